What follows belongs to an exercise in optimizing a design on an open flow for small area, a short achievable clock period and few clock cycles; a production flow would make more cautious choices.
At most, simulation tests tie the RTL to the original design; equivalence was not proved.
Runs are listed by start time; runs that overlapped did not see each other's results, and the first one shown may already differ from the original design.
Not every run is shown, and edits may drop behaviour that the tests do not exercise.
No functional check of the RTL was part of runs 2 to 6, 19 and 23.
Power is estimated from default activity; no workload was simulated.

$ cat flow/run.sh
#!/bin/bash
# synth_recipe.tcl (not shown) runs the flow's synth.tcl, then flattens the netlist and writes it again
# the make line also repeats each setting of config.mk as NAME=value (left out here)
make -C /OpenROAD-flow-scripts/flow DESIGN_CONFIG=/design/flow/config.mk WORK_HOME=/design/flow/orfs CLKGATE_MAP_FILE= SYNTH_SCRIPT=/design/flow/synth_recipe.tcl finish
$ cat flow/config.mk
export PLATFORM = sky130hd
export DESIGN_NAME = Top_002
export DESIGN_NICKNAME = Top_002
export VERILOG_FILES = /design/flow/design.v
export SDC_FILE = /design/flow/constraint.sdc
export NUM_CORES = 4
export LEC_CHECK = 0
export CAP_MARGIN = 20
export CORE_MARGIN = 2
export CORE_UTILIZATION = 40
export SLEW_MARGIN = 20
export SYNTH_MEMORY_MAX_BITS = 8192
$ cat flow/constraint.sdc
create_clock -name core_clock -period 31.0 [get_ports {CLK}]
set_input_delay 6.2000 -clock core_clock [delete_from_list [all_inputs] [get_ports {CLK}]]
set_output_delay 6.2000 -clock core_clock [all_outputs]
set_load 0.01 [all_outputs]
$ cat flow/design.v
`timescale 1ns / 1ps
module Contorl_Memory_002(a,spo);
	input [7:0] a;
	output reg [31:0] spo;
	always@(*)
		begin
		case(a)
			8'h00: spo = 32'h00000010;
			8'h01: spo = 32'h00000010;
			8'h02: spo = 32'h00000010;
			8'h03: spo = 32'h00000008;
			8'h04: spo = 32'h00100000;
			8'h10: spo = 32'h00004100;
			8'h11: spo = 32'h00000010;
			8'h12: spo = 32'h00000020;
			8'h13: spo = 32'h000700C0;
			8'h14: spo = 32'h00000200;
			8'h15: spo = 32'h00200002;
			8'h20: spo = 32'h00004100;
			8'h21: spo = 32'h00000800;
			8'h22: spo = 32'h00001000;
			8'h23: spo = 32'h00200802;
			8'h30: spo = 32'h00004100;
			8'h31: spo = 32'h00000010;
			8'h32: spo = 32'h00000020;
			8'h33: spo = 32'h000000C0;
			8'h34: spo = 32'h00000200;
			8'h35: spo = 32'h00200002;
			8'h40: spo = 32'h00004100;
			8'h41: spo = 32'h00000010;
			8'h42: spo = 32'h00000020;
			8'h43: spo = 32'h000100C0;
			8'h44: spo = 32'h00000200;
			8'h45: spo = 32'h00200002;
			8'h50: spo = 32'h00208000;
			8'h60: spo = 32'h00004100;
			8'h61: spo = 32'h00000010;
			8'h62: spo = 32'h00000020;
			8'h63: spo = 32'h000400C0;
			8'h64: spo = 32'h00000200;
			8'h65: spo = 32'h00200002;
			8'h70: spo = 32'h00004100;
			8'h71: spo = 32'h00000010;
			8'h72: spo = 32'h00000020;
			8'h73: spo = 32'h000500C0;
			8'h74: spo = 32'h00000200;
			8'h75: spo = 32'h00200002;
			8'h80: spo = 32'h00004100;
			8'h81: spo = 32'h00000010;
			8'h82: spo = 32'h00000020;
			8'h83: spo = 32'h000600C0;
			8'h84: spo = 32'h00000200;
			8'h85: spo = 32'h00200002;
			8'h90: spo = 32'h00004100;
			8'h91: spo = 32'h00000010;
			8'h92: spo = 32'h00000020;
			8'h93: spo = 32'h000900C0;
			8'h94: spo = 32'h00000200;
			8'h95: spo = 32'h00200002;
			8'hA0: spo = 32'h00004100;
			8'hA1: spo = 32'h00000010;
			8'hA2: spo = 32'h00000020;
			8'hA3: spo = 32'h000800C0;
			8'hA4: spo = 32'h00000200;
			8'hA5: spo = 32'h00200002;
			8'hB0: spo = 32'h00004100;
			8'hB1: spo = 32'h00000010;
			8'hB2: spo = 32'h00000020;
			8'hB3: spo = 32'h000200C0;
			8'hB4: spo = 32'h00000200;
			8'hB5: spo = 32'h00200002;
			8'hC0: spo = 32'h00004100;
			8'hC1: spo = 32'h00000010;
			8'hC2: spo = 32'h00000020;
			8'hC3: spo = 32'h000300C0;
			8'hC4: spo = 32'h00000200;
			8'hC5: spo = 32'h00200002;
			8'hF0: spo = 32'h00004000;
			8'hF1: spo = 32'h00200002;
			8'hF2: spo = 32'h00000004;
			8'hF3: spo = 32'h00200002;
			default: spo = 32'h00000000;
		endcase
	end
endmodule
`timescale 1ns / 1ps
module CU_001(CLK,IR,CAR,CBR,ROM,zflag,RST);
	input CLK,zflag,RST;
	input [7:0] IR;
	input [31:0] ROM;
	output reg [7:0] CAR;
	output reg [31:0] CBR;   
	parameter	STORE	= 8'b0000_0001,
				LOAD  	= 8'b0000_0010,
				ADD		= 8'b0000_0011,		
				SUB		= 8'b0000_0100,
				JMPGEZ	= 8'b0000_0101,
				JMP		= 8'b0000_0110,
				HALT	   = 8'b0000_0111,
				MPY		= 8'b0000_1000,
				DIV		= 8'b0000_1001,		
				AND		= 8'b0000_1010,		 
				OR		   = 8'b0000_1011,		 
				NOT		= 8'b0000_1100,		 
				SHR		= 8'b0000_1101,		 
				SHL		= 8'b0000_1110,		 
				INC		= 8'b0000_1111,		 
				DEC		= 8'b0001_0000;
	always@(posedge CLK or posedge RST)
		begin
		if(RST)
			begin
			CAR <= 8'h00;
			CBR <= 32'h0000_0010;
		end
		else
			begin
			CBR <= ROM;					
			case(ROM[22:20])
				3'b010: CAR <= 0;
				3'b100: CAR <= 8'h50;
				3'b001:begin
						 	case(IR)
								STORE:   CAR <= 8'h20;
								LOAD:	 	CAR <= 8'h10;	
								ADD:		CAR <= 8'h30;	
								SUB:		CAR <= 8'h40;
								AND:	 	CAR <= 8'h60;	
								OR: 	 	CAR <= 8'h70;	
								NOT:	 	CAR <= 8'h80;	
								SHR:	 	CAR <= 8'h90;	
								SHL:	 	CAR <= 8'hA0;	
								MPY:	 	CAR <= 8'hB0;	
								DIV:	 	CAR <= 8'hC0;						
								HALT: 	CAR <= 8'h50;
								JMP:		CAR <= 8'hF2;
								JMPGEZ:	if(!zflag)
												CAR <= 8'hF2;
											else
												CAR <= 8'hF0;
								default:	CAR <= 8'h00;
							endcase						
					end				
				3'b000: CAR <= CAR+1;				
				default:;			
			endcase
		end
	end
endmodule
`timescale 1ns / 1ps
module Contorl_Uint_003(CLK,zflag,IR,CBR,RST);
	input CLK,zflag,RST;
	input [7:0]IR;
	output [31:0]CBR;
	wire [7:0]CAR;
	wire [31:0]ROM;
	wire [31:0]CBR_CBR;
	CU_001 cu(.CLK(CLK),
				 .IR(IR),
				 .CAR(CAR),
				 .CBR(CBR_CBR),
				 .ROM(ROM),
				 .zflag(zflag),
				 .RST(RST));
	Contorl_Memory_002 cm_1(.a(CAR),
									.spo(ROM));
	assign CBR = CBR_CBR;
endmodule
`timescale 1ns / 1ps
module ALU_001(ACC_IN,BR_IN,ALU_OUT,CON,CLK,zflag,RST);
	input CLK,RST;
	input signed[15:0] BR_IN,ACC_IN;
	input [31:0] CON;
	output reg zflag;
	output reg [15:0] ALU_OUT;
	reg [15:0] res;
	always@(posedge CLK or posedge RST)
		begin
		if(RST)
			begin
			ALU_OUT <= 0;
			zflag <= 0;
		end
		else
			begin
			if(CON[6]&&CON[7])
				begin
				res = ALU_OUT;
				case(CON[19:16])
					4'b0000:	res = ACC_IN + BR_IN;
					4'b0001:	res = ACC_IN - BR_IN;
					4'b0010:	res = ACC_IN * BR_IN;
					4'b0011:	if(BR_IN == 0) res = 16'hFFFF; else res = ACC_IN / BR_IN;
					4'b0100:	res = ACC_IN & BR_IN;
					4'b0101:	res = ACC_IN | BR_IN;
					4'b0110:	res = ~BR_IN ;
					4'b0111:	res = BR_IN;
					4'b1000:	res = ACC_IN << 1;
					4'b1001:	res = ACC_IN >> 1;
					default:;
				endcase
				ALU_OUT <= res;
				if(res==0)
					zflag <= 1;
				else
					zflag <= 0;
			end
			else;
		end		
	end
endmodule
`timescale 1ns / 1ps
module ACC_001(CON,CLK,ALU_IN,ACC_OUT,RST);
	input CLK,RST;
	input[15:0] ALU_IN;
	input[31:0] CON;
	output reg[15:0] ACC_OUT;
	always@(posedge CLK or posedge RST)
		begin
		if(RST)
			begin
			ACC_OUT <= 0;
		end
		else
			begin
			if(CON[9])
				ACC_OUT <= ALU_IN;
			else;
		end
	end
endmodule
`timescale 1ns / 1ps
module BR_001(CON,CLK,MBR_IN,BR_OUT,RST);
	input CLK,RST;
	input[15:0] MBR_IN;
	input[31:0] CON;
	output reg[15:0] BR_OUT;
	always@(posedge CLK or posedge RST)
	begin
		if(RST)
			begin
			BR_OUT <= 0;
		end
		else
			begin
			if(CON[5])
				BR_OUT<=MBR_IN;
			else;
		end		
	end
endmodule
`timescale 1ns / 1ps
module IR_001(CLK,CON,MBR_IN,IR_OUT,RST);
	input CLK,RST;
	input[15:0] MBR_IN;
	input[31:0] CON;
	output reg [7:0] IR_OUT;
	always@(posedge CLK or posedge RST)
		begin
		if(RST)
			begin
			IR_OUT <= 0;
		end
		else
			begin
			if(CON[3])
			IR_OUT <= MBR_IN[15:8];
			else;
		end
	end
endmodule
`timescale 1ns / 1ps
module MAR_001(CON,CLK,MBR_IN,MAR_OUT,PC_IN,RST);
	input CLK,RST;
	input [7:0] PC_IN;
	input [15:0] MBR_IN;
	input [31:0] CON;
	output reg [7:0] MAR_OUT;
	always@(posedge CLK or posedge RST)
		begin
		if(RST)
			begin
			MAR_OUT <= 0;
		end
		else
			begin
			if(CON[8])
				MAR_OUT <= MBR_IN[7:0];
			else;
			if(CON[1])
				MAR_OUT <= PC_IN;
			else;
		end
	end
endmodule
`timescale 1ns / 1ps
module MBR_001(CON,CLK,RAM_IN,MBR_OUT,ACC_IN,R_W,RST);
	input CLK,RST;
	input [15:0] RAM_IN,ACC_IN;
	input [31:0] CON;
	output reg[15:0] MBR_OUT;
	output reg R_W;
	always@(posedge CLK or posedge RST)
		begin
		if(RST)
			begin
			R_W <= 0;
			MBR_OUT <= 0;
		end
		else
			begin
			if(CON[4])
				begin
				MBR_OUT <= RAM_IN;
				R_W <= 0;
			end
			else;
			if(CON[11])
				begin
				MBR_OUT <= ACC_IN;
				R_W <= 0;
			end
			else;
			if(CON[12])
				begin
				R_W <= 1;
			end
			else;					
		end
	end
endmodule
`timescale 1ns / 1ps
module PC_001(CLK,MBR_IN,PC_OUT,CON,RST);
	input CLK,RST;
	input[15:0] MBR_IN;
	input[31:0] CON;
	output reg [7:0] PC_OUT;
	always@(posedge CLK or posedge RST)
		begin
		if(RST)
			begin
			PC_OUT <= 0;
		end
		else
			begin
			if(CON[14])
				PC_OUT <= PC_OUT + 1;
			else;
			if(CON[2])
				PC_OUT <= MBR_IN[7:0];
			else;
		end
	end
endmodule
`timescale 1ns / 1ps
module Top_002(CLK,RST,MEM_ADDR,MEM_RDATA,MEM_WDATA,MEM_WE,HALTED);
	input CLK,RST;
	input [15:0]MEM_RDATA;
	output [7:0]MEM_ADDR;
	output [15:0]MEM_WDATA;
	output MEM_WE;
	output reg HALTED;
	wire [15:0]MBR_OUT,RAM_DATA,ACC_OUT,ALU_OUT,BR_OUT;
	wire R_W,flag;
	wire [31:0]CON;
	wire [7:0]MAR_OUT,PC_OUT,IR_OUT,IR_CU;
	assign RAM_DATA = MEM_RDATA;
	assign MEM_ADDR = MAR_OUT;
	assign MEM_WDATA = MBR_OUT;
	assign MEM_WE = R_W;
	always@ (posedge CLK or posedge RST)
		begin
		if(RST)
			HALTED <= 0;
		else if(CON[15])
			HALTED <= 1;
	end
	assign IR_CU = CON[3] ? MBR_OUT[15:8] : IR_OUT;
	MBR_001 mbr(.CON(CON),
					.CLK(CLK),
					.RAM_IN(RAM_DATA),
					.MBR_OUT(MBR_OUT),
					.ACC_IN(ACC_OUT),
					.R_W(R_W),
					.RST(RST));
	MAR_001 mar(.CON(CON),
					.CLK(CLK),
					.MBR_IN(MBR_OUT),
					.MAR_OUT(MAR_OUT),
					.PC_IN(PC_OUT),
					.RST(RST));
	PC_001 pc(.CLK(CLK),
				 .MBR_IN(MBR_OUT),
				 .PC_OUT(PC_OUT),
				 .CON(CON),
				 .RST(RST));
	ACC_001 acc(.CON(CON),
					.CLK(CLK),
					.ALU_IN(ALU_OUT),
					.ACC_OUT(ACC_OUT),
					.RST(RST));
	ALU_001 alu(.ACC_IN(ACC_OUT),
					.BR_IN(BR_OUT),
					.ALU_OUT(ALU_OUT),
					.CON(CON),
					.CLK(CLK),
					.zflag(flag),
					.RST(RST));
	IR_001 ir(.CLK(CLK),
				 .CON(CON),
				 .MBR_IN(MBR_OUT),
				 .IR_OUT(IR_OUT),
				 .RST(RST));
	BR_001 br(.CON(CON),
				 .CLK(CLK),
				 .MBR_IN(MBR_OUT),
				 .BR_OUT(BR_OUT),
				 .RST(RST));
	Contorl_Uint_003 contorl_unit(.CLK(CLK),
											.zflag(flag),
											.IR(IR_CU),
											.CBR(CON),
											.RST(RST));
endmodule
==> results of run 1 <==
## worst max-delay path, delay by kind of cell, from the launching register on
family                     cells  cell delay (ns)
AOI/OAI and AO/OA             59            11.08
xor gates and xnor gates       1             0.08
adders and majority gates     17             4.74
buffers and inverters         10             1.55
DFF                            1             0.39
muxes                          6             2.06
and+or+nand+nor               44             9.79
## cell usage in the layout, fill, tap and decap left out, types with 14 or more instances in the layout
cell | netlist | routed
nand2_1 | 256 | 252
ha_1 | 227 | 216
nor2_1 | 199 | 197
inv_1 | 180 | 178
buf_4 | 0 | 151
a21oi_1 | 150 | 134
o21ai_0 | 145 | 128
dfrtp_1 | 114 | 114
xnor2_1 | 99 | 98
fa_1 | 80 | 80
mux2_2 | 73 | 73
nor3_1 | 71 | 71
and2_1 | 71 | 66
xor2_1 | 62 | 61
mux2i_1 | 55 | 53
o21a_1 | 51 | 51
clkdlybuf4s50_1 | 0 | 43
nand3_1 | 44 | 42
a21o_1 | 33 | 33
or3_1 | 32 | 31
nand2b_1 | 28 | 28
a211oi_1 | 33 | 24
nor2b_1 | 25 | 24
o31ai_1 | 28 | 22
a31oi_1 | 25 | 22
o211ai_1 | 19 | 19
nand4_1 | 19 | 19
clkbuf_16 | 0 | 17
a21oi_2 | 0 | 15
or2_2 | 14 | 14
## metal layers
| metal | GRT usage [%] | routed length [µm] | vias to the layer above |
|---|---|---|---|
| met3 | 4.62 | 5620 | 173 |
| met1 | 36.0 | 29700 | 9345 |
| met4 | 10.7 | 2830 | 0 |
| met2 | 41.7 | 30200 | 852 |
| met5 | 0 | 0 | - |
| li1 | - | - | 8981 |
## state kept, by name, summed over array words and instances (netlist names)
signal / flops
alu.zflag: 1
alu.ALU_OUT: 16
mar.MAR_OUT: 8
HALTED: 1
contorl_unit.cu.CAR: 8
mbr.MBR_OUT: 16
mbr.R_W: 1
br.BR_OUT: 16
ir.IR_OUT: 8
pc.PC_OUT: 8
contorl_unit.cu.CBR: 16
acc.ACC_OUT: 16
## cell type report
cell class                 count  area share, %
clock buffer                  17           1.88
clock inverter                15          0.863
inverter                     183           3.07
multi-input combinational   2049           70.9
sequential                   115           12.7
tap                          615           3.40
timing repair buffer         199           7.13
## cells by family (layout without fill, tap and decap cells)
logic type | after synthesis | count (layout) | synth area share (%)
xor gates and xnor gates | 162 | 162 | 7.32
and+or+nand+nor | 828 | 828 | 20.5
DFF | 115 | 115 | 14.8
AOI/OAI and AO/OA | 624 | 624 | 21.2
adders and majority gates | 307 | 307 | 22.8
buffers and inverters | 323 | 414 | 6.34
muxes | 128 | 128 | 7.05
## timing repair
| action | in CTS | in global routing |
|---|---|---|
| pin swaps | 0 | 33 |
| resized for setup | 28 | 120 |
| endpoints found under the hold margin | 0 | 0 |
| hold buffers | 0 | 0 |
| gates cloned | 0 | 1 |
| setup endpoints to repair | 16 | 17 |
| setup buffers | 0 | 37 |
## through the flow
| stage | setup WS, ns | hold WS, ns | utilization [%] |
|---|---|---|---|
| 3_5_place_dp | -1.23 | 0.424 | 43.9 |
| 5_1_grt | -0.290 | 0.459 | 47.2 |
| 2_1_floorplan | 0.117 | 0.404 | - |
| 6_report | 1.20 | 0.435 | 47.2 |
| 3_3_place_gp | -0.674 | 0.422 | 43.9 |
| 4_1_cts | 0.0259 | 0.441 | 45.5 |
## path summary, 6_finish.rpt
path                                                   start                         end  slack (ns)  depth (start not counted)
max                               acc.ACC_OUT[1]$_DFFE_PP0P_       alu.zflag$_DFFE_PP0P_        1.20                        137
min                        contorl_unit.cu.CBR[12]$_DFF_PP0_         mbr.R_W$_DFFE_PP0P_        0.44                          1
max reg2reg                       acc.ACC_OUT[1]$_DFFE_PP0P_       alu.zflag$_DFFE_PP0P_        1.20                        137
min reg2reg                contorl_unit.cu.CBR[12]$_DFF_PP0_         mbr.R_W$_DFFE_PP0P_        0.44                          1
max in group asynchronous                                RST  alu.ALU_OUT[0]$_DFFE_PP0P_       23.73                          3
min in group asynchronous                                RST  mar.MAR_OUT[1]$_DFFE_PP0P_        6.16                          2
==> notes.md, run 1 <==
- Relative slew slack: 18.3%
- Count leader, synth: nand2_1
- Final Instance Area: ~23,000 µm²
- Initial DRC Count: 1,606
- Async SR Flop Fraction: 100%
- Final wirelength: 68,300 µm
- Status: no timing/DRC/antenna violations
- Routed len/inst: around 21 µm
- Register area: roughly 2900 µm²
- Fmax: between 0.03 and 0.04 GHz
- First-pass GRT wire length: ~100,000 µm
- Share of cells above drive strength 1: 15.8%
- Post-synthesis sequential area ratio: between 10 and 15%
- CORE AREA: 47,900 µm²
- Post-synth EDFFs: 0
- Die Ht: between 200 and 250 µm
- Tmin final: 29.80 ns
- Fin. max-slew vios: 0
- Via/cell ratio: 6.06
- Placed cell count: between 3,000 and 4,000
- Clk_skew: 0.0145 ns
- Startpoint Class: register
- # fillers: 4,588
- CTS H-tree depth: 4
- Yosys top cell area share: 14.6%
- Ports: 44
- Data arrival, critical path: roughly 30 ns
- CTS Sinks: roughly 120
- Site Rows: 80
- Syn avg cell area: 7.83 µm²
- Tcrit/Tclk final: a little over nine tenths
- Syn-to-layout area delta: 16.2%
- Synth top cells by count: nand2_1 (256), ha_1 (227), nor2_1 (199)
- Nets: 2,890
- HP Class: reg -> reg
- Fin cells: ~3,200
- Full die area: 50,500 µm²
- IO Port Bufs: 43
- N_diodes: 0
- Drc violations: 0
- Worst Setup Path Type: reg -> reg
- Max cap viols: 0
- Synth unique cells: 87
- Via count: 19,351
- Post-synth top flop: dfrtp_1
- DP Area: ~21,000 µm²
- Post-route ant nets: 0
- Largest area contributor in the netlist: dfrtp_1
- Final hold viol count: 0
- Setup TNS: 0 ns
- Global-route usage over all layers: between 20% and 30%
- Post-DP HPWL: 49,800 µm
- Initial DRT Pass Iterations: 8
- Global route total overflow: 0
- Die W: around 220 µm
- Antenna violations before repair: 0
- Worst-Margin Slew: about 1.2 ns
- GP Congestion: approximately 0.94
- Starting Density: 40.6%
- Clock transition at path regs: 0.06 ns
- Post-synth net total: around 2,800
- Synth warnings: 10
- CTS tree: yes
- Area occupied by multi-input gates: 16,000 µm²
- Skew-Pair Late Insertion Delay: roughly 0.43 ns
- Flops & latches, synth: between 100 and 150
- Top post-synthesis cells by area: dfrtp_1 (15%), ha_1 (15%), fa_1 (8.2%), nand2_1 (4.9%), xnor2_1 (4.5%)
- Gate Count Post-Synth: ~2,500
- Crit path max-delay cell type: or4b_2
- CP endpoint kind: register
- Largest net degree at the start of global routing: 80
- Cts bufs inserted: 17
- Most common cell on crit path: ha_1
- Synth Cell Area: 19,500 µm²
- Finish-stage setup viols: 0
- Delay of the slowest cell on the worst path: 0.60 ns
- Worst Path Required: 31.33 ns
- Clock tree buffer depth: 2
- CP Max Fanout: 10
- Root Buffer: clkbuf_16
- Vias in the first global route: around 18,000
Testbench counts, summed over its fixed seeds: cycles 1,151,094.
Power of run 1 is not shown: default switching activity piles up to over one toggle a cycle in this logic, so the estimate is an artifact.
==> run 2, diff against run 1 <==
==> flow/design.v (replaced) <==
`timescale 1ns / 1ps
module Top_002(CLK,RST,MEM_ADDR,MEM_RDATA,MEM_WDATA,MEM_WE,HALTED);
	input CLK,RST;
	input [15:0]MEM_RDATA;
	output [7:0]MEM_ADDR;
	output [15:0]MEM_WDATA;
	output MEM_WE;
	output reg HALTED;
	parameter K = 4;                
	localparam NI = 16 / K;         
	reg [7:0]  PC;
	reg [15:0] ACC, BR, R;
	reg        Z;
	reg [3:0]  op;                  
	reg        pv;                  
	reg        isF, isO, isS, isI;
	reg        WE;
	reg [3:0]  cnt;
	reg        negq;                
	assign MEM_ADDR  = isF ? PC : BR[7:0];
	assign MEM_WDATA = ACC;
	assign MEM_WE    = WE;
	wire [15:0] neg = -ACC;
	reg [15:0] alu;
	always @(*) begin
		case (op)
			4'h2:    alu = BR;
			4'h3:    alu = ACC + BR;
			4'h4:    alu = ACC - BR;
			4'h8:    alu = R;
			4'h9:    alu = (negq && BR != 16'h0) ? neg : ACC;
			4'hA:    alu = ACC & BR;
			4'hB:    alu = ACC | BR;
			4'hC:    alu = ~BR;
			4'hD:    alu = {1'b0, ACC[15:1]};
			4'hE:    alu = {ACC[14:0], 1'b0};
			default: alu = ACC;
		endcase
	end
	wire zn = pv ? (alu == 16'h0) : Z;
	wire        isdiv = op[0];
	wire        inv   = isdiv & ~BR[15];
	wire [15:0] Y     = BR ^ {16{inv}};
	reg  [15:0] rs, qs, X;
	reg  [16:0] S;
	reg         c;
	integer j;
	always @(*) begin
		rs = R; qs = ACC;
		for (j = 0; j < K; j = j + 1) begin
			X = {rs[14:0], isdiv & qs[15]};
			S = {1'b0, X} + {1'b0, Y} + {16'h0, inv};
			c = isdiv ? S[16] : qs[15];
			rs = c ? S[15:0] : X;
			qs = {qs[14:0], S[16]};
		end
	end
	wire [3:0] d = MEM_RDATA[11:8];
	wire [7:0] pc1 = PC + 8'd1;
	always @(posedge CLK or posedge RST) begin
		if (RST) begin
			PC <= 8'h0; ACC <= 16'h0; Z <= 1'b0; pv <= 1'b0;
			isF <= 1'b1; isO <= 1'b0; isS <= 1'b0; isI <= 1'b0;
			WE <= 1'b0; HALTED <= 1'b0;
		end else begin
			if (isF) begin
				if (pv) begin
					ACC <= alu;
					Z <= zn;
				end
				pv <= 1'b0;
				case (d)
					4'h1: begin isF <= 1'b0; isS <= 1'b1; WE <= 1'b1; PC <= pc1; end
					4'h5: PC <= zn ? pc1 : MEM_RDATA[7:0];
					4'h6: PC <= MEM_RDATA[7:0];
					4'h7: begin isF <= 1'b0; HALTED <= 1'b1; end
					4'hD, 4'hE: begin pv <= 1'b1; PC <= pc1; end
					default: begin isF <= 1'b0; isO <= 1'b1; PC <= pc1; end
				endcase
			end
			if (isO) begin
				isO <= 1'b0;
				if (op == 4'h8 || op == 4'h9) begin
					isI <= 1'b1;
					if (op[0] && ACC[15]) ACC <= neg;
				end else begin
					isF <= 1'b1;
					pv <= 1'b1;
				end
			end
			if (isS) begin
				isS <= 1'b0; WE <= 1'b0; isF <= 1'b1;
			end
			if (isI) begin
				ACC <= qs;
				if (cnt == NI - 1) begin
					isI <= 1'b0; isF <= 1'b1; pv <= 1'b1;
				end
			end
		end
	end
	always @(posedge CLK) begin
		if (isF) op <= d;
		if (isF | isO) BR <= MEM_RDATA;
		if (isO) begin
			R <= 16'h0;
			cnt <= 4'h0;
			negq <= ACC[15] ^ MEM_RDATA[15];
		end
		if (isI) begin
			R <= rs;
			cnt <= cnt + 4'h1;
		end
	end
endmodule
==> run 2 against run 1 <==
Effect of this change:
- still clean
- synthesized cell count decreased by 46%
- die area down 46%
- count of clock-buffer cells in the layout down 7
- area after synthesis shrank 46%
- cell count down 48%
- sequential share of layout area rose by 5.2 points
- maximum frequency rose by 120%
- via count decreased by 45%
- register-to-register slack improved by 16 ns
- clock skew decreased by 0.0016 ns
- critical endpoint is now R[11]$_SDFFCE_PN0P_
- highest routed layer unchanged
==> notes.md, run 2 <==
- CP Max Fanout: 66 (was 10)
- Tcrit/Tclk final: 43.6% (was 96.1%)
- Flops & latches, synth: 73 (was 115)
- Vias in the first global route: 9,889 (was 18,444)
- Data arrival, critical path: 13.72 ns (was 30.13 ns)
- Crit path max-delay cell type: a2111oi_0 (was or4b_2)
- Share of cells above drive strength 1: 7.20% (was 15.8%)
- Startpoint Class: register (unchanged)
- Most common cell after layout, fill and taps aside: nand2_1 (unchanged)
- HP Class: reg -> reg (unchanged)
- Tmin final: 13.51 ns (was 29.80 ns)
- Grt peak-use layer: met2 (unchanged)
- Antenna violations before repair: 0 (unchanged)
- R2R Path Start: op[0]$_DFFE_PP_ (was acc.ACC_OUT[1]$_DFFE_PP0P_)
- Most frequent cells in the layout: nand2_1 (122), nor2_1 (113), a21oi_1 (97), o21ai_0 (91), ha_1 (81) (was nand2_1 (252), ha_1 (216), nor2_1 (197), inv_1 (178), buf_4 (151))
- CTS tree: yes (unchanged)
- Die W: 166 µm (was 225 µm)
- Final hold viol count: 0 (unchanged)
- Post-route ant nets: 0 (unchanged)
- Syn-to-layout area delta: 8.62% (was 16.2%)
- Status: no timing/DRC/antenna violations (unchanged)
- Skew-Pair Late Insertion Delay: 0.35 ns (was 0.43 ns)
- Setup TNS: 0 ns (unchanged)
- Post-synth EDFFs: 41 (was 0)
- Via count: 10,714 (was 19,351)
- Worst Setup Path Type: reg -> reg (unchanged)
- CTS Sinks: 73 (was 115)
- Root Buffer: clkbuf_16 (unchanged)
- GP Congestion: 0.948 (was 0.939)
- Yosys top cell area share: 11.8% (was 14.6%)
- Full die area: 27,400 µm² (was 50,500 µm²)
- Final wirelength: 38,400 µm (was 68,300 µm)
- Routed len/inst: 23.0 µm (was 21.4 µm)
- Site Rows: 59 (was 80)
- Largest net degree at the start of global routing: 67 (was 80)
- R2r setup slk: 17.49 ns (was 1.20 ns)
- Global-route usage over all layers: 28.0% (was 26.5%)
- Clk_skew: 0.0130 ns (was 0.0145 ns)
- Fmax: 0.0740 GHz (was 0.0336 GHz)
- Syn avg cell area: 7.81 µm² (was 7.83 µm²)
- Top post-synthesis cells by area: edfxtp_1 (12%), ha_1 (9.7%), dfrtp_1 (7.4%), xnor2_1 (6.0%), a21oi_1 (4.7%) (was dfrtp_1 (15%), ha_1 (15%), fa_1 (8.2%), nand2_1 (4.9%), xnor2_1 (4.5%))
- Largest area contributor in the netlist: edfxtp_1 (was dfrtp_1)
- # fillers: 2,638 (was 4,588)
- Worst r2r dst: R[11]$_SDFFCE_PN0P_ (was alu.zflag$_DFFE_PP0P_)
- Starting Density: 40.4% (was 40.6%)
- Post-synth net total: 1,440 (was 2,812)
- Via/cell ratio: 6.42 (was 6.06)
- Clock transition at path regs: 0.07 ns (was 0.06 ns)
- Routing usage on met1: 39.2% (was 36.0%)
- GRT met3 Usage: 5.62% (was 4.62%)
- Async SR Flop Fraction: 43.8% (was 100%)
- Count leader, synth: nand2_1 (unchanged)
- Drc violations: 0 (unchanged)
- Clock tree buffer depth: 2 (unchanged)
- Gate Count Post-Synth: 1,336 (was 2,487)
- Biggest regs: ACC (16), BR (16), R (16)
- Cts bufs inserted: 9 (was 17)
- Post-synth top flop: edfxtp_1 (was dfrtp_1)
- Synth top cells by count: nand2_1 (122), nor2_1 (113), a21oi_1 (97) (was nand2_1 (256), ha_1 (227), nor2_1 (199))
- CP endpoint kind: register (unchanged)
- Worst-Margin Slew: 1.00 ns (was 1.22 ns)
- Post-DP HPWL: 28,600 µm (was 49,800 µm)
- Synth warnings: 1 (was 10)
- Finish-stage setup viols: 0 (unchanged)
- N_diodes: 0 (unchanged)
- Post-CTS setup buffers: 0 (unchanged)
- IO Port Bufs: 43 (unchanged)
- Post-synthesis sequential area ratio: 19.5% (was 14.8%)
- Ports: 44 (unchanged)
- Met2 Usage GRT: 41.9% (was 41.7%)
- Initial DRC Count: 1,237 (was 1,606)
- CORE AREA: 25,800 µm² (was 47,900 µm²)
- Most common cell on crit path: a21o_1 (was ha_1)
- Worst Path Required: 31.21 ns (was 31.33 ns)
- Top Family by Delay on Critical Path: compound AO/OA/AOI/OAI gates (unchanged)
- Initial DRT Pass Iterations: 5 (was 8)
- Worst Hold Path Cells: 1 (unchanged)
- Hold endpoint: isS$_DFF_PP0_ (was mbr.R_W$_DFFE_PP0P_)
- Delay of the slowest cell on the worst path: 0.82 ns (was 0.60 ns)
- RSZ-0062 raised after global routing: false
- Post_cts resized: 0 (was 28)
- Die Ht: 166 µm (was 225 µm)
- Nets: 1,433 (was 2,890)
- Synth Cell Area: 10,400 µm² (was 19,500 µm²)
- Hold_sp: isS$_DFF_PP0_ (was contorl_unit.cu.CBR[12]$_DFF_PP0_)
- Synth unique cells: 95 (was 87)
- CTS H-tree depth: 3 (was 4)
- Reg2reg path depth: 43 (was 137)
- Max cap viols: 0 (unchanged)
- WP buf/inv: 1 (was 10)
- Global route total overflow: 0 (unchanged)
- First-pass GRT wire length: 58,300 µm (was 105,000 µm)
- Relative slew slack: 31.6% (was 18.3%)
- Post-CTS Hold Buffers: 0 (unchanged)
- Fin. max-slew vios: 0 (unchanged)
run 2: cell types whose count changed in the layout (fill, tap and decap cells not counted), moves of 44 or more:
cell	previous run	this run
inv_1	178	37
ha_1	216	81
buf_4	151	18
nand2_1	252	122
nor2_1	197	113
dfrtp_1	114	31
fa_1	80	5
and2_1	66	15
mux2_2	73	28
nor3_1	71	27
run 2: worst max-delay path by stage:
stage	slack [ns]	end	cells after the start	start
6_report	17.49	R[11]$_SDFFCE_PN0P_	43	op[0]$_DFFE_PP_
5_1_grt	16.61	R[10]$_SDFFCE_PN0P_	43	op[0]$_DFFE_PP_
4_1_cts	17.79	R[11]$_SDFFCE_PN0P_	43	op[0]$_DFFE_PP_
3_5_place_dp	17.82	R[11]$_SDFFCE_PN0P_	43	op[0]$_DFFE_PP_
3_3_place_gp	18.04	R[10]$_SDFFCE_PN0P_	43	op[0]$_DFFE_PP_
2_1_floorplan	18.72	R[10]$_SDFFCE_PN0P_	52	op[0]$_DFFE_PP_
run 2: area by class of cell:
| class | count | area [µm²] | share of cell area (%) |
|---|---|---|---|
| well taps | 335 | 419 | 3.70 |
| clock buffers | 10 | 229 | 2.02 |
| clock inverters | 6 | 43.8 | 0.386 |
| multi-input cells | 1144 | 7900 | 69.7 |
| flip-flops and latches | 73 | 2030 | 17.9 |
| inverters | 40 | 150 | 1.32 |
| repair buffers | 61 | 566 | 4.99 |
run 2: cell families after synthesis:
| family | synth area share, % |
|---|---|
| AND/OR/NAND/NOR | 23.7 |
| XOR/XNOR | 8.39 |
| buffers and inverters | 4.87 |
| AO/OA/AOI/OAI | 28.6 |
| multiplexers | 4.33 |
| flip-flops | 19.5 |
| adder cells (fa/ha/maj) | 10.7 |
run 2: metal layers:
metal  share of wire (%)  routed length, µm
met5                   0                  0
met1                  44              17000
met2                  43              16400
met3                 8.9               3420
met4                 4.1               1570
run 2: metrics by stage:
stage | setup WS [ns] | util, % | cell area (µm²) | cells | hold slack, ns
floorplan | 18.72 | - | 10400 | 1336 | 0.446
global placement | 18.04 | 42.8 | 11100 | 1653 | 0.468
detailed placement | 17.82 | 42.8 | 11100 | 1653 | 0.476
CTS | 17.79 | 43.9 | 11300 | 1669 | 0.486
global route | 16.61 | 43.9 | 11300 | 1669 | 0.495
finish | 17.49 | 43.9 | 11300 | 1669 | 0.482
Power of run 2 is left out for the same reason.
==> run 3, diff against run 2 <==
==> flow/design.v (replaced) <==
`timescale 1ns / 1ps
module Top_002(CLK,RST,MEM_ADDR,MEM_RDATA,MEM_WDATA,MEM_WE,HALTED);
	input CLK,RST;
	input [15:0]MEM_RDATA;
	output [7:0]MEM_ADDR;
	output [15:0]MEM_WDATA;
	output MEM_WE;
	output reg HALTED;
	reg [7:0]  PC;
	reg [15:0] ACC, BR, R;
	reg        Z;
	reg [3:0]  op;                  
	reg        pv;                  
	reg        isF, isO, isI;
	reg        WE;
	reg [3:0]  cnt;
	reg        negq;                
	assign MEM_ADDR  = isF ? PC : BR[7:0];
	assign MEM_WDATA = ACC;
	assign MEM_WE    = WE;
	wire o_ld  = (op == 4'h2);
	wire o_add = (op == 4'h3);
	wire o_sub = (op == 4'h4);
	wire o_mpy = (op == 4'h8);
	wire o_div = (op == 4'h9);
	wire o_and = (op == 4'hA);
	wire o_or  = (op == 4'hB);
	wire o_not = (op == 4'hC);
	wire o_shr = (op == 4'hD);
	wire o_shl = (op == 4'hE);
	wire isdiv  = op[0];
	wire dinv   = isdiv & ~BR[15];
	wire do_neg = ~isI & o_div & (isO ? ACC[15] : negq);
	wire selA   = ~isI & (o_add | o_sub | o_and | o_or | o_shl | (o_div & ~do_neg) | (isO & o_mpy));
	wire selR   = ~isI & ~isO & o_mpy;
	wire selBB  = isI | o_ld | o_add | o_sub | o_and | o_or | o_not;
	wire selBA  = ~isI & (o_shl | do_neg);
	wire inv    = isI ? dinv : (o_sub | o_not | do_neg);
	wire cin    = isI ? dinv : (o_sub | do_neg);
	wire [15:0] X = (ACC & {16{selA}}) | (R & {16{selR}}) |
	                ({R[14:0], isdiv & ACC[15]} & {16{isI}});
	wire [15:0] Y = ((BR & {16{selBB}}) | (ACC & {16{selBA}})) ^ {16{inv}};
	wire [15:0] p = X ^ Y;
	wire [15:0] g = X & Y;
	wire [16:0] sum = {1'b0, X} + {1'b0, Y} + {16'h0, cin};
	wire        cout = sum[16];
	wire div0 = o_div & (BR == 16'h0);
	wire [15:0] res = o_and ? g :
	                  o_or  ? (g | p) :
	                  o_shr ? {1'b0, ACC[15:1]} :
	                  (sum[15:0] | {16{div0 & ~isO}});
	wire zn = pv ? (res == 16'h0) : Z;
	wire takes = isdiv ? cout : ACC[15];    
	wire sml = (res[15:4] == 12'h0);
	reg [15:0] nacc;
	reg [3:0]  ncnt;
	always @(*) begin
		nacc = res; ncnt = 4'd0;
		if (sml) begin
			if (res[3])      begin nacc = {res[3:0], 12'h0}; ncnt = 4'd12; end
			else if (res[2]) begin nacc = {res[2:0], 13'h0}; ncnt = 4'd13; end
			else if (res[1]) begin nacc = {res[1:0], 14'h0}; ncnt = 4'd14; end
			else             begin nacc = {res[0], 15'h0};   ncnt = 4'd15; end
		end
	end
	wire zro = sml & (res[3:0] == 4'h0);
	wire [3:0] d = MEM_RDATA[11:8];
	wire [7:0] pc1 = PC + 8'd1;
	always @(posedge CLK or posedge RST) begin
		if (RST) begin
			PC <= 8'h0; ACC <= 16'h0; Z <= 1'b0; pv <= 1'b0;
			isF <= 1'b1; isO <= 1'b0; isI <= 1'b0;
			WE <= 1'b0; HALTED <= 1'b0;
		end else begin
			if (isF) begin
				if (pv) begin
					ACC <= res;
					Z <= zn;
				end
				pv <= 1'b0;
				case (d)
					4'h1: begin isF <= 1'b0; WE <= 1'b1; PC <= pc1; end
					4'h5: PC <= zn ? pc1 : MEM_RDATA[7:0];
					4'h6: PC <= MEM_RDATA[7:0];
					4'h7: begin isF <= 1'b0; HALTED <= 1'b1; end
					4'hD, 4'hE: begin pv <= 1'b1; PC <= pc1; end
					default: begin isF <= 1'b0; isO <= 1'b1; PC <= pc1; end
				endcase
			end
			if (isO) begin
				isO <= 1'b0;
				if ((o_mpy | o_div) & ~zro) begin
					isI <= 1'b1;
				end else begin
					isF <= 1'b1;
					pv <= 1'b1;
				end
				if (o_mpy | o_div)
					ACC <= nacc;
			end
			if (WE) begin
				WE <= 1'b0; isF <= 1'b1;
			end
			if (isI) begin
				ACC <= {ACC[14:0], cout};
				if (cnt == 4'd15) begin
					isI <= 1'b0; isF <= 1'b1; pv <= 1'b1;
				end
			end
		end
	end
	always @(posedge CLK) begin
		if (isF) op <= d;
		if (isF | isO) BR <= MEM_RDATA;
		if (isO) begin
			R <= 16'h0;
			cnt <= ncnt;
			negq <= ACC[15] ^ MEM_RDATA[15];
		end
		if (isI) begin
			R <= takes ? sum[15:0] : X;
			cnt <= cnt + 4'd1;
		end
	end
endmodule
==> run 3 against run 2 <==
Effect of this change:
- utilization up 2.3 points
- global-route usage fell by 3.7 points
- critical path type is now reg -> out
- count of clock-buffer cells in the layout is 1 higher
- sequential share of layout area increased by 9.8 points
- critical endpoint is now MEM_ADDR[2]
- highest routed layer unchanged
- synthesized cell count fell by 44%
- maximum frequency increased by 63%
==> notes.md, run 3 <==
- Post-DP HPWL: 13,900 µm (was 28,600 µm)
- Setup TNS: 0 ns (unchanged)
- Starting Density: 40.6% (was 40.4%)
- CTS Sinks: 72 (was 73)
- Fin cells: 988 (was 1,669)
- Final core utilization: 46.2% (was 43.9%)
- Ports: 44 (unchanged)
- Cts bufs inserted: 9 (unchanged)
- Tmin final: 8.28 ns (was 13.51 ns)
- HP Class: reg -> reg (unchanged)
- Final wirelength: 20,000 µm (was 38,400 µm)
- Global-route usage over all layers: 24.3% (was 28.0%)
- Placed cell count: 972 (was 1,653)
- Vias in the first global route: 5,606 (was 9,889)
- R2R Path Start: op[0]$_DFFE_PP_ (unchanged)
- Die Ht: 130 µm (was 166 µm)
- Post-Synth Simple-Gate Area: 18.9% (was 23.7%)
- Routed len/inst: 20.3 µm (was 23.0 µm)
- Hold_sp: HALTED$_DFFE_PP0P_ (was isS$_DFF_PP0_)
- Full die area: 17,000 µm² (was 27,400 µm²)
- CTS tree: yes (unchanged)
- Most common cell after layout, fill and taps aside: nand2_1 (unchanged)
- Yosys top cell area share: 19.3% (was 11.8%)
- Post-CTS Hold Buffers: 0 (unchanged)
- Worst-Margin Slew: 1.03 ns (was 1.00 ns)
- Async SR Flop Fraction: 43.1% (was 43.8%)
- Post-synth top flop: edfxtp_1 (unchanged)
- CP Max Fanout: 22 (was 66)
- Synth warnings: 1 (unchanged)
- CP endpoint kind: output pin (was register)
- Finish-stage setup viols: 0 (unchanged)
- Tcrit/Tclk final: 26.7% (was 43.6%)
- Post-synth EDFFs: 41 (unchanged)
- Largest net degree at the start of global routing: 65 (was 67)
- N_diodes: 0 (unchanged)
- Data arrival, critical path: 2.08 ns (was 13.72 ns)
- Top post-synthesis cells by area: edfxtp_1 (19%), dfrtp_1 (12%), ha_1 (6.7%), nand2_1 (4.5%), nor2_1 (3.7%) (was edfxtp_1 (12%), ha_1 (9.7%), dfrtp_1 (7.4%), xnor2_1 (6.0%), a21oi_1 (4.7%))
- Post-synth net total: 807 (was 1,440)
- Post-Synth XOR/XNOR Area: 4.26% (was 8.39%)
- Synth Cell Area: 6380 µm² (was 10,400 µm²)
- Post-CTS setup buffers: 0 (unchanged)
- Via count: 5,941 (was 10,714)
- Site Rows: 46 (was 59)
- Nets: 821 (was 1,433)
- Initial DRT Pass Iterations: 6 (was 5)
- Max cap viols: 0 (unchanged)
- Antenna violations before repair: 0 (unchanged)
- Via/cell ratio: 6.01 (was 6.42)
- Die W: 130 µm (was 166 µm)
- Compound-cell area share of the yosys netlist: 28.3% (was 28.6%)
- Largest family of logic cells by synthesized area: compound AO/OA/AOI/OAI gates (unchanged)
- Syn-to-layout area delta: 13.8% (was 8.62%)
- Flops & latches, synth: 72 (was 73)
- Clk_skew: 0.0106 ns (was 0.0130 ns)
- Adder-cell share of the synthesized area: 7.30% (was 10.7%)
- Share of cells above drive strength 1: 8.42% (was 7.20%)
- Startpoint Class: register (unchanged)
- Post-route ant nets: 0 (unchanged)
- GP Congestion: 0.919 (was 0.948)
- Most frequent cells in the layout: nand2_1 (77), nor2_1 (63), inv_1 (54), a21oi_1 (46), clkdlybuf4s50_1 (43) (was nand2_1 (122), nor2_1 (113), a21oi_1 (97), o21ai_0 (91), ha_1 (81))
- Worst Path Required: 24.80 ns (was 31.21 ns)
- Worst Setup Path Type: reg -> out (was reg -> reg)
- CORE AREA: 15,700 µm² (was 25,800 µm²)
- RSZ-0062 raised after global routing: false (unchanged)
- Synth top cells by count: nand2_1 (77), nor2_1 (63), inv_1 (54) (was nand2_1 (122), nor2_1 (113), a21oi_1 (97))
- Post_cts resized: 0 (unchanged)
- Final hold viol count: 0 (unchanged)
- Clock tree buffer depth: 2 (unchanged)
- IO Port Bufs: 43 (unchanged)
- Status: no timing/DRC/antenna violations (unchanged)
- Critical Path Source: isF$_DFF_PP1_ (was op[0]$_DFFE_PP_)
- # fillers: 1,540 (was 2,638)
- Drc violations: 0 (unchanged)
- Clock transition at path regs: 0.06 ns (was 0.07 ns)
- Syn avg cell area: 8.47 µm² (was 7.81 µm²)
- Post-synthesis sequential area ratio: 31.5% (was 19.5%)
- Skew-Pair Late Insertion Delay: 0.35 ns (about the same)
- Largest area contributor in the netlist: edfxtp_1 (unchanged)
- Biggest regs: ACC (16), BR (16), R (16) (unchanged)
- Post-synthesis mux area share: 3.26% (was 4.33%)
- Hold Slack: 0.477 ns (was 0.482 ns)
- Count leader, synth: nand2_1 (unchanged)
- Global route total overflow: 0 (unchanged)
- Initial DRC Count: 578 (was 1,237)
- Relative slew slack: 30.7% (was 31.6%)
- Gate Count Post-Synth: 753 (was 1,336)
- Root Buffer: clkbuf_16 (unchanged)
- CTS H-tree depth: 3 (unchanged)
- Fin. max-slew vios: 0 (unchanged)
- Fmax: 0.121 GHz (was 0.0740 GHz)
- First-pass GRT wire length: 31,400 µm (was 58,300 µm)
- Synth unique cells: 83 (was 95)
## run 3: kinds of logic (layout without fill, tap and decap cells)
kind of cell,count (synthesis),count (layout)
multiplexers,19,19
XOR/XNOR,31,31
flip-flops,72,72
buffers and inverters,104,123
adder cells (fa/ha/maj),36,36
AND/OR/NAND/NOR,241,241
AO/OA/AOI/OAI,250,250
## run 3: worst paths after layout
| path | to | slack [ns] | depth (start not counted) |
|---|---|---|---|
| min reg2reg | HALTED$_DFFE_PP0P_ | 0.48 | 1 |
| min in group asynchronous | ACC[9]$_DFF_PP0_ | 6.27 | 3 |
| max | MEM_ADDR[2] | 22.72 | 2 |
| min | HALTED$_DFFE_PP0P_ | 0.48 | 1 |
| max in group asynchronous | isI$_DFF_PP0_ | 24.36 | 3 |
| max reg2reg | PC[0]$_DFFE_PP0P_ | 25.01 | 21 |
## run 3: worst max-delay path: stages (launching register included)
cell             delay [ns]
dfstp_2                0.83
mux2_2                 0.41
clkdlybuf4s50_1        0.48
## run 3: cell type report
cell class              count  area (µm²)  share of cell area (%)
clock buffers              11         243                    3.34
clock inverters             5        56.3                   0.776
inverters                  54         203                    2.79
multi-input cells         577        3970                    54.7
flip-flops and latches     72        2010                    27.7
well taps                 216         270                    3.72
repair buffers             53         505                    6.97
## run 3: stage by stage
stage / instance area (µm²) / setup slack, ns
floorplan: 6380 / 23.27
global placement: 6950 / 22.58
detailed placement: 6950 / 22.47
CTS: 7250 / 22.71
global route: 7260 / 22.64
finish: 7260 / 22.72
## run 3: per-layer routing
layer | GRT usage [%] | vias to the layer above | routed length [µm]
met5 | 0 | - | 0
met4 | 9.30 | 0 | 577
met3 | 2.71 | 43 | 1050
met2 | 40.3 | 210 | 9400
met1 | 32.6 | 2885 | 8990
li1 | - | 2803 | -
Power of run 3 is not shown: the default activity estimate is doubtful for this run.
==> run 4, diff against run 3 <==
--- a/flow/design.v
+++ b/flow/design.v
@@ -7,5 +7,5 @@
 	output MEM_WE;
 	output reg HALTED;
-	reg [7:0]  PC;
+	reg [7:0]  PC, MAR;
 	reg [15:0] ACC, BR, R;
 	reg        Z;
@@ -16,5 +16,5 @@
 	reg [3:0]  cnt;
 	reg        negq;                
-	assign MEM_ADDR  = isF ? PC : BR[7:0];
+	assign MEM_ADDR  = MAR;
 	assign MEM_WDATA = ACC;
 	assign MEM_WE    = WE;
@@ -66,8 +66,12 @@
 	wire zro = sml & (res[3:0] == 4'h0);
 	wire [3:0] d = MEM_RDATA[11:8];
+	wire [7:0] a = MEM_RDATA[7:0];
 	wire [7:0] pc1 = PC + 8'd1;
+	wire jump = ~d[3] & d[2] & ((d[1] & ~d[0]) | (~d[1] & d[0] & ~zn));
+	wire opnd = (d == 4'h1) | (d == 4'h2) | (d == 4'h3) | (d == 4'h4) |
+	            (d[3] & ~(d[2] & (d[1] | d[0])));
 	always @(posedge CLK or posedge RST) begin
 		if (RST) begin
-			PC <= 8'h0; ACC <= 16'h0; Z <= 1'b0; pv <= 1'b0;
+			PC <= 8'h0; MAR <= 8'h0; ACC <= 16'h0; Z <= 1'b0; pv <= 1'b0;
 			isF <= 1'b1; isO <= 1'b0; isI <= 1'b0;
 			WE <= 1'b0; HALTED <= 1'b0;
@@ -79,13 +83,15 @@
 				end
 				pv <= 1'b0;
+				PC <= jump ? a : pc1;
+				MAR <= (jump | opnd) ? a : pc1;
 				case (d)
-					4'h1: begin isF <= 1'b0; WE <= 1'b1; PC <= pc1; end
-					4'h5: PC <= zn ? pc1 : MEM_RDATA[7:0];
-					4'h6: PC <= MEM_RDATA[7:0];
+					4'h1: begin isF <= 1'b0; WE <= 1'b1; end
+					4'h5, 4'h6: ;
 					4'h7: begin isF <= 1'b0; HALTED <= 1'b1; end
-					4'hD, 4'hE: begin pv <= 1'b1; PC <= pc1; end
-					default: begin isF <= 1'b0; isO <= 1'b1; PC <= pc1; end
+					4'hD, 4'hE: pv <= 1'b1;
+					default: begin isF <= 1'b0; isO <= 1'b1; end
 				endcase
-			end
+			end else
+				MAR <= PC;
 			if (isO) begin
 				isO <= 1'b0;
@@ -112,5 +118,5 @@
 	always @(posedge CLK) begin
 		if (isF) op <= d;
-		if (isF | isO) BR <= MEM_RDATA;
+		if (isO) BR <= MEM_RDATA;
 		if (isO) begin
 			R <= 16'h0;
==> run 4 against run 3 <==
Effect of this change:
- first-iteration DRC count rose by 20%
- maximum frequency down 1.6%
- utilization is 0.61 points higher
- worst hold slack improved by 0.0058 ns
- count of clock-buffer cells in the layout fell by 2
==> notes.md, run 4 <==
- Post-CTS Hold Buffers: 0 (unchanged)
- Tcrit/Tclk final: 27.1% (was 26.7%)
- Global route total overflow: 0 (unchanged)
- Clock transition at path regs: 0.06 ns (about the same)
- Flops & latches, synth: 80 (was 72)
- Post_cts resized: 0 (unchanged)
- Starting Density: 41.0% (was 40.6%)
- CTS tree: yes (unchanged)
- Met2 Usage GRT: 38.7% (was 40.3%)
- Worst r2r dst: ACC[2]$_DFF_PP0_ (was PC[0]$_DFFE_PP0P_)
- Worst Path Required: 31.25 ns (was 24.80 ns)
- Clk_skew: 0.00882 ns (was 0.0106 ns)
- Global-route usage over all layers: 23.9% (was 24.3%)
- R2R Path Start: isI$_DFF_PP0_ (was op[0]$_DFFE_PP_)
- Reg2reg path depth: 17 (was 21)
- IO Port Bufs: 43 (unchanged)
- R2r setup slk: 24.45 ns (was 25.01 ns)
- Fmax: 0.119 GHz (was 0.121 GHz)
- Via/cell ratio: 6.35 (was 6.01)
- Async SR Flop Fraction: 48.8% (was 43.1%)
- Syn-to-layout area delta: 14.2% (was 13.8%)
- Worst-Margin Slew: 0.991 ns (was 1.03 ns)
- Final wirelength: 19,200 µm (was 20,000 µm)
- Skew-Pair Late Insertion Delay: 0.35 ns (about the same)
- CTS Sinks: 80 (was 72)
- Share of cells above drive strength 1: 6.91% (was 8.42%)
- Clock tree buffer depth: 2 (unchanged)
- Die Ht: 129 µm (was 130 µm)
- Antenna violations before repair: 0 (unchanged)
- Syn avg cell area: 8.75 µm² (was 8.47 µm²)
- CTS H-tree depth: 3 (unchanged)
- Post-synth top flop: edfxtp_1 (unchanged)
- Count leader, synth: nand2_1 (unchanged)
- Routed len/inst: 20.8 µm (was 20.3 µm)
- Most common cell after layout, fill and taps aside: nand2_1 (unchanged)
- Yosys top cell area share: 19.8% (was 19.3%)
- Tmin final: 8.41 ns (was 8.28 ns)
- Initial DRC Count: 694 (was 578)
- Synth top cells by count: nand2_1 (66), nor2_1 (58), inv_1 (47) (was nand2_1 (77), nor2_1 (63), inv_1 (54))
- Synth Cell Area: 6230 µm² (was 6380 µm²)
- CORE AREA: 15,200 µm² (was 15,700 µm²)
- First-pass GRT wire length: 31,000 µm (was 31,400 µm)
- Post-route ant nets: 0 (unchanged)
- Relative slew slack: 33.5% (was 30.7%)
- Grt peak-use layer: met2 (unchanged)
- Routing usage on met1: 31.8% (was 32.6%)
- Drc violations: 0 (unchanged)
- Largest area contributor in the netlist: edfxtp_1 (unchanged)
- Full die area: 16,600 µm² (was 17,000 µm²)
- Die W: 129 µm (was 130 µm)
- Setup ws final: 22.59 ns (was 22.72 ns)
- Fin. max-slew vios: 0 (unchanged)
- Status: no timing/DRC/antenna violations (unchanged)
- N_diodes: 0 (unchanged)
- Site Rows: 45 (was 46)
- Vias in the first global route: 5,806 (was 5,606)
- Most frequent cells in the layout: nand2_1 (66), nor2_1 (58), inv_1 (46), clkdlybuf4s50_1 (43), edfxtp_1 (41) (was nand2_1 (77), nor2_1 (63), inv_1 (54), a21oi_1 (46), clkdlybuf4s50_1 (43))
- Hold_sp: HALTED$_DFFE_PP0P_ (unchanged)
- Initial DRT Pass Iterations: 8 (was 6)
- Nets: 787 (was 821)
- CP endpoint kind: register (was output pin)
- Final hold viol count: 0 (unchanged)
- Cts bufs inserted: 9 (unchanged)
- Worst Hold Path Cells: 1 (unchanged)
- Root Buffer: clkbuf_16 (unchanged)
- Synth unique cells: 72 (was 83)
- CP Max Fanout: 23 (was 22)
- Worst Setup Path Type: in -> reg (was reg -> out)
- Startpoint Class: primary input (was register)
- Post-synth net total: 766 (was 807)
- Ports: 44 (unchanged)
- Finish-stage setup viols: 0 (unchanged)
- Gate Count Post-Synth: 712 (was 753)
- Via count: 5,879 (was 5,941)
- Post-synthesis sequential area ratio: 35.5% (was 31.5%)
- Top post-synthesis cells by area: edfxtp_1 (20%), dfrtp_1 (15%), ha_1 (6.8%), nand2_1 (4.0%), nor2_1 (3.5%) (was edfxtp_1 (19%), dfrtp_1 (12%), ha_1 (6.7%), nand2_1 (4.5%), nor2_1 (3.7%))
- Post-DP HPWL: 13,200 µm (was 13,900 µm)
- Setup TNS: 0 ns (unchanged)
- Max cap viols: 0 (unchanged)
- HP Class: reg -> reg (unchanged)
- GRT met3 Usage: 4.70% (was 2.71%)
- Data arrival, critical path: 8.67 ns (was 2.08 ns)
- Synth warnings: 1 (unchanged)
- Largest net degree at the start of global routing: 56 (was 65)
- GP Congestion: 0.899 (was 0.919)
- RSZ-0062 raised after global routing: false (unchanged)
- Post-synth EDFFs: 41 (unchanged)
- Biggest regs: ACC (16), BR (16), R (16) (unchanged)
- Post-CTS setup buffers: 0 (unchanged)
- Hold endpoint: HALTED$_DFFE_PP0P_ (unchanged)
- Place WS: 22.26 ns (was 22.47 ns)
[run 4: cell count changes after synthesis, moves of 11 or more]
cell,before,now
o22ai_1,5,16
xnor2_1,24,7
xor2_1,7,24
o211ai_1,10,28
a22o_1,19,2
nand2_1,77,66
a222oi_1,0,15
[run 4: cells by family after synthesis]
| kind of cell | after synthesis | share of synthesized area, % |
|---|---|---|
| multiplexers | 19 | 3.15 |
| flip-flops | 80 | 35.5 |
| buffers and inverters | 95 | 5.97 |
| adder cells (fa/ha/maj) | 36 | 7.47 |
| AO/OA/AOI/OAI | 226 | 25.8 |
| AND/OR/NAND/NOR | 225 | 17.8 |
| XOR/XNOR | 31 | 4.36 |
[run 4: metrics by stage]
stage | hold WS [ns] | std cells | utilization (%) | instance area [µm²]
finish | 0.482 | 926 | 46.8 | 7110
global route | 0.506 | 926 | 46.8 | 7110
CTS | 0.485 | 926 | 46.8 | 7110
detailed placement | 0.466 | 910 | 44.8 | 6810
global placement | 0.457 | 910 | 44.8 | 6810
floorplan | 0.435 | 712 | - | 6230
[run 4: worst max-delay path by stage]
stage / cells after the start / slack (ns) / end / startpoint
finish: 9 / 22.59 / MAR[2]$_DFF_PP0_ / MEM_RDATA[9]
global route: 9 / 22.35 / MAR[2]$_DFF_PP0_ / MEM_RDATA[8]
CTS: 9 / 22.65 / MAR[2]$_DFF_PP0_ / MEM_RDATA[9]
detailed placement: 9 / 22.26 / MAR[2]$_DFF_PP0_ / MEM_RDATA[9]
global placement: 9 / 22.41 / MAR[2]$_DFF_PP0_ / MEM_RDATA[9]
floorplan: 7 / 23.22 / MAR[3]$_DFF_PP0_ / MEM_RDATA[9]
[run 4: cell type report]
class,instances,area [µm²]
clock inverters,7,80.1
well taps,188,235
fillers,1498,8090
repair buffers,55,520
clock buffers,9,225
multi-input cells,537,3660
flip-flops and latches,80,2210
inverters,50,188
[run 4: critical path, stage by stage]
cell and delay (ns):
clkdlybuf4s50_1 0.61, nand2b_1 0.17, o21ai_0 0.11, nand2_1 0.57, inv_1 0.20, nor4_1 0.26
a21oi_1 0.09, and3_1 0.20, o311ai_2 0.24
[run 4: routing by layer]
metal | up-vias | wire length [µm] | part of all wire (%)
met5 | - | 0 | 0
met4 | 0 | 515 | 2.7
met3 | 44 | 1500 | 7.8
met2 | 269 | 9010 | 47
met1 | 2847 | 8210 | 43
li1 | 2719 | - | -
Power of run 4 is not shown: the default activity estimate is doubtful for this run.
==> run 5, diff against run 4 <==
--- a/flow/design.v
+++ b/flow/design.v
@@ -29,13 +29,15 @@
 	wire o_shr = (op == 4'hD);
 	wire o_shl = (op == 4'hE);
+	wire md     = o_mpy | o_div;
 	wire isdiv  = op[0];
-	wire dinv   = isdiv & ~BR[15];
-	wire do_neg = ~isI & o_div & (isO ? ACC[15] : negq);
-	wire selA   = ~isI & (o_add | o_sub | o_and | o_or | o_shl | (o_div & ~do_neg) | (isO & o_mpy));
+	wire minv   = isdiv ? ~BR[15] : negq;      
+	wire do_neg = ~isI & (isO ? (md & ACC[15]) : (o_div & negq));
+	wire selA   = ~isI & (o_add | o_sub | o_and | o_or | o_shl |
+	                      (isO & md & ~ACC[15]) | (~isO & o_div & ~negq));
 	wire selR   = ~isI & ~isO & o_mpy;
 	wire selBB  = isI | o_ld | o_add | o_sub | o_and | o_or | o_not;
 	wire selBA  = ~isI & (o_shl | do_neg);
-	wire inv    = isI ? dinv : (o_sub | o_not | do_neg);
-	wire cin    = isI ? dinv : (o_sub | do_neg);
+	wire inv    = isI ? minv : (o_sub | o_not | do_neg);
+	wire cin    = isI ? minv : (o_sub | do_neg);
 	wire [15:0] X = (ACC & {16{selA}}) | (R & {16{selR}}) |
 	                ({R[14:0], isdiv & ACC[15]} & {16{isI}});
@@ -45,24 +47,24 @@
 	wire [16:0] sum = {1'b0, X} + {1'b0, Y} + {16'h0, cin};
 	wire        cout = sum[16];
-	wire div0 = o_div & (BR == 16'h0);
-	wire [15:0] res = o_and ? g :
-	                  o_or  ? (g | p) :
-	                  o_shr ? {1'b0, ACC[15:1]} :
-	                  (sum[15:0] | {16{div0 & ~isO}});
+	wire bz   = (BR == 16'h0);
+	wire div0 = o_div & bz;
+	wire m_sum = ~(o_and | o_or | o_shr);
+	wire [15:0] res = (g & {16{o_and}}) | ((g | p) & {16{o_or}}) |
+	                  ({1'b0, ACC[15:1]} & {16{o_shr}}) |
+	                  (sum[15:0] & {16{m_sum}}) | {16{div0 & ~isO}};
 	wire zn = pv ? (res == 16'h0) : Z;
 	wire takes = isdiv ? cout : ACC[15];    
-	wire sml = (res[15:4] == 12'h0);
-	reg [15:0] nacc;
-	reg [3:0]  ncnt;
+	wire sml  = (res[15:4] == 12'h0);
+	wire zro  = sml & (res[3:0] == 4'h0);
+	wire nrm  = isO & sml;
+	reg [3:0] top;
+	reg [3:0] ncnt;
 	always @(*) begin
-		nacc = res; ncnt = 4'd0;
-		if (sml) begin
-			if (res[3])      begin nacc = {res[3:0], 12'h0}; ncnt = 4'd12; end
-			else if (res[2]) begin nacc = {res[2:0], 13'h0}; ncnt = 4'd13; end
-			else if (res[1]) begin nacc = {res[1:0], 14'h0}; ncnt = 4'd14; end
-			else             begin nacc = {res[0], 15'h0};   ncnt = 4'd15; end
-		end
+		if (res[3])      begin top = res[3:0];         ncnt = 4'd12; end
+		else if (res[2]) begin top = {res[2:0], 1'b0}; ncnt = 4'd13; end
+		else if (res[1]) begin top = {res[1:0], 2'b0}; ncnt = 4'd14; end
+		else             begin top = {res[0], 3'b0};   ncnt = 4'd15; end
 	end
-	wire zro = sml & (res[3:0] == 4'h0);
+	wire [15:0] nacc = {nrm ? top : res[15:12], res[11:0] & {12{~nrm}}};
 	wire [3:0] d = MEM_RDATA[11:8];
 	wire [7:0] a = MEM_RDATA[7:0];
@@ -79,5 +81,5 @@
 			if (isF) begin
 				if (pv) begin
-					ACC <= res;
+					ACC <= nacc;
 					Z <= zn;
 				end
@@ -96,5 +98,5 @@
 			if (isO) begin
 				isO <= 1'b0;
-				if ((o_mpy | o_div) & ~zro) begin
+				if (md & ~zro) begin
 					isI <= 1'b1;
 				end else begin
@@ -102,5 +104,5 @@
 					pv <= 1'b1;
 				end
-				if (o_mpy | o_div)
+				if (md)
 					ACC <= nacc;
 			end
@@ -110,5 +112,5 @@
 			if (isI) begin
 				ACC <= {ACC[14:0], cout};
-				if (cnt == 4'd15) begin
+				if (cnt == 4'd15 || bz) begin
 					isI <= 1'b0; isF <= 1'b1; pv <= 1'b1;
 				end
@@ -119,12 +121,8 @@
 		if (isF) op <= d;
 		if (isO) BR <= MEM_RDATA;
+		R <= {16{isI}} & (takes ? sum[15:0] : X);
+		cnt <= isO ? (sml ? ncnt : 4'd0) : cnt + 4'd1;
 		if (isO) begin
-			R <= 16'h0;
-			cnt <= ncnt;
-			negq <= ACC[15] ^ MEM_RDATA[15];
-		end
-		if (isI) begin
-			R <= takes ? sum[15:0] : X;
-			cnt <= cnt + 4'd1;
+			negq <= ACC[15] ^ (op[0] & MEM_RDATA[15]);
 		end
 	end
==> run 5 against run 4 <==
Effect of this change:
- global-route usage grew 1.1 points
- first-iteration DRC count is 21% lower
- register-to-register slack better by 0.27 ns
- wire length grew 3.6%
==> notes.md, run 5 <==
- Clock tree buffer depth: 2 (unchanged)
- Drc violations: 0 (unchanged)
- Worst Path Required: 31.26 ns (was 31.25 ns)
- N_diodes: 0 (unchanged)
- Post-route ant nets: 0 (unchanged)
- Final wirelength: 19,900 µm (was 19,200 µm)
- Power per cell area: 95.0 nW/µm²
- R2r setup slk: 24.72 ns (was 24.45 ns)
- Startpoint Class: primary input (unchanged)
- Worst Setup Path Type: in -> reg (unchanged)
- Starting Density: 40.4% (was 41.0%)
- Skew-Pair Late Insertion Delay: 0.36 ns (was 0.35 ns)
- Top post-synthesis cells by area: dfrtp_1 (16%), edfxtp_1 (10%), ha_1 (7.0%), dfxtp_1 (6.6%), nand2_1 (3.6%) (was edfxtp_1 (20%), dfrtp_1 (15%), ha_1 (6.8%), nand2_1 (4.0%), nor2_1 (3.5%))
- Clock transition at path regs: 0.06 ns (about the same)
- Fmax: 0.121 GHz (was 0.119 GHz)
- Post-synth net total: 740 (was 766)
- Die W: 127 µm (was 129 µm)
- Hold Slack: 0.467 ns (was 0.482 ns)
- Clk_skew: 0.0142 ns (was 0.00882 ns)
- Global-route usage over all layers: 25.0% (was 23.9%)
- R2R Path Start: op[3]$_DFFE_PP_ (was isI$_DFF_PP0_)
- Routed len/inst: 22.0 µm (was 20.8 µm)
- Syn avg cell area: 8.85 µm² (was 8.75 µm²)
- Relative slew slack: 27.0% (was 33.5%)
- CTS Sinks: 80 (unchanged)
- CORE AREA: 15,000 µm² (was 15,200 µm²)
- Gate Count Post-Synth: 686 (was 712)
- RSZ-0062 raised after global routing: false (unchanged)
- Hold_sp: HALTED$_DFFE_PP0P_ (unchanged)
- Vias in the first global route: 5,637 (was 5,806)
- CTS H-tree depth: 3 (unchanged)
- Worst-Margin Slew: 1.09 ns (was 0.991 ns)
- Ports: 44 (unchanged)
- Post-synth EDFFs: 21 (was 41)
- Largest area contributor in the netlist: dfrtp_1 (was edfxtp_1)
- Most common cell after layout, fill and taps aside: nand2_1 (unchanged)
- Via count: 5,781 (was 5,879)
- Final hold viol count: 0 (unchanged)
- First-pass GRT wire length: 31,200 µm (was 31,000 µm)
- Synth unique cells: 94 (was 72)
- Root Buffer: clkbuf_16 (unchanged)
- VDD IR max: 0.0311 mV
- Area occupied by multi-input gates: 3680 µm² (was 3660 µm²)
- Max cap viols: 0 (unchanged)
- Via/cell ratio: 6.38 (was 6.35)
- Fin. max-slew vios: 0 (unchanged)
- Count leader, synth: nand2_1 (unchanged)
- Reg2reg path depth: 20 (was 17)
- Tcrit/Tclk final: 26.7% (was 27.1%)
- HP Class: reg -> reg (unchanged)
- Most frequent cells in the layout: nand2_1 (58), nor2_1 (53), inv_1 (50), clkdlybuf4s50_1 (43), dfrtp_1 (38) (was nand2_1 (66), nor2_1 (58), inv_1 (46), clkdlybuf4s50_1 (43), edfxtp_1 (41))
- Global route total overflow: 0 (unchanged)
- Synth warnings: 1 (unchanged)
- Static leakage: 0.00279 µW
- CP Max Fanout: 9 (was 23)
- Worst Hold Path Cells: 1 (unchanged)
- Initial DRT Pass Iterations: 6 (was 8)
- Status: no timing/DRC/antenna violations (unchanged)
- Yosys top cell area share: 15.7% (was 19.8%)
- CP endpoint kind: register (unchanged)
- Final core utilization: 46.4% (was 46.8%)
- Register area: 2010 µm² (was 2210 µm²)
- Synth top cells by count: nand2_1 (58), nor2_1 (53), inv_1 (51) (was nand2_1 (66), nor2_1 (58), inv_1 (47))
- Nets: 767 (was 787)
- Full die area: 16,200 µm² (was 16,600 µm²)
- Post-DP HPWL: 14,200 µm (was 13,200 µm)
- Biggest regs: ACC (16), BR (16), R (16) (unchanged)
- Design Power: roughly 660 µW
- Finish-stage setup viols: 0 (unchanged)
- Initial DRC Count: 550 (was 694)
- Flops & latches, synth: 80 (unchanged)
- Placed cell count: 890 (was 910)
- # fillers: 1,455 (was 1,498)
- Largest net degree at the start of global routing: 55 (was 56)
- GP Congestion: 0.933 (was 0.899)
- CTS tree: yes (unchanged)
- Post_cts resized: 0 (unchanged)
- Setup TNS: 0 ns (unchanged)
- IO Port Bufs: 43 (unchanged)
- Site Rows: 45 (unchanged)
- Worst r2r dst: ACC[12]$_DFF_PP0_ (was ACC[2]$_DFF_PP0_)
- Post-CTS Hold Buffers: 0 (unchanged)
- Post-synth top flop: dfrtp_1 (was edfxtp_1)
- Syn-to-layout area delta: 14.9% (was 14.2%)
- Synth Cell Area: 6070 µm² (was 6230 µm²)
- Post-CTS setup buffers: 0 (unchanged)
- Tmin final: 8.29 ns (was 8.41 ns)
- Critical Path Source: MEM_RDATA[11] (was MEM_RDATA[9])
- Data arrival, critical path: 8.55 ns (was 8.67 ns)
- Die Ht: 127 µm (was 129 µm)
- Antenna violations before repair: 0 (unchanged)
- Fin cells: 906 (was 926)
- Async SR Flop Fraction: 48.8% (unchanged)
- Cts bufs inserted: 9 (unchanged)
- Hold endpoint: HALTED$_DFFE_PP0P_ (unchanged)
- Share of cells above drive strength 1: 10.2% (was 6.91%)
- Post-synthesis sequential area ratio: 33.1% (was 35.5%)
run 5: routing by layer:
metal  wire length (µm)  track usage (%)
met3               1330             3.77
met1               8550             33.2
met5                  0                0
met4                632             12.7
met2               9430             39.7
run 5: metrics by stage:
stage | area (µm²) | worst slack, ns
finish | 6970 | 22.71
global route | 6970 | 22.58
CTS | 6970 | 22.76
detailed placement | 6650 | 22.40
global placement | 6650 | 22.43
floorplan | 6070 | 23.32
run 5: cell type report:
class | count | share of cell area, %
timing repair buffer | 56 | 7.57
inverter | 52 | 2.80
multi-input combinational | 514 | 52.8
clock buffer | 9 | 3.23
sequential | 80 | 28.8
tap | 188 | 3.37
clock inverter | 7 | 1.45
run 5: worst max-delay path: stages:
cell and delay (ns):
clkdlybuf4s50_1 0.55, or2_2 0.35, o32ai_1 0.40, inv_1 0.20
nor2_1 0.51, nor3_1 0.13, nor3_1 0.21
run 5: cell families (layout without fill, tap and decap cells):
| logic type | after synthesis | in the layout | synth area share [%] |
|---|---|---|---|
| AOI/OAI and AO/OA | 216 | 216 | 27.3 |
| xor gates and xnor gates | 32 | 32 | 4.62 |
| adders and majority gates | 36 | 36 | 7.67 |
| buffers and inverters | 92 | 124 | 6.74 |
| DFF | 80 | 80 | 33.1 |
| muxes | 12 | 12 | 2.08 |
| and+or+nand+nor | 218 | 218 | 18.6 |
run 5: worst max-delay path by stage:
stage | end | slack, ns | cells after the start
global route | MAR[1]$_DFF_PP0_ | 22.58 | 7
finish | MAR[1]$_DFF_PP0_ | 22.71 | 7
global placement | MAR[2]$_DFF_PP0_ | 22.43 | 7
floorplan | MAR[2]$_DFF_PP0_ | 23.32 | 7
CTS | MAR[1]$_DFF_PP0_ | 22.76 | 7
detailed placement | MAR[1]$_DFF_PP0_ | 22.40 | 7
run 5: power breakdown:
group,internal [µW],switching [µW]
registers,139,40.5
logic,151,211
clock network,71.3,48.9
==> run 6, diff against run 5 <==
--- a/flow/design.v
+++ b/flow/design.v
@@ -7,5 +7,5 @@
 	output MEM_WE;
 	output reg HALTED;
-	reg [7:0]  PC, MAR;
+	reg [7:0]  MAR;
 	reg [15:0] ACC, BR, R;
 	reg        Z;
@@ -69,56 +69,42 @@
 	wire [3:0] d = MEM_RDATA[11:8];
 	wire [7:0] a = MEM_RDATA[7:0];
-	wire [7:0] pc1 = PC + 8'd1;
-	wire jump = ~d[3] & d[2] & ((d[1] & ~d[0]) | (~d[1] & d[0] & ~zn));
-	wire opnd = (d == 4'h1) | (d == 4'h2) | (d == 4'h3) | (d == 4'h4) |
-	            (d[3] & ~(d[2] & (d[1] | d[0])));
+	wire [7:0] pc1 = MAR + 8'd1;
+	wire i_st  = ~d[3] & ~d[2] & ~d[1] & d[0];         
+	wire i_hlt = ~d[3] & d[2] & d[1] & d[0];           
+	wire i_shx = d[3] & d[2] & (d[1] | d[0]);          
+	wire i_opO = (~d[2] & ~i_st) | (d[2] & ~d[1] & ~d[0]);    
+	wire i_stF = d[2] & (d[1] ^ d[0]);                 
+	wire maj  = (d[3] & d[1]) | (d[3] & d[0]) | (d[1] & d[0]);
+	wire nad  = d[2] & (maj | (d[0] & zn));
+	wire last = (cnt == 4'd15) | bz;    
+	wire endO = isO & (~md | zro);      
 	always @(posedge CLK or posedge RST) begin
 		if (RST) begin
-			PC <= 8'h0; MAR <= 8'h0; ACC <= 16'h0; Z <= 1'b0; pv <= 1'b0;
+			MAR <= 8'h0; ACC <= 16'h0; Z <= 1'b0; pv <= 1'b0;
 			isF <= 1'b1; isO <= 1'b0; isI <= 1'b0;
 			WE <= 1'b0; HALTED <= 1'b0;
 		end else begin
-			if (isF) begin
-				if (pv) begin
-					ACC <= nacc;
-					Z <= zn;
-				end
-				pv <= 1'b0;
-				PC <= jump ? a : pc1;
-				MAR <= (jump | opnd) ? a : pc1;
-				case (d)
-					4'h1: begin isF <= 1'b0; WE <= 1'b1; end
-					4'h5, 4'h6: ;
-					4'h7: begin isF <= 1'b0; HALTED <= 1'b1; end
-					4'hD, 4'hE: pv <= 1'b1;
-					default: begin isF <= 1'b0; isO <= 1'b1; end
-				endcase
-			end else
-				MAR <= PC;
-			if (isO) begin
-				isO <= 1'b0;
-				if (md & ~zro) begin
-					isI <= 1'b1;
-				end else begin
-					isF <= 1'b1;
-					pv <= 1'b1;
-				end
-				if (md)
-					ACC <= nacc;
-			end
-			if (WE) begin
-				WE <= 1'b0; isF <= 1'b1;
-			end
-			if (isI) begin
+			isF <= (isF & i_stF) | endO | WE | (isI & last);
+			isO <= isF & i_opO;
+			isI <= (isO & md & ~zro) | (isI & ~last);
+			WE  <= isF & i_st;
+			pv  <= (isF & i_shx) | endO | (isI & last);
+			if (isF & i_hlt) HALTED <= 1'b1;
+			if (isF & ~nad)
+				MAR <= a;
+			else if (isF)
+				MAR <= pc1;
+			else if (~isI)
+				MAR <= BR[7:0];
+			if (isF & pv) Z <= zn;
+			if ((isF & pv) | (isO & md))
+				ACC <= nacc;
+			else if (isI)
 				ACC <= {ACC[14:0], cout};
-				if (cnt == 4'd15 || bz) begin
-					isI <= 1'b0; isF <= 1'b1; pv <= 1'b1;
-				end
-			end
 		end
 	end
 	always @(posedge CLK) begin
 		if (isF) op <= d;
-		if (isO) BR <= MEM_RDATA;
+		if (isF | isO) BR <= {MEM_RDATA[15:8], isF ? pc1 : MEM_RDATA[7:0]};
 		R <= {16{isI}} & (takes ? sum[15:0] : X);
 		cnt <= isO ? (sml ? ncnt : 4'd0) : cnt + 4'd1;
==> flow/flow/run.sh (new file) <==
#!/bin/bash
export SETUP_SLACK_MARGIN=${MARGIN:-24}
bash standard.sh > standard.log 2>&1
==> flow/standard.sh (new file) <==
#!/bin/bash
# synth_recipe.tcl (not shown) runs the flow's synth.tcl, then flattens the netlist and writes it again
# the make line also repeats each setting of config.mk as NAME=value (left out here)
make -C /OpenROAD-flow-scripts/flow DESIGN_CONFIG=/design/flow/config.mk WORK_HOME=/design/flow/orfs CLKGATE_MAP_FILE= SYNTH_SCRIPT=/design/flow/synth_recipe.tcl "${@:-finish}"
removed: flow/run.sh
==> run 6 against run 5 <==
Effect of this change:
- still clean
- global-route usage decreased by 0.19 points
- area after synthesis decreased by 4.1%
- wire length decreased by 3.9%
- critical path type is now reg -> out
- critical endpoint is now MEM_WDATA[13]
==> notes.md, run 6 <==
- Nets: 773 (was 767)
- Site Rows: 44 (was 45)
- # fillers: 1,326 (was 1,455)
- Synth unique cells: 74 (was 94)
- Skew-Pair Late Insertion Delay: 0.35 ns (was 0.36 ns)
- WP buf/inv: 1 (was 2)
- Post-synth EDFFs: 21 (unchanged)
- Initial DRT Pass Iterations: 8 (was 6)
- Register area: 1830 µm² (was 2010 µm²)
- Final wirelength: 19,200 µm (was 19,900 µm)
- Root Buffer: clkbuf_16 (unchanged)
- Via/cell ratio: 6.27 (was 6.38)
- Initial DRC Count: 833 (was 550)
- CTS Sinks: 72 (was 80)
- Post-DP HPWL: 12,400 µm (was 14,200 µm)
- Worst r2r dst: MAR[0]$_DFFE_PP0P_ (was ACC[12]$_DFF_PP0_)
- Most common cell after layout, fill and taps aside: nand2_1 (unchanged)
- Post-CTS Hold Buffers: 0 (unchanged)
- Startpoint Class: register (was primary input)
- VDD IR max: 0.0368 mV (was 0.0311 mV)
- Final hold viol count: 0 (unchanged)
- Reg2reg path depth: 16 (was 20)
- Largest net degree at the start of global routing: 64 (was 55)
- Crit path cell chain: buf_6 (was clkdlybuf4s50_1, or2_2, o32ai_1, inv_1, nor2_1, nor3_1, nor3_1)
- CTS H-tree depth: 3 (unchanged)
- CORE AREA: 14,400 µm² (was 15,000 µm²)
- Clock transition at path regs: 0.06 ns (about the same)
- Gate Count Post-Synth: 671 (was 686)
- Die Ht: 125 µm (was 127 µm)
- Cts bufs inserted: 9 (unchanged)
- N_diodes: 0 (unchanged)
- Status: no timing/DRC/antenna violations (unchanged)
- Clock tree buffer depth: 2 (unchanged)
- Design Power: 739 µW (was 662 µW)
- Syn-to-layout area delta: 21.1% (was 14.9%)
- First-pass GRT wire length: 30,600 µm (was 31,200 µm)
- Static leakage: 0.00306 µW (was 0.00279 µW)
- Async SR Flop Fraction: 43.1% (was 48.8%)
- Worst Path Required: 24.80 ns (was 31.26 ns)
- Max cap viols: 0 (unchanged)
- Crit path max-delay cell type: dfrtp_2 (was clkdlybuf4s50_1)
- Tmin final: 7.12 ns (was 8.29 ns)
- Setup TNS: 0 ns (unchanged)
- HP Class: reg -> reg (unchanged)
- Biggest regs: ACC (16), BR (16), R (16) (unchanged)
- Area occupied by multi-input gates: 3750 µm² (was 3680 µm²)
- Post-synth net total: 727 (was 740)
- Antenna violations before repair: 0 (unchanged)
- Post-synth top flop: dfrtp_1 (unchanged)
- Clk_skew: 0.00881 ns (was 0.0142 ns)
- CP endpoint kind: output pin (was register)
- Via count: 5,677 (was 5,781)
- Synth warnings: 1 (unchanged)
- Fmax: 0.140 GHz (was 0.121 GHz)
- Syn avg cell area: 8.67 µm² (was 8.85 µm²)
- Worst Setup EP: MEM_WDATA[13] (was MAR[1]$_DFF_PP0_)
- Worst Setup Path Type: reg -> out (was in -> reg)
- Drc violations: 0 (unchanged)
- GP Congestion: 0.927 (was 0.933)
- Fin cells: 906 (unchanged)
- Critical Path Source: ACC[13]$_DFFE_PP0P_ (was MEM_RDATA[11])
- Vias in the first global route: 5,598 (was 5,637)
- Yosys top cell area share: 12.9% (was 15.7%)
- Largest area contributor in the netlist: dfrtp_1 (unchanged)
- Global-route usage over all layers: 24.8% (was 25.0%)
- Starting Density: 40.5% (was 40.4%)
- Delay of the slowest cell on the worst path: 0.44 ns (was 0.55 ns)
- Post-route ant nets: 0 (unchanged)
- Relative slew slack: 34.9% (was 27.0%)
- IO Port Bufs: 43 (unchanged)
- R2R Path Start: op[3]$_DFFE_PP_ (unchanged)
- Count leader, synth: nand2_1 (unchanged)
- Levels on crit path: 1 (was 7)
- Tcrit/Tclk final: 23.0% (was 26.7%)
- Top Family by Delay on Critical Path: flip-flops (was simple AND/OR/NAND/NOR gates)
- Share of cells above drive strength 1: 19.3% (was 10.2%)
- R2r setup slk: 24.21 ns (was 24.72 ns)
- Full die area: 15,500 µm² (was 16,200 µm²)
- RSZ-0062 raised after global routing: true (was false)
- Fin. max-slew vios: 0 (unchanged)
- Placed cell count: 856 (was 890)
- Global route total overflow: 0 (unchanged)
- Finish-stage setup viols: 0 (unchanged)
- Routed len/inst: 21.1 µm (was 22.0 µm)
- Post-synthesis sequential area ratio: 31.1% (was 33.1%)
- Synth Cell Area: 5820 µm² (was 6070 µm²)
- Top post-synthesis cells by area: dfrtp_1 (13%), edfxtp_1 (11%), ha_1 (7.7%), dfxtp_1 (6.9%), xnor2_1 (3.8%) (was dfrtp_1 (16%), edfxtp_1 (10%), ha_1 (7.0%), dfxtp_1 (6.6%), nand2_1 (3.6%))
- Data arrival, critical path: 0.92 ns (was 8.55 ns)
- Synth top cells by count: nand2_1 (53), nor2_1 (48), inv_1 (46) (was nand2_1 (58), nor2_1 (53), inv_1 (51))
- Die W: 125 µm (was 127 µm)
- Power per cell area: 105 nW/µm² (was 95.0 nW/µm²)
- Ports: 44 (unchanged)
- Worst-Margin Slew: 0.971 ns (was 1.09 ns)
- CTS tree: yes (unchanged)
- Flops & latches, synth: 72 (was 80)
- Most frequent cells in the layout: nand2_1 (52), nor2_1 (47), inv_1 (46), buf_4 (41), ha_1 (35) (was nand2_1 (58), nor2_1 (53), inv_1 (50), clkdlybuf4s50_1 (43), dfrtp_1 (38))
- CP Max Fanout: 2 (was 9)
## run 6: cell types whose count changed in the layout (fill, tap and decap cells not counted), moves of 11 or more
cell and delta:
o221ai_1 -11, o211a_1 +11, buf_6 +20, dfrtp_1 -27, buf_4 +28, nor2b_1 +13, dfrtp_2 +19, clkdlybuf4s50_1 -30
## run 6: how the worst min path moves through the flow
stage / from / slack [ns] / cells after the start / to
2_1_floorplan: isO$_DFF_PP0_ / 0.45 / 0 / negq$_DFFE_PP_
6_report: cnt[0]$_DFF_P_ / 0.49 / 1 / cnt[0]$_DFF_P_
4_1_cts: HALTED$_DFFE_PP0P_ / 0.48 / 1 / HALTED$_DFFE_PP0P_
3_3_place_gp: HALTED$_DFFE_PP0P_ / 0.46 / 1 / HALTED$_DFFE_PP0P_
3_5_place_dp: HALTED$_DFFE_PP0P_ / 0.47 / 1 / HALTED$_DFFE_PP0P_
5_1_grt: cnt[0]$_DFF_P_ / 0.51 / 1 / cnt[0]$_DFF_P_
## run 6: logic make-up after synthesis
kind of cell             Yosys count  synth area share (%)
adder cells (fa/ha/maj)           38                  8.43
AND/OR/NAND/NOR                  201                  17.8
multiplexers                      20                  3.53
buffers and inverters             97                  6.51
AO/OA/AOI/OAI                    208                  27.4
flip-flops                        72                  31.1
XOR/XNOR                          35                  5.27
## run 6: layer usage
| metal | up-vias | global-route usage (%) | share of wire (%) |
|---|---|---|---|
| met3 | 45 | 3.95 | 7.4 |
| met5 | - | 0 | 0 |
| met2 | 291 | 40.0 | 47 |
| li1 | 2591 | - | - |
| met1 | 2750 | 32.4 | 42 |
| met4 | 0 | 12.0 | 3.5 |
## run 6: power breakdown
part           total (µW)  switching, µW  internal [µW]  leakage [µW]
Sequential            164           33.5            131      0.000712
Clock                 117           43.7           73.2      0.000157
Combinational         458            265            193       0.00219
## run 6: per-stage QoR
| stage | hold WS, ns | util (%) | setup WS, ns | cell area [µm²] |
|---|---|---|---|---|
| 6_report | 0.494 | 49.1 | 23.88 | 7050 |
| 5_1_grt | 0.507 | 49.1 | 23.88 | 7050 |
| 4_1_cts | 0.478 | 48.5 | 23.89 | 6960 |
| 3_5_place_dp | 0.466 | 44.3 | 23.07 | 6370 |
| 3_3_place_gp | 0.458 | 44.3 | 23.11 | 6370 |
| 2_1_floorplan | 0.449 | - | 23.81 | 5830 |
## run 6: layout make-up
cell class	instances	area share, %
clock buffers	12	3.50
clock inverters	4	1.10
inverters	46	2.45
multi-input cells	503	53.2
flip-flops and latches	72	26.0
well taps	184	3.27
repair buffers	85	10.5
## run 6: repair_timing
| item | in CTS | in global routing |
|---|---|---|
| setup buffers | 28 | 5 |
| cloned | 1 | 0 |
| gates resized for setup | 175 | 8 |
| setup endpoints to repair | 41 | 50 |
| pin swaps | 5 | 3 |
==> run 7, diff against run 6 <==
--- a/flow/design.v
+++ b/flow/design.v
@@ -33,24 +33,21 @@
 	wire minv   = isdiv ? ~BR[15] : negq;      
 	wire do_neg = ~isI & (isO ? (md & ACC[15]) : (o_div & negq));
-	wire selA   = ~isI & (o_add | o_sub | o_and | o_or | o_shl |
+	wire selA   = ~isI & (o_add | o_sub | o_shl |
 	                      (isO & md & ~ACC[15]) | (~isO & o_div & ~negq));
 	wire selR   = ~isI & ~isO & o_mpy;
-	wire selBB  = isI | o_ld | o_add | o_sub | o_and | o_or | o_not;
+	wire selBB  = isI | o_ld | o_add | o_sub | o_or | o_not;
 	wire selBA  = ~isI & (o_shl | do_neg);
 	wire inv    = isI ? minv : (o_sub | o_not | do_neg);
 	wire cin    = isI ? minv : (o_sub | do_neg);
-	wire [15:0] X = (ACC & {16{selA}}) | (R & {16{selR}}) |
-	                ({R[14:0], isdiv & ACC[15]} & {16{isI}});
+	wire [15:0] eA = {16{selA}} | (BR & {16{o_and}}) | (~BR & {16{o_or}});
+	wire [15:0] X = (ACC & eA) | (R & {16{selR}}) |
+	                ({R[14:0], isdiv & ACC[15]} & {16{isI}}) |
+	                ({1'b0, ACC[15:1]} & {16{o_shr}});
 	wire [15:0] Y = ((BR & {16{selBB}}) | (ACC & {16{selBA}})) ^ {16{inv}};
-	wire [15:0] p = X ^ Y;
-	wire [15:0] g = X & Y;
 	wire [16:0] sum = {1'b0, X} + {1'b0, Y} + {16'h0, cin};
 	wire        cout = sum[16];
 	wire bz   = (BR == 16'h0);
 	wire div0 = o_div & bz;
-	wire m_sum = ~(o_and | o_or | o_shr);
-	wire [15:0] res = (g & {16{o_and}}) | ((g | p) & {16{o_or}}) |
-	                  ({1'b0, ACC[15:1]} & {16{o_shr}}) |
-	                  (sum[15:0] & {16{m_sum}}) | {16{div0 & ~isO}};
+	wire [15:0] res = sum[15:0] | {16{div0 & ~isO}};
 	wire zn = pv ? (res == 16'h0) : Z;
 	wire takes = isdiv ? cout : ACC[15];    
==> flow/flow/run.sh (replaced) <==
#!/bin/bash
# Layout flow: the standard flow (standard.sh: ORFS synthesis to final
# layout, unchanged), run with
#  - a setup-slack margin, so that ORFS's repair_timing sizes the design for
#    a period shorter than the design's;
export SETUP_SLACK_MARGIN=${MARGIN:-24}
export BUFFER_PORTS_ARGS="-buffer_cell sky130_fd_sc_hd__buf_1"
bash standard.sh > standard.log 2>&1
--- a/flow/config.mk
+++ b/flow/config.mk
@@ -8,5 +8,6 @@
 export CAP_MARGIN = 20
 export CORE_MARGIN = 2
-export CORE_UTILIZATION = 40
+export CORE_UTILIZATION = 70
+export CTS_BUF_LIST = sky130_fd_sc_hd__clkbuf_4 sky130_fd_sc_hd__clkbuf_8
 export SLEW_MARGIN = 20
 export SYNTH_MEMORY_MAX_BITS = 8192
==> run 7 against run 6 <==
Effect of this change:
- clock skew grew 0.0055 ns
- via count grew 8.0%
- worst hold slack gained 0.016 ns
- flip-flop and latch count is the same
- area after synthesis shrank 6.6%
- maximum frequency shrank 1.6%
==> notes.md, run 7 <==
- Status: no timing/DRC/antenna violations (unchanged)
- Worst Path Required: 24.80 ns (about the same)
- IO Port Bufs: 43 (unchanged)
- Clock tree buffer depth: 2 (unchanged)
- Initial DRC Count: 1,168 (was 833)
- Full die area: 8490 µm² (was 15,500 µm²)
- WP buf/inv: 1 (unchanged)
- Site Rows: 32 (was 44)
- Biggest regs: ACC (16), BR (16), R (16) (unchanged)
- RSZ-0062 raised after global routing: true (unchanged)
- Die W: 92.1 µm (was 125 µm)
- Root Buffer: clkbuf_8 (was clkbuf_16)
- Largest area contributor in the netlist: dfrtp_1 (unchanged)
- Crit path cell chain: clkbuf_2 (was buf_6)
- Worst-Margin Slew: 1.08 ns (was 0.971 ns)
- Via count: 6,132 (was 5,677)
- CTS Sinks: 72 (unchanged)
- Worst Setup Path Type: reg -> out (unchanged)
- Final wirelength: 20,600 µm (was 19,200 µm)
- Final hold viol count: 0 (unchanged)
- Post-synthesis sequential area ratio: 33.2% (was 31.1%)
- CP endpoint kind: output pin (unchanged)
- Skew-Pair Late Insertion Delay: 0.38 ns (was 0.35 ns)
- Global route total overflow: 0 (unchanged)
- CP Max Fanout: 3 (was 2)
- CTS tree: yes (unchanged)
- Antenna violations before repair: 0 (unchanged)
- Flops & latches, synth: 72 (unchanged)
- Most common cell after layout, fill and taps aside: nand2_1 (unchanged)
- Clk_skew: 0.0143 ns (was 0.00881 ns)
- Synth top cells by count: nand2_1 (62), nor2_1 (42), a21oi_1 (35) (was nand2_1 (53), nor2_1 (48), inv_1 (46))
- Syn avg cell area: 8.71 µm² (was 8.67 µm²)
- N_diodes: 0 (unchanged)
- Count leader, synth: nand2_1 (unchanged)
- Tmin final: 7.24 ns (was 7.12 ns)
- HP Class: reg -> reg (unchanged)
- Post-CTS Hold Buffers: 0 (unchanged)
- Post-synth top flop: dfrtp_1 (unchanged)
- Max cap viols: 0 (unchanged)
- Setup TNS: 0 ns (unchanged)
- Data arrival, critical path: 1.04 ns (was 0.92 ns)
- Tcrit/Tclk final: 23.4% (was 23.0%)
- First-pass GRT wire length: 29,300 µm (was 30,600 µm)
- Clock transition at path regs: 0.10 ns (was 0.06 ns)
- Routed len/inst: 26.0 µm (was 21.1 µm)
- Nets: 726 (was 773)
- Post-route ant nets: 0 (unchanged)
- Fin. max-slew vios: 0 (unchanged)
- Via/cell ratio: 7.72 (was 6.27)
- Relative slew slack: 28.1% (was 34.9%)
- Vias in the first global route: 5,482 (was 5,598)
- Most frequent cells in the layout: nand2_1 (62), buf_4 (43), nor2_1 (42), o21ai_0 (31), a21oi_1 (30) (was nand2_1 (52), nor2_1 (47), inv_1 (46), buf_4 (41), ha_1 (35))
- CTS H-tree depth: 3 (unchanged)
- Synth warnings: 1 (unchanged)
- Post-synth net total: 663 (was 727)
- Synth unique cells: 72 (was 74)
- Startpoint Class: register (unchanged)
- Finish-stage setup viols: 0 (unchanged)
- Post-synth EDFFs: 21 (unchanged)
- Yosys top cell area share: 13.8% (was 12.9%)
- Initial DRT Pass Iterations: 9 (was 8)
- Top post-synthesis cells by area: dfrtp_1 (14%), edfxtp_1 (12%), dfxtp_1 (7.4%), ha_1 (4.4%), nand2_1 (4.3%) (was dfrtp_1 (13%), edfxtp_1 (11%), ha_1 (7.7%), dfxtp_1 (6.9%), xnor2_1 (3.8%))
- Synth Cell Area: 5440 µm² (was 5820 µm²)
- Ports: 44 (unchanged)
- Share of cells above drive strength 1: 24.4% (was 19.3%)
- Die Ht: 92.1 µm (was 125 µm)
- Largest net degree at the start of global routing: 54 (was 64)
- Global-route usage over all layers: 44.8% (was 24.8%)
- Post-DP HPWL: 11,200 µm (was 12,400 µm)
- Drc violations: 0 (unchanged)
- Fmax: 0.138 GHz (was 0.140 GHz)
- Gate Count Post-Synth: 624 (was 671)
- Top Family by Delay on Critical Path: flip-flops (unchanged)
- Delay of the slowest cell on the worst path: 0.47 ns (was 0.44 ns)
- Crit path max-delay cell type: dfrtp_1 (was dfrtp_2)
- Async SR Flop Fraction: 43.1% (unchanged)
- GP Congestion: 0.944 (was 0.927)
- Cts bufs inserted: 9 (unchanged)
- Starting Density: 71.5% (was 40.5%)
- CORE AREA: 7610 µm² (was 14,400 µm²)
- Syn-to-layout area delta: 20.7% (was 21.1%)
==> run 7: metrics by stage <==
| stage | cells | setup WS (ns) | area (µm²) | utilization, % | hold slack, ns |
|---|---|---|---|---|---|
| final | 794 | 23.76 | 6560 | 86.3 | 0.510 |
| after global routing | 794 | 23.80 | 6560 | 86.3 | 0.545 |
| after CTS | 784 | 23.87 | 6290 | 82.6 | 0.515 |
| after detailed placement | 738 | 22.90 | 5670 | 74.6 | 0.483 |
| after global placement | 738 | 23.02 | 5670 | 74.6 | 0.448 |
| after floorplan | 624 | 23.75 | 5480 | - | 0.441 |
==> run 7: final timing paths <==
check | start | end | depth (start not counted) | slack (ns)
max | MAR[7]$_DFFE_PP0P_ | MEM_ADDR[7] | 1 | 23.76
max reg2reg | isO$_DFF_PP0_ | MAR[2]$_DFFE_PP0P_ | 16 | 24.49
min | cnt[0]$_DFF_P_ | cnt[0]$_DFF_P_ | 1 | 0.51
min reg2reg | cnt[0]$_DFF_P_ | cnt[0]$_DFF_P_ | 1 | 0.51
min in group asynchronous | RST | MAR[0]$_DFFE_PP0P_ | 3 | 5.92
max in group asynchronous | RST | ACC[6]$_DFFE_PP0P_ | 3 | 24.68
==> run 7: kinds of logic (layout without fill, tap and decap cells) <==
logic type | after synthesis | in the layout | share of synthesized area (%)
xor gates and xnor gates | 47 | 47 | 7.57
AOI/OAI and AO/OA | 195 | 195 | 26.0
buffers and inverters | 57 | 124 | 4.23
muxes | 25 | 25 | 4.81
DFF | 72 | 72 | 33.2
and+or+nand+nor | 207 | 208 | 19.1
adders and majority gates | 21 | 21 | 5.11
==> run 7: final cells by class <==
type	instances	area (µm²)
timing repair buffer	91	708
sequential	72	1830
clock inverter	7	61.3
inverter	17	63.8
clock buffer	9	124
multi-input combinational	496	3650
tap	102	128
fill	382	1050
==> run 7: layer usage <==
metal  wire length [µm]  share of wire [%]  global-route usage, %
met4               1740                8.4                   20.9
met5                  0                  0                      0
met3               2610                 13                   10.6
met2               9240                 45                   73.1
met1               7050                 34                   56.3
==> run 7: repair_timing <==
item,in CTS,in global routing
pin swaps,9,6
gates cloned,2,0
setup endpoints to repair,34,34
buffers inserted,28,10
gates resized for setup,47,60
Testbench counts for the RTL of run 7, summed over its fixed seeds: cycles 251,751.
Power of run 7 is not shown: the default activity estimate is doubtful for this run.
==> run 8, diff against run 7 <==
--- a/flow/config.mk
+++ b/flow/config.mk
@@ -8,5 +8,5 @@
 export CAP_MARGIN = 20
 export CORE_MARGIN = 2
-export CORE_UTILIZATION = 70
+export CORE_UTILIZATION = 55
 export CTS_BUF_LIST = sky130_fd_sc_hd__clkbuf_4 sky130_fd_sc_hd__clkbuf_8
 export SLEW_MARGIN = 20
==> run 8 against run 7 <==
Effect of this change:
- final area is 3.2% lower
- synthesized cell count unchanged
- wire length is 19% lower
- clock skew barely moved
- utilization is 21 points lower
- still clean
- maximum frequency up 1.5%
- critical endpoint is now MEM_WDATA[15]
==> notes.md, run 8 <==
- Most frequent cells in the layout: nand2_1 (62), nor2_1 (42), buf_4 (40), a21oi_1 (35), o21ai_0 (31) (was nand2_1 (62), buf_4 (43), nor2_1 (42), o21ai_0 (31), a21oi_1 (30))
- Relative slew slack: 33.6% (was 28.1%)
- Crit path max-delay cell type: dfrtp_2 (was dfrtp_1)
- Register area: 1830 µm² (about the same)
- Flops & latches, synth: 72 (unchanged)
- Final core utilization: 65.6% (was 86.3%)
- CP endpoint kind: output pin (unchanged)
- Drc violations: 0 (unchanged)
- Delay of the slowest cell on the worst path: 0.45 ns (was 0.47 ns)
- Hold Slack: 0.480 ns (was 0.510 ns)
- Via/cell ratio: 6.51 (was 7.72)
- Biggest regs: ACC (16), BR (16), R (16) (unchanged)
- Post-synth EDFFs: 21 (unchanged)
- Post-synth top flop: dfrtp_1 (unchanged)
- Root Buffer: clkbuf_8 (unchanged)
- Ports: 44 (unchanged)
- Initial DRC Count: 477 (was 1,168)
- Area occupied by multi-input gates: 3500 µm² (was 3650 µm²)
- Yosys top cell area share: 13.8% (unchanged)
- Syn avg cell area: 8.71 µm² (unchanged)
- Most common cell after layout, fill and taps aside: nand2_1 (unchanged)
- N_diodes: 0 (unchanged)
- Final Instance Area: 6350 µm² (was 6560 µm²)
- Post-DP HPWL: 11,300 µm (was 11,200 µm)
- Crit path cell chain: buf_6 (was clkbuf_2)
- Site Rows: 36 (was 32)
- Global-route usage over all layers: 31.7% (was 44.8%)
- Antenna violations before repair: 0 (unchanged)
- Routed len/inst: 20.4 µm (was 26.0 µm)
- Initial DRT Pass Iterations: 5 (was 9)
- Max cap viols: 0 (unchanged)
- Final wirelength: 16,700 µm (was 20,600 µm)
- CTS Sinks: 72 (unchanged)
- Post-CTS Hold Buffers: 0 (unchanged)
- Hold_sp: cnt[0]$_DFF_P_ (unchanged)
- Count leader, synth: nand2_1 (unchanged)
- Post-synth net total: 663 (unchanged)
- Full die area: 10,700 µm² (was 8490 µm²)
- Fin. max-slew vios: 0 (unchanged)
- Share of cells above drive strength 1: 20.4% (was 24.4%)
- Starting Density: 56.1% (was 71.5%)
- Data arrival, critical path: 0.93 ns (was 1.04 ns)
- Startpoint Class: register (unchanged)
- Die Ht: 103 µm (was 92.1 µm)
- Top post-synthesis cells by area: dfrtp_1 (14%), edfxtp_1 (12%), dfxtp_1 (7.4%), ha_1 (4.4%), nand2_1 (4.3%) (unchanged)
- Top Family by Delay on Critical Path: flip-flops (unchanged)
- CORE AREA: 9680 µm² (was 7610 µm²)
- CTS H-tree depth: 3 (unchanged)
- Largest net degree at the start of global routing: 54 (unchanged)
- Worst-Margin Slew: 0.993 ns (was 1.08 ns)
- Global route total overflow: 0 (unchanged)
- Synth top cells by count: nand2_1 (62), nor2_1 (42), a21oi_1 (35) (unchanged)
- Skew-Pair Late Insertion Delay: 0.36 ns (was 0.38 ns)
- Fmax: 0.140 GHz (was 0.138 GHz)
- Vias in the first global route: 4,980 (was 5,482)
- Setup TNS: 0 ns (unchanged)
- Post-route ant nets: 0 (unchanged)
- Cts bufs inserted: 9 (unchanged)
- CP Max Fanout: 2 (was 3)
- Synth Cell Area: 5440 µm² (unchanged)
- Clock tree buffer depth: 2 (unchanged)
- Via count: 5,322 (was 6,132)
- Largest area contributor in the netlist: dfrtp_1 (unchanged)
- Clk_skew: 0.0143 ns (about the same)
- Gate Count Post-Synth: 624 (unchanged)
- R2R Path Start: op[0]$_DFFE_PP_ (was isO$_DFF_PP0_)
- # fillers: 798 (was 382)
- Critical Path Source: ACC[15]$_DFFE_PP0P_ (was MAR[7]$_DFFE_PP0P_)
- RSZ-0062 raised after global routing: true (unchanged)
- R2r setup slk: 25.01 ns (was 24.49 ns)
- WP buf/inv: 1 (unchanged)
- Worst Setup Path Type: reg -> out (unchanged)
- Finish-stage setup viols: 0 (unchanged)
- Nets: 719 (was 726)
- HP Class: reg -> reg (unchanged)
- Tmin final: 7.13 ns (was 7.24 ns)
- Synth unique cells: 72 (unchanged)
- CTS tree: yes (unchanged)
- GP Congestion: 0.900 (was 0.944)
- First-pass GRT wire length: 25,700 µm (was 29,300 µm)
- IO Port Bufs: 43 (unchanged)
- Synth warnings: 1 (unchanged)
- Syn-to-layout area delta: 16.8% (was 20.7%)
- Die W: 103 µm (was 92.1 µm)
- Async SR Flop Fraction: 43.1% (unchanged)
- DP Area: 5700 µm² (was 5670 µm²)
- Post-synthesis sequential area ratio: 33.2% (unchanged)
- Final hold viol count: 0 (unchanged)
- Tcrit/Tclk final: 23.0% (was 23.4%)
- Clock transition at path regs: 0.09 ns (was 0.10 ns)
- Worst Path Required: 24.80 ns (about the same)
- Status: no timing/DRC/antenna violations (unchanged)
[run 8: stage by stage]
step | instances | setup WS (ns)
after floorplan | 624 | 23.75
after global placement | 768 | 23.01
after global routing | 818 | 23.85
after CTS | 810 | 23.86
after detailed placement | 768 | 22.90
final | 818 | 23.87
[run 8: worst paths after layout]
kind                                        to  depth (start not counted)
hold / removal                  cnt[0]$_DFF_P_                          1
setup / recovery                 MEM_WDATA[15]                          1
hold reg to reg                 cnt[0]$_DFF_P_                          1
max in group asynchronous   MAR[0]$_DFFE_PP0P_                          3
setup reg to reg           ACC[12]$_DFFE_PP0P_                         16
min in group asynchronous   MAR[3]$_DFFE_PP0P_                          3
[run 8: repair_timing]
action | CTS | global route
endpoints found under the hold margin | 0 | 0
pin swaps | 4 | 7
setup buffers | 26 | 7
resized for setup | 33 | 44
cloned | 0 | 1
endpoints found under the setup margin | 34 | 34
[run 8: metal layers]
layer	wire length (µm)	GRT usage (%)	up-vias	share of wire, %
met5	0	0	-	0
met4	586	16.3	0	3.5
met3	1130	5.31	37	6.8
met2	7750	48.7	241	47
met1	7190	43.0	2554	43
li1	-	-	2490	-
[run 8: final cells by class]
type                    instances  area share [%]
clock buffers                   9            1.95
clock inverters                 7           0.965
flip-flops and latches         72            28.7
well taps                     133            2.62
inverters                      17            1.00
multi-input cells             496            55.1
repair buffers                 84            9.61
[run 8: cell families (layout without fill, tap and decap cells)]
| kind of cell | count (synthesis) | count (layout) | share of synthesized area [%] |
|---|---|---|---|
| buffers and inverters | 57 | 117 | 4.23 |
| AND/OR/NAND/NOR | 207 | 208 | 19.1 |
| flip-flops | 72 | 72 | 33.2 |
| adder cells (fa/ha/maj) | 21 | 21 | 5.11 |
| multiplexers | 25 | 25 | 4.81 |
| XOR/XNOR | 47 | 47 | 7.57 |
| AO/OA/AOI/OAI | 195 | 195 | 26.0 |
Power of run 8 is not shown: the default activity estimate is doubtful for this run.
==> run 9, diff against run 8 <==
--- a/flow/flow/run.sh
+++ b/flow/flow/run.sh
@@ -4,5 +4,5 @@
 #  - a setup-slack margin, so that ORFS's repair_timing sizes the design for
 #    a period shorter than the design's;
-export SETUP_SLACK_MARGIN=${MARGIN:-24}
+export SETUP_SLACK_MARGIN=${MARGIN:-23.3}
 export BUFFER_PORTS_ARGS="-buffer_cell sky130_fd_sc_hd__buf_1"
 bash standard.sh > standard.log 2>&1
--- a/flow/config.mk
+++ b/flow/config.mk
@@ -8,5 +8,5 @@
 export CAP_MARGIN = 20
 export CORE_MARGIN = 2
-export CORE_UTILIZATION = 55
+export CORE_UTILIZATION = 70
 export CTS_BUF_LIST = sky130_fd_sc_hd__clkbuf_4 sky130_fd_sc_hd__clkbuf_8
 export SLEW_MARGIN = 20
==> run 9 against run 8 <==
Effect of this change:
- wire length shrank 6.6%
- critical endpoint is now MAR[4]$_DFFE_PP0P_
- via count shrank 0.19%
- maximum frequency shrank 4.9%
- area after synthesis is the same
- clock skew shrank 0.0022 ns
- highest routed layer unchanged
- still clean
- synthesized cell count is the same
==> notes.md, run 9 <==
- Largest net degree at the start of global routing: 54 (unchanged)
- Global route total overflow: 0 (unchanged)
- Post-CTS Hold Buffers: 0 (unchanged)
- Nets: 684 (was 719)
- R2r setup slk: 24.89 ns (was 25.01 ns)
- Setup TNS: 0 ns (unchanged)
- Worst-Margin Slew: 1.07 ns (was 0.993 ns)
- First-pass GRT wire length: 25,200 µm (was 25,700 µm)
- Ports: 44 (unchanged)
- Die W: 92.1 µm (was 103 µm)
- Area occupied by multi-input gates: 3430 µm² (was 3500 µm²)
- Data arrival, critical path: 7.75 ns (was 0.93 ns)
- Final wirelength: 15,600 µm (was 16,700 µm)
- Most frequent cells in the layout: nand2_1 (62), buf_1 (43), nor2_1 (42), a21oi_1 (35), o21ai_0 (31) (was nand2_1 (62), nor2_1 (42), buf_4 (40), a21oi_1 (35), o21ai_0 (31))
- Clk_skew: 0.0120 ns (was 0.0143 ns)
- Worst r2r dst: MAR[5]$_DFFE_PP0P_ (was ACC[12]$_DFFE_PP0P_)
- Synth Cell Area: 5440 µm² (unchanged)
- Root Buffer: clkbuf_8 (unchanged)
- Post-route ant nets: 0 (unchanged)
- Count leader, synth: nand2_1 (unchanged)
- Most common cell after layout, fill and taps aside: nand2_1 (unchanged)
- Clock transition at path regs: 0.08 ns (was 0.09 ns)
- Worst Setup Path Type: in -> reg (was reg -> out)
- Full die area: 8490 µm² (was 10,700 µm²)
- N_diodes: 0 (unchanged)
- Worst Path Required: 31.25 ns (was 24.80 ns)
- CP endpoint kind: register (was output pin)
- Reg2reg path depth: 15 (was 16)
- Global-route usage over all layers: 37.7% (was 31.7%)
- Post-DP HPWL: 10,800 µm (was 11,300 µm)
- Startpoint Class: primary input (was register)
- Via/cell ratio: 7.06 (was 6.51)
- Yosys top cell area share: 13.8% (unchanged)
- Post-synth net total: 663 (unchanged)
- Syn-to-layout area delta: 7.92% (was 16.8%)
- R2R Path Start: isO$_DFF_PP0_ (was op[0]$_DFFE_PP_)
- Hold_sp: HALTED$_DFFE_PP0P_ (was cnt[0]$_DFF_P_)
- Post-synthesis sequential area ratio: 33.2% (unchanged)
- Clock tree buffer depth: 2 (unchanged)
- Tmin final: 7.50 ns (was 7.13 ns)
- Post-CTS setup buffers: 0 (was 26)
- Finish-stage setup viols: 0 (unchanged)
- Initial DRT Pass Iterations: 8 (was 5)
- Via count: 5,312 (was 5,322)
- CTS Sinks: 72 (unchanged)
- Status: no timing/DRC/antenna violations (unchanged)
- Flops & latches, synth: 72 (unchanged)
- Share of cells above drive strength 1: 8.46% (was 20.4%)
- Initial DRC Count: 582 (was 477)
- RSZ-0062 raised after global routing: false (was true)
- GP Congestion: 0.953 (was 0.900)
- HP Class: reg -> reg (unchanged)
- Drc violations: 0 (unchanged)
- Register area: 1810 µm² (was 1830 µm²)
- Fin. max-slew vios: 0 (unchanged)
- Post-synth EDFFs: 21 (unchanged)
- Fmax: 0.133 GHz (was 0.140 GHz)
- Syn avg cell area: 8.71 µm² (unchanged)
- # fillers: 566 (was 798)
- Skew-Pair Late Insertion Delay: 0.36 ns (about the same)
- CTS H-tree depth: 3 (unchanged)
- Gate Count Post-Synth: 624 (unchanged)
- CP Max Fanout: 9 (was 2)
- Biggest regs: ACC (16), BR (16), R (16) (unchanged)
- Vias in the first global route: 5,017 (was 4,980)
- Largest area contributor in the netlist: dfrtp_1 (unchanged)
- Post-synth top flop: dfrtp_1 (unchanged)
- Async SR Flop Fraction: 43.1% (unchanged)
- Final hold viol count: 0 (unchanged)
- Starting Density: 71.5% (was 56.1%)
- Routed len/inst: 20.7 µm (was 20.4 µm)
- Synth warnings: 1 (unchanged)
- CORE AREA: 7610 µm² (was 9680 µm²)
- Hold endpoint: HALTED$_DFFE_PP0P_ (was cnt[0]$_DFF_P_)
- Antenna violations before repair: 0 (unchanged)
- Worst Hold Path Cells: 1 (unchanged)
- Top post-synthesis cells by area: dfrtp_1 (14%), edfxtp_1 (12%), dfxtp_1 (7.4%), ha_1 (4.4%), nand2_1 (4.3%) (unchanged)
- Die Ht: 92.1 µm (was 103 µm)
- Relative slew slack: 28.6% (was 33.6%)
- CTS tree: yes (unchanged)
- Max cap viols: 0 (unchanged)
- IO Port Bufs: 43 (unchanged)
- Cts bufs inserted: 9 (unchanged)
- Synth unique cells: 72 (unchanged)
- Tcrit/Tclk final: 24.2% (was 23.0%)
- Synth top cells by count: nand2_1 (62), nor2_1 (42), a21oi_1 (35) (unchanged)
- Site Rows: 32 (was 36)
## run 9: through the flow
| step | instances | instance area (µm²) | worst slack [ns] | hold slack (ns) | util [%] |
|---|---|---|---|---|---|
| finish | 752 | 5870 | 23.50 | 0.481 | 77.1 |
| global route | 752 | 5870 | 23.31 | 0.500 | 77.1 |
| CTS | 752 | 5860 | 23.48 | 0.491 | 77.1 |
| detailed placement | 736 | 5630 | 22.82 | 0.472 | 74.1 |
| global placement | 736 | 5630 | 23.05 | 0.461 | 74.1 |
| floorplan | 624 | 5440 | 23.59 | 0.441 | - |
## run 9: timing repair
action                                 CTS  global route
gates resized for setup                  1             1
setup endpoints to repair                8             1
endpoints found under the hold margin    0             0
## run 9: cells by family after synthesis
logic type | synth area share [%]
AO/OA/AOI/OAI | 26.0
XOR/XNOR | 7.57
multiplexers | 4.81
flip-flops | 33.2
adder cells (fa/ha/maj) | 5.11
buffers and inverters | 4.23
AND/OR/NAND/NOR | 19.1
## run 9: how the worst max path moves through the flow
stage | startpoint | slack (ns) | to
2_1_floorplan | MEM_RDATA[8] | 23.59 | MAR[1]$_DFFE_PP0P_
6_report | MEM_RDATA[9] | 23.50 | MAR[4]$_DFFE_PP0P_
3_5_place_dp | MEM_RDATA[9] | 22.82 | MAR[5]$_DFFE_PP0P_
5_1_grt | MEM_RDATA[9] | 23.31 | MAR[5]$_DFFE_PP0P_
4_1_cts | MEM_RDATA[9] | 23.48 | MAR[5]$_DFFE_PP0P_
3_3_place_gp | MEM_RDATA[9] | 23.05 | MAR[0]$_DFFE_PP0P_
## run 9: layout make-up
type                            count  area share [%]
Inverter                           17            1.09
Tap cell                          102            2.17
Clock inverter                      7            1.75
Multi-Input combinational cell    495            58.4
Sequential cell                    72            30.8
Clock buffer                        9            2.11
Timing Repair Buffer               50            3.65
## run 9: worst max-delay path, stage by stage
cell and delay, ns:
buf_1 0.17, ha_1 0.25, nor3_1 0.70, a21oi_1 0.16, nor3_1 0.27
## run 9: layer usage
| metal | vias to the layer above | track usage [%] | routed length, µm | part of all wire [%] |
|---|---|---|---|---|
| li1 | 2419 | - | - | - |
| met1 | 2474 | 50.1 | 6050 | 39 |
| met2 | 356 | 60.4 | 7400 | 48 |
| met3 | 63 | 7.31 | 1560 | 10 |
| met4 | 0 | 15.9 | 554 | 3.6 |
| met5 | - | 0 | 0 | 0 |
Power of run 9 is not shown: the default activity estimate is doubtful for this run.
==> run 10, diff against run 9 <==
==> flow/run.sh (new file) <==
#!/bin/bash
# synth_recipe.tcl (not shown) runs the flow's synth.tcl, then flattens the netlist and writes it again
# the make line also repeats each setting of config.mk as NAME=value (left out here)
make -C /OpenROAD-flow-scripts/flow DESIGN_CONFIG=/design/flow/config.mk WORK_HOME=/design/flow/orfs CLKGATE_MAP_FILE= SYNTH_SCRIPT=/design/flow/synth_recipe.tcl finish
removed: flow/flow/run.sh
removed: flow/standard.sh
==> run 10 against run 9 <==
Effect of this change:
- still clean on timing, DRC and antenna
- setup slack worse by 0.44 ns
- clock skew up 0.0030 ns
- synthesized cell count stayed put
- worst hold slack worse by 0.0038 ns
- critical path type unchanged
- critical endpoint is now MAR[2]$_DFFE_PP0P_
- largest cell class unchanged
==> notes.md, run 10 <==
- Post-synthesis sequential area ratio: 33.2% (unchanged)
- Skew-Pair Late Insertion Delay: 0.35 ns (was 0.36 ns)
- Die Ht: 92.1 µm (unchanged)
- Hold endpoint: HALTED$_DFFE_PP0P_ (unchanged)
- Largest net degree at the start of global routing: 54 (unchanged)
- Starting Density: 71.5% (unchanged)
- Area occupied by multi-input gates: 3420 µm² (was 3430 µm²)
- Clk_skew: 0.0150 ns (was 0.0120 ns)
- Final wirelength: 15,900 µm (was 15,600 µm)
- Reg2reg path depth: 15 (unchanged)
- Clock tree buffer depth: 2 (unchanged)
- Cts bufs inserted: 9 (unchanged)
- Final hold viol count: 0 (unchanged)
- Routed len/inst: 21.2 µm (was 20.7 µm)
- Global-route usage over all layers: 38.1% (was 37.7%)
- Tcrit/Tclk final: 25.6% (was 24.2%)
- Setup TNS: 0 ns (unchanged)
- Post-synth EDFFs: 21 (unchanged)
- Initial DRT Pass Iterations: 6 (was 8)
- Worst-Margin Slew: 1.07 ns (about the same)
- First-pass GRT wire length: 25,500 µm (was 25,200 µm)
- Post-CTS setup buffers: 0 (unchanged)
- Nets: 685 (was 684)
- Gate Count Post-Synth: 624 (unchanged)
- N_diodes: 0 (unchanged)
- RSZ-0062 raised after global routing: false (unchanged)
- Largest area contributor in the netlist: dfrtp_1 (unchanged)
- Met1 WL: 6130 µm (was 6050 µm)
- Setup ws final: 23.06 ns (was 23.50 ns)
- Met3 wire length: 1520 µm (was 1560 µm)
- Startpoint Class: primary input (unchanged)
- Fin. max-slew vios: 0 (unchanged)
- Fmax: 0.126 GHz (was 0.133 GHz)
- Worst Path Required: 31.23 ns (was 31.25 ns)
- Post_cts resized: 0 (was 1)
- Metal2 WL: 7570 µm (was 7400 µm)
- Via count: 5,383 (was 5,312)
- CORE AREA: 7610 µm² (unchanged)
- Ports: 44 (unchanged)
- R2R Path Start: isO$_DFF_PP0_ (unchanged)
- Top post-synthesis cells by area: dfrtp_1 (14%), edfxtp_1 (12%), dfxtp_1 (7.4%), ha_1 (4.4%), nand2_1 (4.3%) (unchanged)
- Initial DRC Count: 587 (was 582)
- Synth unique cells: 72 (unchanged)
- Worst Hold Path Cells: 1 (unchanged)
- # fillers: 529 (was 566)
- Register area: 1810 µm² (unchanged)
- HP Class: reg -> reg (unchanged)
- Most common cell after layout, fill and taps aside: nand2_1 (unchanged)
- Highest routed layer: met4 (unchanged)
- Clock transition at path regs: 0.09 ns (was 0.08 ns)
- Place WS: 22.40 ns (was 22.82 ns)
- Finish-stage setup viols: 0 (unchanged)
- Post-DP HPWL: 11,100 µm (was 10,800 µm)
- Tmin final: 7.94 ns (was 7.50 ns)
- Syn avg cell area: 8.71 µm² (unchanged)
- CTS H-tree depth: 3 (unchanged)
- Hold_sp: HALTED$_DFFE_PP0P_ (unchanged)
- Biggest regs: ACC (16), BR (16), R (16) (unchanged)
- Async SR Flop Fraction: 43.1% (unchanged)
- R2r setup slk: 25.04 ns (was 24.89 ns)
- Global route total overflow: 0 (unchanged)
- Worst r2r dst: MAR[2]$_DFFE_PP0P_ (was MAR[5]$_DFFE_PP0P_)
- Flops & latches, synth: 72 (unchanged)
- Antenna violations before repair: 0 (unchanged)
- Most frequent cells in the layout: nand2_1 (62), clkdlybuf4s50_1 (43), nor2_1 (42), a21oi_1 (35), o21ai_0 (31) (was nand2_1 (62), buf_1 (43), nor2_1 (42), a21oi_1 (35), o21ai_0 (31))
- Synth top cells by count: nand2_1 (62), nor2_1 (42), a21oi_1 (35) (unchanged)
- Drc violations: 0 (unchanged)
- Syn-to-layout area delta: 12.4% (was 7.92%)
- Relative slew slack: 28.4% (was 28.6%)
- Yosys top cell area share: 13.8% (unchanged)
- Post-synth top flop: dfrtp_1 (unchanged)
- CTS tree: yes (unchanged)
- GP Congestion: 0.940 (was 0.953)
- Post-route ant nets: 0 (unchanged)
- Vias in the first global route: 5,226 (was 5,017)
- Die W: 92.1 µm (unchanged)
- Count leader, synth: nand2_1 (unchanged)
- Synth Cell Area: 5440 µm² (unchanged)
- Full die area: 8490 µm² (unchanged)
- Share of cells above drive strength 1: 8.45% (was 8.46%)
- Status: no timing/DRC/antenna violations (unchanged)
- Post-synth net total: 663 (unchanged)
- IO Port Bufs: 43 (unchanged)
- Max cap viols: 0 (unchanged)
- CP Max Fanout: 11 (was 9)
- Post-CTS Hold Buffers: 0 (unchanged)
- Synth warnings: 1 (unchanged)
- Root Buffer: clkbuf_8 (unchanged)
- Data arrival, critical path: 8.17 ns (was 7.75 ns)
- Worst Setup Path Type: in -> reg (unchanged)
- CTS Sinks: 72 (unchanged)
- CP endpoint kind: register (unchanged)
- Via/cell ratio: 7.15 (was 7.06)
- Site Rows: 32 (unchanged)
run 10: changes by cell type in the layout (fill, tap and decap cells not counted), sizes merged:
| cell | change |
|---|---|
| clkinv | +1 |
| bufinv | -1 |
| clkdlybuf4s50 | +43 |
| buf | -42 |
run 10: kinds of logic (layout without fill, tap and decap cells):
logic type	Yosys count	after routing	synth area share [%]
buffers and inverters	57	84	4.23
AO/OA/AOI/OAI	195	195	26.0
AND/OR/NAND/NOR	207	207	19.1
XOR/XNOR	47	47	7.57
multiplexers	25	25	4.81
flip-flops	72	72	33.2
adder cells (fa/ha/maj)	21	21	5.11
run 10: through the flow:
step	cell area (µm²)	hold WS, ns	utilization (%)	std cells
2_1_floorplan	5440	0.441	-	624
3_3_place_gp	5900	0.461	77.6	736
3_5_place_dp	5900	0.462	77.6	736
4_1_cts	6100	0.483	80.2	752
5_1_grt	6110	0.510	80.3	753
6_report	6110	0.477	80.3	753
run 10: metal layers:
layer	vias up	global-route usage, %
li1	2425	-
met1	2532	47.4
met2	356	63.2
met3	70	7.81
met4	0	18.9
met5	-	0
run 10: worst max-delay path by stage:
| stage | from | endpoint | slack [ns] | depth (start not counted) |
|---|---|---|---|---|
| floorplan | MEM_RDATA[8] | MAR[1]$_DFFE_PP0P_ | 23.59 | 8 |
| global placement | MEM_RDATA[9] | MAR[7]$_DFFE_PP0P_ | 22.64 | 7 |
| detailed placement | MEM_RDATA[9] | MAR[2]$_DFFE_PP0P_ | 22.40 | 7 |
| CTS | MEM_RDATA[9] | MAR[2]$_DFFE_PP0P_ | 22.76 | 7 |
| global route | MEM_RDATA[9] | MAR[2]$_DFFE_PP0P_ | 22.94 | 8 |
| finish | MEM_RDATA[9] | MAR[2]$_DFFE_PP0P_ | 23.06 | 8 |
run 10: worst max-delay path: stages:
cell,delay [ns]
clkdlybuf4s50_1,0.62
ha_1,0.25
a211oi_1,0.07
nor2b_1,0.37
buf_4,0.27
nand3_1,0.11
a21oi_1,0.20
nor3_1,0.08
run 10: final cells by class:
type	instances	area share, %
repair buffers	51	8.02
clock buffers	9	2.03
clock inverters	7	1.27
flip-flops and latches	72	29.6
inverters	17	1.04
multi-input cells	495	55.9
well taps	102	2.09
Power of run 10 is not shown: the default activity estimate is doubtful for this run.
==> run 11, diff against run 10 <==
==> flow/flow/run.sh (new file) <==
#!/bin/bash
# Layout flow: the standard flow (standard.sh: ORFS synthesis to final
# layout, unchanged), run with
#  - a setup-slack margin, so that ORFS's repair_timing sizes the design for
#    a period shorter than the design's;
export SETUP_SLACK_MARGIN=${MARGIN:-24}
export BUFFER_PORTS_ARGS="-buffer_cell sky130_fd_sc_hd__buf_1"
bash standard.sh > standard.log 2>&1
==> flow/standard.sh (new file) <==
#!/bin/bash
# synth_recipe.tcl (not shown) runs the flow's synth.tcl, then flattens the netlist and writes it again
# the make line also repeats each setting of config.mk as NAME=value (left out here)
make -C /OpenROAD-flow-scripts/flow DESIGN_CONFIG=/design/flow/config.mk WORK_HOME=/design/flow/orfs CLKGATE_MAP_FILE= SYNTH_SCRIPT=/design/flow/synth_recipe.tcl "${@:-finish}"
--- a/flow/config.mk
+++ b/flow/config.mk
@@ -8,5 +8,5 @@
 export CAP_MARGIN = 20
 export CORE_MARGIN = 2
-export CORE_UTILIZATION = 70
+export CORE_UTILIZATION = 48
 export CTS_BUF_LIST = sky130_fd_sc_hd__clkbuf_4 sky130_fd_sc_hd__clkbuf_8
 export SLEW_MARGIN = 20
removed: flow/run.sh
==> run 11 against run 10 <==
Effect of this change:
- count of clock-buffer cells in the layout is 4 higher
- register-to-register slack worse by 0.14 ns
- still clean
- clock skew is 0.0041 ns lower
- critical endpoint is now MEM_WDATA[15]
==> notes.md, run 11 <==
- Fin cells: 827 (was 753)
- Via/cell ratio: 6.46 (was 7.15)
- Worst Setup Path Type: reg -> out (was in -> reg)
- Post-synth top flop: dfrtp_1 (unchanged)
- Synth Cell Area: 5440 µm² (unchanged)
- # fillers: 972 (was 529)
- Hold Slack: 0.479 ns (was 0.477 ns)
- IO Port Bufs: 43 (unchanged)
- N_diodes: 0 (unchanged)
- Max cap viols: 0 (unchanged)
- Die W: 110 µm (was 92.1 µm)
- Synth top cells by count: nand2_1 (62), nor2_1 (42), a21oi_1 (35) (unchanged)
- Ports: 44 (unchanged)
- Setup ws final: 23.86 ns (was 23.06 ns)
- Async SR Flop Fraction: 43.1% (unchanged)
- Fin. max-slew vios: 0 (unchanged)
- Drc violations: 0 (unchanged)
- CORE AREA: 10,900 µm² (was 7610 µm²)
- First-pass GRT wire length: 27,300 µm (was 25,500 µm)
- VDD IR max: 0.0571 mV
- Syn avg cell area: 8.71 µm² (unchanged)
- Gate Count Post-Synth: 624 (unchanged)
- Routed len/inst: 21.0 µm (was 21.2 µm)
- Largest area contributor in the netlist: dfrtp_1 (unchanged)
- Worst Setup EP: MEM_WDATA[15] (was MAR[2]$_DFFE_PP0P_)
- Fmax: 0.140 GHz (was 0.126 GHz)
- Post-synthesis sequential area ratio: 33.2% (unchanged)
- Nets: 721 (was 685)
- Startpoint Class: register (was primary input)
- Global-route usage over all layers: 27.9% (was 38.1%)
- Site Rows: 38 (was 32)
- Full die area: 12,200 µm² (was 8490 µm²)
- Clk_skew: 0.0109 ns (was 0.0150 ns)
- Vias in the first global route: 5,054 (was 5,226)
- Antenna violations before repair: 0 (unchanged)
- Tcrit/Tclk final: 23.0% (was 25.6%)
- CP Max Fanout: 2 (was 11)
- Via count: 5,345 (was 5,383)
- Synth warnings: 1 (unchanged)
- Power per cell area: roughly 110 nW/µm²
- Yosys top cell area share: 13.8% (unchanged)
- Crit path cell chain: buf_6 (was clkdlybuf4s50_1, ha_1, a211oi_1, nor2b_1, buf_4, nand3_1, a21oi_1, nor3_1)
- Reg2reg path depth: 16 (was 15)
- Final Instance Area: 6470 µm² (was 6110 µm²)
- Post-route ant nets: 0 (unchanged)
- Post-synth net total: 663 (unchanged)
- Flops & latches, synth: 72 (unchanged)
- Data arrival, critical path: 0.94 ns (was 8.17 ns)
- Placed cell count: 775 (was 736)
- Die Ht: 110 µm (was 92.1 µm)
- WP buf/inv: 1 (was 2)
- Levels on crit path: 1 (was 8)
- Synth unique cells: 72 (unchanged)
- Initial DRT Pass Iterations: 6 (unchanged)
- Delay of the slowest cell on the worst path: 0.44 ns (was 0.62 ns)
- Top Family by Delay on Critical Path: flip-flops (was buffers and inverters)
- Root Buffer: clkbuf_8 (unchanged)
- CP endpoint kind: output pin (was register)
- Global route total overflow: 0 (unchanged)
- Clock tree buffer depth: 2 (unchanged)
- Crit path max-delay cell type: dfrtp_2 (was clkdlybuf4s50_1)
- Cts bufs inserted: 9 (unchanged)
- Final wirelength: 17,400 µm (was 15,900 µm)
- Clock transition at path regs: 0.09 ns (about the same)
- RSZ-0062 raised after global routing: true (was false)
- DP Area: 5710 µm² (was 5900 µm²)
- Count leader, synth: nand2_1 (unchanged)
- Tmin final: 7.14 ns (was 7.94 ns)
- HP Class: reg -> reg (unchanged)
- Worst-Margin Slew: 0.929 ns (was 1.07 ns)
- Initial DRC Count: 524 (was 587)
- Static leakage: 0.00262 µW
- Critical Path Source: ACC[15]$_DFFE_PP0P_ (was MEM_RDATA[9])
- Setup TNS: 0 ns (unchanged)
- Worst r2r dst: MAR[6]$_DFFE_PP0P_ (was MAR[2]$_DFFE_PP0P_)
- Top post-synthesis cells by area: dfrtp_1 (14%), edfxtp_1 (12%), dfxtp_1 (7.4%), ha_1 (4.4%), nand2_1 (4.3%) (unchanged)
- Syn-to-layout area delta: 19.0% (was 12.4%)
- CTS Sinks: 72 (unchanged)
- Most frequent cells in the layout: nand2_1 (62), nor2_1 (42), buf_4 (42), o21ai_0 (31), a21oi_1 (31) (was nand2_1 (62), clkdlybuf4s50_1 (43), nor2_1 (42), a21oi_1 (35), o21ai_0 (31))
- GP Congestion: 0.862 (was 0.940)
- Biggest regs: ACC (16), BR (16), R (16) (unchanged)
- Relative slew slack: 38.1% (was 28.4%)
- CTS tree: yes (unchanged)
- Most common cell after layout, fill and taps aside: nand2_1 (unchanged)
- Worst Path Required: 24.80 ns (was 31.23 ns)
- Status: no timing/DRC/antenna violations (unchanged)
- Post-DP HPWL: 11,300 µm (was 11,100 µm)
- R2R Path Start: isO$_DFF_PP0_ (unchanged)
- Finish-stage setup viols: 0 (unchanged)
- Largest net degree at the start of global routing: 54 (unchanged)
- R2r setup slk: 24.90 ns (was 25.04 ns)
- Post-synth EDFFs: 21 (unchanged)
- CTS H-tree depth: 3 (unchanged)
- Post-CTS Hold Buffers: 0 (unchanged)
- Share of cells above drive strength 1: 22.6% (was 8.45%)
- Skew-Pair Late Insertion Delay: 0.38 ns (was 0.35 ns)
- Starting Density: 49.7% (was 71.5%)
- Final hold viol count: 0 (unchanged)
- Place WS: 22.88 ns (was 22.40 ns)
-- run 11: cell types whose count changed in the layout (fill, tap and decap cells not counted), sizes merged --
| cell | delta |
|---|---|
| clkinv | -1 |
| inv | -2 |
| clkdlybuf4s50 | -43 |
| clkinvlp | -1 |
| clkbuf | +18 |
| buf | +65 |
-- run 11: area by class of cell --
cell class	count	area (µm²)	area share (%)
clock inverter	3	43.8	0.677
multi-input combinational	495	3570	55.2
clock buffer	13	154	2.38
tap	140	175	2.71
timing repair buffer	87	633	9.79
inverter	17	63.8	0.986
sequential	72	1830	28.3
-- run 11: kinds of logic after synthesis --
family / synth area share (%)
XOR/XNOR: 7.57
flip-flops: 33.2
multiplexers: 4.81
adder cells (fa/ha/maj): 5.11
AND/OR/NAND/NOR: 19.1
AO/OA/AOI/OAI: 26.0
buffers and inverters: 4.23
-- run 11: worst register-to-register path, cell delays in order, from the launching register on --
cell	delay, ns
dfrtp_1	0.78
nor2b_1	0.14
nand2_1	0.29
o221ai_1	0.16
nand2_1	0.47
o21ai_0	0.19
a221o_1	0.36
fa_1	0.46
fa_1	0.51
a21o_1	0.23
a221o_2	0.38
o211ai_1	0.27
a21oi_1	0.12
nor3_1	0.60
nand4_1	0.61
a21oi_2	0.37
nor3_2	0.06
-- run 11: routing by layer --
| metal | global-route usage [%] | vias up | part of all wire, % |
|---|---|---|---|
| met5 | 0 | - | 0 |
| met4 | 14.7 | 0 | 3.9 |
| met3 | 4.50 | 44 | 7.7 |
| met2 | 43.1 | 260 | 46 |
| met1 | 37.6 | 2552 | 42 |
| li1 | - | 2489 | - |
-- run 11: what timing repair did --
| action | 4_1_cts | 5_1_grt |
|---|---|---|
| resized for setup | 38 | 47 |
| gates cloned | 0 | 1 |
| setup endpoints to repair | 34 | 34 |
| buffers inserted | 26 | 9 |
| pin swaps | 6 | 6 |
-- run 11: stage by stage --
step | power, µW | utilization [%]
2_1_floorplan | 484 | -
3_3_place_gp | 593 | 52.2
3_5_place_dp | 596 | 52.2
4_1_cts | 711 | 56.9
5_1_grt | 792 | 59.2
6_report | 737 | 59.2
-- run 11: how the worst min path moves through the flow --
stage / startpoint / end / slack, ns / depth (start not counted)
final: HALTED$_DFFE_PP0P_ / HALTED$_DFFE_PP0P_ / 0.48 / 1
after global placement: HALTED$_DFFE_PP0P_ / HALTED$_DFFE_PP0P_ / 0.47 / 1
after CTS: HALTED$_DFFE_PP0P_ / HALTED$_DFFE_PP0P_ / 0.49 / 1
after floorplan: cnt[0]$_DFF_P_ / cnt[0]$_DFF_P_ / 0.44 / 1
after detailed placement: HALTED$_DFFE_PP0P_ / HALTED$_DFFE_PP0P_ / 0.47 / 1
after global routing: HALTED$_DFFE_PP0P_ / HALTED$_DFFE_PP0P_ / 0.52 / 1
-- run 11: power breakdown --
part / switching, µW / leakage (µW) / internal (µW)
clock network: 38.7 / 0.000105 / 40.9
registers: 30.3 / 0.000710 / 133
logic: 295 / 0.00180 / 200
total: 364 / 0.00262 / 373
==> run 12, diff against run 11 <==
--- a/flow/flow/run.sh
+++ b/flow/flow/run.sh
@@ -4,5 +4,5 @@
 #  - a setup-slack margin, so that ORFS's repair_timing sizes the design for
 #    a period shorter than the design's;
-export SETUP_SLACK_MARGIN=${MARGIN:-24}
+export SETUP_SLACK_MARGIN=${MARGIN:-23.6}
 export BUFFER_PORTS_ARGS="-buffer_cell sky130_fd_sc_hd__buf_1"
 bash standard.sh > standard.log 2>&1
--- a/flow/config.mk
+++ b/flow/config.mk
@@ -8,5 +8,5 @@
 export CAP_MARGIN = 20
 export CORE_MARGIN = 2
-export CORE_UTILIZATION = 48
+export CORE_UTILIZATION = 62
 export CTS_BUF_LIST = sky130_fd_sc_hd__clkbuf_4 sky130_fd_sc_hd__clkbuf_8
 export SLEW_MARGIN = 20
==> run 12 against run 11 <==
Effect of this change:
- still clean on timing, DRC and antenna
- via count down 1.3%
- flip-flop and latch count did not move
- wire length shrank 9.9%
- register-to-register slack improved by 0.11 ns
- count of clock-buffer cells in the layout down 4
- critical path type is now in -> reg
- critical endpoint is now MAR[4]$_DFFE_PP0P_
- largest cell class unchanged
==> notes.md, run 12 <==
- Status: no timing/DRC/antenna violations (unchanged)
- Post-DP HPWL: 10,800 µm (was 11,300 µm)
- Vias in the first global route: 5,131 (was 5,054)
- Largest area contributor in the netlist: dfrtp_1 (unchanged)
- Crit path max-delay cell type: ha_1 (was dfrtp_2)
- Via/cell ratio: 6.92 (was 6.46)
- # fillers: 717 (was 972)
- Site Rows: 34 (was 38)
- Crit path cell chain: buf_1, ha_1, a211oi_2, nor2b_4, buf_12, buf_4, o22ai_1, nor3_1 (was buf_6)
- Final hold viol count: 0 (unchanged)
- Die W: 97.7 µm (was 110 µm)
- Data arrival, critical path: 7.54 ns (was 0.94 ns)
- Async SR Flop Fraction: 43.1% (unchanged)
- Final Instance Area: 5950 µm² (was 6470 µm²)
- Nets: 688 (was 721)
- Ports: 44 (unchanged)
- Worst-Margin Slew: 0.906 ns (was 0.929 ns)
- Cts bufs inserted: 9 (unchanged)
- Clock tree buffer depth: 2 (unchanged)
- Tcrit/Tclk final: 23.5% (was 23.0%)
- Antenna violations before repair: 0 (unchanged)
- Die Ht: 97.7 µm (was 110 µm)
- Global-route usage over all layers: 33.0% (was 27.9%)
- Post-synthesis sequential area ratio: 33.2% (unchanged)
- Initial DRC Count: 506 (was 524)
- Routed len/inst: 20.5 µm (was 21.0 µm)
- Initial DRT Pass Iterations: 8 (was 6)
- Hold_sp: Z$_DFFE_PP0P_ (was HALTED$_DFFE_PP0P_)
- Root Buffer: clkbuf_8 (unchanged)
- Post-synth EDFFs: 21 (unchanged)
- Full die area: 9540 µm² (was 12,200 µm²)
- Yosys top cell area share: 13.8% (unchanged)
- Synth warnings: 1 (unchanged)
- Final wirelength: 15,600 µm (was 17,400 µm)
- DP Area: 5650 µm² (was 5710 µm²)
- CORE AREA: 8590 µm² (was 10,900 µm²)
- Relative slew slack: 39.4% (was 38.1%)
- Post-synth top flop: dfrtp_1 (unchanged)
- Register area: 1810 µm² (was 1830 µm²)
- IO Port Bufs: 43 (unchanged)
- Gate Count Post-Synth: 624 (unchanged)
- Tmin final: 7.29 ns (was 7.14 ns)
- Startpoint Class: primary input (was register)
- Starting Density: 63.3% (was 49.7%)
- N_diodes: 0 (unchanged)
- Most common cell after layout, fill and taps aside: nand2_1 (unchanged)
- CTS Sinks: 72 (unchanged)
- Flops & latches, synth: 72 (unchanged)
- Drc violations: 0 (unchanged)
- Critical Path Source: MEM_RDATA[9] (was ACC[15]$_DFFE_PP0P_)
- First-pass GRT wire length: 25,200 µm (was 27,300 µm)
- Clock transition at path regs: 0.08 ns (was 0.09 ns)
- Max cap viols: 0 (unchanged)
- Syn-to-layout area delta: 9.43% (was 19.0%)
- Share of cells above drive strength 1: 9.48% (was 22.6%)
- Syn avg cell area: 8.71 µm² (unchanged)
- GP Congestion: 0.943 (was 0.862)
- CTS tree: yes (unchanged)
- Synth top cells by count: nand2_1 (62), nor2_1 (42), a21oi_1 (35) (unchanged)
- CTS H-tree depth: 3 (unchanged)
- Finish-stage setup viols: 0 (unchanged)
- Synth Cell Area: 5440 µm² (unchanged)
- Area occupied by multi-input gates: 3440 µm² (was 3570 µm²)
- Most frequent cells in the layout: nand2_1 (62), buf_1 (43), nor2_1 (42), a21oi_1 (35), o21ai_0 (31) (was nand2_1 (62), nor2_1 (42), buf_4 (42), o21ai_0 (31), a21oi_1 (31))
- Largest net degree at the start of global routing: 54 (unchanged)
- Post-route ant nets: 0 (unchanged)
- Clk_skew: 0.0148 ns (was 0.0109 ns)
- Via count: 5,276 (was 5,345)
- Skew-Pair Late Insertion Delay: 0.36 ns (was 0.38 ns)
- Count leader, synth: nand2_1 (unchanged)
- Fmax: 0.137 GHz (was 0.140 GHz)
- Fin. max-slew vios: 0 (unchanged)
- Worst Path Required: 31.25 ns (was 24.80 ns)
- Post-synth net total: 663 (unchanged)
- RSZ-0062 raised after global routing: true (unchanged)
- Biggest regs: ACC (16), BR (16), R (16) (unchanged)
- CP endpoint kind: register (was output pin)
- Delay of the slowest cell on the worst path: 0.29 ns (was 0.44 ns)
- Top post-synthesis cells by area: dfrtp_1 (14%), edfxtp_1 (12%), dfxtp_1 (7.4%), ha_1 (4.4%), nand2_1 (4.3%) (unchanged)
- Synth unique cells: 72 (unchanged)
- Setup TNS: 0 ns (unchanged)
- R2R Path Start: isO$_DFF_PP0_ (unchanged)
- Worst Setup Path Type: in -> reg (was reg -> out)
- HP Class: reg -> reg (unchanged)
- CP Max Fanout: 14 (was 2)
- Global route total overflow: 0 (unchanged)
-- run 12: cell counts after synthesis --
Identical to the previous run, type by type.
-- run 12: cells by family after synthesis --
| group | share of synthesized area [%] |
|---|---|
| xor gates and xnor gates | 7.57 |
| AOI/OAI and AO/OA | 26.0 |
| DFF | 33.2 |
| adders and majority gates | 5.11 |
| and+or+nand+nor | 19.1 |
| buffers and inverters | 4.23 |
| muxes | 4.81 |
-- run 12: path summary, 6_finish.rpt --
kind	endpoint	slack (ns)	cells past startpoint
max in group asynchronous	isI$_DFF_PP0_	24.72	3
min in group asynchronous	MAR[1]$_DFFE_PP0P_	5.91	3
worst min register to register	Z$_DFFE_PP0P_	0.48	2
worst min-delay path	Z$_DFFE_PP0P_	0.48	2
worst max register to register	MAR[5]$_DFFE_PP0P_	25.01	16
worst max-delay path	MAR[4]$_DFFE_PP0P_	23.71	8
-- run 12: worst max-delay path: cells and delay by family --
kind                     cells  cell delay (ns)
AND/OR/NAND/NOR              2             0.14
AO/OA/AOI/OAI                2             0.44
buffers and inverters        3             0.47
adder cells (fa/ha/maj)      1             0.29
-- run 12: final cells by class --
| type | count | area share, % |
|---|---|---|
| flip-flops and latches | 72 | 30.4 |
| inverters | 17 | 1.07 |
| repair buffers | 54 | 4.31 |
| well taps | 108 | 2.27 |
| clock inverters | 7 | 2.00 |
| clock buffers | 9 | 2.08 |
| multi-input cells | 495 | 57.8 |
-- run 12: timing repair --
action / CTS / global route
endpoints found under the setup margin: 9 / 8
buffers inserted: 0 / 3
hold buffers: 0 / 0
gates cloned: 0 / 0
resized for setup: 3 / 3
pin swaps: 0 / 0
-- run 12: per-stage QoR --
| stage | utilization [%] | hold slack, ns | setup slack [ns] | std cells |
|---|---|---|---|---|
| floorplan | - | 0.441 | 23.62 | 624 |
| global placement | 65.7 | 0.463 | 23.01 | 743 |
| detailed placement | 65.7 | 0.468 | 22.82 | 743 |
| CTS | 68.7 | 0.485 | 23.66 | 759 |
| global route | 69.2 | 0.499 | 23.59 | 762 |
| finish | 69.2 | 0.482 | 23.71 | 762 |
-- run 12: metal layers --
metal	global-route usage [%]	share of wire (%)
met2	51.8	48
met5	0	0
met4	19.0	4.2
met3	6.55	7.8
met1	42.2	40
Power of run 12 is not shown: the default activity estimate is doubtful for this run.
==> run 13, diff against run 12 <==
--- a/flow/flow/run.sh
+++ b/flow/flow/run.sh
@@ -4,5 +4,8 @@
 #  - a setup-slack margin, so that ORFS's repair_timing sizes the design for
 #    a period shorter than the design's;
+#  - small port buffers (every port still gets its buffer); repair_timing
+#    upsizes the ones on critical paths;
 export SETUP_SLACK_MARGIN=${MARGIN:-23.6}
 export BUFFER_PORTS_ARGS="-buffer_cell sky130_fd_sc_hd__buf_1"
+export CTS_ARGS="-sink_clustering_enable -repair_clock_nets -dont_use_dummy_load -sink_clustering_size 30 -sink_clustering_max_diameter 60 -buf_list {sky130_fd_sc_hd__clkbuf_4 sky130_fd_sc_hd__clkbuf_8}"
 bash standard.sh > standard.log 2>&1
--- a/flow/config.mk
+++ b/flow/config.mk
@@ -8,6 +8,5 @@
 export CAP_MARGIN = 20
 export CORE_MARGIN = 2
-export CORE_UTILIZATION = 62
-export CTS_BUF_LIST = sky130_fd_sc_hd__clkbuf_4 sky130_fd_sc_hd__clkbuf_8
+export CORE_UTILIZATION = 68
 export SLEW_MARGIN = 20
 export SYNTH_MEMORY_MAX_BITS = 8192
==> run 13 against run 12 <==
Effect of this change:
- sequential share of layout area grew 0.73 points
- largest cell class unchanged
- critical path depth is the same
- maximum frequency shrank 1.0%
- wire length grew 0.61%
- die area shrank 8.5%
- synthesized cell count is the same
- still clean
- global-route usage grew 4.1 points
- non-clock buffer count shrank 2
- setup slack lost 0.076 ns
==> notes.md, run 13 <==
- Via count: 5,307 (was 5,276)
- Most frequent cells in the layout: nand2_1 (62), buf_1 (43), nor2_1 (42), a21oi_1 (35), o21ai_0 (31) (unchanged)
- Synth top cells by count: nand2_1 (62), nor2_1 (42), a21oi_1 (35) (unchanged)
- Gate Count Post-Synth: 624 (unchanged)
- CTS H-tree depth: 3 (unchanged)
- Flops & latches, synth: 72 (unchanged)
- Top post-synthesis cells by area: dfrtp_1 (14%), edfxtp_1 (12%), dfxtp_1 (7.4%), ha_1 (4.4%), nand2_1 (4.3%) (unchanged)
- Post-synthesis sequential area ratio: 33.2% (unchanged)
- Tmin final: 7.37 ns (was 7.29 ns)
- IO Port Bufs: 43 (unchanged)
- Largest area contributor in the netlist: dfrtp_1 (unchanged)
- Data arrival, critical path: 7.60 ns (was 7.54 ns)
- CORE AREA: 7730 µm² (was 8590 µm²)
- Worst Setup Path Type: in -> reg (unchanged)
- Post-synth EDFFs: 21 (unchanged)
- Post-synthesis mux area share: 4.81% (unchanged)
- Global route total overflow: 0 (unchanged)
- Top Family by Delay on Critical Path: buffers and inverters (unchanged)
- Yosys top cell area share: 13.8% (unchanged)
- Fin. max-slew vios: 0 (unchanged)
- Clk_skew: 0.0317 ns (was 0.0148 ns)
- Most common cell after layout, fill and taps aside: nand2_1 (unchanged)
- Largest family of logic cells by synthesized area: compound AO/OA/AOI/OAI gates (unchanged)
- WP buf/inv: 3 (unchanged)
- Largest net degree at the start of global routing: 54 (unchanged)
- Root Buffer: clkbuf_8 (unchanged)
- Final core utilization: 75.2% (was 69.2%)
- Global-route usage over all layers: 37.0% (was 33.0%)
- Delay of the slowest cell on the worst path: 0.32 ns (was 0.29 ns)
- Relative slew slack: 24.5% (was 39.4%)
- Synth warnings: 1 (unchanged)
- Syn avg cell area: 8.71 µm² (unchanged)
- Placed cell count: 736 (was 743)
- CTS Sinks: 72 (unchanged)
- R2r setup slk: 24.85 ns (was 25.01 ns)
- Biggest regs: ACC (16), BR (16), R (16) (unchanged)
- N_diodes: 0 (unchanged)
- Post-Synth Simple-Gate Area: 19.1% (unchanged)
- Full die area: 8730 µm² (was 9540 µm²)
- Synth Cell Area: 5440 µm² (unchanged)
- Compound-cell area share of the yosys netlist: 26.0% (unchanged)
- Via/cell ratio: 7.10 (was 6.92)
- Crit path max-delay cell type: a211oi_2 (was ha_1)
- R2R Path Start: isO$_DFF_PP0_ (unchanged)
- Synth unique cells: 72 (unchanged)
- Count leader, synth: nand2_1 (unchanged)
- Tcrit/Tclk final: 23.8% (was 23.5%)
- Die Ht: 93.4 µm (was 97.7 µm)
- Critical Path Source: MEM_RDATA[9] (unchanged)
- HP Class: reg -> reg (unchanged)
- Status: no timing/DRC/antenna violations (unchanged)
- Fin cells: 747 (was 762)
- Setup TNS: 0 ns (unchanged)
- Syn-to-layout area delta: 6.81% (was 9.43%)
- Post-synth top flop: dfrtp_1 (unchanged)
- Cts bufs inserted: 9 (unchanged)
- Initial DRT Pass Iterations: 6 (was 8)
- Worst Setup EP: MAR[2]$_DFFE_PP0P_ (was MAR[4]$_DFFE_PP0P_)
- Final wirelength: 15,700 µm (was 15,600 µm)
- Worst r2r dst: ACC[12]$_DFFE_PP0P_ (was MAR[5]$_DFFE_PP0P_)
- Final hold viol count: 0 (unchanged)
- Worst Path Required: 31.23 ns (was 31.25 ns)
- Async SR Flop Fraction: 43.1% (unchanged)
- Site Rows: 32 (was 34)
- Max cap viols: 0 (unchanged)
- Ports: 44 (unchanged)
- Post-DP HPWL: 11,000 µm (was 10,800 µm)
- Crit path cell chain: buf_1, ha_1, a211oi_2, nor2b_4, buf_12, buf_4, o22ai_1, nor3_1 (unchanged)
- Clock transition at path regs: 0.09 ns (was 0.08 ns)
- Nets: 686 (was 688)
- CP endpoint kind: register (unchanged)
- Die W: 93.4 µm (was 97.7 µm)
- Drc violations: 0 (unchanged)
- Post-Synth XOR/XNOR Area: 7.57% (unchanged)
- Finish-stage setup viols: 0 (unchanged)
- Routed len/inst: 21.1 µm (was 20.5 µm)
- Adder-cell share of the synthesized area: 5.11% (unchanged)
- Vias in the first global route: 5,155 (was 5,131)
- Reg2reg path depth: 16 (unchanged)
- Skew-Pair Late Insertion Delay: 0.36 ns (about the same)
- Share of cells above drive strength 1: 8.22% (was 9.48%)
- Clock tree buffer depth: 2 (unchanged)
- CP Max Fanout: 15 (was 14)
- Post-route ant nets: 0 (unchanged)
- Levels on crit path: 8 (unchanged)
- Antenna violations before repair: 0 (unchanged)
- RSZ-0062 raised after global routing: false (was true)
- Initial DRC Count: 679 (was 506)
- Hold Slack: 0.478 ns (was 0.482 ns)
- Post-synth net total: 663 (unchanged)
- Worst-Margin Slew: 1.13 ns (was 0.906 ns)
- GP Congestion: 0.950 (was 0.943)
- Fmax: 0.136 GHz (was 0.137 GHz)
- First-pass GRT wire length: 25,400 µm (was 25,200 µm)
- Starting Density: 70.4% (was 63.3%)
- Startpoint Class: primary input (unchanged)
- Post-CTS Hold Buffers: 0 (unchanged)
- CTS tree: yes (unchanged)
[run 13: cell counts after synthesis]
No cell type changed its count.
[run 13: how the worst min path moves through the flow]
stage	from	end	slack (ns)	depth (start not counted)
global route	HALTED$_DFFE_PP0P_	HALTED$_DFFE_PP0P_	0.51	1
floorplan	cnt[0]$_DFF_P_	cnt[0]$_DFF_P_	0.44	1
finish	HALTED$_DFFE_PP0P_	HALTED$_DFFE_PP0P_	0.48	1
CTS	HALTED$_DFFE_PP0P_	HALTED$_DFFE_PP0P_	0.48	1
detailed placement	HALTED$_DFFE_PP0P_	HALTED$_DFFE_PP0P_	0.46	1
global placement	HALTED$_DFFE_PP0P_	HALTED$_DFFE_PP0P_	0.45	1
[run 13: final cells by class]
| type | instances | area, µm² |
|---|---|---|
| tap | 102 | 128 |
| multi-input combinational | 495 | 3440 |
| fill | 597 | 1920 |
| clock buffer | 9 | 124 |
| sequential | 72 | 1810 |
| inverter | 17 | 63.8 |
| timing repair buffer | 52 | 241 |
[run 13: cells by family (layout without fill, tap and decap cells)]
group                    count (synthesis)  in the layout
AND/OR/NAND/NOR                        207            207
AO/OA/AOI/OAI                          195            195
flip-flops                              72             72
buffers and inverters                   57             78
XOR/XNOR                                47             47
multiplexers                            25             25
adder cells (fa/ha/maj)                 21             21
[run 13: routing by layer]
| layer | routed length [µm] | GRT usage (%) |
|---|---|---|
| met1 | 6210 | 47.3 |
| met2 | 7480 | 59.8 |
| met3 | 1460 | 8.14 |
| met4 | 600 | 17.3 |
| met5 | 0 | 0 |
[run 13: through the flow]
| stage | instance area (µm²) | setup WS (ns) |
|---|---|---|
| 2_1_floorplan | 5440 | 23.62 |
| 3_3_place_gp | 5630 | 23.01 |
| 3_5_place_dp | 5630 | 22.85 |
| 4_1_cts | 5770 | 23.66 |
| 5_1_grt | 5810 | 23.57 |
| 6_report | 5810 | 23.63 |
[run 13: what timing repair did]
item,4_1_cts,5_1_grt
gates resized for setup,3,2
setup buffers,0,2
pin swaps,0,0
setup endpoints to repair,8,8
hold endpoints to repair,0,0
Power of run 13 is not shown: the default activity estimate is doubtful for this run.
==> run 14, diff against run 13 <==
--- a/flow/config.mk
+++ b/flow/config.mk
@@ -8,5 +8,5 @@
 export CAP_MARGIN = 20
 export CORE_MARGIN = 2
-export CORE_UTILIZATION = 68
+export CORE_UTILIZATION = 62
 export SLEW_MARGIN = 20
 export SYNTH_MEMORY_MAX_BITS = 8192
==> run 14 against run 13 <==
Effect of this change:
- register-to-register slack better by 0.08 ns
- count of clock-buffer cells in the layout unchanged
- area after synthesis unchanged
- die area up 9.2%
- utilization down 7.3 points
- first-iteration DRC count down 35%
- synthesized cell count unchanged
- global-route usage down 4.3 points
- critical path type unchanged
- worst hold slack better by 0.0011 ns
- final area up 0.41%
- wire length down 0.80%
- flip-flop and latch count unchanged
==> notes.md, run 14 <==
- Status: no timing/DRC/antenna violations (unchanged)
- Worst r2r dst: MAR[5]$_DFFE_PP0P_ (was ACC[12]$_DFFE_PP0P_)
- Reg2reg path depth: 16 (unchanged)
- Syn-to-layout area delta: 7.25% (was 6.81%)
- Global-route usage over all layers: 32.8% (was 37.0%)
- Highest routed layer: met4 (unchanged)
- IO Port Bufs: 43 (unchanged)
- Global route total overflow: 0 (unchanged)
- Gate Count Post-Synth: 624 (unchanged)
- HP Class: reg -> reg (unchanged)
- Relative slew slack: 40.0% (was 24.5%)
- Post-synthesis mux area share: 4.81% (unchanged)
- CTS H-tree depth: 3 (unchanged)
- Post-CTS Hold Buffers: 0 (unchanged)
- Biggest regs: ACC (16), BR (16), R (16) (unchanged)
- Post-Synth XOR/XNOR Area: 7.57% (unchanged)
- Most frequent cells in the layout: nand2_1 (62), buf_1 (43), nor2_1 (42), a21oi_1 (35), o21ai_0 (31) (unchanged)
- Routed len/inst: 20.7 µm (was 21.1 µm)
- Worst Path Required: 31.26 ns (was 31.23 ns)
- Adder-cell share of the synthesized area: 5.11% (unchanged)
- Critical Path Source: MEM_RDATA[9] (unchanged)
- Cts bufs inserted: 9 (unchanged)
- Initial DRC Count: 444 (was 679)
- Starting Density: 63.3% (was 70.4%)
- R2R Path Start: isO$_DFF_PP0_ (unchanged)
- Post-Synth Simple-Gate Area: 19.1% (unchanged)
- Fin. max-slew vios: 0 (unchanged)
- Final wirelength: 15,600 µm (was 15,700 µm)
- Crit path cell chain: buf_1, ha_1, or3_4, o2111ai_1, nor3b_1 (was buf_1, ha_1, a211oi_2, nor2b_4, buf_12, buf_4, o22ai_1, nor3_1)
- Largest net degree at the start of global routing: 54 (unchanged)
- Tcrit/Tclk final: 23.5% (was 23.8%)
- Top post-synthesis cells by area: dfrtp_1 (14%), edfxtp_1 (12%), dfxtp_1 (7.4%), ha_1 (4.4%), nand2_1 (4.3%) (unchanged)
- Drc violations: 0 (unchanged)
- Met3 wire length: 1070 µm (was 1460 µm)
- Post-DP HPWL: 10,800 µm (was 11,000 µm)
- Worst-Margin Slew: 0.896 ns (was 1.13 ns)
- Initial DRT Pass Iterations: 6 (unchanged)
- Via count: 5,255 (was 5,307)
- Top Family by Delay on Critical Path: simple AND/OR/NAND/NOR gates (was buffers and inverters)
- CP endpoint kind: register (unchanged)
- Delay of the slowest cell on the worst path: 0.45 ns (was 0.32 ns)
- Via/cell ratio: 6.96 (was 7.10)
- Root Buffer: clkbuf_8 (unchanged)
- CTS tree: yes (unchanged)
- Yosys top cell area share: 13.8% (unchanged)
- Hold Slack: 0.480 ns (was 0.478 ns)
- Tmin final: 7.28 ns (was 7.37 ns)
- Worst Hold Path Cells: 2 (was 1)
- RSZ-0062 raised after global routing: true (was false)
- CORE AREA: 8590 µm² (was 7730 µm²)
- Skew-Pair Late Insertion Delay: 0.36 ns (about the same)
- CTS Sinks: 72 (unchanged)
- Clk_skew: 0.0196 ns (was 0.0317 ns)
- Post-synth net total: 663 (unchanged)
- Finish-stage setup viols: 0 (unchanged)
- GP Congestion: 0.943 (was 0.950)
- N_diodes: 0 (unchanged)
- Most common cell after layout, fill and taps aside: nand2_1 (unchanged)
- Worst Setup Path Type: in -> reg (unchanged)
- Compound-cell area share of the yosys netlist: 26.0% (unchanged)
- Largest family of logic cells by synthesized area: compound AO/OA/AOI/OAI gates (unchanged)
- Crit path max-delay cell type: or3_4 (was a211oi_2)
- CP Max Fanout: 9 (was 15)
- Vias in the first global route: 5,072 (was 5,155)
- Die W: 97.7 µm (was 93.4 µm)
- Post-route ant nets: 0 (unchanged)
- First-pass GRT wire length: 25,000 µm (was 25,400 µm)
- Ports: 44 (unchanged)
- Die Ht: 97.7 µm (was 93.4 µm)
- Setup TNS: 0 ns (unchanged)
- Async SR Flop Fraction: 43.1% (unchanged)
- Share of cells above drive strength 1: 8.66% (was 8.22%)
- Max cap viols: 0 (unchanged)
- Fmax: 0.137 GHz (was 0.136 GHz)
- Site Rows: 34 (was 32)
- Syn avg cell area: 8.71 µm² (unchanged)
- Largest area contributor in the netlist: dfrtp_1 (unchanged)
- Worst Setup EP: MAR[0]$_DFFE_PP0P_ (was MAR[2]$_DFFE_PP0P_)
- Levels on crit path: 5 (was 8)
- Synth warnings: 1 (unchanged)
- Nets: 688 (was 686)
- Met1 WL: 6470 µm (was 6210 µm)
- Full die area: 9540 µm² (was 8730 µm²)
- Final hold viol count: 0 (unchanged)
- Data arrival, critical path: 7.54 ns (was 7.60 ns)
- Count leader, synth: nand2_1 (unchanged)
- Startpoint Class: primary input (unchanged)
- R2r setup slk: 24.93 ns (was 24.85 ns)
- Synth Cell Area: 5440 µm² (unchanged)
- Synth unique cells: 72 (unchanged)
- Metal2 WL: 7430 µm (was 7480 µm)
- WP buf/inv: 1 (was 3)
- Synth top cells by count: nand2_1 (62), nor2_1 (42), a21oi_1 (35) (unchanged)
- Antenna violations before repair: 0 (unchanged)
- Flops & latches, synth: 72 (unchanged)
- Post-synth EDFFs: 21 (unchanged)
- Post-synthesis sequential area ratio: 33.2% (unchanged)
- Clock transition at path regs: 0.06 ns (was 0.09 ns)
- Post-synth top flop: dfrtp_1 (unchanged)
- Clock tree buffer depth: 2 (unchanged)
## run 14: cell count changes in the layout (fill, tap and decap cells not counted), sizes merged
cell  change
buf       +2
## run 14: final cells by class
type / count / area, µm²
inverters: 17 / 63.8
repair buffers: 54 / 256
well taps: 108 / 135
clock buffers: 9 / 124
multi-input cells: 495 / 3440
fillers: 732 / 2760
flip-flops and latches: 72 / 1810
## run 14: worst reg2reg max path: stages, from the launching register on
cell and delay, ns:
dfrtp_1 0.74, nor2b_1 0.13, nand2_1 0.27, o221ai_1 0.17
nand2_1 0.50, o21ai_0 0.18, a221o_1 0.36, fa_1 0.45
fa_1 0.51, a21o_1 0.24, a221o_2 0.39, o211ai_1 0.27
a21oi_1 0.10, nor3_1 0.72, nand4_1 0.54, a21oi_1 0.30
nor3_1 0.08
## run 14: metal layers
layer  vias to the layer above  global-route usage [%]
met4                         0                    18.1
met3                        59                    6.55
met5                         -                       0
li1                       2422                       -
met2                       245                    51.8
met1                      2529                    42.0
## run 14: metrics by stage
step | worst slack (ns) | utilization, % | instances | instance area (µm²)
4_1_cts | 23.63 | 67.3 | 752 | 5780
3_5_place_dp | 22.82 | 65.7 | 743 | 5650
6_report | 23.72 | 67.9 | 755 | 5830
3_3_place_gp | 23.01 | 65.7 | 743 | 5650
5_1_grt | 23.57 | 67.9 | 755 | 5830
2_1_floorplan | 23.62 | - | 624 | 5440
## run 14: how the worst min path moves through the flow
stage                             from                  to  slack, ns
CTS                      Z$_DFFE_PP0P_       Z$_DFFE_PP0P_       0.48
detailed placement       Z$_DFFE_PP0P_       Z$_DFFE_PP0P_       0.47
global route        HALTED$_DFFE_PP0P_  HALTED$_DFFE_PP0P_       0.50
global placement         Z$_DFFE_PP0P_       Z$_DFFE_PP0P_       0.46
finish                   Z$_DFFE_PP0P_       Z$_DFFE_PP0P_       0.48
floorplan               cnt[0]$_DFF_P_      cnt[0]$_DFF_P_       0.44
## run 14: cell families (layout without fill, tap and decap cells)
kind of cell    Yosys count  count (layout)
flops                    72              72
compound gates          195             195
buf+inv                  57              80
simple gates            207             207
fa+ha+maj                21              21
mux                      25              25
xor+xnor                 47              47
## run 14: repair_timing
| action | CTS | global route |
|---|---|---|
| gates resized for setup | 2 | 4 |
| endpoints found under the hold margin | 0 | 0 |
| buffers inserted | 0 | 3 |
| setup endpoints to repair | 8 | 9 |
| pin swaps | 0 | 0 |
Power of run 14 is not shown: the default activity estimate is doubtful for this run.
==> run 15, diff against run 14 <==
--- a/flow/flow/run.sh
+++ b/flow/flow/run.sh
@@ -8,4 +8,4 @@
 export SETUP_SLACK_MARGIN=${MARGIN:-23.6}
 export BUFFER_PORTS_ARGS="-buffer_cell sky130_fd_sc_hd__buf_1"
-export CTS_ARGS="-sink_clustering_enable -repair_clock_nets -dont_use_dummy_load -sink_clustering_size 30 -sink_clustering_max_diameter 60 -buf_list {sky130_fd_sc_hd__clkbuf_4 sky130_fd_sc_hd__clkbuf_8}"
+export CTS_ARGS="-sink_clustering_enable -repair_clock_nets -dont_use_dummy_load -sink_clustering_size 36 -sink_clustering_max_diameter 70 -buf_list {sky130_fd_sc_hd__clkbuf_8}"
 bash standard.sh > standard.log 2>&1
==> run 15 against run 14 <==
Effect of this change:
- clock skew did not move
- synthesized cell count did not move
- area after synthesis did not move
- cell count did not move
- largest cell class unchanged
==> notes.md, run 15 <==
- Status: no timing/DRC/antenna violations (unchanged)
- Startpoint Class: primary input (unchanged)
- Setup TNS: 0 ns (unchanged)
- Worst-Margin Slew: 0.896 ns (unchanged)
- IO Port Bufs: 43 (unchanged)
- Full die area: 9540 µm² (unchanged)
- Post-synth net total: 663 (unchanged)
- Most common cell after layout, fill and taps aside: nand2_1 (unchanged)
- # fillers: 732 (unchanged)
- Tmin final: 7.28 ns (unchanged)
- Crit path max-delay cell type: or3_4 (unchanged)
- Worst Path Required: 31.26 ns (about the same)
- Async SR Flop Fraction: 43.1% (unchanged)
- Starting Density: 63.3% (unchanged)
- Post-Synth Simple-Gate Area: 19.1% (unchanged)
- Crit path cell chain: buf_1, ha_1, or3_4, o2111ai_1, nor3b_1 (unchanged)
- CTS H-tree depth: 3 (unchanged)
- RSZ-0062 raised after global routing: true (unchanged)
- Syn avg cell area: 8.71 µm² (unchanged)
- Post-Synth XOR/XNOR Area: 7.57% (unchanged)
- Initial DRT Pass Iterations: 6 (unchanged)
- Ports: 44 (unchanged)
- Share of cells above drive strength 1: 8.66% (unchanged)
- Via count: 5,255 (unchanged)
- CP Max Fanout: 9 (unchanged)
- Post-synth top flop: dfrtp_1 (unchanged)
- Syn-to-layout area delta: 7.25% (unchanged)
- Final hold viol count: 0 (unchanged)
- Relative slew slack: 40.0% (unchanged)
- Tcrit/Tclk final: 23.5% (unchanged)
- Post-synthesis mux area share: 4.81% (unchanged)
- Antenna violations before repair: 0 (unchanged)
- Critical Path Source: MEM_RDATA[9] (unchanged)
- Synth warnings: 1 (unchanged)
- Hold_sp: Z$_DFFE_PP0P_ (unchanged)
- Post-synthesis sequential area ratio: 33.2% (unchanged)
- Root Buffer: clkbuf_8 (unchanged)
- Synth unique cells: 72 (unchanged)
- Die W: 97.7 µm (unchanged)
- Most frequent cells in the layout: nand2_1 (62), buf_1 (43), nor2_1 (42), a21oi_1 (35), o21ai_0 (31) (unchanged)
- Count leader, synth: nand2_1 (unchanged)
- Delay of the slowest cell on the worst path: 0.45 ns (about the same)
- Post-synth EDFFs: 21 (unchanged)
- Compound-cell area share of the yosys netlist: 26.0% (unchanged)
- Vias in the first global route: 5,072 (unchanged)
- Initial DRC Count: 444 (unchanged)
- Top Family by Delay on Critical Path: simple AND/OR/NAND/NOR gates (unchanged)
- WP buf/inv: 1 (unchanged)
- Nets: 688 (unchanged)
- Largest net degree at the start of global routing: 54 (unchanged)
- Synth top cells by count: nand2_1 (62), nor2_1 (42), a21oi_1 (35) (unchanged)
- CTS Sinks: 72 (unchanged)
- Register area: 1810 µm² (unchanged)
- Clk_skew: 0.0196 ns (unchanged)
- Largest family of logic cells by synthesized area: compound AO/OA/AOI/OAI gates (unchanged)
- Via/cell ratio: 6.96 (unchanged)
- Worst Setup Path Type: in -> reg (unchanged)
- Fin. max-slew vios: 0 (unchanged)
- GP Congestion: 0.943 (unchanged)
- Finish-stage setup viols: 0 (unchanged)
- Cts bufs inserted: 9 (unchanged)
- Data arrival, critical path: 7.54 ns (about the same)
- Largest area contributor in the netlist: dfrtp_1 (unchanged)
- Site Rows: 34 (unchanged)
- Adder-cell share of the synthesized area: 5.11% (unchanged)
- R2R Path Start: isO$_DFF_PP0_ (unchanged)
- HP Class: reg -> reg (unchanged)
- Biggest regs: ACC (16), BR (16), R (16) (unchanged)
- CP endpoint kind: register (unchanged)
- Post-CTS Hold Buffers: 0 (unchanged)
- Routed len/inst: 20.7 µm (unchanged)
- Clock tree buffer depth: 2 (unchanged)
- Skew-Pair Late Insertion Delay: 0.36 ns (about the same)
- Flops & latches, synth: 72 (unchanged)
- Max cap viols: 0 (unchanged)
- CORE AREA: 8590 µm² (unchanged)
- Yosys top cell area share: 13.8% (unchanged)
- Gate Count Post-Synth: 624 (unchanged)
- Global route total overflow: 0 (unchanged)
- CTS tree: yes (unchanged)
- Area occupied by multi-input gates: 3440 µm² (unchanged)
- Drc violations: 0 (unchanged)
- First-pass GRT wire length: 25,000 µm (unchanged)
- Final wirelength: 15,600 µm (unchanged)
- Post-DP HPWL: 10,800 µm (unchanged)
- Synth Cell Area: 5440 µm² (unchanged)
- N_diodes: 0 (unchanged)
- Top post-synthesis cells by area: dfrtp_1 (14%), edfxtp_1 (12%), dfxtp_1 (7.4%), ha_1 (4.4%), nand2_1 (4.3%) (unchanged)
- Fmax: 0.137 GHz (unchanged)
- Die Ht: 97.7 µm (unchanged)
- Clock transition at path regs: 0.06 ns (about the same)
- Global-route usage over all layers: 32.8% (unchanged)
- Post-route ant nets: 0 (unchanged)
## run 15: cell counts after synthesis
Identical to the previous run, type by type.
## run 15: routing by layer
layer / part of all wire [%] / up-vias / track usage (%)
met5: 0 / - / 0
met2: 48 / 245 / 51.8
li1: - / 2422 / -
met3: 6.8 / 59 / 6.55
met4: 4.1 / 0 / 18.1
met1: 41 / 2529 / 42.0
## run 15: kinds of logic (layout without fill, tap and decap cells)
logic type               count (synthesis)  after routing
flip-flops                              72             72
AO/OA/AOI/OAI                          195            195
adder cells (fa/ha/maj)                 21             21
multiplexers                            25             25
buffers and inverters                   57             80
XOR/XNOR                                47             47
AND/OR/NAND/NOR                        207            207
## run 15: area by class of cell
class,instances,share of cell area (%)
sequential,72,31.0
clock buffer,9,2.12
inverter,17,1.09
multi-input combinational,495,59.0
timing repair buffer,54,4.40
tap,108,2.32
## run 15: final timing paths
path	to	slack [ns]	cells after the start
hold reg to reg	Z$_DFFE_PP0P_	0.48	2
setup reg to reg	MAR[5]$_DFFE_PP0P_	24.93	16
setup / recovery	MAR[0]$_DFFE_PP0P_	23.72	5
hold / removal	Z$_DFFE_PP0P_	0.48	2
max in group asynchronous	isI$_DFF_PP0_	24.71	3
min in group asynchronous	MAR[1]$_DFFE_PP0P_	5.90	3
## run 15: per-stage QoR
step / utilization, % / cell area [µm²] / instances / hold slack, ns / setup slack [ns]
floorplan: - / 5440 / 624 / 0.441 / 23.62
detailed placement: 65.7 / 5650 / 743 / 0.468 / 22.82
global placement: 65.7 / 5650 / 743 / 0.463 / 23.01
CTS: 67.3 / 5780 / 752 / 0.482 / 23.63
global route: 67.9 / 5830 / 755 / 0.499 / 23.57
finish: 67.9 / 5830 / 755 / 0.480 / 23.72
## run 15: tightest hold or removal path: stages, from the launching register on
cell and delay (ns):
dfrtp_1 0.33, nand2_1 0.04, o21ai_0 0.07
## run 15: timing repair
action                     in CTS  in global routing
setup buffers                   0                  3
setup endpoints to repair       8                  9
gates resized for setup         2                  4
Power of run 15 is not shown: the default activity estimate is doubtful for this run.
==> run 16, diff against run 15 <==
--- a/flow/flow/run.sh
+++ b/flow/flow/run.sh
@@ -8,4 +8,4 @@
 export SETUP_SLACK_MARGIN=${MARGIN:-23.6}
 export BUFFER_PORTS_ARGS="-buffer_cell sky130_fd_sc_hd__buf_1"
-export CTS_ARGS="-sink_clustering_enable -repair_clock_nets -dont_use_dummy_load -sink_clustering_size 36 -sink_clustering_max_diameter 70 -buf_list {sky130_fd_sc_hd__clkbuf_8}"
+export CTS_ARGS="-sink_clustering_enable -repair_clock_nets -dont_use_dummy_load -sink_clustering_size 30 -sink_clustering_max_diameter 60 -buf_list {sky130_fd_sc_hd__clkbuf_4 sky130_fd_sc_hd__clkbuf_8}"
 bash standard.sh > standard.log 2>&1
--- a/flow/config.mk
+++ b/flow/config.mk
@@ -9,4 +9,5 @@
 export CORE_MARGIN = 2
 export CORE_UTILIZATION = 62
+export GPL_TIMING_DRIVEN = 1
 export SLEW_MARGIN = 20
 export SYNTH_MEMORY_MAX_BITS = 8192
==> run 16 against run 15 <==
Effect of this change:
- first-iteration DRC count did not move
- register-to-register slack barely moved
- non-clock buffer count did not move
- critical path type unchanged
- synthesized cell count did not move
- maximum frequency did not move
- die area did not move
- area after synthesis did not move
- final area did not move
- clock skew did not move
- critical endpoint unchanged
- cell count did not move
==> notes.md, run 16 <==
- Skew-Pair Late Insertion Delay: 0.36 ns (about the same)
- Count leader, synth: nand2_1 (unchanged)
- Fmax: 0.137 GHz (unchanged)
- IO Port Bufs: 43 (unchanged)
- Initial DRT Pass Iterations: 6 (unchanged)
- Global-route usage over all layers: 32.8% (unchanged)
- Final hold viol count: 0 (unchanged)
- CTS Sinks: 72 (unchanged)
- Die W: 97.7 µm (unchanged)
- CTS tree: yes (unchanged)
- Post-synth net total: 663 (unchanged)
- Post-synth EDFFs: 21 (unchanged)
- Clk_skew: 0.0196 ns (unchanged)
- Antenna violations before repair: 0 (unchanged)
- Starting Density: 63.3% (unchanged)
- Max cap viols: 0 (unchanged)
- Synth Cell Area: 5440 µm² (unchanged)
- Synth top cells by count: nand2_1 (62), nor2_1 (42), a21oi_1 (35) (unchanged)
- Flops & latches, synth: 72 (unchanged)
- Vias in the first global route: 5,072 (unchanged)
- CORE AREA: 8590 µm² (unchanged)
- Post-Synth XOR/XNOR Area: 7.57% (unchanged)
- Post-synthesis mux area share: 4.81% (unchanged)
- Drc violations: 0 (unchanged)
- Worst Setup Path Type: in -> reg (unchanged)
- Gate Count Post-Synth: 624 (unchanged)
- Syn-to-layout area delta: 7.25% (unchanged)
- Post-route ant nets: 0 (unchanged)
- Routed len/inst: 20.7 µm (unchanged)
- Startpoint Class: primary input (unchanged)
- CP endpoint kind: register (unchanged)
- Cts bufs inserted: 9 (unchanged)
- Delay of the slowest cell on the worst path: 0.45 ns (about the same)
- Crit path cell chain: buf_1, ha_1, or3_4, o2111ai_1, nor3b_1 (unchanged)
- Most common cell after layout, fill and taps aside: nand2_1 (unchanged)
- Post-CTS Hold Buffers: 0 (unchanged)
- Post-Synth Simple-Gate Area: 19.1% (unchanged)
- Crit path max-delay cell type: or3_4 (unchanged)
- Largest net degree at the start of global routing: 54 (unchanged)
- Ports: 44 (unchanged)
- Compound-cell area share of the yosys netlist: 26.0% (unchanged)
- HP Class: reg -> reg (unchanged)
- N_diodes: 0 (unchanged)
- First-pass GRT wire length: 25,000 µm (unchanged)
- Via/cell ratio: 6.96 (unchanged)
- # fillers: 732 (unchanged)
- Adder-cell share of the synthesized area: 5.11% (unchanged)
- Register area: 1810 µm² (unchanged)
- Area occupied by multi-input gates: 3440 µm² (unchanged)
- Data arrival, critical path: 7.54 ns (about the same)
- Largest area contributor in the netlist: dfrtp_1 (unchanged)
- Relative slew slack: 40.0% (unchanged)
- Yosys top cell area share: 13.8% (unchanged)
- Most frequent cells in the layout: nand2_1 (62), buf_1 (43), nor2_1 (42), a21oi_1 (35), o21ai_0 (31) (unchanged)
- Biggest regs: ACC (16), BR (16), R (16) (unchanged)
- Nets: 688 (unchanged)
- Die Ht: 97.7 µm (unchanged)
- Post-synthesis sequential area ratio: 33.2% (unchanged)
- Full die area: 9540 µm² (unchanged)
- CTS H-tree depth: 3 (unchanged)
- Initial DRC Count: 444 (unchanged)
- Clock tree buffer depth: 2 (unchanged)
- Tcrit/Tclk final: 23.5% (unchanged)
- Fin. max-slew vios: 0 (unchanged)
- Synth warnings: 1 (unchanged)
- Finish-stage setup viols: 0 (unchanged)
- Site Rows: 34 (unchanged)
- Post-DP HPWL: 10,800 µm (unchanged)
- Via count: 5,255 (unchanged)
- Clock transition at path regs: 0.06 ns (about the same)
- Largest family of logic cells by synthesized area: compound AO/OA/AOI/OAI gates (unchanged)
- Top post-synthesis cells by area: dfrtp_1 (14%), edfxtp_1 (12%), dfxtp_1 (7.4%), ha_1 (4.4%), nand2_1 (4.3%) (unchanged)
- CP Max Fanout: 9 (unchanged)
- Tmin final: 7.28 ns (unchanged)
- Final core utilization: 67.9% (unchanged)
- Status: no timing/DRC/antenna violations (unchanged)
- Syn avg cell area: 8.71 µm² (unchanged)
- Async SR Flop Fraction: 43.1% (unchanged)
- Share of cells above drive strength 1: 8.66% (unchanged)
- Global route total overflow: 0 (unchanged)
- Synth unique cells: 72 (unchanged)
- GP Congestion: 0.943 (unchanged)
- RSZ-0062 raised after global routing: true (unchanged)
- Final wirelength: 15,600 µm (unchanged)
- Post-synth top flop: dfrtp_1 (unchanged)
- Worst-Margin Slew: 0.896 ns (unchanged)
- Root Buffer: clkbuf_8 (unchanged)
- Worst Path Required: 31.26 ns (about the same)
- Setup TNS: 0 ns (unchanged)
-- run 16: final timing paths --
path,start,to,slack [ns],cells past startpoint
max,MEM_RDATA[9],MAR[0]$_DFFE_PP0P_,23.72,5
min,Z$_DFFE_PP0P_,Z$_DFFE_PP0P_,0.48,2
max reg2reg,isO$_DFF_PP0_,MAR[5]$_DFFE_PP0P_,24.93,16
min reg2reg,Z$_DFFE_PP0P_,Z$_DFFE_PP0P_,0.48,2
max in group asynchronous,RST,isI$_DFF_PP0_,24.71,3
min in group asynchronous,RST,MAR[1]$_DFFE_PP0P_,5.90,3
-- run 16: routing by layer --
layer,wire length [µm],part of all wire (%),track usage [%],up-vias
li1,-,-,-,2422
met1,6470,41,42.0,2529
met2,7430,48,51.8,245
met3,1070,6.8,6.55,59
met4,641,4.1,18.1,0
met5,0,0,0,-
-- run 16: cell families after synthesis --
| group | after synthesis |
|---|---|
| AO/OA/AOI/OAI | 195 |
| XOR/XNOR | 47 |
| adder cells (fa/ha/maj) | 21 |
| buffers and inverters | 57 |
| flip-flops | 72 |
| multiplexers | 25 |
| AND/OR/NAND/NOR | 207 |
-- run 16: critical path: cells and delay by family --
kind	cells	cell delay (ns)
AOI/OAI and AO/OA	1	0.21
adders and majority gates	1	0.29
buffers and inverters	1	0.19
and+or+nand+nor	2	0.65
-- run 16: what timing repair did --
action / CTS / global route
setup endpoints to repair: 8 / 9
gates cloned: 0 / 0
resized for setup: 2 / 4
buffers inserted: 0 / 3
-- run 16: cell type report --
type                            count  share of cell area (%)
Multi-Input combinational cell    495                    59.0
Clock buffer                        9                    2.12
Sequential cell                    72                    31.0
Tap cell                          108                    2.32
Timing Repair Buffer               54                    4.40
Inverter                           17                    1.09
-- run 16: stage by stage --
step	instance area [µm²]	cells	hold WS [ns]	worst slack [ns]
floorplan	5440	624	0.441	23.62
global placement	5650	743	0.463	23.01
detailed placement	5650	743	0.468	22.82
CTS	5780	752	0.482	23.63
global route	5830	755	0.499	23.57
finish	5830	755	0.480	23.72
Power of run 16 is not shown: the default activity estimate is doubtful for this run.
==> run 17, diff against run 16 <==
--- a/flow/flow/run.sh
+++ b/flow/flow/run.sh
@@ -6,5 +6,5 @@
 #  - small port buffers (every port still gets its buffer); repair_timing
 #    upsizes the ones on critical paths;
-export SETUP_SLACK_MARGIN=${MARGIN:-23.6}
+export SETUP_SLACK_MARGIN=${MARGIN:-23.4}
 export BUFFER_PORTS_ARGS="-buffer_cell sky130_fd_sc_hd__buf_1"
 export CTS_ARGS="-sink_clustering_enable -repair_clock_nets -dont_use_dummy_load -sink_clustering_size 30 -sink_clustering_max_diameter 60 -buf_list {sky130_fd_sc_hd__clkbuf_4 sky130_fd_sc_hd__clkbuf_8}"
--- a/flow/config.mk
+++ b/flow/config.mk
@@ -9,5 +9,4 @@
 export CORE_MARGIN = 2
 export CORE_UTILIZATION = 62
-export GPL_TIMING_DRIVEN = 1
 export SLEW_MARGIN = 20
 export SYNTH_MEMORY_MAX_BITS = 8192
==> run 17 against run 16 <==
Effect of this change:
- final area fell by 0.88%
- first-iteration DRC count rose by 32%
- non-clock buffer count fell by 3
- area after synthesis did not move
- maximum frequency fell by 2.7%
- critical endpoint is now MAR[1]$_DFFE_PP0P_
- setup slack got worse by 0.20 ns
- still clean
- count of clock-buffer cells in the layout did not move
- sequential share of layout area rose by 0.25 points
==> notes.md, run 17 <==
- Fin. max-slew vios: 0 (unchanged)
- Post-synthesis sequential area ratio: 33.2% (unchanged)
- Worst-Margin Slew: 0.854 ns (was 0.896 ns)
- Initial DRC Count: 587 (was 444)
- Crit path max-delay cell type: nor3_1 (was or3_4)
- Final wirelength: 15,600 µm (about the same)
- Async SR Flop Fraction: 43.1% (unchanged)
- Tcrit/Tclk final: 24.1% (was 23.5%)
- Post-synth net total: 663 (unchanged)
- Post-route ant nets: 0 (unchanged)
- Starting Density: 63.3% (unchanged)
- Post-Synth Simple-Gate Area: 19.1% (unchanged)
- Flops & latches, synth: 72 (unchanged)
- Most frequent cells in the layout: nand2_1 (62), buf_1 (43), nor2_1 (42), a21oi_1 (35), o21ai_0 (31) (unchanged)
- Ports: 44 (unchanged)
- R2r setup slk: 25.03 ns (was 24.93 ns)
- Via count: 5,171 (was 5,255)
- Syn-to-layout area delta: 6.30% (was 7.25%)
- CTS tree: yes (unchanged)
- Delay of the slowest cell on the worst path: 0.70 ns (was 0.45 ns)
- Synth Cell Area: 5440 µm² (unchanged)
- Largest area contributor in the netlist: dfrtp_1 (unchanged)
- CP endpoint kind: register (unchanged)
- RSZ-0062 raised after global routing: false (was true)
- First-pass GRT wire length: 24,800 µm (was 25,000 µm)
- Largest net degree at the start of global routing: 54 (unchanged)
- Post-synth EDFFs: 21 (unchanged)
- Data arrival, critical path: 7.74 ns (was 7.54 ns)
- Syn avg cell area: 8.71 µm² (unchanged)
- Biggest regs: ACC (16), BR (16), R (16) (unchanged)
- Met2 Usage GRT: 51.2% (was 51.8%)
- Skew-Pair Late Insertion Delay: 0.35 ns (was 0.36 ns)
- Post-DP HPWL: 10,900 µm (was 10,800 µm)
- Synth warnings: 1 (unchanged)
- IO Port Bufs: 43 (unchanged)
- Crit path cell chain: buf_1, ha_1, nor3_1, a21oi_1, nor3_1 (was buf_1, ha_1, or3_4, o2111ai_1, nor3b_1)
- # fillers: 740 (was 732)
- Adder-cell share of the synthesized area: 5.11% (unchanged)
- CTS Sinks: 72 (unchanged)
- Final hold viol count: 0 (unchanged)
- Routing usage on met1: 43.2% (was 42.0%)
- Compound-cell area share of the yosys netlist: 26.0% (unchanged)
- Grt peak-use layer: met2 (unchanged)
- Synth top cells by count: nand2_1 (62), nor2_1 (42), a21oi_1 (35) (unchanged)
- Finish-stage setup viols: 0 (unchanged)
- CP Max Fanout: 9 (unchanged)
- Clock transition at path regs: 0.07 ns (was 0.06 ns)
- Clock tree buffer depth: 2 (unchanged)
- Cts bufs inserted: 9 (unchanged)
- GRT met3 Usage: 6.04% (was 6.55%)
- Root Buffer: clkbuf_8 (unchanged)
- Die W: 97.7 µm (unchanged)
- Setup TNS: 0 ns (unchanged)
- Tmin final: 7.48 ns (was 7.28 ns)
- Vias in the first global route: 4,812 (was 5,072)
- Antenna violations before repair: 0 (unchanged)
- Post-synth top flop: dfrtp_1 (unchanged)
- Full die area: 9540 µm² (unchanged)
- Max cap viols: 0 (unchanged)
- Clk_skew: 0.0244 ns (was 0.0196 ns)
- Critical Path Source: MEM_RDATA[9] (unchanged)
- Worst Setup Path Type: in -> reg (unchanged)
- Post-Synth XOR/XNOR Area: 7.57% (unchanged)
- Global-route usage over all layers: 32.6% (was 32.8%)
- Global route total overflow: 0 (unchanged)
- Largest family of logic cells by synthesized area: compound AO/OA/AOI/OAI gates (unchanged)
- Hold_sp: cnt[0]$_DFF_P_ (was Z$_DFFE_PP0P_)
- R2R Path Start: isO$_DFF_PP0_ (unchanged)
- Post-CTS Hold Buffers: 0 (unchanged)
- Share of cells above drive strength 1: 7.61% (was 8.66%)
- GP Congestion: 0.929 (was 0.943)
- Initial DRT Pass Iterations: 9 (was 6)
- Most common cell after layout, fill and taps aside: nand2_1 (unchanged)
- Nets: 685 (was 688)
- Status: no timing/DRC/antenna violations (unchanged)
- Yosys top cell area share: 13.8% (unchanged)
- Site Rows: 34 (unchanged)
- Post-CTS setup buffers: 0 (unchanged)
- Gate Count Post-Synth: 624 (unchanged)
- Relative slew slack: 42.6% (was 40.0%)
- CTS H-tree depth: 3 (unchanged)
- Routed len/inst: 20.7 µm (about the same)
- HP Class: reg -> reg (unchanged)
- Most common cell on crit path: nor3_1
- Final core utilization: 67.3% (was 67.9%)
- CORE AREA: 8590 µm² (unchanged)
- Via/cell ratio: 6.88 (was 6.96)
- Fmax: 0.134 GHz (was 0.137 GHz)
- Top post-synthesis cells by area: dfrtp_1 (14%), edfxtp_1 (12%), dfxtp_1 (7.4%), ha_1 (4.4%), nand2_1 (4.3%) (unchanged)
- Worst Path Required: 31.25 ns (was 31.26 ns)
- Post-synthesis mux area share: 4.81% (unchanged)
- Drc violations: 0 (unchanged)
- Count leader, synth: nand2_1 (unchanged)
- N_diodes: 0 (unchanged)
- Startpoint Class: primary input (unchanged)
- Synth unique cells: 72 (unchanged)
- Die Ht: 97.7 µm (unchanged)
run 17: cell counts after synthesis:
No cell type changed its count.
run 17: final timing paths:
kind | endpoint | cells after the start
worst max register to register | MAR[1]$_DFFE_PP0P_ | 16
worst min-delay path | cnt[0]$_DFF_P_ | 1
max in group asynchronous | isI$_DFF_PP0_ | 3
worst max-delay path | MAR[1]$_DFFE_PP0P_ | 5
min in group asynchronous | MAR[1]$_DFFE_PP0P_ | 3
worst min register to register | cnt[0]$_DFF_P_ | 1
run 17: routing by layer:
metal | wire (µm) | up-vias
met2 | 7480 | 268
met3 | 1280 | 42
met1 | 6300 | 2455
met5 | 0 | -
li1 | - | 2406
met4 | 494 | 0
run 17: cell type report:
| class | instances | area (µm²) | area share, % |
|---|---|---|---|
| repair buffers | 51 | 221 | 3.83 |
| multi-input cells | 495 | 3430 | 59.3 |
| well taps | 108 | 135 | 2.34 |
| inverters | 17 | 63.8 | 1.10 |
| flip-flops and latches | 72 | 1810 | 31.3 |
| clock buffers | 9 | 124 | 2.14 |
run 17: kinds of logic after synthesis:
kind of cell | Yosys count
buf+inv | 57
compound gates | 195
mux | 25
simple gates | 207
fa+ha+maj | 21
flops | 72
xor+xnor | 47
run 17: repair_timing:
item	4_1_cts	5_1_grt
pin swaps	0	0
endpoints found under the setup margin	8	8
gates resized for setup	1	1
run 17: worst max-delay path, delay by kind of cell:
kind | cells | cell delay (ns)
AND/OR/NAND/NOR | 2 | 0.94
adder cells (fa/ha/maj) | 1 | 0.26
buffers and inverters | 1 | 0.17
AO/OA/AOI/OAI | 1 | 0.16
run 17: metrics by stage:
stage	hold slack (ns)	cells	cell area, µm²	setup WS [ns]
after floorplan	0.441	624	5440	23.59
after global placement	0.463	743	5650	23.02
after detailed placement	0.484	743	5650	22.82
after CTS	0.493	752	5780	23.49
after global routing	0.516	752	5780	23.40
final	0.484	752	5780	23.52
Power of run 17 is not shown: the default activity estimate is doubtful for this run.
==> run 18, diff against run 17 <==
--- a/flow/flow/run.sh
+++ b/flow/flow/run.sh
@@ -6,5 +6,5 @@
 #  - small port buffers (every port still gets its buffer); repair_timing
 #    upsizes the ones on critical paths;
-export SETUP_SLACK_MARGIN=${MARGIN:-23.4}
+export SETUP_SLACK_MARGIN=${MARGIN:-23.6}
 export BUFFER_PORTS_ARGS="-buffer_cell sky130_fd_sc_hd__buf_1"
 export CTS_ARGS="-sink_clustering_enable -repair_clock_nets -dont_use_dummy_load -sink_clustering_size 30 -sink_clustering_max_diameter 60 -buf_list {sky130_fd_sc_hd__clkbuf_4 sky130_fd_sc_hd__clkbuf_8}"
--- a/flow/config.mk
+++ b/flow/config.mk
@@ -8,5 +8,5 @@
 export CAP_MARGIN = 20
 export CORE_MARGIN = 2
-export CORE_UTILIZATION = 62
+export CORE_UTILIZATION = 58
 export SLEW_MARGIN = 20
 export SYNTH_MEMORY_MAX_BITS = 8192
==> run 18 against run 17 <==
Effect of this change:
- final area grew 0.82%
- critical endpoint is now MEM_WDATA[15]
- worst hold slack worse by 0.0087 ns
- still clean
- flip-flop and latch count unchanged
- sequential share of layout area shrank 0.23 points
==> notes.md, run 18 <==
- Full die area: 10,200 µm² (was 9540 µm²)
- Initial DRC Count: 460 (was 587)
- Status: no timing/DRC/antenna violations (unchanged)
- Largest net degree at the start of global routing: 54 (unchanged)
- Skew-Pair Late Insertion Delay: 0.36 ns (was 0.35 ns)
- Synth Cell Area: 5440 µm² (unchanged)
- Top Family by Delay on Critical Path: flip-flops (was simple AND/OR/NAND/NOR gates)
- Worst-Margin Slew: 0.907 ns (was 0.854 ns)
- Routed len/inst: 20.6 µm (was 20.7 µm)
- Worst Setup Path Type: reg -> out (was in -> reg)
- Largest area contributor in the netlist: dfrtp_1 (unchanged)
- N_diodes: 0 (unchanged)
- Clock transition at path regs: 0.09 ns (was 0.07 ns)
- Post-DP HPWL: 10,800 µm (was 10,900 µm)
- Delay of the slowest cell on the worst path: 0.54 ns (was 0.70 ns)
- Gate Count Post-Synth: 624 (unchanged)
- Tmin final: 7.27 ns (was 7.48 ns)
- Clk_skew: 0.0206 ns (was 0.0244 ns)
- Initial DRT Pass Iterations: 5 (was 9)
- Finish-stage setup viols: 0 (unchanged)
- Cts bufs inserted: 9 (unchanged)
- Crit path cell chain: buf_1 (was buf_1, ha_1, nor3_1, a21oi_1, nor3_1)
- First-pass GRT wire length: 25,100 µm (was 24,800 µm)
- Die W: 101 µm (was 97.7 µm)
- Fmax: 0.138 GHz (was 0.134 GHz)
- Crit path max-delay cell type: dfrtp_2 (was nor3_1)
- Clock tree buffer depth: 2 (unchanged)
- Global route total overflow: 0 (unchanged)
- Global-route usage over all layers: 31.7% (was 32.6%)
- Drc violations: 0 (unchanged)
- Vias in the first global route: 4,721 (was 4,812)
- CTS Sinks: 72 (unchanged)
- Fin. max-slew vios: 0 (unchanged)
- Syn avg cell area: 8.71 µm² (unchanged)
- Relative slew slack: 39.3% (was 42.6%)
- Nets: 687 (was 685)
- RSZ-0062 raised after global routing: false (unchanged)
- CTS tree: yes (unchanged)
- Synth top cells by count: nand2_1 (62), nor2_1 (42), a21oi_1 (35) (unchanged)
- Startpoint Class: register (was primary input)
- Post-route ant nets: 0 (unchanged)
- CTS H-tree depth: 3 (unchanged)
- Count leader, synth: nand2_1 (unchanged)
- Final wirelength: 15,600 µm (about the same)
- Async SR Flop Fraction: 43.1% (unchanged)
- Post-synthesis sequential area ratio: 33.2% (unchanged)
- Worst Path Required: 24.80 ns (was 31.25 ns)
- Top post-synthesis cells by area: dfrtp_1 (14%), edfxtp_1 (12%), dfxtp_1 (7.4%), ha_1 (4.4%), nand2_1 (4.3%) (unchanged)
- Post-synth EDFFs: 21 (unchanged)
- # fillers: 804 (was 740)
- Data arrival, critical path: 1.07 ns (was 7.74 ns)
- Setup TNS: 0 ns (unchanged)
- Root Buffer: clkbuf_8 (unchanged)
- Via/cell ratio: 6.77 (was 6.88)
- Max cap viols: 0 (unchanged)
- Site Rows: 35 (was 34)
- CP Max Fanout: 10 (was 9)
- Hold Slack: 0.475 ns (was 0.484 ns)
- HP Class: reg -> reg (unchanged)
- Ports: 44 (unchanged)
- Biggest regs: ACC (16), BR (16), R (16) (unchanged)
- Tcrit/Tclk final: 23.4% (was 24.1%)
- IO Port Bufs: 43 (unchanged)
- Yosys top cell area share: 13.8% (unchanged)
- Starting Density: 59.4% (was 63.3%)
- Flops & latches, synth: 72 (unchanged)
- Via count: 5,125 (was 5,171)
- Post-synth net total: 663 (unchanged)
- CORE AREA: 9150 µm² (was 8590 µm²)
- Most common cell after layout, fill and taps aside: nand2_1 (unchanged)
- Post-synth top flop: dfrtp_1 (unchanged)
- Syn-to-layout area delta: 7.18% (was 6.30%)
- Most frequent cells in the layout: nand2_1 (62), buf_1 (43), nor2_1 (42), a21oi_1 (35), o21ai_0 (31) (unchanged)
- Synth warnings: 1 (unchanged)
- Share of cells above drive strength 1: 8.51% (was 7.61%)
- Antenna violations before repair: 0 (unchanged)
- Final hold viol count: 0 (unchanged)
- Die Ht: 101 µm (was 97.7 µm)
- Synth unique cells: 72 (unchanged)
- WP buf/inv: 1 (unchanged)
- CP endpoint kind: output pin (was register)
- GP Congestion: 0.927 (was 0.929)
==> run 18: timing repair <==
action / in CTS / in global routing
resized for setup: 3 / 3
setup endpoints to repair: 8 / 9
setup buffers: 0 / 1
hold buffers: 0 / 0
==> run 18: layout make-up <==
| class | count | area (µm²) | share of cell area, % |
|---|---|---|---|
| multi-input cells | 495 | 3440 | 59.1 |
| flip-flops and latches | 72 | 1810 | 31.1 |
| repair buffers | 53 | 249 | 4.27 |
| well taps | 111 | 139 | 2.38 |
| clock buffers | 9 | 124 | 2.13 |
| inverters | 17 | 63.8 | 1.09 |
==> run 18: worst register-to-register path: stages, from the launching register on <==
cell and delay (ns):
dfrtp_1 0.74, nor2b_1 0.13, nand2_1 0.26, o221ai_1 0.18, nand2_1 0.49, o21ai_0 0.19
a221o_1 0.36, fa_1 0.45, fa_1 0.51, a21o_1 0.23, a221oi_2 0.43, nor4_1 0.13
or4_4 0.51, a221oi_2 0.37, and4_2 0.45, o2111ai_1 0.13, nor3b_1 0.19
==> run 18: per-layer routing <==
layer / vias to the layer above / routed length [µm] / GRT usage, %
li1: 2412 / - / -
met1: 2498 / 6830 / 43.0
met2: 186 / 7500 / 52.4
met3: 29 / 912 / 3.40
met4: 0 / 365 / 11.8
met5: - / 0 / 0
==> run 18: through the flow <==
step           cell area [µm²]  util [%]  worst slack (ns)  instances
3_3_place_gp              5660      61.8             23.00        747
3_5_place_dp              5660      61.8             22.89        747
2_1_floorplan             5440         -             23.62        624
5_1_grt                   5830      63.7             23.59        757
6_report                  5830      63.7             23.73        757
4_1_cts                   5800      63.3             23.62        756
==> run 18: cell families after synthesis <==
family                   count (synthesis)  share of synthesized area [%]
buffers and inverters                   57                           4.23
flip-flops                              72                           33.2
multiplexers                            25                           4.81
AND/OR/NAND/NOR                        207                           19.1
adder cells (fa/ha/maj)                 21                           5.11
AO/OA/AOI/OAI                          195                           26.0
XOR/XNOR                                47                           7.57
==> run 18: worst paths after layout <==
| kind | slack (ns) | endpoint | start | cells past startpoint |
|---|---|---|---|---|
| worst max-delay path | 23.73 | MEM_WDATA[15] | ACC[15]$_DFFE_PP0P_ | 1 |
| worst min-delay path | 0.47 | HALTED$_DFFE_PP0P_ | HALTED$_DFFE_PP0P_ | 1 |
| worst max register to register | 25.11 | MAR[0]$_DFFE_PP0P_ | isO$_DFF_PP0_ | 16 |
| worst min register to register | 0.47 | HALTED$_DFFE_PP0P_ | HALTED$_DFFE_PP0P_ | 1 |
| max in group asynchronous | 24.72 | isF$_DFF_PP1_ | RST | 3 |
| min in group asynchronous | 5.91 | MAR[1]$_DFFE_PP0P_ | RST | 3 |
Power of run 18 is not shown: the default activity estimate is doubtful for this run.
==> run 19, diff against run 18 <==
--- a/flow/design.v
+++ b/flow/design.v
@@ -74,4 +74,7 @@
 	wire maj  = (d[3] & d[1]) | (d[3] & d[0]) | (d[1] & d[0]);
 	wire nad  = d[2] & (maj | (d[0] & zn));
+	wire [7:0] marH = isI ? MAR : BR[7:0];
+	wire [7:0] marP = isF ? pc1 : marH;
+	wire [7:0] marA = isF ? a : marH;
 	wire last = (cnt == 4'd15) | bz;    
 	wire endO = isO & (~md | zro);      
@@ -88,10 +91,5 @@
 			pv  <= (isF & i_shx) | endO | (isI & last);
 			if (isF & i_hlt) HALTED <= 1'b1;
-			if (isF & ~nad)
-				MAR <= a;
-			else if (isF)
-				MAR <= pc1;
-			else if (~isI)
-				MAR <= BR[7:0];
+			MAR <= nad ? marP : marA;
 			if (isF & pv) Z <= zn;
 			if ((isF & pv) | (isO & md))
==> run 19 against run 18 <==
Effect of this change:
- synthesized cell count increased by 1.8%
- die area rose by 1.4%
- clock skew is 0.0059 ns higher
- first-iteration DRC count increased by 28%
- area after synthesis grew 1.5%
- critical path depth is 7 higher
- sequential share of layout area decreased by 0.46 points
- worst hold slack improved by 0.019 ns
- global-route usage increased by 1.0 points
- via count is 2.5% higher
- final area rose by 1.4%
- wire length grew 5.0%
- critical endpoint is now MAR[7]$_DFF_PP0_
==> notes.md, run 19 <==
- IO Port Bufs: 43 (unchanged)
- Syn-to-layout area delta: 7.10% (was 7.18%)
- Static leakage: 0.00236 µW
- Clk_skew: 0.0265 ns (was 0.0206 ns)
- Global route total overflow: 0 (unchanged)
- GRT met3 Usage: 7.18% (was 3.40%)
- Via/cell ratio: 6.71 (was 6.77)
- Vias in the first global route: 4,935 (was 4,721)
- Top Family by Delay on Critical Path: compound AO/OA/AOI/OAI gates (was flip-flops)
- Clock tree buffer depth: 2 (unchanged)
- Fin. max-slew vios: 0 (unchanged)
- Int Power: 292 µW
- Nets: 695 (was 687)
- Clk network pwr share: 9.6%
- Synth warnings: 1 (unchanged)
- Max cap viols: 0 (unchanged)
- Antenna violations before repair: 0 (unchanged)
- Hold Slack: 0.494 ns (was 0.475 ns)
- RSZ-0062 raised after global routing: false (unchanged)
- Clock transition at path regs: 0.08 ns (was 0.09 ns)
- Synth unique cells: 77 (was 72)
- Synth Cell Area: 5520 µm² (was 5440 µm²)
- Routed len/inst: 20.9 µm (was 20.6 µm)
- GP Congestion: 0.920 (was 0.927)
- Post-synthesis sequential area ratio: 32.8% (was 33.2%)
- Worst Path Required: 31.20 ns (was 24.80 ns)
- Cts bufs inserted: 9 (unchanged)
- Die Ht: 102 µm (was 101 µm)
- VDD IR max: approximately 0.044 mV
- Delay of the slowest cell on the worst path: 0.31 ns (was 0.54 ns)
- WP buf/inv: 1 (unchanged)
- Routing usage on met1: 44.9% (was 43.0%)
- Finish-stage setup viols: 0 (unchanged)
- Count leader, synth: nand2_1 (unchanged)
- Root Buffer: clkbuf_8 (unchanged)
- Final hold viol count: 0 (unchanged)
- Final core utilization: 64.0% (was 63.7%)
- Ports: 44 (unchanged)
- Post-DP HPWL: 11,800 µm (was 10,800 µm)
- Skew-Pair Late Insertion Delay: 0.35 ns (was 0.36 ns)
- Most common cell after layout, fill and taps aside: nand2_1 (unchanged)
- Largest net degree at the start of global routing: 61 (was 54)
- CP Max Fanout: 9 (was 10)
- Power per cell area: 102 nW/µm²
- Status: no timing/DRC/antenna violations (unchanged)
- # fillers: 838 (was 804)
- Startpoint Class: primary input (was register)
- Largest area contributor in the netlist: dfrtp_1 (unchanged)
- Post-synth net total: 674 (was 663)
- Syn avg cell area: 8.69 µm² (was 8.71 µm²)
- CORE AREA: 9240 µm² (was 9150 µm²)
- HP Class: reg -> reg (unchanged)
- Top post-synthesis cells by area: dfrtp_1 (14%), edfxtp_1 (11%), dfxtp_1 (7.3%), nand2_1 (4.6%), ha_1 (4.3%) (was dfrtp_1 (14%), edfxtp_1 (12%), dfxtp_1 (7.4%), ha_1 (4.4%), nand2_1 (4.3%))
- Post-synth EDFFs: 21 (unchanged)
- Site Rows: 35 (unchanged)
- Die W: 102 µm (was 101 µm)
- Net Sw Power: between 300 and 400 µW
- CP endpoint kind: register (was output pin)
- Switching share of total power: 51.6%
- Setup ws final: 23.66 ns (was 23.73 ns)
- Tmin final: 7.34 ns (was 7.27 ns)
- Tcrit/Tclk final: 23.7% (was 23.4%)
- Gate Count Post-Synth: 635 (was 624)
- Drc violations: 0 (unchanged)
- Initial DRC Count: 591 (was 460)
- Yosys top cell area share: 13.6% (was 13.8%)
- CTS Sinks: 72 (unchanged)
- Fmax: 0.136 GHz (was 0.138 GHz)
- Full die area: 10,300 µm² (was 10,200 µm²)
- Biggest regs: ACC (16), BR (16), R (16) (unchanged)
- CTS tree: yes (unchanged)
- Crit path cell chain: buf_4, ha_1, nand2b_4, o21ai_2, nand2_2, o21a_1, a41oi_4, a221oi_1 (was buf_1)
- Combinational Power Share: 61.9%
- Worst-Margin Slew: 1.21 ns (was 0.907 ns)
- Met2 Usage GRT: 50.0% (was 52.4%)
- Share of cells above drive strength 1: 7.80% (was 8.51%)
- Setup TNS: 0 ns (unchanged)
- Crit path max-delay cell type: a41oi_4 (was dfrtp_2)
- CTS H-tree depth: 3 (unchanged)
- Relative slew slack: 19.0% (was 39.3%)
- First-pass GRT wire length: 26,100 µm (was 25,100 µm)
- Data arrival, critical path: 7.54 ns (was 1.07 ns)
- Flops & latches, synth: 72 (unchanged)
- N_diodes: 0 (unchanged)
- Grt peak-use layer: met2 (unchanged)
- Async SR Flop Fraction: 43.1% (unchanged)
- Via count: 5,251 (was 5,125)
- Post-CTS Hold Buffers: 0 (unchanged)
- Place WS: 23.13 ns (was 22.89 ns)
- Most frequent cells in the layout: nand2_1 (67), buf_1 (40), nor2_1 (37), a21oi_1 (36), o21ai_0 (36) (was nand2_1 (62), buf_1 (43), nor2_1 (42), a21oi_1 (35), o21ai_0 (31))
- Post-synth top flop: dfrtp_1 (unchanged)
- Global-route usage over all layers: 32.7% (was 31.7%)
- Synth top cells by count: nand2_1 (68), nor2_1 (38), o21ai_0 (38) (was nand2_1 (62), nor2_1 (42), a21oi_1 (35))
- Initial DRT Pass Iterations: 6 (was 5)
- Starting Density: 59.7% (was 59.4%)
- Final wirelength: 16,400 µm (was 15,600 µm)
- Worst Setup Path Type: in -> reg (was reg -> out)
- Seq pwr share: 28.5%
- Post-route ant nets: 0 (unchanged)
## run 19: cell count changes in the layout (fill, tap and decap cells not counted), sizes merged, moves of 6 or more
cell	change
o22ai	-7
o211a	+6
nand2b	-6
nand2	+6
o21ai	+8
inv	+6
a21o	-7
mux2	-7
a311oi	-6
nor3	-6
## run 19: path summary, 6_finish.rpt
check / start / to / slack (ns) / cells after the start
setup / recovery: MEM_RDATA[8] / MAR[7]$_DFF_PP0_ / 23.66 / 8
hold / removal: cnt[0]$_DFF_P_ / cnt[0]$_DFF_P_ / 0.49 / 1
setup reg to reg: isO$_DFF_PP0_ / ACC[14]$_DFFE_PP0P_ / 24.55 / 19
hold reg to reg: cnt[0]$_DFF_P_ / cnt[0]$_DFF_P_ / 0.49 / 1
max in group asynchronous: RST / ACC[9]$_DFFE_PP0P_ / 24.73 / 3
min in group asynchronous: RST / MAR[6]$_DFF_PP0_ / 5.92 / 3
## run 19: logic make-up after synthesis
group	synth area share, %
DFF	32.8
AOI/OAI and AO/OA	28.8
buffers and inverters	4.74
adders and majority gates	5.03
xor gates and xnor gates	6.98
and+or+nand+nor	18.2
muxes	3.49
## run 19: power groups by stage
stage               Combinational (µW)  Clock, µW  Sequential, µW
floorplan                          277          0             162
global placement                   358          0             171
detailed placement                 361          0             173
CTS                                366       58.7             171
global route                       409       61.9             176
finish                             373       58.0             172
## run 19: area by class of cell
cell class                 instances  area (µm²)  area share (%)
multi-input combinational        499        3500            59.2
sequential                        72        1810            30.6
timing repair buffer              51         230            3.90
tap                              129         161            2.73
clock buffer                       9         124            2.10
inverter                          23        86.3            1.46
## run 19: worst register-to-register path, delay by kind of cell (launching register included)
family | cells | cell delay [ns]
AND/OR/NAND/NOR | 6 | 2.22
AO/OA/AOI/OAI | 8 | 2.05
adder cells (fa/ha/maj) | 2 | 0.82
flip-flops | 1 | 0.56
buffers and inverters | 2 | 0.48
XOR/XNOR | 1 | 0.21
## run 19: routing by layer
metal | wire (µm) | vias up
met1 | 7010 | 2470
met2 | 7410 | 274
met4 | 629 | 0
met3 | 1340 | 48
li1 | - | 2459
met5 | 0 | -
## run 19: stage by stage
stage	cell area [µm²]	instances	total power (µW)
after floorplan	5530	635	439
after global placement	5760	774	529
after detailed placement	5760	774	534
after CTS	5900	783	596
after global routing	5910	783	646
final	5910	783	604
## run 19: timing repair
item,in CTS,in global routing
endpoints found under the setup margin,8,8
resized for setup,3,7
setup buffers,0,0
pin swaps,0,2
cloned,0,0
==> run 20, diff against run 19 <==
--- a/flow/design.v
+++ b/flow/design.v
@@ -74,7 +74,4 @@
 	wire maj  = (d[3] & d[1]) | (d[3] & d[0]) | (d[1] & d[0]);
 	wire nad  = d[2] & (maj | (d[0] & zn));
-	wire [7:0] marH = isI ? MAR : BR[7:0];
-	wire [7:0] marP = isF ? pc1 : marH;
-	wire [7:0] marA = isF ? a : marH;
 	wire last = (cnt == 4'd15) | bz;    
 	wire endO = isO & (~md | zro);      
@@ -91,5 +88,10 @@
 			pv  <= (isF & i_shx) | endO | (isI & last);
 			if (isF & i_hlt) HALTED <= 1'b1;
-			MAR <= nad ? marP : marA;
+			if (isF & ~nad)
+				MAR <= a;
+			else if (isF)
+				MAR <= pc1;
+			else if (~isI)
+				MAR <= BR[7:0];
 			if (isF & pv) Z <= zn;
 			if ((isF & pv) | (isO & md))
--- a/flow/flow/run.sh
+++ b/flow/flow/run.sh
@@ -8,4 +8,4 @@
 export SETUP_SLACK_MARGIN=${MARGIN:-23.6}
 export BUFFER_PORTS_ARGS="-buffer_cell sky130_fd_sc_hd__buf_1"
-export CTS_ARGS="-sink_clustering_enable -repair_clock_nets -dont_use_dummy_load -sink_clustering_size 30 -sink_clustering_max_diameter 60 -buf_list {sky130_fd_sc_hd__clkbuf_4 sky130_fd_sc_hd__clkbuf_8}"
+export CTS_ARGS="-sink_clustering_enable -repair_clock_nets -dont_use_dummy_load -sink_clustering_size 80 -sink_clustering_max_diameter 250 -buf_list {sky130_fd_sc_hd__clkbuf_8 sky130_fd_sc_hd__clkbuf_16}"
 bash standard.sh > standard.log 2>&1
==> run 20 against run 19 <==
Effect of this change:
- utilization is 0.29 points lower
- final area is 1.4% lower
- count of clock-buffer cells in the layout stayed put
- non-clock buffer count is 2 higher
- cell count is 3.3% lower
- via count is 2.4% lower
- wire length is 4.7% lower
- setup slack better by 0.079 ns
- synthesized cell count is 1.7% lower
- critical path type is now reg -> out
- largest cell class unchanged
==> notes.md, run 20 <==
- Status: no timing/DRC/antenna violations (unchanged)
- Max cap viols: 0 (unchanged)
- Delay of the slowest cell on the worst path: 0.54 ns (was 0.31 ns)
- Root Buffer: clkbuf_8 (unchanged)
- Largest area contributor in the netlist: dfrtp_1 (unchanged)
- Data arrival, critical path: 1.07 ns (was 7.54 ns)
- Post-synthesis mux area share: 4.81% (was 3.49%)
- Relative slew slack: 39.3% (was 19.0%)
- Die W: 101 µm (was 102 µm)
- Site Rows: 35 (unchanged)
- Startpoint Class: register (was primary input)
- Worst-Margin Slew: 0.907 ns (was 1.21 ns)
- Global route total overflow: 0 (unchanged)
- Synth top cells by count: nand2_1 (62), nor2_1 (42), a21oi_1 (35) (was nand2_1 (68), nor2_1 (38), o21ai_0 (38))
- Post-synth top flop: dfrtp_1 (unchanged)
- CTS H-tree depth: 3 (unchanged)
- CP endpoint kind: output pin (was register)
- Syn-to-layout area delta: 7.18% (was 7.10%)
- Initial DRT Pass Iterations: 5 (was 6)
- Clock tree buffer depth: 2 (unchanged)
- IO Port Bufs: 43 (unchanged)
- Ports: 44 (unchanged)
- Tmin final: 7.27 ns (was 7.34 ns)
- Fin. max-slew vios: 0 (unchanged)
- Largest net degree at the start of global routing: 54 (was 61)
- Async SR Flop Fraction: 43.1% (unchanged)
- Post-Synth XOR/XNOR Area: 7.57% (was 6.98%)
- Biggest regs: ACC (16), BR (16), R (16) (unchanged)
- Tcrit/Tclk final: 23.4% (was 23.7%)
- Count leader, synth: nand2_1 (unchanged)
- Post-route ant nets: 0 (unchanged)
- N_diodes: 0 (unchanged)
- Final wirelength: 15,600 µm (was 16,400 µm)
- Synth unique cells: 72 (was 77)
- CTS Sinks: 72 (unchanged)
- Post-synthesis sequential area ratio: 33.2% (was 32.8%)
- Synth warnings: 1 (unchanged)
- Global-route usage over all layers: 31.7% (was 32.7%)
- Crit path max-delay cell type: dfrtp_2 (was a41oi_4)
- Via count: 5,125 (was 5,251)
- CTS tree: yes (unchanged)
- Via/cell ratio: 6.77 (was 6.71)
- Flops & latches, synth: 72 (unchanged)
- WP buf/inv: 1 (unchanged)
- Clock transition at path regs: 0.09 ns (was 0.08 ns)
- Routed len/inst: 20.6 µm (was 20.9 µm)
- Post-CTS Hold Buffers: 0 (unchanged)
- Fmax: 0.138 GHz (was 0.136 GHz)
- Initial DRC Count: 460 (was 591)
- Drc violations: 0 (unchanged)
- Cts bufs inserted: 9 (unchanged)
- Post-DP HPWL: 10,800 µm (was 11,800 µm)
- GP Congestion: 0.927 (was 0.920)
- Vias in the first global route: 4,721 (was 4,935)
- Starting Density: 59.4% (was 59.7%)
- Antenna violations before repair: 0 (unchanged)
- Worst Setup Path Type: reg -> out (was in -> reg)
- Worst Path Required: 24.80 ns (was 31.20 ns)
- Synth Cell Area: 5440 µm² (was 5520 µm²)
- Largest family of logic cells by synthesized area: compound AO/OA/AOI/OAI gates (unchanged)
- Full die area: 10,200 µm² (was 10,300 µm²)
- First-pass GRT wire length: 25,100 µm (was 26,100 µm)
- Post-synth net total: 663 (was 674)
- Post-synth EDFFs: 21 (unchanged)
- Skew-Pair Late Insertion Delay: 0.36 ns (was 0.35 ns)
- CORE AREA: 9150 µm² (was 9240 µm²)
- Most frequent cells in the layout: nand2_1 (62), buf_1 (43), nor2_1 (42), a21oi_1 (35), o21ai_0 (31) (was nand2_1 (67), buf_1 (40), nor2_1 (37), a21oi_1 (36), o21ai_0 (36))
- Nets: 687 (was 695)
- Die Ht: 101 µm (was 102 µm)
- Finish-stage setup viols: 0 (unchanged)
- Crit path cell chain: buf_1 (was buf_4, ha_1, nand2b_4, o21ai_2, nand2_2, o21a_1, a41oi_4, a221oi_1)
- HP Class: reg -> reg (unchanged)
- RSZ-0062 raised after global routing: false (unchanged)
- Adder-cell share of the synthesized area: 5.11% (was 5.03%)
- Top Family by Delay on Critical Path: flip-flops (was compound AO/OA/AOI/OAI gates)
- Most common cell after layout, fill and taps aside: nand2_1 (unchanged)
- Syn avg cell area: 8.71 µm² (was 8.69 µm²)
- Share of cells above drive strength 1: 8.51% (was 7.80%)
- Clk_skew: 0.0206 ns (was 0.0265 ns)
- Gate Count Post-Synth: 624 (was 635)
- Final hold viol count: 0 (unchanged)
- Yosys top cell area share: 13.8% (was 13.6%)
- Post-Synth Simple-Gate Area: 19.1% (was 18.2%)
- CP Max Fanout: 10 (was 9)
- Compound-cell area share of the yosys netlist: 26.0% (was 28.8%)
- Setup TNS: 0 ns (unchanged)
- Top post-synthesis cells by area: dfrtp_1 (14%), edfxtp_1 (12%), dfxtp_1 (7.4%), ha_1 (4.4%), nand2_1 (4.3%) (was dfrtp_1 (14%), edfxtp_1 (11%), dfxtp_1 (7.3%), nand2_1 (4.6%), ha_1 (4.3%))
-- run 20: cell type report --
cell class / instances / area (µm²)
clock buffer: 9 / 124
inverter: 17 / 63.8
timing repair buffer: 53 / 249
tap: 111 / 139
multi-input combinational: 495 / 3440
fill: 804 / 3320
sequential: 72 / 1810
-- run 20: worst paths after layout --
kind                                startpoint            endpoint  slack, ns  depth (start not counted)
min in group asynchronous                  RST  MAR[1]$_DFFE_PP0P_       5.91                          3
max reg2reg                      isO$_DFF_PP0_  MAR[0]$_DFFE_PP0P_      25.11                         16
min                         HALTED$_DFFE_PP0P_  HALTED$_DFFE_PP0P_       0.47                          1
max in group asynchronous                  RST       isF$_DFF_PP1_      24.72                          3
min reg2reg                 HALTED$_DFFE_PP0P_  HALTED$_DFFE_PP0P_       0.47                          1
max                        ACC[15]$_DFFE_PP0P_       MEM_WDATA[15]      23.73                          1
-- run 20: cell families after synthesis --
kind of cell / after synthesis
adder cells (fa/ha/maj): 21
multiplexers: 25
XOR/XNOR: 47
buffers and inverters: 57
AO/OA/AOI/OAI: 195
AND/OR/NAND/NOR: 207
flip-flops: 72
-- run 20: repair_timing --
| action | in CTS | in global routing |
|---|---|---|
| buffers inserted | 0 | 1 |
| endpoints found under the hold margin | 0 | 0 |
| resized for setup | 3 | 3 |
| endpoints found under the setup margin | 8 | 9 |
-- run 20: metrics by stage --
| step | cells | setup slack [ns] | hold slack [ns] | cell area (µm²) | util [%] |
|---|---|---|---|---|---|
| final | 757 | 23.73 | 0.475 | 5830 | 63.7 |
| after global routing | 757 | 23.59 | 0.498 | 5830 | 63.7 |
| after CTS | 756 | 23.62 | 0.482 | 5800 | 63.3 |
| after detailed placement | 747 | 22.89 | 0.461 | 5660 | 61.8 |
| after global placement | 747 | 23.00 | 0.461 | 5660 | 61.8 |
| after floorplan | 624 | 23.62 | 0.441 | 5440 | - |
-- run 20: routing by layer --
metal  share of wire, %  global-route usage (%)  wire length, µm
met1                 44                    43.0             6830
met2                 48                    52.4             7500
met3                5.8                    3.40              912
met4                2.3                    11.8              365
met5                  0                       0                0
Testbench counts for the RTL of run 20, summed over its fixed seeds: cycles 251,751.
Power of run 20 is not shown: the default activity estimate is doubtful for this run.
==> run 21, diff against run 20 <==
==> flow/flow/run.sh (replaced) <==
#!/bin/bash
# Layout flow: the standard flow (standard.sh: ORFS synthesis to final
# layout, unchanged), run with
#  - a setup-slack margin, so that ORFS's repair_timing sizes the design for
#    a period shorter than the design's;
#  - small port buffers (every port still gets its buffer); repair_timing
#    upsizes the ones on critical paths;
#  - power recovery after global routing (downsizes gates off the
#    critical paths);
export SETUP_SLACK_MARGIN=${MARGIN:-23.75}
export BUFFER_PORTS_ARGS="-buffer_cell sky130_fd_sc_hd__buf_1"
export RECOVER_POWER=100
export CTS_ARGS="-sink_clustering_enable -repair_clock_nets -dont_use_dummy_load -sink_clustering_size 30 -sink_clustering_max_diameter 60 -buf_list {sky130_fd_sc_hd__clkbuf_4 sky130_fd_sc_hd__clkbuf_8}"
bash standard.sh > standard.log 2>&1
==> run 21 against run 20 <==
Effect of this change:
- highest routed layer unchanged
- wire length grew 0.39%
- critical path depth grew 2
- flip-flop and latch count is the same
- clock skew shrank 0.0015 ns
- the layout now fails its checks (max-capacitance violations, max-slew violations)
==> notes.md, run 21 <==
- Drc violations: 0 (unchanged)
- Global-route usage over all layers: 31.5% (was 31.7%)
- SO Viols: max-capacitance violations, max-slew violations
- Die Ht: 101 µm (unchanged)
- Status: failed layout checks (was no timing/DRC/antenna violations)
- HP Class: reg -> reg (unchanged)
- Cts bufs inserted: 9 (unchanged)
- Worst Setup Path Type: in -> async (was reg -> out)
- Syn avg cell area: 8.71 µm² (unchanged)
- CTS Sinks: 72 (unchanged)
- Startpoint Class: primary input (was register)
- Tcrit/Tclk final: 25.5% (was 23.4%)
- Fin. max-slew vios: 82 (was 0)
- Finish-stage setup viols: 0 (unchanged)
- Largest area contributor in the netlist: dfrtp_1 (unchanged)
- IO Port Bufs: 43 (unchanged)
- Top post-synthesis cells by area: dfrtp_1 (14%), edfxtp_1 (12%), dfxtp_1 (7.4%), ha_1 (4.4%), nand2_1 (4.3%) (unchanged)
- Clock tree buffer depth: 2 (unchanged)
- Site Rows: 35 (unchanged)
- Worst-Margin Slew: 2.05 ns (was 0.907 ns)
- CP endpoint kind: async pin (was output pin)
- Fmax: 0.127 GHz (was 0.138 GHz)
- Async SR Flop Fraction: 43.1% (unchanged)
- Relative slew slack: -36.4% (was 39.3%)
- Worst Setup EP: isI$_DFF_PP0_ (was MEM_WDATA[15])
- Synth warnings: 1 (unchanged)
- Post-synth net total: 663 (unchanged)
- Tmin final: 7.89 ns (was 7.27 ns)
- GP Congestion: 0.955 (was 0.927)
- Most frequent cells in the layout: nand2_1 (62), nor2_1 (42), buf_1 (39), a21oi_1 (35), o21ai_0 (31) (was nand2_1 (62), buf_1 (43), nor2_1 (42), a21oi_1 (35), o21ai_0 (31))
- Die W: 101 µm (unchanged)
- Syn-to-layout area delta: 6.67% (was 7.18%)
- Post-synthesis sequential area ratio: 33.2% (unchanged)
- Clock transition at path regs: 0.09 ns (about the same)
- Final wirelength: 15,700 µm (was 15,600 µm)
- N_diodes: 0 (unchanged)
- CTS tree: yes (unchanged)
- Ports: 44 (unchanged)
- Post-synth EDFFs: 21 (unchanged)
- R2r setup slk: 24.40 ns (was 25.11 ns)
- Initial DRC Count: 416 (was 460)
- DP Area: 5680 µm² (was 5660 µm²)
- CORE AREA: 9150 µm² (unchanged)
- Largest net degree at the start of global routing: 54 (unchanged)
- Synth unique cells: 72 (unchanged)
- CTS H-tree depth: 3 (unchanged)
- Starting Density: 59.4% (unchanged)
- Max cap viols: 2 (was 0)
- First-pass GRT wire length: 24,900 µm (was 25,100 µm)
- Final Instance Area: 5800 µm² (was 5830 µm²)
- Global route total overflow: 0 (unchanged)
- Place WS: 22.85 ns (was 22.89 ns)
- Post-route ant nets: 0 (unchanged)
- Nets: 690 (was 687)
- Synth Cell Area: 5440 µm² (unchanged)
- Via count: 5,104 (was 5,125)
- Full die area: 10,200 µm² (unchanged)
- Root Buffer: clkbuf_8 (unchanged)
- Share of cells above drive strength 1: 7.09% (was 8.51%)
- Post-synth top flop: dfrtp_1 (unchanged)
- Setup TNS: 0 ns (unchanged)
- Gate Count Post-Synth: 624 (unchanged)
- Post-DP HPWL: 10,900 µm (was 10,800 µm)
- Synth top cells by count: nand2_1 (62), nor2_1 (42), a21oi_1 (35) (unchanged)
- Antenna violations before repair: 0 (unchanged)
- CP Max Fanout: 31 (was 10)
- Routed len/inst: 20.6 µm (about the same)
- Biggest regs: ACC (16), BR (16), R (16) (unchanged)
- Final core utilization: 63.4% (was 63.7%)
- Post-CTS Hold Buffers: 0 (unchanged)
- Flops & latches, synth: 72 (unchanged)
- Worst r2r dst: ACC[12]$_DFFE_PP0P_ (was MAR[0]$_DFFE_PP0P_)
- Worst Path Required: 30.88 ns (was 24.80 ns)
- Initial DRT Pass Iterations: 9 (was 5)
- Skew-Pair Late Insertion Delay: 0.35 ns (was 0.36 ns)
- Reg2reg path depth: 16 (unchanged)
- Clk_skew: 0.0190 ns (was 0.0206 ns)
- Vias in the first global route: 4,795 (was 4,721)
- Data arrival, critical path: 7.78 ns (was 1.07 ns)
- Most common cell after layout, fill and taps aside: nand2_1 (unchanged)
- R2R Path Start: isO$_DFF_PP0_ (unchanged)
- Critical Path Source: RST (was ACC[15]$_DFFE_PP0P_)
- Final hold viol count: 0 (unchanged)
- Yosys top cell area share: 13.8% (unchanged)
- Count leader, synth: nand2_1 (unchanged)
- Via/cell ratio: 6.72 (was 6.77)
- RSZ-0062 raised after global routing: true (was false)
- Setup ws final: 23.11 ns (was 23.73 ns)
==> run 21: cell types whose count changed in the layout (fill, tap and decap cells not counted), sizes merged <==
| cell | delta |
|---|---|
| buf | -5 |
| clkbuf | +8 |
==> run 21: final cells by class <==
type | instances | area [µm²]
clock buffer | 9 | 124
fill | 822 | 3350
inverter | 17 | 63.8
multi-input combinational | 495 | 3420
sequential | 72 | 1810
tap | 111 | 139
timing repair buffer | 56 | 244
==> run 21: cell families after synthesis <==
logic type	synth area share, %
AO/OA/AOI/OAI	26.0
XOR/XNOR	7.57
adder cells (fa/ha/maj)	5.11
buffers and inverters	4.23
flip-flops	33.2
multiplexers	4.81
AND/OR/NAND/NOR	19.1
==> run 21: worst min path at each step <==
stage | cells past startpoint | slack, ns | endpoint | start
2_1_floorplan | 1 | 0.44 | cnt[0]$_DFF_P_ | cnt[0]$_DFF_P_
3_3_place_gp | 1 | 0.46 | HALTED$_DFFE_PP0P_ | HALTED$_DFFE_PP0P_
3_5_place_dp | 1 | 0.45 | HALTED$_DFFE_PP0P_ | HALTED$_DFFE_PP0P_
4_1_cts | 1 | 0.47 | HALTED$_DFFE_PP0P_ | HALTED$_DFFE_PP0P_
5_1_grt | 1 | 0.50 | cnt[0]$_DFF_P_ | cnt[0]$_DFF_P_
6_report | 1 | 0.47 | HALTED$_DFFE_PP0P_ | HALTED$_DFFE_PP0P_
==> run 21: critical path: stages <==
cell and delay [ns]:
buf_1 0.07, inv_1 0.04, clkbuf_1 1.45
==> run 21: routing by layer <==
metal | vias to the layer above | track usage [%] | wire, µm
met5 | - | 0 | 0
met4 | 0 | 11.4 | 373
met3 | 34 | 5.41 | 1320
met2 | 248 | 51.5 | 7500
met1 | 2405 | 41.9 | 6480
li1 | 2417 | - | -
==> run 21: stage by stage <==
step,instances,hold WS (ns)
6_report,760,0.475
5_1_grt,760,0.498
2_1_floorplan,624,0.441
3_3_place_gp,746,0.458
4_1_cts,757,0.474
3_5_place_dp,746,0.454
==> run 21: what timing repair did <==
| action | CTS | global route |
|---|---|---|
| setup buffers | 2 | 3 |
| gates resized for setup | 6 | 4 |
| cloned | 0 | 0 |
| endpoints found under the setup margin | 9 | 10 |
| pin swaps | 0 | 2 |
Power of run 21 is not shown: the default activity estimate is doubtful for this run.
==> run 22, diff against run 21 <==
--- a/flow/flow/run.sh
+++ b/flow/flow/run.sh
@@ -6,9 +6,6 @@
 #  - small port buffers (every port still gets its buffer); repair_timing
 #    upsizes the ones on critical paths;
-#  - power recovery after global routing (downsizes gates off the
-#    critical paths);
 export SETUP_SLACK_MARGIN=${MARGIN:-23.75}
 export BUFFER_PORTS_ARGS="-buffer_cell sky130_fd_sc_hd__buf_1"
-export RECOVER_POWER=100
 export CTS_ARGS="-sink_clustering_enable -repair_clock_nets -dont_use_dummy_load -sink_clustering_size 30 -sink_clustering_max_diameter 60 -buf_list {sky130_fd_sc_hd__clkbuf_4 sky130_fd_sc_hd__clkbuf_8}"
 bash standard.sh > standard.log 2>&1
==> run 22 against run 21 <==
Effect of this change:
- now clean on timing, DRC and antenna
- wire length about the same
- synthesized cell count unchanged
- setup slack improved by 0.69 ns
- worst hold slack got worse by 0.0011 ns
- cell count unchanged
- area after synthesis unchanged
- critical path type is now reg -> out
==> notes.md, run 22 <==
- Post-synthesis sequential area ratio: 33.2% (unchanged)
- Starting Density: 59.4% (unchanged)
- Yosys top cell area share: 13.8% (unchanged)
- Worst-Margin Slew: 0.821 ns (was 2.05 ns)
- Synth top cells by count: nand2_1 (62), nor2_1 (42), a21oi_1 (35) (unchanged)
- Drc violations: 0 (unchanged)
- Via count: 5,108 (was 5,104)
- Fmax: 0.139 GHz (was 0.127 GHz)
- Share of cells above drive strength 1: 9.86% (was 7.09%)
- Largest area contributor in the netlist: dfrtp_1 (unchanged)
- Most common cell after layout, fill and taps aside: nand2_1 (unchanged)
- Vias in the first global route: 4,795 (unchanged)
- HP Class: reg -> reg (unchanged)
- Async SR Flop Fraction: 43.1% (unchanged)
- Crit path cell chain: buf_1 (was buf_1, inv_1, clkbuf_1)
- N_diodes: 0 (unchanged)
- Die Ht: 101 µm (unchanged)
- RSZ-0062 raised after global routing: true (unchanged)
- Grt peak-use layer: met2 (unchanged)
- Largest net degree at the start of global routing: 54 (unchanged)
- Post-synth net total: 663 (unchanged)
- Final wirelength: 15,700 µm (about the same)
- Most frequent cells in the layout: nand2_1 (62), nor2_1 (42), buf_1 (41), a21oi_1 (35), o21ai_0 (31) (was nand2_1 (62), nor2_1 (42), buf_1 (39), a21oi_1 (35), o21ai_0 (31))
- Max cap viols: 0 (was 2)
- Initial DRC Count: 383 (was 416)
- Flops & latches, synth: 72 (unchanged)
- Final hold viol count: 0 (unchanged)
- Post-route ant nets: 0 (unchanged)
- Syn-to-layout area delta: 8.21% (was 6.67%)
- Delay of the slowest cell on the worst path: 0.47 ns (was 1.45 ns)
- Startpoint Class: register (was primary input)
- Top Family by Delay on Critical Path: flip-flops (was buffers and inverters)
- Finish-stage setup viols: 0 (unchanged)
- Via/cell ratio: 6.72 (about the same)
- CTS tree: yes (unchanged)
- Skew-Pair Late Insertion Delay: 0.35 ns (about the same)
- Data arrival, critical path: 1.00 ns (was 7.78 ns)
- Global-route usage over all layers: 31.5% (unchanged)
- Synth warnings: 1 (unchanged)
- WP buf/inv: 1 (was 3)
- Worst Path Required: 24.80 ns (was 30.88 ns)
- Gate Count Post-Synth: 624 (unchanged)
- # fillers: 807 (was 822)
- Post-synth top flop: dfrtp_1 (unchanged)
- CORE AREA: 9150 µm² (unchanged)
- Relative slew slack: 45.2% (was -36.4%)
- Setup TNS: 0 ns (unchanged)
- GP Congestion: 0.955 (unchanged)
- Post-DP HPWL: 10,900 µm (unchanged)
- Ports: 44 (unchanged)
- Clock transition at path regs: 0.08 ns (was 0.09 ns)
- Met2 Usage GRT: 51.5% (unchanged)
- GRT met3 Usage: 5.41% (unchanged)
- Syn avg cell area: 8.71 µm² (unchanged)
- Global route total overflow: 0 (unchanged)
- Tcrit/Tclk final: 23.2% (was 25.5%)
- Cts bufs inserted: 9 (unchanged)
- Crit path max-delay cell type: dfrtp_1 (was clkbuf_1)
- Antenna violations before repair: 0 (unchanged)
- Biggest regs: ACC (16), BR (16), R (16) (unchanged)
- Worst Setup Path Type: reg -> out (was in -> async)
- Root Buffer: clkbuf_8 (unchanged)
- Full die area: 10,200 µm² (unchanged)
- Clk_skew: 0.0187 ns (was 0.0190 ns)
- First-pass GRT wire length: 24,900 µm (unchanged)
- CTS Sinks: 72 (unchanged)
- Synth Cell Area: 5440 µm² (unchanged)
- Post-synth EDFFs: 21 (unchanged)
- Site Rows: 35 (unchanged)
- Top post-synthesis cells by area: dfrtp_1 (14%), edfxtp_1 (12%), dfxtp_1 (7.4%), ha_1 (4.4%), nand2_1 (4.3%) (unchanged)
- Initial DRT Pass Iterations: 8 (was 9)
- Count leader, synth: nand2_1 (unchanged)
- Clock tree buffer depth: 2 (unchanged)
- Routed len/inst: 20.6 µm (about the same)
- Status: no timing/DRC/antenna violations (was failed layout checks)
- CP endpoint kind: output pin (was async pin)
- IO Port Bufs: 43 (unchanged)
- Synth unique cells: 72 (unchanged)
- Routing usage on met1: 41.9% (unchanged)
- CTS H-tree depth: 3 (unchanged)
- Register area: 1810 µm² (about the same)
- Tmin final: 7.20 ns (was 7.89 ns)
- Die W: 101 µm (unchanged)
- Nets: 690 (unchanged)
- Area occupied by multi-input gates: 3470 µm² (was 3420 µm²)
- Fin. max-slew vios: 0 (was 82)
- CP Max Fanout: 6 (was 31)
## run 22: area by class of cell
type | instances | area share [%]
sequential | 72 | 30.8
timing repair buffer | 56 | 4.66
inverter | 17 | 1.08
clock buffer | 9 | 2.11
multi-input combinational | 495 | 59.0
tap | 111 | 2.36
## run 22: worst paths after layout
kind,slack (ns),depth (start not counted),from,end
worst min-delay path,0.47,1,HALTED$_DFFE_PP0P_,HALTED$_DFFE_PP0P_
max in group asynchronous,24.69,3,RST,ACC[15]$_DFFE_PP0P_
worst max register to register,25.07,16,isO$_DFF_PP0_,ACC[12]$_DFFE_PP0P_
min in group asynchronous,5.92,3,RST,MAR[1]$_DFFE_PP0P_
worst max-delay path,23.80,1,ACC[3]$_DFFE_PP0P_,MEM_WDATA[3]
worst min register to register,0.47,1,HALTED$_DFFE_PP0P_,HALTED$_DFFE_PP0P_
## run 22: kinds of logic after synthesis
kind of cell	count (synthesis)	synth area share (%)
adders and majority gates	21	5.11
and+or+nand+nor	207	19.1
buffers and inverters	57	4.23
muxes	25	4.81
DFF	72	33.2
xor gates and xnor gates	47	7.57
AOI/OAI and AO/OA	195	26.0
## run 22: through the flow
step / util, % / std cells / area [µm²] / hold slack, ns / worst slack [ns]
3_5_place_dp: 62.0 / 746 / 5680 / 0.454 / 22.85
4_1_cts: 63.9 / 757 / 5850 / 0.474 / 23.78
5_1_grt: 64.3 / 760 / 5880 / 0.498 / 23.74
3_3_place_gp: 62.0 / 746 / 5680 / 0.458 / 22.99
6_report: 64.3 / 760 / 5880 / 0.474 / 23.80
2_1_floorplan: - / 624 / 5480 / 0.441 / 23.75
## run 22: worst register-to-register path: stages, from the launching register on
cell and delay (ns):
dfrtp_1 0.76, nor2b_1 0.13, nand2_1 0.28, o221ai_1 0.16, nand2_1 0.49, o21ai_0 0.19
a221o_1 0.37, fa_1 0.45, fa_1 0.50, a21o_1 0.23, a221o_2 0.37, o211ai_1 0.25
a21oi_1 0.11, nor3_1 0.60, and3_4 0.44, nand4_1 0.22, a32oi_1 0.28
## run 22: routing by layer
| layer | wire length [µm] | part of all wire [%] | vias to the layer above |
|---|---|---|---|
| li1 | - | - | 2404 |
| met1 | 6510 | 42 | 2431 |
| met2 | 7480 | 48 | 244 |
| met3 | 1310 | 8.3 | 29 |
| met4 | 375 | 2.4 | 0 |
| met5 | 0 | 0 | - |
## run 22: timing repair
action,in CTS,in global routing
setup endpoints to repair,9,10
gates resized for setup,6,4
buffers inserted,2,3
endpoints found under the hold margin,0,0
pin swaps,0,2
hold buffers,0,0
Power of run 22 is not shown: the default activity estimate is doubtful for this run.
==> run 23, diff against run 22 <==
--- a/flow/design.v
+++ b/flow/design.v
@@ -75,4 +75,6 @@
 	wire nad  = d[2] & (maj | (d[0] & zn));
 	wire last = (cnt == 4'd15) | bz;    
+	wire bigd = BR[15] ? (BR[14:12] != 3'b111) : (BR[14:12] != 3'b000);
+	wire skip = isdiv & bigd & (cnt == 4'd0);
 	wire endO = isO & (~md | zro);      
 	always @(posedge CLK or posedge RST) begin
@@ -98,5 +100,5 @@
 				ACC <= nacc;
 			else if (isI)
-				ACC <= {ACC[14:0], cout};
+				ACC <= skip ? {ACC[3:0], 12'h0} : {ACC[14:0], cout};
 		end
 	end
@@ -104,6 +106,6 @@
 		if (isF) op <= d;
 		if (isF | isO) BR <= {MEM_RDATA[15:8], isF ? pc1 : MEM_RDATA[7:0]};
-		R <= {16{isI}} & (takes ? sum[15:0] : X);
-		cnt <= isO ? (sml ? ncnt : 4'd0) : cnt + 4'd1;
+		R <= {16{isI}} & (skip ? {4'h0, ACC[15:4]} : (takes ? sum[15:0] : X));
+		cnt <= isO ? (sml ? ncnt : 4'd0) : (skip ? 4'd12 : cnt + 4'd1);
 		if (isO) begin
 			negq <= ACC[15] ^ (op[0] & MEM_RDATA[15]);
==> run 23 against run 22 <==
Effect of this change:
- cell count rose by 11%
- count of clock-buffer cells in the layout did not move
- critical endpoint is now MEM_WDATA[14]
- critical path type unchanged
- largest cell class unchanged
- synthesized cell count rose by 11%
- via count rose by 10%
- wire length rose by 12%
- setup slack got worse by 0.0087 ns
- maximum frequency fell by 0.12%
- critical path depth did not move
- utilization fell by 0.35 points
- worst hold slack improved by 0.0078 ns
- area after synthesis rose by 4.6%
==> notes.md, run 23 <==
- Fin. max-slew vios: 0 (unchanged)
- Worst-Margin Slew: 1.09 ns (was 0.821 ns)
- CP Max Fanout: 7 (was 6)
- IO Port Bufs: 43 (unchanged)
- Tcrit/Tclk final: 23.3% (was 23.2%)
- Root Buffer: clkbuf_8 (unchanged)
- Clock tree buffer depth: 2 (unchanged)
- CP endpoint kind: output pin (unchanged)
- Starting Density: 59.0% (was 59.4%)
- Site Rows: 36 (was 35)
- Crit path cell chain: buf_1 (unchanged)
- Yosys top cell area share: 13.2% (was 13.8%)
- Gate Count Post-Synth: 692 (was 624)
- Via/cell ratio: 6.64 (was 6.72)
- Syn avg cell area: 8.22 µm² (was 8.71 µm²)
- Cts bufs inserted: 9 (unchanged)
- Synth warnings: 1 (unchanged)
- Worst Path Required: 24.80 ns (about the same)
- Final wirelength: 17,600 µm (was 15,700 µm)
- Synth Cell Area: 5690 µm² (was 5440 µm²)
- Tmin final: 7.21 ns (was 7.20 ns)
- Post-Synth Simple-Gate Area: 20.2% (was 19.1%)
- Clk_skew: 0.0262 ns (was 0.0187 ns)
- Nets: 756 (was 690)
- Post-synthesis sequential area ratio: 31.8% (was 33.2%)
- Most frequent cells in the layout: nand2_1 (81), nor2_1 (54), a21oi_1 (45), buf_1 (41), o21ai_0 (38) (was nand2_1 (62), nor2_1 (42), buf_1 (41), a21oi_1 (35), o21ai_0 (31))
- Most common cell after layout, fill and taps aside: nand2_1 (unchanged)
- Setup TNS: 0 ns (unchanged)
- Die W: 103 µm (was 101 µm)
- Compound-cell area share of the yosys netlist: 29.6% (was 26.0%)
- Initial DRT Pass Iterations: 12 (was 8)
- Relative slew slack: 27.4% (was 45.2%)
- Post-Synth XOR/XNOR Area: 6.93% (was 7.57%)
- Post-synth EDFFs: 21 (unchanged)
- Post-route ant nets: 0 (unchanged)
- Via count: 5,625 (was 5,108)
- Ports: 44 (unchanged)
- Largest area contributor in the netlist: dfrtp_1 (unchanged)
- Syn-to-layout area delta: 8.38% (was 8.21%)
- Fmax: 0.139 GHz (about the same)
- GP Congestion: 0.954 (was 0.955)
- Largest net degree at the start of global routing: 49 (was 54)
- Largest family of logic cells by synthesized area: compound AO/OA/AOI/OAI gates (unchanged)
- Routed len/inst: 20.8 µm (was 20.6 µm)
- CTS tree: yes (unchanged)
- Top Family by Delay on Critical Path: flip-flops (unchanged)
- Global route total overflow: 0 (unchanged)
- Flops & latches, synth: 72 (unchanged)
- Crit path max-delay cell type: dfrtp_1 (unchanged)
- Global-route usage over all layers: 34.2% (was 31.5%)
- N_diodes: 0 (unchanged)
- Synth unique cells: 70 (was 72)
- Drc violations: 0 (unchanged)
- Startpoint Class: register (unchanged)
- Final hold viol count: 0 (unchanged)
- Share of cells above drive strength 1: 9.10% (was 9.86%)
- Post-synth net total: 732 (was 663)
- Vias in the first global route: 5,297 (was 4,795)
- CTS H-tree depth: 3 (unchanged)
- Adder-cell share of the synthesized area: 5.10% (was 5.11%)
- CTS Sinks: 72 (unchanged)
- CORE AREA: 9640 µm² (was 9150 µm²)
- Synth top cells by count: nand2_1 (83), nor2_1 (54), a21oi_1 (45) (was nand2_1 (62), nor2_1 (42), a21oi_1 (35))
- Async SR Flop Fraction: 43.1% (unchanged)
- Status: no timing/DRC/antenna violations (unchanged)
- Clock transition at path regs: 0.07 ns (was 0.08 ns)
- First-pass GRT wire length: 27,800 µm (was 24,900 µm)
- Post-synth top flop: dfrtp_1 (unchanged)
- Skew-Pair Late Insertion Delay: 0.36 ns (was 0.35 ns)
- Finish-stage setup viols: 0 (unchanged)
- Top post-synthesis cells by area: dfrtp_1 (13%), edfxtp_1 (11%), dfxtp_1 (7.0%), nand2_1 (5.5%), ha_1 (4.4%) (was dfrtp_1 (14%), edfxtp_1 (12%), dfxtp_1 (7.4%), ha_1 (4.4%), nand2_1 (4.3%))
- Post-DP HPWL: 12,200 µm (was 10,900 µm)
- Full die area: 10,600 µm² (was 10,200 µm²)
- WP buf/inv: 1 (unchanged)
- Antenna violations before repair: 0 (unchanged)
- Data arrival, critical path: 1.01 ns (was 1.00 ns)
- Die Ht: 103 µm (was 101 µm)
- Biggest regs: ACC (16), BR (16), R (16) (unchanged)
- Delay of the slowest cell on the worst path: 0.49 ns (was 0.47 ns)
- Initial DRC Count: 693 (was 383)
- Post-synthesis mux area share: 1.61% (was 4.81%)
- Count leader, synth: nand2_1 (unchanged)
- Worst Setup Path Type: reg -> out (unchanged)
- HP Class: reg -> reg (unchanged)
- Max cap viols: 0 (unchanged)
- RSZ-0062 raised after global routing: false (was true)
- Post-CTS Hold Buffers: 0 (unchanged)
## run 23: final cells by class
class	count	area [µm²]
inverters	19	71.3
well taps	133	166
fillers	883	3480
multi-input cells	553	3670
repair buffers	61	299
flip-flops and latches	72	1830
clock buffers	9	124
## run 23: worst paths after layout
path	from	to	slack, ns	cells after the start
worst max-delay path	ACC[14]$_DFFE_PP0P_	MEM_WDATA[14]	23.79	1
worst min-delay path	HALTED$_DFFE_PP0P_	HALTED$_DFFE_PP0P_	0.48	1
worst max register to register	isI$_DFF_PP0_	ACC[2]$_DFFE_PP0P_	24.18	15
worst min register to register	HALTED$_DFFE_PP0P_	HALTED$_DFFE_PP0P_	0.48	1
max in group asynchronous	RST	ACC[4]$_DFFE_PP0P_	24.72	3
min in group asynchronous	RST	MAR[2]$_DFFE_PP0P_	5.91	3
## run 23: what timing repair did
action	4_1_cts	5_1_grt
resized for setup	7	19
setup buffers	0	5
setup endpoints to repair	13	32
endpoints found under the hold margin	0	0
## run 23: kinds of logic after synthesis
family,Yosys count
adders and majority gates,22
DFF,72
AOI/OAI and AO/OA,236
muxes,9
and+or+nand+nor,241
xor gates and xnor gates,45
buffers and inverters,67
## run 23: layer usage
metal / vias to the layer above / global-route usage, % / wire length (µm)
met5: - / 0 / 0
li1: 2657 / - / -
met1: 2676 / 45.4 / 7380
met2: 254 / 54.5 / 8190
met3: 38 / 7.80 / 1650
met4: 0 / 13.0 / 386
## run 23: per-stage QoR
step | hold slack [ns] | instances | setup slack, ns | instance area [µm²] | util (%)
after floorplan | 0.449 | 692 | 23.78 | 5690 | -
after global placement | 0.469 | 833 | 23.35 | 5950 | 61.7
after detailed placement | 0.472 | 833 | 23.29 | 5950 | 61.7
after CTS | 0.490 | 842 | 23.74 | 6080 | 63.1
after global routing | 0.505 | 847 | 23.75 | 6160 | 63.9
final | 0.482 | 847 | 23.79 | 6160 | 63.9
Power of run 23 is not shown: the default activity estimate is doubtful for this run.

-- afterwards: timing with drivers on the ports --
Ports are ideal in the flow. The routed layouts listed here were re-timed in OpenROAD. Step 1: set_driving_cell puts a clkbuf_16 on CLK and a buf_2 on each other input, an assumption about the parent block. Step 2 also shifts input and output timing later by t, the mid clock arrival at the registers, as if the neighbouring blocks saw the same clock. Three values: ideal ports, drivers, drivers and shift; two values: the first two.
| run | shift t [ns] | setup slack, ns | clock arrival spread, ns |
|---|---|---|---|
| run 1 | 0.476 | 1.197 / 1.197 / 1.197 | 0.016 / 0.016 |
| run 2 | 0.386 | 17.489 / 17.489 / 17.489 | 0.013 / 0.013 |
| run 3 | 0.389 | 22.724 / 22.682 / 22.424 | 0.011 / 0.011 |
| run 4 | 0.394 | 22.585 / 22.606 / 22.212 | 0.009 / 0.008 |
| run 5 | 0.392 | 22.712 / 22.728 / 22.336 | 0.014 / 0.014 |
| run 6 | 0.387 | 23.878 / 23.839 / 23.535 | 0.009 / 0.009 |
| run 7 | 0.410 | 23.761 / 23.724 / 23.418 | 0.015 / 0.014 |
| run 8 | 0.383 | 23.867 / 23.834 / 23.589 | 0.014 / 0.014 |
| run 9 | 0.386 | 23.497 / 23.514 / 23.128 | 0.012 / 0.012 |
| run 10 | 0.381 | 23.060 / 23.076 / 22.695 | 0.015 / 0.015 |
| run 11 | 0.409 | 23.857 / 23.820 / 23.552 | 0.011 / 0.011 |
| run 12 | 0.390 | 23.709 / 23.693 / 23.333 | 0.015 / 0.014 |
| run 13 | 0.373 | 23.632 / 23.640 / 23.267 | 0.032 / 0.032 |
| run 14 | 0.387 | 23.724 / 23.702 / 23.349 | 0.019 / 0.020 |
| run 15 | 0.387 | 23.724 / 23.702 / 23.349 | 0.019 / 0.020 |
| run 16 | 0.387 | 23.724 / 23.702 / 23.349 | 0.019 / 0.020 |
| run 17 | 0.375 | 23.520 / 23.534 / 23.159 | 0.025 / 0.024 |
| run 18 | 0.383 | 23.734 / 23.699 / 23.373 | 0.020 / 0.020 |
| run 19 | 0.369 | 23.655 / 23.632 / 23.299 | 0.027 / 0.027 |
| run 20 | 0.383 | 23.734 / 23.699 / 23.373 | 0.020 / 0.020 |
| run 21 | 0.375 | 23.107 / 23.123 / 22.748 | 0.019 / 0.020 |
| run 22 | 0.374 | 23.795 / 23.760 / 23.444 | 0.019 / 0.019 |
| run 23 | 0.381 | 23.786 / 23.750 / 23.504 | 0.027 / 0.027 |
Setup slack includes reset recovery checks.
